Context: an optimization exercise on an open-source flow, tuned for small area. The choices shown serve that exercise and are no tape-out recipe.
RTL that was checked went through simulation tests only; none was proved equivalent to the original.
Order is by start time. A run may have started before the one above it ended, and the first run may already hold edits.
Not every run is shown, and edits may drop behaviour that the tests do not exercise.
The RTL of runs 2, 3, 11, 17, 18, 22 and 23 was laid out without a check of its function.
Power and IR drop assume default switching activity.

**run.sh**
```bash
#!/bin/bash
# synth_recipe.tcl (not shown) runs the flow's synth.tcl, then flattens the netlist and writes it again
# the make line also repeats each setting of config.mk as NAME=value (left out here)
make -C /OpenROAD-flow-scripts/flow DESIGN_CONFIG=/design/flow/config.mk WORK_HOME=/design/flow/orfs CLKGATE_MAP_FILE= SYNTH_SCRIPT=/design/flow/synth_recipe.tcl finish
```
**constraint.sdc**
```tcl
create_clock -name core_clock -period 7.0 [get_ports {clk}]
set_input_delay 1.4000 -clock core_clock [delete_from_list [all_inputs] [get_ports {clk}]]
set_output_delay 1.4000 -clock core_clock [all_outputs]
set_load 0.01 [all_outputs]
```
**config.mk**
```make
export PLATFORM = sky130hd
export DESIGN_NAME = Processor
export DESIGN_NICKNAME = Processor
export VERILOG_FILES = /design/flow/design.v
export SDC_FILE = /design/flow/constraint.sdc
export NUM_CORES = 4
export LEC_CHECK = 0
export CAP_MARGIN = 20
export CORE_MARGIN = 2
export CORE_UTILIZATION = 40
export SLEW_MARGIN = 20
```
**design.v**
```verilog
`timescale 1ns / 1ps
module Start(
    input startSwitch,
    input clk,
    output reg reset
    );
always@ (posedge clk)
begin
	if(startSwitch == 1'b0)
		reset <= 1;
	else
		reset <= 0;
end
endmodule
`timescale 1ns / 1ps
module BranchUnit(
	input clk,
	input reset,
    input [INST_WIDTH - 1:0] Immediate,
    input branch,
    input zero,
    output reg [INST_WIDTH - 1:0] PC
    );
	parameter INST_WIDTH = 16;
wire branchSelect;
assign branchSelect = branch & (~zero); 
always@ (posedge clk)
begin
	if(reset)
		PC <= 0;
	else if (branchSelect == 1'b1)
		PC <= PC - Immediate;
	else
		PC <= PC + 16'd2;
end
endmodule
`timescale 1ns / 1ps
module Control(opcode,clk,regWrite,regDest,ALUsrc,ALUControl, MemWriteEnable, MemReadEnable, MemToReg, branch);
parameter OPCODE_WIDTH = 3;
parameter ALU_OP = 3;
    input [OPCODE_WIDTH - 1:0] opcode;
	 input clk;
    output reg regWrite;
    output reg regDest;
	 output reg ALUsrc;
	 output reg MemWriteEnable;
	 output reg MemReadEnable;
	 output reg MemToReg;
	 output reg branch;
    output reg [ALU_OP - 1:0] ALUControl;
	parameter ADDI = 3'd1;
	parameter ADD = 3'd0;
	parameter LOAD = 3'd2;
	parameter STORE = 3'd3;
	parameter BNQ = 3'd4;
	parameter SUBI = 3'd5;
	parameter SUB = 3'd6;
	always@(*)
	begin
		case(opcode)
			ADDI : 
			begin
				ALUControl = 3'b000;
				regDest = 0;
				regWrite = 1;
				ALUsrc = 1;
				MemWriteEnable = 0;
				MemReadEnable = 0;
				MemToReg = 0;
				branch = 0;
			end
			SUBI : 
			begin
				ALUControl = 3'b001;
				regDest = 0;
				regWrite = 1;
				ALUsrc = 1;
				MemWriteEnable = 0;
				MemReadEnable = 0;
				MemToReg = 0;
				branch = 0;
			end
			ADD : 
			begin
				ALUControl = 3'b000;
				ALUsrc = 0;
				regDest= 1;
				regWrite = 1;
				MemWriteEnable = 0;
				MemReadEnable = 0;
				MemToReg = 0;
				branch = 0;
			end
			SUB : 
			begin
				ALUControl = 3'b001;
				ALUsrc = 0;
				regDest= 1;
				regWrite = 1;
				MemWriteEnable = 0;
				MemReadEnable = 0;
				MemToReg = 0;
				branch = 0;
			end
			LOAD : 
			begin
				ALUControl = 3'b000;
				ALUsrc = 1;
				regDest= 0;
				regWrite = 1;
				MemWriteEnable = 0;
				MemReadEnable = 1;
				MemToReg = 1;
				branch = 0;
			end
			STORE : 
			begin
				ALUControl = 3'b000;
				ALUsrc = 1;
				regDest= 0;
				regWrite= 0;
				MemWriteEnable = 1;
				MemReadEnable = 0;
				MemToReg = 0;
				branch = 0;
			end
			BNQ: 
			begin
				ALUControl = 3'b001;
				ALUsrc = 0;
				regDest= 0;
				regWrite= 0;
				MemWriteEnable = 0;
				MemReadEnable = 0;
				MemToReg = 0;
				branch = 1;
			end
			default : 
			begin
				ALUControl = 3'b000;
				regDest = 0;
				regWrite = 0;
				ALUsrc = 0;
				MemWriteEnable = 0;
				MemReadEnable = 0;
				MemToReg = 0;
				branch = 0;
			end			
		endcase
	end
endmodule
`timescale 1ns / 1ps
module SignExtend(inst_in,inst_out);
    input [IMM_DATA_WIDTH - 1:0] inst_in;
    output reg [DATA_WIDTH - 1:0] inst_out;
	 parameter DATA_WIDTH = 16;
	 parameter IMM_DATA_WIDTH = 7;
always @ (inst_in)
begin
	inst_out[IMM_DATA_WIDTH - 2:0] <= inst_in[IMM_DATA_WIDTH - 2:0];
	if(inst_in[IMM_DATA_WIDTH - 1] == 1'b1)
		inst_out[DATA_WIDTH - 1 : IMM_DATA_WIDTH - 1] <= 10'b1111111111;
	else
		inst_out[DATA_WIDTH - 1 : IMM_DATA_WIDTH - 1] <= 10'b0000000000;
	end
endmodule
`timescale 1ns / 1ps
module RegFile(readAddr1, readAddr2, writeAddr, writeData, regWrite, readData1, readData2, sw, reset, clk, Led);
parameter DATA_WIDTH = 16;
parameter REG_WIDTH  = 3;
parameter SWITCH_WIDTH = 8;
parameter LED_WIDTH = 8;
input reset;
input clk;
input [REG_WIDTH - 1 : 0] readAddr1;
input [REG_WIDTH - 1 : 0] readAddr2;
input [REG_WIDTH - 1 : 0] writeAddr;
input [DATA_WIDTH - 1 : 0] writeData;
input regWrite;
input [SWITCH_WIDTH - 1:0] sw;
output reg [DATA_WIDTH - 1 : 0] readData1;
output reg [DATA_WIDTH - 1 : 0] readData2;
output reg [LED_WIDTH - 1:0] Led;
reg [DATA_WIDTH - 1:0] Register[0:7];  
always@(*)
begin
	if (reset) begin
		readData1 <= 0;
		readData2 <= 0;
	end	
	 else begin
	  if(readAddr1 == 0)
			readData1 <= 0;
	  else
			readData1 <= Register[readAddr1];
	  if(readAddr2 == 0)
			readData2 <= 0;
	  else
			readData2 <= Register[readAddr2];
		end
end
always@ (posedge clk) begin
    if(regWrite) begin
        Register[writeAddr] <= writeData;
    end
end
always@(*) begin
	if (sw[1] == 1'b1)
		Led <= Register[1][LED_WIDTH - 1:0];
	else if (sw[2] == 1'b1)
		Led <= Register[2][LED_WIDTH - 1:0];
	else if (sw[3] == 1'b1)
		Led <= Register[3][LED_WIDTH - 1:0];
	else if (sw[4] == 1'b1)
		Led <= Register[4][LED_WIDTH - 1:0];
	else
		Led <= 0;
end
endmodule
`timescale 1ns / 1ps
module ALU(A,B,Cin,op,OUT,Z,V,N,C);
	parameter DATA_WIDTH = 16;
	parameter ALU_OP = 3;
	 input [DATA_WIDTH - 1:0] A;
    input [DATA_WIDTH - 1:0] B;
    input Cin;
    input [ALU_OP - 1:0] op;
    output reg [DATA_WIDTH - 1:0] OUT;
    output reg Z;
    output reg N;
    output reg V;
    output reg C;
	parameter ADD_OP = 3'b0;
	parameter SUB_OP = 3'b1;
	always @ (*)
	begin  
			Z = 0;
			N = 0;
			C = 0;
			V = 0;
			case (op)
				ADD_OP: 	{C,OUT} = A + B + Cin;
				SUB_OP:	{C,OUT} = A - B - Cin;
				default: {C,OUT} = 0;
			endcase
			if (OUT == 0)
				Z = 1;
			if (OUT[DATA_WIDTH - 1] == 1)
				N = 1;
			if (OUT[DATA_WIDTH - 1] == 1 && (A[DATA_WIDTH - 1] == 0 && B[DATA_WIDTH - 1] == 0))
				V = 1;
			if (OUT[DATA_WIDTH - 1] == 0 && (A[DATA_WIDTH - 1] == 1 && B[DATA_WIDTH - 1] == 1))
				V = 1;
		end
endmodule
`timescale 1ns / 1ps
module ALUmux(immData,RegData,ALUsrc,OutData);
parameter DATA_WIDTH = 16;
    input [DATA_WIDTH - 1:0] immData;
    input [DATA_WIDTH - 1:0] RegData;
    input ALUsrc;
    output reg [DATA_WIDTH - 1:0] OutData;
always@(*)
begin
	if(ALUsrc)
		OutData = immData;
	else
		OutData = RegData;
	end
endmodule
`timescale 1ns / 1ps
module WriteBackMux(
    input MemToReg,
    input [DATA_WIDTH - 1:0] ALU_OUT,
    input [DATA_WIDTH - 1:0] MemDataOut,
    output reg [DATA_WIDTH - 1:0] WriteBack
    );
parameter DATA_WIDTH = 16;
always @(*)
    begin 
      case(MemToReg)      
          1'b0:  WriteBack <= ALU_OUT;
          1'b1:  WriteBack <= MemDataOut;
			default: WriteBack <= 0;
      endcase
    end
endmodule
`timescale 1ns / 1ps
module mux_5bit(input1,input2,sel,output1);
parameter REG_WIDTH  = 3;
    input [REG_WIDTH - 1:0] input1;
	 input [REG_WIDTH - 1:0] input2;
	 input sel;
    output reg [REG_WIDTH - 1:0] output1;
always @(*)
    begin 
      case(sel)      
          1'b0:  output1 =input1;
          1'b1:  output1 =input2;
			default: output1 = 0;			 
      endcase
    end
endmodule
`timescale 1ns / 1ps
module Processor(clk, sw, Led, imem_addr, imem_data, dmem_addr, dmem_wdata, dmem_we, dmem_re, dmem_rdata);
input clk;
input [SWITCH_WIDTH - 1:0] sw;
output [LED_WIDTH - 1:0] Led;
output [INST_WIDTH - 1:0] imem_addr;
input [INST_WIDTH - 1:0] imem_data;
output [DATA_WIDTH - 1:0] dmem_addr;
output [DATA_WIDTH - 1:0] dmem_wdata;
output dmem_we;
output dmem_re;
input [DATA_WIDTH - 1:0] dmem_rdata;
	parameter SWITCH_WIDTH = 8;
	parameter LED_WIDTH = 8;
	parameter DATA_WIDTH = 16;
	parameter INST_WIDTH = 16;
	parameter REG_WIDTH = 3;
	parameter ALU_OP = 3;
	wire [DATA_WIDTH - 1:0] WriteBack;
	wire [INST_WIDTH - 1:0] PC;
	wire[INST_WIDTH - 1:0]instData;
	wire branch;
	wire Z;
	wire reset;
	Start start(
			 .startSwitch (sw[0]),
			 .clk (clk),
			 .reset (reset)
			 );
	parameter IMM_DATA_WIDTH = 7;
	wire [DATA_WIDTH - 1:0] ImmExt;
	SignExtend signextend(.inst_in (instData[IMM_DATA_WIDTH - 1:0]),
								.inst_out(ImmExt));
	BranchUnit BranchUnit(.clk(clk),
					 .reset(reset),
					 .Immediate (ImmExt),
					 .branch(branch),
					 .zero(Z),
					 .PC(PC));
	assign imem_addr = PC;
	assign instData = imem_data;
	wire[ALU_OP - 1:0]ALUop;
	wire regWrite;
	wire regDest;
	wire ALUsrc;
	wire MemWriteEnable;
	wire MemReadEnable;
	wire MemToReg;
	Control Control(.opcode(instData[15:13]),
					  .clk(clk),
					  .regWrite(regWrite),
					  .regDest(regDest),
					  .ALUsrc(ALUsrc),
					  .ALUControl(ALUop), 
					  .MemWriteEnable(MemWriteEnable), 
					  .MemReadEnable(MemReadEnable), 
					  .MemToReg(MemToReg), 
					  .branch(branch));
	wire [REG_WIDTH - 1:0] regDestmuxOut;
	mux_5bit mux_5bit(.input1(instData[9:7]),
						  .input2(instData[6:4]),
						  .sel(regDest),
						  .output1(regDestmuxOut));
	wire[DATA_WIDTH - 1:0] Data1;
	wire[DATA_WIDTH - 1:0] Data2;
	RegFile RegFile(.readAddr1(instData[12:10]),
					  .readAddr2(instData[9:7]),
					  .writeAddr(regDestmuxOut),
					  .writeData(WriteBack), 
					  .regWrite(regWrite), 
					  .readData1(Data1), 
					  .readData2(Data2), 
					  .sw(sw), 
					  .reset(reset), 
					  .clk(clk), 
					  .Led (Led));
	wire [DATA_WIDTH - 1:0]MuxToAluData;
	ALUmux ALUmux(.immData(ImmExt),
					  .RegData(Data2),
					  .ALUsrc(ALUsrc),
					  .OutData(MuxToAluData));
	wire V;
	wire N;
	wire C;
	wire [DATA_WIDTH - 1:0]ALU_OUT; 
	ALU ALU(.A(Data1),
			  .B(MuxToAluData),
			  .Cin(1'b0),
			  .op(ALUop),
			  .OUT(ALU_OUT),
			  .Z(Z),
			  .V(V),
			  .N(N),
			  .C(C));
	wire [DATA_WIDTH - 1:0]MemDataOut; 
	assign dmem_addr = ALU_OUT;
	assign dmem_wdata = Data2;
	assign dmem_we = MemWriteEnable;
	assign dmem_re = MemReadEnable;
	assign MemDataOut = (MemReadEnable == 1'b1 && MemWriteEnable == 1'b0) ? dmem_rdata : 16'h0;
	WriteBackMux writebackmux (.MemToReg(MemToReg), 
								.ALU_OUT(ALU_OUT), 
								.MemDataOut(MemDataOut), 
								.WriteBack(WriteBack));
endmodule
```
==> impl.org, run 1 <==
** STA
- At the pin with the least slew margin, the transition time is 0.9891 ns.
- Based on the critical path, the design can be clocked at up to 144.5 MHz.
- Setup violations remaining at the end of the flow were counted as 0.
- Hold Fails Final Rpt :: 0
- Final Cycle Share :: 98.88%
- Final Hold Slack :: 0.5409 ns
- Headroom to the max-slew limit came out at 33.36%.
- Setup repair after global routing could not meet its margin everywhere.
- Minimum period implied by the final worst setup slack :: 6.921 ns
- Clock skew on the completed layout was measured at roughly 0.019 ns.
- Final Max Slew Viols :: 0
- Setup total negative slack on the finished layout was measured at 0 ns.

** Power
- Of the total power, the share spent switching nets is 34.07%.
- Proportion of power drawn by the clock network :: 29.9%
- Sequential cells burn 33.7% of the power.
- Power Density :: 241.5 nW/µm²
- Standby leakage power :: slightly below 5 nW
- Cell internal pwr :: approximately 0.0019 W
- The analysis attributes to net switching a power of 0.001006 W.
- Max rail drop VDD :: 170.0 µV
- Combinational cells account for between 30% and 40% of the total power.

** Clock network
- Worst-path clk slew :: roughly 0.07 ns
- Clock tree from TritonCTS :: built
- The H-tree was split into 4 levels.
- No sink is reached through more buffers than the 2 on the longest clock path.
- Clock insertion delay at the later pin of the skew report :: ~0.44 ns
- Inserted Clock Buffers :: 17
- Clock sink count :: 129
- The tree is rooted in a sky130_fd_sc_hd__clkbuf_16.
- Post-CTS Hold Buffers :: 0

** Drt
- # DRC :: 0
- Total via count after detailed routing :: 8003
- Using the TritonRoute via totals, the vias-per-cell ratio works out to 5.632.
- For this run, the detailed router's first-pass iteration total came to 5.
- For this block, the routed nets add up to about 29000 µm of wire.
- In this run the remaining antenna-violating nets after routing total 0.
- In this run, the number of DRC markers left after iteration 0 of detailed routing was 701.
- Dividing the detail-routed wire length by the instance count gives ~20 µm.

** Logic synthesis
- The synthesized netlist devotes between 10% and 20% of its cell area to compound gates.
- The number of nets in the synthesized netlist is 961.
- After synthesis, the cell types taking the most area are sky130_fd_sc_hd__edfxtp_1 38%, sky130_fd_sc_hd__mux4_2 5.8%, sky130_fd_sc_hd__ha_1 4.5%, sky130_fd_sc_hd__nor2_1 4.5%, sky130_fd_sc_hd__a21oi_1 4.3%.
- By instance count, the leading cell after synthesis is sky130_fd_sc_hd__edfxtp_1.
- Synthesis instantiated 78 different standard cells from the library.
- After synthesis, the largest family of logic cells by area is compound AO/OA/AOI/OAI gates.
- Flops & latches, synth :: roughly 130
- Summing the areas of all fa, ha and maj instances in the mapped netlist gives 4.933% of the synthesized area.
- Cells after synthesis :: about 890
- The Yosys step of the flow raised 9 warnings.
- Sequential cells were found to cover 41.48% of the synthesized design area.
- Asr flop ratio synth :: 0%
- Leading area contributor after synthesis :: sky130_fd_sc_hd__edfxtp_1
- In the synthesized netlist, the cells that appear most often are 112 x sky130_fd_sc_hd__edfxtp_1, 106 x sky130_fd_sc_hd__nor2_1, 76 x sky130_fd_sc_hd__a21oi_1.
- In this run the cell area of the synthesized design comes to 8929 µm².
- Fraction of post-synthesis cell area in the top cell type by area :: 37.67%
- Summing the areas of all xor and xnor instances in the mapped netlist gives 4.400% of the synthesized area.
- Multiplexer area fraction after synthesis :: around 12%
- In this run, synthesis inferred 112 flip-flops with an integrated enable.
- For this run, the leading register cell type out of synthesis is sky130_fd_sc_hd__edfxtp_1.
- Each instance of the synthesized netlist takes up on average 10.08 µm².
- Basic-gate share of the synthesized area counting and, or, nand and nor cells :: 16.62%

** Layout
- 0 antenna diodes ended up in the layout.
- Cells with a size suffix above 1 make up around 30% of the layout.
- Final Util :: 55.86%
- The net count of the finished layout is 1203.
- Compared with the post-synthesis result, the final layout area differs by 36.95%.

** Flow run
- The tool flagged a number of max-cap violations equal to 0.

** Worst setup path
- The worst setup path is of the primary input to output port kind.
- Crit-path max FO :: 6
- By instance count, the cell type seen most on the critical path is sky130_fd_sc_hd__buf_4.
- Category of the worst setup path launch point :: primary input
- For this run, the slowest stage of the critical path takes 0.38 ns.
- Critical Path Slowest Stage Cell :: sky130_fd_sc_hd__o311a_1
- Type of element capturing the critical path :: output port
- Required time at the endpoint of the critical path :: 5.60 ns
- Data on the critical path arrives at its endpoint at 5.52 ns.
- Counting both buffers and inverters, the worst setup path holds a total of 6.
- Grouping stages by cell kind, the critical path spends the most delay in compound AO/OA/AOI/OAI gates.
- Traced cell by cell, the critical path runs through buf_8 > clkbuf_16 > buf_4 > mux2i_1 > a211o_1 > a21oi_2 > mux2i_1 > buf_4 > ha_4 > nand2_4 > nor2_4 > a41o_1 > xor2_1 > ha_1 > o21a_1 > o21ai_1 > buf_4 > nor2_2 > o311a_1 > or3_4 > and2_4 > xor2_4 > buf_2.

** Global routing
- Pin count of the biggest net entering global routing :: 23
- Number of global-route vias before repair :: 7714
- After global routing the overflow that remains totals 0.
- In the global route stage, overall resource usage came out at between 20 and 25%.
- First-pass GRT wire length :: 43360 µm
- Initial antenna violation count :: 0

** Floorplanning
- Die Footprint :: 23530 µm²
- In this run the horizontal extent of the chip is 153.4 µm.
- Number of top-level pins :: 99
- Die height :: 153.4 µm
- The floorplan has 54 rows.
- The core region is 21890 µm².
- Once the floorplan was initialized, standard cells occupied 40.79% of the core.

** Min path
- The tightest min-delay check is of the flop to flop type.

** Place
- Routability-driven placement finished with a final weighted congestion of 0.9057.
- The wire-length estimate of the detail-placed layout is about 21000 µm.
- Count of buffers from port buffering :: 95

** Status
- Outcome :: no timing/DRC/antenna violations
-- layout make-up --
| class | instances | area, µm² |
|---|---|---|
| sequential | 129 | 3705 |
| timing repair buffer | 271 | 2344 |
| fill | 1938 | 9663 |
| tap | 280 | 350.3 |
| inverter | 27 | 101.3 |
| clock buffer | 17 | 425.4 |
| clock inverter | 15 | 142.6 |
| multi-input combinational | 682 | 5160 |
-- worst min-delay path, cell delays in order (launching register included) --
cell and delay, ns:
sky130_fd_sc_hd__dfxtp_1 0.33, sky130_fd_sc_hd__a21oi_1 0.11, sky130_fd_sc_hd__a211oi_1 0.05
-- cells in the final DEF, fill, tap and decap left out, types with 19 or more instances in the layout --
master | Yosys | layout
sky130_fd_sc_hd__buf_4 | 3 | 166
sky130_fd_sc_hd__edfxtp_1 | 112 | 112
sky130_fd_sc_hd__nor2_1 | 106 | 103
sky130_fd_sc_hd__clkdlybuf4s50_1 | 0 | 87
sky130_fd_sc_hd__nand2_1 | 75 | 73
sky130_fd_sc_hd__a21oi_1 | 76 | 72
sky130_fd_sc_hd__o21ai_0 | 45 | 40
sky130_fd_sc_hd__ha_1 | 32 | 31
sky130_fd_sc_hd__mux2_2 | 30 | 29
sky130_fd_sc_hd__inv_1 | 27 | 27
sky130_fd_sc_hd__nor3_1 | 28 | 25
sky130_fd_sc_hd__xnor2_1 | 24 | 24
sky130_fd_sc_hd__mux4_2 | 23 | 23
sky130_fd_sc_hd__mux2i_1 | 21 | 21
sky130_fd_sc_hd__xor2_1 | 19 | 19
-- power by group through the flow --
stage	Clock [W]	Sequential [W]	Combinational, W
2_1_floorplan	0	0.00100	0.000519
3_3_place_gp	0	0.00101	0.00101
3_5_place_dp	0	0.00101	0.00102
4_1_cts	0.000891	0.000994	0.00104
5_1_grt	0.000923	0.00100	0.00116
6_report	0.000882	0.000995	0.00108
-- what timing repair did --
action                     in CTS  in global routing
resized for setup              29                 47
buffers inserted                1                 11
cloned                          0                  1
setup endpoints to repair       7                  7
pin swaps                       2                 21
-- worst paths after layout --
kind                                                        from                             to  slack (ns)  depth (start not counted)
worst max-delay path                                imem_data[7]                  dmem_addr[15]        0.08                         23
worst max register to register  RegFile.Register[4][1]$_DFFE_PP_    BranchUnit.PC[4]$_SDFF_PP0_        2.01                         26
worst min register to register     BranchUnit.PC[0]$_SDFFE_PP0P_  BranchUnit.PC[0]$_SDFFE_PP0P_        0.54                          2
worst min-delay path               BranchUnit.PC[0]$_SDFFE_PP0P_  BranchUnit.PC[0]$_SDFFE_PP0P_        0.54                          2
-- cell families (layout without fill, tap and decap cells) --
kind of cell | count (synthesis) | after routing
xor+xnor | 44 | 44
buf+inv | 75 | 330
compound gates | 221 | 221
simple gates | 307 | 307
mux | 76 | 76
flops | 129 | 129
fa+ha+maj | 34 | 34
-- layer usage --
layer	vias up	GRT usage, %	part of all wire (%)
met5	-	0	0
met4	0	8.344	3.0
met3	46	4.338	5.6
met2	262	40.48	49
met1	3888	31.30	43
li1	3807	-	-
-- flip-flops by register name, indices dropped and copies added, names as in the netlist --
name	count
start.reset	1
RegFile.Register	112
BranchUnit.PC	16
-- metrics by stage --
stage	setup slack (ns)	total power, W	cell area, µm²	instances
2_1_floorplan	0.2167	0.001520	8929	886
3_3_place_gp	-0.7810	0.002021	11300	1376
3_5_place_dp	-0.8415	0.002033	11300	1376
4_1_cts	0.007653	0.002923	11940	1409
5_1_grt	-0.03638	0.003081	12230	1421
6_report	0.07872	0.002953	12230	1421
==> inputs of run 2 (changes only) <==
==> design.v (replaced) <==
module g_aoi222(input a1, a2, b1, b2, c1, c2, output y); assign y = ~((a1 & a2) | (b1 & b2) | (c1 & c2)); endmodule
module g_nand2(input a, b, output y); assign y = ~(a & b); endmodule
module g_nand3(input a, b, c, output y); assign y = ~(a & b & c); endmodule
module g_xor2(input a, b, output y); assign y = a ^ b; endmodule
module g_xnor2(input a, b, output y); assign y = ~(a ^ b); endmodule
module g_mux2i(input a0, a1, s, output y); assign y = ~(s ? a1 : a0); endmodule
module g_a21oi(input a1, a2, b1, output y); assign y = ~((a1 & a2) | b1); endmodule
module g_nand2b(input an, b, output y); assign y = ~(~an & b); endmodule
module g_fa(input a, b, c, output s, co); assign {co, s} = a + b + c; endmodule
module g_ha(input a, b, output s, co); assign {co, s} = a + b; endmodule
module g_o21ai(input a1, a2, b1, output y); assign y = ~((a1 | a2) & b1); endmodule
module rdport(input [7:1] sel, input [15:0] R1, R2, R3, R4, R5, R6, R7, output [15:0] D);
	genvar i;
	generate for (i = 0; i < 16; i = i + 1) begin : b
		wire x, y, z;
		g_aoi222 u0(sel[1], R1[i], sel[2], R2[i], sel[3], R3[i], x);
		g_aoi222 u1(sel[4], R4[i], sel[5], R5[i], sel[6], R6[i], y);
		g_nand2  u2(sel[7], R7[i], z);
		g_nand3  u3(x, y, z, D[i]);
	end endgenerate
endmodule
module alu(input [15:0] A, input [15:0] Bv, input [6:0] imm, input alusrc, input sub,
           output [15:0] S, output eq);
	wire nalusrc = ~alusrc;
	wire Kc = imm[6] ^ sub;
	wire kk = alusrc & Kc;
	wire kkn = ~kk;
	wire [16:0] c;         
	assign c[0] = sub;
	wire [15:0] hx;        
	wire [15:0] bx;        
	wire [16:0] cr;        
	genvar i;
	generate for (i = 0; i < 16; i = i + 1) begin : b
		if (i % 2 == 0) begin : ev
			wire tn;
			g_xnor2 ut(Bv[i], sub, tn);
			if (i < 6) begin : lo
				wire kn;
				g_xnor2 uk(imm[i], sub, kn);
				g_mux2i um(tn, kn, alusrc, bx[i]);
			end else begin : hi
				g_o21ai um(alusrc, tn, kkn, bx[i]);
			end
			g_xor2  uh(A[i], bx[i], hx[i]);
			g_mux2i uc(bx[i], c[i], hx[i], cr[i+1]);
			g_xor2  us(hx[i], c[i], S[i]);
		end else begin : od
			wire t;
			g_xor2 ut(Bv[i], sub, t);
			if (i < 6) begin : lo
				wire k;
				g_xor2 uk(imm[i], sub, k);
				g_mux2i um(t, k, alusrc, bx[i]);
			end else begin : hi
				g_a21oi um(nalusrc, t, kk, bx[i]);
			end
			g_xor2  uh(A[i], bx[i], hx[i]);
			if (i != 7 && i != 11) begin : rc
				g_mux2i uc(c[i], bx[i], hx[i], cr[i+1]);
			end
			g_xor2  us(hx[i], c[i], S[i]);
		end
		if (i != 7 && i != 11) begin : pass
			assign c[i+1] = cr[i+1];
		end
	end endgenerate
	generate for (i = 4; i < 12; i = i + 4) begin : la
		wire x1, x2, x3, G, P;
		g_nand2b ux1(hx[i], bx[i], x1);           
		g_mux2i  ux2(x1, bx[i+1], hx[i+1], x2);
		g_mux2i  ux3(bx[i+2], x2, hx[i+2], x3);
		g_mux2i  ux4(x3, bx[i+3], hx[i+3], G);
		assign P = hx[i] & ~hx[i+1] & hx[i+2] & ~hx[i+3];
		assign c[i+4] = G | (P & c[i]);
	end endgenerate
	assign eq = (&{hx[14], hx[12], hx[10], hx[8], hx[6], hx[4], hx[2], hx[0]}) &
	            ~(|{hx[15], hx[13], hx[11], hx[9], hx[7], hx[5], hx[3], hx[1]});
endmodule
module pcnext(input [15:0] PC, input rst, input taken, input [6:0] imm, output [15:0] nx);
	wire tk = taken & ~rst;
	wire ntk = ~taken & ~rst;
	wire [7:0] c;    
	wire [7:0] o;    
	wire [6:0] br, p2;
	assign nx[0] = ~rst & (PC[0] ^ (taken & imm[0]));
	assign c[1] = PC[0] | ~imm[0];
	assign p2[1] = ~PC[1];
	assign o[2] = PC[1];
	genvar i;
	generate for (i = 1; i < 7; i = i + 1) begin : lo
		g_fa f(PC[i], ~imm[i], c[i], br[i], c[i+1]);
		if (i > 1) begin : h
			g_ha h(PC[i], o[i], p2[i], o[i+1]);
		end
		assign nx[i] = (tk & br[i]) | (ntk & p2[i]);
	end endgenerate
	wire u = ~imm[6];
	wire selInc = ~rst & (taken ? (c[7] & ~u) : o[7]);
	wire selDec = ~rst & taken & ~c[7] & u;
	wire [16:7] O, Z;
	assign O[7] = 1'b1;
	assign Z[7] = 1'b1;
	generate for (i = 7; i < 16; i = i + 1) begin : hi
		assign O[i+1] = O[i] & PC[i];
		assign Z[i+1] = Z[i] & ~PC[i];
		assign nx[i] = PC[i] ^ ((rst & PC[i]) | (selInc & O[i]) | (selDec & Z[i]));
	end endgenerate
endmodule
module Processor(clk, sw, Led, imem_addr, imem_data, dmem_addr, dmem_wdata, dmem_we, dmem_re, dmem_rdata);
input clk;
input [7:0] sw;
output [7:0] Led;
output [15:0] imem_addr;
input [15:0] imem_data;
output [15:0] dmem_addr;
output [15:0] dmem_wdata;
output dmem_we;
output dmem_re;
input [15:0] dmem_rdata;
	reg reset;
	always @(posedge clk) reset <= ~sw[0];
	wire [2:0] op = imem_data[15:13];
	wire [2:0] rs = imem_data[12:10];
	wire [2:0] rt = imem_data[9:7];
	wire [2:0] rd = imem_data[6:4];
	wire [15:0] imm = {{9{imem_data[6]}}, imem_data[6:0]};
	wire is_rr    = (op == 3'd0) | (op == 3'd6);           
	wire alusrc   = (op == 3'd1) | (op == 3'd2) | (op == 3'd3) | (op == 3'd5);
	wire sub      = (op == 3'd4) | (op == 3'd5) | (op == 3'd6);
	wire memread  = (op == 3'd2);
	wire memwrite = (op == 3'd3);
	wire branch   = (op == 3'd4);
	wire regwrite = is_rr | (op == 3'd1) | (op == 3'd2) | (op == 3'd5);
	wire [2:0] waddr = is_rr ? rd : rt;
	reg [15:0] R1, R2, R3, R4, R5, R6, R7;
	wire [7:1] ss, st;
	genvar j;
	generate for (j = 1; j < 8; j = j + 1) begin : dec
		assign ss[j] = ~reset & (rs == j);
		assign st[j] = ~reset & (rt == j);
	end endgenerate
	wire [15:0] A, Bv;
	rdport pa(.sel(ss), .R1(R1), .R2(R2), .R3(R3), .R4(R4), .R5(R5), .R6(R6), .R7(R7), .D(A));
	rdport pb(.sel(st), .R1(R1), .R2(R2), .R3(R3), .R4(R4), .R5(R5), .R6(R6), .R7(R7), .D(Bv));
	wire [15:0] sum;
	wire eq;
	alu ualu(.A(A), .Bv(Bv), .imm(imem_data[6:0]), .alusrc(alusrc), .sub(sub), .S(sum), .eq(eq));
	wire taken = branch & ~eq;    
	assign dmem_addr  = sum;
	assign dmem_wdata = Bv;
	assign dmem_we    = memwrite;
	assign dmem_re    = memread;
	wire [15:0] wb = memread ? dmem_rdata : sum;
	always @(posedge clk) begin
		if (regwrite && waddr == 3'd1) R1 <= wb;
		if (regwrite && waddr == 3'd2) R2 <= wb;
		if (regwrite && waddr == 3'd3) R3 <= wb;
		if (regwrite && waddr == 3'd4) R4 <= wb;
		if (regwrite && waddr == 3'd5) R5 <= wb;
		if (regwrite && waddr == 3'd6) R6 <= wb;
		if (regwrite && waddr == 3'd7) R7 <= wb;
	end
	reg [15:0] PC;
	wire [15:0] PCn;
	pcnext upc(.PC(PC), .rst(reset), .taken(taken), .imm(imem_data[6:0]), .nx(PCn));
	always @(posedge clk) PC <= PCn;
	assign imem_addr = PC;
	assign Led = sw[1] ? R1[7:0] : sw[2] ? R2[7:0] : sw[3] ? R3[7:0] : sw[4] ? R4[7:0] : 8'd0;
endmodule
--- a/config.mk
+++ b/config.mk
@@ -10,2 +10,3 @@
 export CORE_UTILIZATION = 40
 export SLEW_MARGIN = 20
+export SYNTH_HIERARCHICAL = 1
==> impl.org, run 2 <==
** Status
- The flow ran to the end and the layout has no timing, DRC or antenna violations.

** Logic synthesis
- Syn avg cell area :: 12.15 µm²
- Count of synthesis-stage warnings from yosys :: 7
- sky130_fd_sc_hd__edfxtp_1 takes more of the synthesized area than any other cell.
- Fraction of post-synthesis cell area in the top cell type by area :: 47.82%
- Synth area leaders :: sky130_fd_sc_hd__edfxtp_1 48%, sky130_fd_sc_hd__a222oi_1 9.1%, sky130_fd_sc_hd__xor2_1 5.7%, sky130_fd_sc_hd__dfxtp_1 4.8%, sky130_fd_sc_hd__mux2i_1 4.6%
- Most common library cells after synthesis :: 112 x sky130_fd_sc_hd__edfxtp_1, 64 x sky130_fd_sc_hd__a222oi_1, 49 x sky130_fd_sc_hd__nand2_1
- Counting flops with an async set or reset pin after synthesis yields a share of 0%.
- By instance count, the leading cell after synthesis is sky130_fd_sc_hd__edfxtp_1.
- Flops & latches, synth :: 129
- In this run the cell area of the synthesized design comes to 7033 µm².
- Number of synthesized flops with an enable pin :: ~110
- Synthesis handed over a netlist of about 580 instances.
- Portion of the post-synthesis area used by sequential elements :: 52.66%
- The netlist uses 52 different library cells.
- Number of nets produced by synthesis :: around 630
- In the synthesized netlist the dominant register cell turns out to be sky130_fd_sc_hd__edfxtp_1.

** Clock network
- The clock reaches the later pin of the worst-skew pair after 0.43 ns.
- The cell sitting at the root of the clock tree is a sky130_fd_sc_hd__clkbuf_16.
- For this design, the sink count on the clock tree is roughly 130.
- The number of clock buffers added by TritonCTS is 17.
- In this run the deepest clock path goes through 2 buffers.
- Post-CTS Hold Buffers :: 0
- H-tree Lvls :: 4
- TritonCTS built the clock tree.
- Clock-pin slew was measured on the worst setup and hold paths at 0.06 ns.

** Layout
- The repair_antennas step left the layout with diodes totalling 0.
- The area growth from synthesis to layout is 39.99%.
- In the layout the commonest cells are 112 x sky130_fd_sc_hd__edfxtp_1, 105 x sky130_fd_sc_hd__buf_4, 88 x sky130_fd_sc_hd__clkdlybuf4s50_1, 64 x sky130_fd_sc_hd__a222oi_1, 49 x sky130_fd_sc_hd__nand2_1.
- The post-route netlist has a little under a quarter of its cells at a drive strength greater than 1.
- In the final layout, the multi-input gates occupy about 3400 µm².
- Registers take 3704 µm².
- The library cell used most frequently in the layout, excluding fill and tap cells, is sky130_fd_sc_hd__edfxtp_1.
- Total of fill cells in the finished design :: 1400
- Post-layout net count :: 840
- Number of standard cells in the layout, taps in and fillers out :: 1026

** Power
- Standby leakage power :: between 3 and 4 nW
- Power Density :: 303.2 nW/µm²
- The worst-case IR drop observed on VDD is 188.3 µV.

** Floorplanning
- During I/O placement, the number of pins put on the boundary was between 90 and 100.
- In this run the standard cell core region covers 17240 µm².
- Die width :: roughly 140 µm
- Number of cell rows :: 48
- Die height :: 136.6 µm
- The initial utilization of the core area, before any placement, comes to 40.80%.
- Die Footprint :: 18660 µm²

** STA
- Across all hold checks on the routed design, the worst slack comes to slightly above 0.5 ns.
- Final Cycle Share :: 97.42%
- Derived from the worst setup path, the maximum achievable clock frequency is about 150 MHz.
- Minimum period implied by the final worst setup slack :: 6.820 ns
- The number of hold violations in the final report was 0.
- For the pin with the worst max-slew slack, the measured transition is roughly 1.2 ns.
- The max-slew violation total from the final report came to 0.
- Setup violations remaining at the end of the flow were counted as 0.
- Worst slew margin relative to its limit :: 23.06%
- Max Clock Skew :: roughly 0.0065 ns

** Worst setup path
- The critical path in this run is classified as primary input to output port.
- Data on the critical path is required at its endpoint by between 5 and 6 ns.
- Origin of the worst setup path :: imem_data[9]
- Cell seen most often among critical-path stages :: sky130_fd_sc_hd__mux2i_1
- Crit path largest cell delay :: around 0.56 ns
- Cells along the critical path :: clkbuf_2 > nand2b_1 > nor3_2 > a222oi_1 > nand3_1 > xnor2_1 > mux2i_1 > xor2_2 > mux2i_1 > mux2i_1 > mux2i_1 > mux2i_1 > buf_4 > a21o_1 > buf_4 > mux2i_1 > mux2i_1 > buf_4 > xor2_1 > clkdlybuf4s50_1
- On the critical path the largest part of the delay comes from multiplexers.
- Buffer and inverter count on the worst path :: 5
- Of all nets on the critical path, the largest fanout is 6.
- The worst setup path is captured at an output port.
- Arrival time at the worst endpoint :: roughly 5.4 ns
- The worst setup path is launched from a primary input.
- Critical Path Slowest Stage Cell :: sky130_fd_sc_hd__clkdlybuf4s50_1
- Startpoint of the worst register-to-register path :: reset$_DFF_P_

** Drt
- Total routed wirelength :: ~22000 µm
- Dividing the detail-routed wire length by the instance count gives between 20 and 25 µm.
- Violation count after the first detailed-route iteration :: 727
- After detailed routing, the number of remaining DRC violations is 0.
- The detail route stage leaves a number of antenna-violating nets equal to 0.
- For this run, the detailed router's first-pass iteration total came to 7.
- Vias/cell :: just under 6
- Detailed routing inserted a total of 6037 vias.

** Global routing
- Initial antenna violation count :: 0
- Global routing used 24.04% of the available tracks.
- First-pass GRT wire length :: 32950 µm
- Number of global-route vias before repair :: 6024
- Total overflow reported by the global router :: 0
- Entering global routing, the biggest net connects 19 pins.

** Flow run
- Across the run, the number of max-cap violations was 0.

** Place
- Detailed Place HPWL :: 15460 µm
- Count of buffers from port buffering :: 95
- Placed cells :: 977
- The congestion estimate from routability-driven global placement came to roughly 0.86.

** Min path
- Worst min path class :: flop to flop
- The worst hold path begins at PC[14]$_DFF_P_.
-- run 2: changes by cell type in the layout (fill, tap and decap cells not counted), sizes merged, moves of 27 or more --
cell | before | now
a21oi | 78 | 14
o21ai | 46 | 12
nor2 | 108 | 26
a222oi | 0 | 64
ha | 32 | 5
buf | 178 | 109
xor2 | 20 | 47
-- run 2: logic make-up (layout without fill, tap and decap cells) --
| logic type | count (synthesis) | after routing | share of synthesized area (%) |
|---|---|---|---|
| AO/OA/AOI/OAI | 129 | 129 | 15.76 |
| XOR/XNOR | 59 | 59 | 7.454 |
| multiplexers | 49 | 49 | 7.276 |
| adder cells (fa/ha/maj) | 11 | 11 | 2.597 |
| buffers and inverters | 28 | 250 | 1.921 |
| AND/OR/NAND/NOR | 174 | 174 | 12.33 |
| flip-flops | 129 | 129 | 52.66 |
-- run 2: Yosys stat by module, one instance, submodules excluded, a selection --
module     cells inside  flops+latches  area [µm²]
g_ha                  1              0       12.51
g_nand2               1              0       3.754
g_a21oi               1              0       8.758
g_mux2i               1              0       10.01
g_o21ai               1              0       5.005
g_nand2b              1              0       6.256
pcnext               88              0       540.5
alu                  14              0       82.58
Processor           247            129        4502
g_fa                  1              0       20.02
g_aoi222              1              0       10.01
g_nand3               1              0       5.005
g_xnor2               1              0       8.758
g_xor2                1              0       8.758
-- run 2: per-stage QoR --
step	area (µm²)	utilization (%)	setup slack, ns	setup TNS [ns]	total power (W)
6_report	9846	57.12	0.1803	0	0.002986
5_1_grt	9846	57.12	-0.04005	-0.04005	0.003102
4_1_cts	9761	56.63	0.01437	0	0.002981
3_5_place_dp	9009	52.26	-0.6309	-3.112	0.001973
3_3_place_gp	9009	52.26	-0.5419	-2.041	0.001944
2_1_floorplan	7037	-	0.1704	0	0.001509
-- run 2: layout make-up --
class | instances | area share (%)
sequential | 129 | 37.62
multi-input combinational | 422 | 34.12
timing repair buffer | 204 | 18.12
clock buffer | 18 | 4.359
tap | 225 | 2.859
clock inverter | 14 | 2.389
inverter | 14 | 0.5337
-- run 2: what timing repair did --
action / in CTS / in global routing
setup buffers: 9 / 5
hold endpoints to repair: 0 / 0
resized for setup: 8 / 11
endpoints found under the setup margin: 10 / 9
gates cloned: 0 / 0
pin swaps: 5 / 8
-- run 2: report_power, final --
part	switching [W]	total [W]	leakage (nW)	internal (W)
logic	0.000466	0.000905	2.21	0.000440
clock network	0.000336	0.00100	0.318	0.000667
registers	0.0000456	0.00108	1.16	0.00103
-- run 2: per-layer routing --
metal | vias up | track usage (%) | routed length, µm
li1 | 2767 | - | -
met1 | 3001 | 29.08 | 8872
met2 | 227 | 42.44 | 11550
met3 | 42 | 4.556 | 1348
met4 | 0 | 8.970 | 425
met5 | - | 0 | 0
-- run 2: worst paths after layout --
| kind | end | slack (ns) | cells past startpoint |
|---|---|---|---|
| setup / recovery | dmem_addr[10] | 0.18 | 20 |
| hold / removal | PC[14]$_DFF_P_ | 0.52 | 1 |
| setup reg to reg | PC[15]$_DFF_P_ | 2.11 | 18 |
| hold reg to reg | PC[14]$_DFF_P_ | 0.52 | 1 |
==> inputs of run 3 (changes only) <==
--- a/config.mk
+++ b/config.mk
@@ -8,5 +8,7 @@
 export CAP_MARGIN = 20
 export CORE_MARGIN = 2
-export CORE_UTILIZATION = 40
+export CORE_UTILIZATION = 60
+export GPL_TIMING_DRIVEN = 0
+export PLACE_DENSITY = 0.7
 export SLEW_MARGIN = 20
 export SYNTH_HIERARCHICAL = 1
==> impl.org, run 3 <==
** Status
- Outcome :: complete, but fails checks
- In this run the layout check failures are negative setup slack.

** Worst setup path
- By startpoint and endpoint, the worst setup path is classified as primary input to output port.
- Crit-path max FO :: 7
- Type of element capturing the critical path :: output port
- Arrival time at the worst endpoint :: 5.93 ns
- Required time at the endpoint of the critical path :: between 5 and 6 ns
- The worst setup path is launched from a primary input.

** STA
- Final Max Slew Viols :: 0
- Fmax :: 136.3 MHz
- Final Hold Slack :: 0.5176 ns
- At the pin with the least slew margin, the transition time is 0.9816 ns.
- Unrepaired setup endpoints after global routing :: yes
- Headroom to the max-slew limit came out at between 30% and 40%.
- Setup violations remaining at the end of the flow were counted as 6.
- Worst path setup slack after routing :: -0.3346 ns
- Clock skew on the completed layout was measured at 0.01446 ns.
- Hold Fails Final Rpt :: 0
- Minimum period implied by the final worst setup slack :: 7.335 ns
- In the final timing run, aggregate negative setup slack is -1.220 ns.
- Final Cycle Share :: 104.8%

** Floorplanning
- After floorplanning, the core was sized to cover between 10000 and 15000 µm².
- For this configuration, the core starts out at a cell density of 61.59%.
- Number of cell rows :: 39
- The die is roughly 110 µm tall.
- Die width :: 112.3 µm
- Number of top-level pins :: 99
- Die Footprint :: 12600 µm²

** Layout
- Leaving out fill and tap cells, the most frequent cells in the layout are 112 x sky130_fd_sc_hd__edfxtp_1, 79 x sky130_fd_sc_hd__clkdlybuf4s50_1, 64 x sky130_fd_sc_hd__a222oi_1, 49 x sky130_fd_sc_hd__nand2_1.
- The library cell used most frequently in the layout, excluding fill and tap cells, is sky130_fd_sc_hd__edfxtp_1.
- The final layout contains around 800 nets.
- Share of cells above drive strength 1 :: 22.22%
- Antenna Diode Count :: 0
- Area delta synth->final :: 37.08%
- Sequential cell area :: 3704 µm²
- Total of fill cells in the finished design :: 613
- Summing all multi-input logic gate instances after layout gives 3570 µm².

** Drt
- For this block, the initial DRC count from the detailed router was 1444.
- Dividing the detail-routed wire length by the instance count gives 28.88 µm.
- Before antenna repair, the detailed router went through 14 iterations.
- Total via count after detailed routing :: 6717
- Vias/cell :: 7.472
- Total routed wirelength :: between 20000 and 30000 µm
- Once detail routing completed, the nets flagged for antenna violations numbered 0.
- # DRC :: 0

** Logic synthesis
- After synthesis, the largest family of logic cells by area is compound AO/OA/AOI/OAI gates.
- Asr flop ratio synth :: 0%
- Most common cell in the synthesized netlist :: sky130_fd_sc_hd__edfxtp_1
- During synthesis, Yosys emitted a total of 7 warnings.
- The synthesized design devotes to its leading area cell type 47.82% of total area.
- Cell variety after synth :: 52
- Most used flip-flop cell after synthesis :: sky130_fd_sc_hd__edfxtp_1
- Fraction of synthesized cell area in xor and xnor cells :: 7.454%
- The synthesized netlist devotes 12.33% of its cell area to simple gates.
- The synthesized netlist occupies a cell area of 7033 µm².
- Synthesis handed over a netlist of 579 instances.
- Counting flops with a built-in enable in the synthesized netlist gives 112.
- By count the netlist is led by 112 x sky130_fd_sc_hd__edfxtp_1, 64 x sky130_fd_sc_hd__a222oi_1, 49 x sky130_fd_sc_hd__nand2_1.
- Sequential cells were found to cover 52.66% of the synthesized design area.
- Counting every net in the synthesized netlist gives 631.
- Counting flops and latches in the post-synthesis netlist gives ~130.
- Post-synthesis adder-cell area fraction :: 2.597%
- Synth area leaders :: sky130_fd_sc_hd__edfxtp_1 48%, sky130_fd_sc_hd__a222oi_1 9.1%, sky130_fd_sc_hd__xor2_1 5.7%, sky130_fd_sc_hd__dfxtp_1 4.8%, sky130_fd_sc_hd__mux2i_1 4.6%
- The largest total area in the synthesized netlist belongs to sky130_fd_sc_hd__edfxtp_1.
- The portion of synthesized area spent on multiplexers is ~7.3%.
- Synth Area in Compound Gates :: 15.76%
- Averaged over all synthesized cells, the footprint is 12.15 µm².

** Clock network
- Clock sink count :: 129
- Clock tree synthesis inserted a total of 17 buffers.
- Worst-path clk slew :: approximately 0.050 ns
- CTS Root Buffer Type :: sky130_fd_sc_hd__clkbuf_16
- Clock insertion delay at the later pin of the skew report :: 0.44 ns
- Hold repair after CTS inserted 0 buffers.
- TritonCTS built the clock tree.
- Counting along the longest clock path gives a buffer depth of 2.
- In this run the number of H-tree levels came out at 4.

** Global routing
- Number of global-route vias before repair :: 6191
- Across every metal layer, demand over resource in global routing totals 37.06%.
- Initial antenna violation count :: 0
- Summed over all layers, the global routing overflow is 0.
- Pin count of the biggest net entering global routing :: 17
- The first global-routing pass estimated between 30000 and 40000 µm of wire.

** Place
- The HPWL after detailed placement is 15300 µm.
- Count of buffers from port buffering :: 92
- At the end of routability-driven placement, the weighted congestion stood at 0.8558.

** Min path
- Worst min path class :: flop to flop

** Power
- In this run the static leakage power is 3.538 nW.
- Max rail drop VDD :: 273.6 µV
- Power Density :: 300.3 nW/µm²

** Flow run
- # Max-Cap Violations :: 0
==> run 3: cell count changes in the layout (fill, tap and decap cells not counted), moves of 6 or more <==
cell and delta:
sky130_fd_sc_hd__buf_4 -67, sky130_fd_sc_hd__buf_6 +12, sky130_fd_sc_hd__clkdlybuf4s50_1 -9, sky130_fd_sc_hd__mux2i_1 -8
sky130_fd_sc_hd__buf_8 +7, sky130_fd_sc_hd__mux2i_2 +7, sky130_fd_sc_hd__nor3_4 +7, sky130_fd_sc_hd__nor2_1 -6
==> run 3: power by group <==
part           leakage (nW)  internal (W)  switching [W]  total (W)
clock network         0.282      0.000557       0.000352   0.000909
logic                  2.09      0.000390       0.000515   0.000905
registers              1.16       0.00103      0.0000488    0.00108
==> run 3: worst paths after layout <==
kind | start | to | slack [ns] | cells past startpoint
worst min-delay path | PC[14]$_DFF_P_ | PC[14]$_DFF_P_ | 0.52 | 1
worst min register to register | PC[14]$_DFF_P_ | PC[14]$_DFF_P_ | 0.52 | 1
worst max register to register | reset$_DFF_P_ | R1[15]$_DFFE_PP_ | 1.30 | 21
worst max-delay path | imem_data[9] | dmem_addr[15] | -0.33 | 20
==> run 3: through the flow <==
step	utilization, %	std cells	setup slack, ns	instance area (µm²)	power [W]
after floorplan	-	579	0.1704	7037	0.001509
after global placement	71.26	814	-2.749	8137	0.001804
after detailed placement	75.38	841	-1.354	8607	0.001861
after CTS	82.14	881	0.01032	9379	0.002766
after global routing	84.43	899	-0.2942	9641	0.002961
final	84.43	899	-0.3346	9641	0.002895
==> run 3: per-layer routing <==
metal | vias to the layer above | wire length [µm] | global-route usage [%]
li1 | 2687 | - | -
met1 | 3117 | 8596 | 45.31
met2 | 749 | 11940 | 58.76
met3 | 164 | 3824 | 9.989
met4 | 0 | 1597 | 23.25
met5 | - | 0 | 0
==> run 3: cells by family (layout without fill, tap and decap cells) <==
group           Yosys count  count (layout)
simple gates            174             174
compound gates          129             129
flops                   129             129
xor+xnor                 59              59
mux                      49              49
buf+inv                  28             205
fa+ha+maj                11              11
==> run 3: Yosys stat by module, one instance, submodules excluded, excerpt <==
module / cells / cell area, µm² / times used
Processor: 247 / 4502 / 1
alu: 14 / 82.58 / 1
g_a21oi: 1 / 8.758 / 5
g_aoi222: 1 / 10.01 / 64
g_fa: 1 / 20.02 / 6
g_ha: 1 / 12.51 / 5
g_mux2i: 1 / 10.01 / 25
g_nand2: 1 / 3.754 / 32
g_nand2b: 1 / 6.256 / 2
g_nand3: 1 / 5.005 / 32
g_o21ai: 1 / 5.005 / 5
g_xnor2: 1 / 8.758 / 11
g_xor2: 1 / 8.758 / 43
pcnext: 88 / 540.5 / 1
==> run 3: worst max-delay path, stage by stage <==
cell,delay (ns)
sky130_fd_sc_hd__buf_12,0.11
sky130_fd_sc_hd__nand2b_4,0.16
sky130_fd_sc_hd__nor3_4,0.07
sky130_fd_sc_hd__buf_6,0.15
sky130_fd_sc_hd__a222oi_1,0.47
sky130_fd_sc_hd__nand3_1,0.28
sky130_fd_sc_hd__xnor2_2,0.24
sky130_fd_sc_hd__mux2i_4,0.23
sky130_fd_sc_hd__xor2_2,0.23
sky130_fd_sc_hd__mux2i_2,0.31
sky130_fd_sc_hd__mux2i_1,0.14
sky130_fd_sc_hd__mux2i_1,0.31
sky130_fd_sc_hd__mux2i_2,0.20
sky130_fd_sc_hd__a21o_1,0.27
sky130_fd_sc_hd__a41o_1,0.28
sky130_fd_sc_hd__mux2i_2,0.23
sky130_fd_sc_hd__mux2i_2,0.14
sky130_fd_sc_hd__mux2i_1,0.23
sky130_fd_sc_hd__xor2_1,0.28
sky130_fd_sc_hd__buf_2,0.19
==> run 3: cell type report <==
cell class              instances  share of cell area, %
flip-flops and latches        129                  38.42
multi-input cells             422                  37.03
clock inverters                13                  1.687
repair buffers                147                  15.18
plain buffers                  13                 0.8306
inverters                      14                 0.5451
well taps                     143                  1.856
clock buffers                  18                  4.452
==> run 3: timing repair <==
action	4_1_cts	5_1_grt
hold endpoints to repair	0	0
resized for setup	49	31
pin swaps	5	13
endpoints found under the setup margin	13	9
buffers inserted	10	19
==> inputs of run 4 (changes only) <==
--- a/design.v
+++ b/design.v
@@ -9,4 +9,5 @@
 module g_fa(input a, b, c, output s, co); assign {co, s} = a + b + c; endmodule
 module g_ha(input a, b, output s, co); assign {co, s} = a + b; endmodule
+module g_a22o(input a1, a2, b1, b2, output y); assign y = (a1 & a2) | (b1 & b2); endmodule
 module g_o21ai(input a1, a2, b1, output y); assign y = ~((a1 | a2) & b1); endmodule
 module rdport(input [7:1] sel, input [15:0] R1, R2, R3, R4, R5, R6, R7, output [15:0] D);
@@ -81,7 +82,7 @@
 	wire tk = taken & ~rst;
 	wire ntk = ~taken & ~rst;
-	wire [7:0] c;    
-	wire [7:0] o;    
-	wire [6:0] br, p2;
+	wire [7:1] c;    
+	wire [7:2] o;    
+	wire [6:1] br, p2;
 	assign nx[0] = ~rst & (PC[0] ^ (taken & imm[0]));
 	assign c[1] = PC[0] | ~imm[0];
@@ -94,16 +95,20 @@
 			g_ha h(PC[i], o[i], p2[i], o[i+1]);
 		end
-		assign nx[i] = (tk & br[i]) | (ntk & p2[i]);
+		g_a22o m(tk, br[i], ntk, p2[i], nx[i]);
 	end endgenerate
-	wire u = ~imm[6];
-	wire selInc = ~rst & (taken ? (c[7] & ~u) : o[7]);
-	wire selDec = ~rst & taken & ~c[7] & u;
-	wire [16:7] O, Z;
-	assign O[7] = 1'b1;
-	assign Z[7] = 1'b1;
-	generate for (i = 7; i < 16; i = i + 1) begin : hi
-		assign O[i+1] = O[i] & PC[i];
-		assign Z[i+1] = Z[i] & ~PC[i];
-		assign nx[i] = PC[i] ^ ((rst & PC[i]) | (selInc & O[i]) | (selDec & Z[i]));
+	wire selInc = ~rst & (taken ? (c[7] & imm[6]) : o[7]);
+	wire selDec = ~rst & taken & ~c[7] & ~imm[6];
+	wire [16:8] O, Z;      
+	assign O[8] = PC[7];
+	assign Z[8] = ~PC[7];
+	assign nx[7] = PC[7] ^ ((rst & PC[7]) | selInc | selDec);
+	generate for (i = 8; i < 16; i = i + 1) begin : hi
+		wire fn;
+		if (i < 15) begin : ch
+			assign O[i+1] = O[i] & PC[i];
+			assign Z[i+1] = Z[i] & ~PC[i];
+		end
+		g_aoi222 a(rst, PC[i], selInc, O[i], selDec, Z[i], fn);
+		g_xnor2 x(PC[i], fn, nx[i]);
 	end endgenerate
 endmodule
@@ -167,4 +172,13 @@
 	always @(posedge clk) PC <= PCn;
 	assign imem_addr = PC;
-	assign Led = sw[1] ? R1[7:0] : sw[2] ? R2[7:0] : sw[3] ? R3[7:0] : sw[4] ? R4[7:0] : 8'd0;
+	wire l1 = sw[1];
+	wire l2 = ~sw[1] & sw[2];
+	wire l3 = ~sw[1] & ~sw[2] & sw[3];
+	wire l4 = ~sw[1] & ~sw[2] & ~sw[3] & sw[4];
+	generate for (j = 0; j < 8; j = j + 1) begin : led
+		wire x, y;
+		g_aoi222 u0(l1, R1[j], l2, R2[j], l3, R3[j], x);
+		g_nand2  u1(l4, R4[j], y);
+		g_nand2  u2(x, y, Led[j]);
+	end endgenerate
 endmodule
==> flow/run.sh (new file) <==
#!/bin/bash
# Standard ORFS layout with two changes: ports are buffered with buf_1 cells
# instead of the default delay-buffer cells, and CTS inserts no dummy loads.
set -euo pipefail
export BUFFER_PORTS_ARGS="-buffer_cell sky130_fd_sc_hd__buf_1"
export CTS_ARGS="-sink_clustering_enable -repair_clock_nets -dont_use_dummy_load"
bash standard.sh finish > flow.log 2>&1
==> standard.sh (new file) <==
#!/bin/bash
# synth_recipe.tcl (not shown) runs the flow's synth.tcl, then flattens the netlist and writes it again
# the make line also repeats each setting of config.mk as NAME=value (left out here)
make -C /OpenROAD-flow-scripts/flow DESIGN_CONFIG=/design/flow/config.mk WORK_HOME=/design/flow/orfs CLKGATE_MAP_FILE= SYNTH_SCRIPT=/design/flow/synth_recipe.tcl "${@:-finish}"
--- a/config.mk
+++ b/config.mk
@@ -8,7 +8,9 @@
 export CAP_MARGIN = 20
 export CORE_MARGIN = 2
-export CORE_UTILIZATION = 60
+export CORE_UTILIZATION = 40
+export CTS_BUF_LIST = sky130_fd_sc_hd__clkbuf_8
+export CTS_CLUSTER_SIZE = 30
 export GPL_TIMING_DRIVEN = 0
-export PLACE_DENSITY = 0.7
+export SETUP_SLACK_MARGIN = 0.05
 export SLEW_MARGIN = 20
 export SYNTH_HIERARCHICAL = 1
removed: run.sh
==> impl.org, run 4 <==
** Status
- The run finished with no timing, DRC or antenna violations.

** STA
- Minimum period implied by the final worst setup slack :: 6.826 ns
- Final Hold Slack :: 0.4969 ns
- On the final layout, the worst clock skew is between 0.015 and 0.02 ns.
- Final Cycle Share :: a little over nine tenths
- Unrepaired setup endpoints after global routing :: yes
- The number of hold violations in the final report came to 0.
- Setup-failing EPs final :: 0
- Final Max Slew Viols :: 0
- Fmax :: 146.5 MHz
- Final TNS setup :: 0 ns
- Worst slew margin relative to its limit :: 35.08%
- Worst-margin pin slew :: 0.9664 ns

** Global routing
- Total overflow reported by the global router :: 0
- First-pass GRT wire length :: 32620 µm
- GR Util All Layers :: approximately a quarter
- The via count of the first global-routing pass came to just under 6000.
- Entering global routing, the biggest net connects 17 pins.
- Initial antenna violation count :: 0

** Clock network
- Clock tree from TritonCTS :: built
- Clock insertion delay at the later pin of the skew report :: 0.43 ns
- Post-CTS Hold Buffers :: 0
- Worst-path clk slew :: about 0.050 ns
- Counting the buffers created by CTS gives 17.
- CTS built an H-tree with a depth of 4.
- Buffers from clock root to sink, at most :: 2
- Clock sink count :: 129
- CTS Root Buffer Type :: sky130_fd_sc_hd__clkbuf_16

** Logic synthesis
- Syn avg cell area :: 12.81 µm²
- Leading area contributor after synthesis :: sky130_fd_sc_hd__edfxtp_1
- After synthesis, the largest area contributor takes up 48.90% of total cell area.
- Synth area leaders :: sky130_fd_sc_hd__edfxtp_1 49%, sky130_fd_sc_hd__a222oi_1 12%, sky130_fd_sc_hd__xor2_1 5.9%, sky130_fd_sc_hd__dfxtp_1 4.9%, sky130_fd_sc_hd__mux2i_1 3.6%
- Number of nets produced by synthesis :: 589
- In this run the cell area of the synthesized design comes to 6878 µm².
- Count of synthesis-stage warnings from yosys :: 7
- For this run, the leading register cell type out of synthesis is sky130_fd_sc_hd__edfxtp_1.
- Cells after synthesis :: between 500 and 600
- Asr flop ratio synth :: 0%
- Number of synthesized flops with an enable pin :: 112
- Flops & latches, synth :: 129
- The netlist uses 55 different library cells.
- Portion of the post-synthesis area used by sequential elements :: 53.85%
- The commonest cells after synthesis are 112 x sky130_fd_sc_hd__edfxtp_1, 80 x sky130_fd_sc_hd__a222oi_1, 53 x sky130_fd_sc_hd__nand2_1.
- Among all cell types in the netlist, the one instantiated most often is sky130_fd_sc_hd__edfxtp_1.

** Layout
- Most frequent cells in the layout :: 112 x sky130_fd_sc_hd__edfxtp_1, 90 x sky130_fd_sc_hd__buf_1, 80 x sky130_fd_sc_hd__a222oi_1, 52 x sky130_fd_sc_hd__nand2_1, 46 x sky130_fd_sc_hd__xor2_1
- Area delta synth->final :: 26.32%
- In the final layout, the share of cells above drive strength 1 is 21.05%.
- Commonest non-fill, non-tap cell in the layout :: sky130_fd_sc_hd__edfxtp_1
- The number of antenna diodes in the final layout is 0.
- For this run, the share of the core covered by cells in the final layout is 52.02%.
- Total of fill cells in the finished design :: ~1400
- Post-layout net count :: approximately 760

** Drt
- Summing over every cut layer, the via total after detailed routing is around 5700.
- For this block, the initial DRC count from the detailed router was between 700 and 800.
- Wire length per cell after detailed routing :: around 24 µm
- After detailed routing, the number of remaining DRC violations is 0.
- The detail route stage leaves a number of antenna-violating nets equal to 0.
- In the routed layout, each cell is associated on average with a via count of 6.205.
- The first detailed-routing pass ran for 8 iterations.
- Total routed wirelength :: 22140 µm

** Floorplanning
- In this run the vertical extent of the chip is 135.1 µm.
- Number of cell rows :: 47
- Die Footprint :: 18260 µm²
- Once the floorplan was initialized, standard cells occupied 41.18% of the core.
- Std-Cell Core Area :: 16700 µm²
- Number of top-level pins :: 99
- Die width :: between 100 and 150 µm

** Worst setup path
- Data on the critical path arrives at its endpoint at 5.43 ns.
- Required time at the endpoint of the critical path :: 5.60 ns
- Type of element capturing the critical path :: output port
- Measured in cells, the most critical reg-to-reg path has a length of 18.
- The critical path is of the primary input to output port type.
- The worst setup path is launched from a primary input.
- Crit-path max FO :: 9

** Min path
- The min-delay analysis places its worst path in the category flop to flop.
- Instance count along the most critical hold path :: 1

** Power
- Power Density :: 293.8 nW/µm²
- VDD sags by at most 188.0 µV.
- Power comes to 0.002552 W.
- Standby leakage power :: about 3.1 nW

** Place
- Buffers placed on the I/O ports in this run total 94.
- Final weighted congestion of routability-driven global placement :: 0.9134
- Detailed Place HPWL :: 16130 µm

** Flow run
- # Max-Cap Violations :: 0
-- run 4: changes by cell type in the layout (fill, tap and decap cells not counted), moves of 7 or more --
cell / change
sky130_fd_sc_hd__a211oi_4: -7
sky130_fd_sc_hd__a21oi_1: -7
sky130_fd_sc_hd__a221oi_1: -8
sky130_fd_sc_hd__a222oi_1: +16
sky130_fd_sc_hd__a22oi_2: +7
sky130_fd_sc_hd__buf_1: +87
sky130_fd_sc_hd__clkdlybuf4s50_1: -79
sky130_fd_sc_hd__nor2_1: -10
sky130_fd_sc_hd__nor2b_1: -10
sky130_fd_sc_hd__o31ai_1: -9
sky130_fd_sc_hd__xnor2_1: +8
sky130_fd_sc_hd__xor2_1: +8
sky130_fd_sc_hd__xor2_2: -9
-- run 4: final timing paths --
path / startpoint / to / slack [ns]
worst max-delay path: imem_data[10] / dmem_addr[15] / 0.17
worst min-delay path: PC[15]$_DFF_P_ / PC[15]$_DFF_P_ / 0.50
worst max register to register: reset$_DFF_P_ / PC[9]$_DFF_P_ / 1.26
worst min register to register: PC[15]$_DFF_P_ / PC[15]$_DFF_P_ / 0.50
-- run 4: per-stage QoR --
stage / area [µm²] / setup slack, ns / cells
final: 8688 / 0.1744 / 923
after global routing: 8688 / 0.008422 / 923
after CTS: 8516 / 0.07452 / 909
after detailed placement: 7980 / -0.5322 / 885
after global placement: 7510 / -2.002 / 851
after floorplan: 6882 / 0.2076 / 537
-- run 4: where the power goes --
| part | internal (W) | switching (W) | total [W] | leakage, nW |
|---|---|---|---|---|
| sequential | 0.00103 | 0.0000739 | 0.00110 | 1.16 |
| combinational | 0.000299 | 0.000455 | 0.000754 | 1.78 |
| clock | 0.000418 | 0.000278 | 0.000696 | 0.209 |
| total | 0.00175 | 0.000807 | 0.00255 | 3.15 |
-- run 4: cell families (layout without fill, tap and decap cells) --
family / after synthesis / in the layout / synth area share [%]
and+or+nand+nor: 155 / 155 / 11.84
AOI/OAI and AO/OA: 116 / 116 / 15.48
muxes: 41 / 41 / 6.258
DFF: 129 / 129 / 53.85
xor gates and xnor gates: 66 / 66 / 8.678
adders and majority gates: 11 / 11 / 2.656
buffers and inverters: 19 / 185 / 1.237
-- run 4: critical path: stages --
cell                       delay [ns]
sky130_fd_sc_hd__buf_1           0.12
sky130_fd_sc_hd__nand2b_1        0.21
sky130_fd_sc_hd__nor3_2          0.60
sky130_fd_sc_hd__buf_4           0.34
sky130_fd_sc_hd__a222oi_1        0.14
sky130_fd_sc_hd__nand3_1         0.11
sky130_fd_sc_hd__xor2_1          0.23
sky130_fd_sc_hd__mux2i_1         0.31
sky130_fd_sc_hd__mux2i_2         0.13
sky130_fd_sc_hd__mux2i_2         0.23
sky130_fd_sc_hd__mux2i_2         0.16
sky130_fd_sc_hd__a21o_1          0.24
sky130_fd_sc_hd__a41o_1          0.28
sky130_fd_sc_hd__mux2i_1         0.19
sky130_fd_sc_hd__mux2i_1         0.14
sky130_fd_sc_hd__mux2i_1         0.19
sky130_fd_sc_hd__xor2_1          0.23
sky130_fd_sc_hd__buf_2           0.17
-- run 4: timing repair --
| action | CTS | global route |
|---|---|---|
| setup endpoints to repair | 6 | 5 |
| hold endpoints to repair | 0 | 0 |
| resized for setup | 16 | 24 |
| buffers inserted | 7 | 14 |
| pin swaps | 4 | 11 |
-- run 4: Yosys stat by module, one instance, submodules excluded, excerpt --
module	flops+latches	times used	cell area, µm²	cells inside
g_nand2b	0	2	6.256	1
g_mux2i	0	25	10.01	1
g_o21ai	0	5	5.005	1
g_a21oi	0	5	8.758	1
g_xor2	0	43	8.758	1
g_a22o	0	6	8.758	1
pcnext	0	1	249.0	40
-- run 4: final cells by class --
class	instances	area, µm²	share of cell area (%)
Buffer	6	38.79	0.4464
Clock buffer	17	425.4	4.896
Inverter	13	48.80	0.5616
Multi-Input combinational cell	389	3282	37.77
Sequential cell	129	3705	42.64
Tap cell	220	275.3	3.168
Timing Repair Buffer	149	913.4	10.51
-- run 4: layer usage --
layer  up-vias  share of wire (%)  wire [µm]  GRT usage [%]
li1       2565                  -          -              -
met1      2801                 37       8228          28.32
met2       303                 53      11640          43.26
met3        58                7.2       1584          4.452
met4         0                3.1        692          12.09
met5         -                  0          0              0
==> inputs of run 5 (changes only) <==
--- a/config.mk
+++ b/config.mk
@@ -11,5 +11,4 @@
 export CTS_BUF_LIST = sky130_fd_sc_hd__clkbuf_8
 export CTS_CLUSTER_SIZE = 30
-export GPL_TIMING_DRIVEN = 0
 export SETUP_SLACK_MARGIN = 0.05
 export SLEW_MARGIN = 20
==> impl.org, run 5 <==
** Floorplanning
- The die is 135.1 µm tall.
- Number of cell rows :: 47
- The core region is 16700 µm².
- Die width :: 135.1 µm
- Starting Density :: 41.18%
- Number of top-level pins :: 99
- The floorplan step defined a die boundary enclosing 18260 µm².

** Global routing
- Global routing consumed, over all layers together, 24.25% of the routing resources.
- The initial antenna violation count was 0.
- Summed over all layers, the global routing overflow is 0.
- The via count of the first global-routing pass is 5630.
- Pin count of the biggest net entering global routing :: 20
- The first global-routing pass estimated 32550 µm of wire.

** Place
- Buffers placed on the I/O ports in this run total 95.
- Final weighted congestion of routability-driven global placement :: 0.8578
- Worst setup slack before clock tree synthesis :: 0.08528 ns
- The wire-length estimate of the detail-placed layout is 14290 µm.

** Worst setup path
- Of all nets on the critical path, the largest fanout is 6.
- At the worst endpoint, the arrival time is 5.42 ns.
- Category of the worst setup path launch point :: primary input
- Kind of critical path :: primary input to output port
- The worst setup path is captured at an output port.
- Required time at the endpoint of the critical path :: 5.60 ns

** Clock network
- TritonCTS created 17 clock buffers.
- The tree is rooted in a sky130_fd_sc_hd__clkbuf_16.
- The H-tree was split into 4 levels.
- Worst-path clk slew :: 0.05 ns
- Post-CTS Hold Buffers :: 0
- Buffers from clock root to sink, at most :: 2
- Clock tree from TritonCTS :: built
- Counting every sink on the clock net gives 129.
- Clock insertion delay at the later pin of the skew report :: around 0.42 ns

** Drt
- # DRC :: 0
- Vias/cell :: 6.428
- Number of nets with antenna violations after routing :: 0
- Violation count after the first detailed-route iteration :: 940
- The detailed router placed 5811 vias in this run.
- Wire length per cell after detailed routing :: 24.58 µm
- Total routed wirelength :: 22220 µm
- Drt first pass iters :: 7

** Logic synthesis
- Most common library cells after synthesis :: 112 x sky130_fd_sc_hd__edfxtp_1, 80 x sky130_fd_sc_hd__a222oi_1, 53 x sky130_fd_sc_hd__nand2_1
- Sorting the synthesized cells by area gives the leading types as sky130_fd_sc_hd__edfxtp_1 49%, sky130_fd_sc_hd__a222oi_1 12%, sky130_fd_sc_hd__xor2_1 5.9%, sky130_fd_sc_hd__dfxtp_1 4.9%, sky130_fd_sc_hd__mux2i_1 3.6%.
- Count of synthesis-stage warnings from yosys :: 7
- In the synthesized netlist the dominant register cell turns out to be sky130_fd_sc_hd__edfxtp_1.
- Cell variety after synth :: 55
- Cells after synthesis :: 537
- Number of nets produced by synthesis :: 589
- Fraction of post-synthesis cell area in the top cell type by area :: 48.90%
- By instance count, the leading cell after synthesis is sky130_fd_sc_hd__edfxtp_1.
- Netlist area before placement :: 6878 µm²
- Flops & latches, synth :: 129
- Number of synthesized flops with an enable pin :: roughly 110
- Syn avg cell area :: 12.81 µm²
- Leading area contributor after synthesis :: sky130_fd_sc_hd__edfxtp_1
- Asr flop ratio synth :: 0%
- Sequential elements use 53.85% of the synthesized area.

** Layout
- The net count of the finished layout is about 740.
- Cells with a size suffix above 1 make up 16.52% of the layout.
- The library cells used most frequently in the layout, excluding fill and tap cells, are 112 x sky130_fd_sc_hd__edfxtp_1, 91 x sky130_fd_sc_hd__buf_1, 80 x sky130_fd_sc_hd__a222oi_1, 53 x sky130_fd_sc_hd__nand2_1, 45 x sky130_fd_sc_hd__xor2_1.
- The number of antenna diodes in the final layout is 0.
- The area growth from synthesis to layout is 20.98%.
- Leaving out fill and tap cells, the most frequent cell in the layout is sky130_fd_sc_hd__edfxtp_1.

** STA
- Final TNS setup :: 0 ns
- The max-slew violation total from the final report was 0.
- The worst path in the final design needs a cycle of 6.820 ns, including I/O delays and setup.
- Setup repair after global routing left no endpoint under its margin.
- Once routing completed, OpenROAD measured the worst setup slack at 0.1803 ns.
- Worst-margin pin slew :: 1.187 ns
- Worst slew margin relative to its limit :: 20.64%
- Hold Fails Final Rpt :: 0
- Derived from the worst setup path, the maximum achievable clock frequency is 146.6 MHz.
- Setup-failing EPs final :: 0
- On the final layout, the worst clock skew is 0.02332 ns.
- Final Cycle Share :: 97.42%

** Power
- Dividing total power by cell area gives a power density of around 300 nW/µm².
- VDD sags by at most 185.5 µV.
- Standby leakage power :: 2.987 nW

** Status
- The run finished with no timing, DRC or antenna violations.

** Min path
- Worst min path class :: flop to flop

** Flow run
- The tool flagged a number of max-cap violations equal to 0.
-- run 5: layout make-up --
type	count	area, µm²
clock buffers	17	425.4
fillers	1468	8381
multi-input cells	389	3186
well taps	220	275.3
inverters	13	48.80
flip-flops and latches	129	3704
repair buffers	136	681.9
-- run 5: kinds of logic (layout without fill, tap and decap cells) --
family / Yosys count / in the layout / share of synthesized area, %
buffers and inverters: 19 / 166 / 1.237
and+or+nand+nor: 155 / 155 / 11.84
muxes: 41 / 41 / 6.258
adders and majority gates: 11 / 11 / 2.656
AOI/OAI and AO/OA: 116 / 116 / 15.48
DFF: 129 / 129 / 53.85
xor gates and xnor gates: 66 / 66 / 8.678
-- run 5: final timing paths --
path,start,endpoint,slack [ns],depth (start not counted)
max,imem_data[9],dmem_addr[15],0.18,19
min,PC[15]$_DFF_P_,PC[15]$_DFF_P_,0.50,1
max reg2reg,reset$_DFF_P_,PC[13]$_DFF_P_,1.60,16
min reg2reg,PC[15]$_DFF_P_,PC[15]$_DFF_P_,0.50,1
-- run 5: routing by layer --
layer	wire, µm	GRT usage (%)	vias to the layer above
li1	-	-	2516
met1	8644	30.70	2879
met2	10750	40.10	348
met3	2064	4.265	68
met4	759	12.33	0
met5	0	0	-
-- run 5: per-module statistics from Yosys, one instance, submodules excluded, excerpt --
module	cells	area [µm²]
g_a21oi	1	8.758
pcnext	40	249.0
g_xnor2	1	8.758
g_xor2	1	8.758
g_a22o	1	8.758
g_nand2	1	3.754
g_ha	1	12.51
Processor	207	4295
g_nand2b	1	6.256
g_mux2i	1	10.01
g_fa	1	20.02
g_nand3	1	5.005
alu	14	82.58
-- run 5: critical path, stage by stage --
cell                       delay, ns
sky130_fd_sc_hd__clkbuf_2       0.17
sky130_fd_sc_hd__nand2b_1       0.17
sky130_fd_sc_hd__nor2_1         0.10
sky130_fd_sc_hd__a222oi_1       0.33
sky130_fd_sc_hd__nand3_1        0.22
sky130_fd_sc_hd__xnor2_1        0.18
sky130_fd_sc_hd__mux2i_1        0.25
sky130_fd_sc_hd__xor2_1         0.25
sky130_fd_sc_hd__mux2i_1        0.30
sky130_fd_sc_hd__mux2i_1        0.17
sky130_fd_sc_hd__mux2i_2        0.24
sky130_fd_sc_hd__mux2i_2        0.15
sky130_fd_sc_hd__a21o_1         0.24
sky130_fd_sc_hd__a41o_1         0.28
sky130_fd_sc_hd__mux2i_2        0.20
sky130_fd_sc_hd__mux2i_1        0.15
sky130_fd_sc_hd__mux2i_1        0.20
sky130_fd_sc_hd__xor2_1         0.23
sky130_fd_sc_hd__clkbuf_2       0.17
-- run 5: stage by stage --
step                cell area (µm²)  hold WS, ns  total power [W]  utilization, %  instances
global placement               7834       0.4664         0.001798           46.91        884
detailed placement             7834       0.4914         0.001826           46.91        884
finish                         8320       0.4962         0.002529           49.82        904
global route                   8320       0.5123         0.002630           49.82        904
floorplan                      6882       0.4875         0.001558               -        537
CTS                            8259       0.5032         0.002515           49.45        901
-- run 5: timing repair --
item,in CTS,in global routing
buffers inserted,0,3
gates resized for setup,0,10
endpoints found under the setup margin,0,3
-- run 5: report_power, final --
| group | total, W | switching [W] | leakage, nW | internal [W] |
|---|---|---|---|---|
| registers | 0.00110 | 0.0000747 | 1.16 | 0.00103 |
| clock network | 0.000691 | 0.000274 | 0.209 | 0.000418 |
| logic | 0.000734 | 0.000455 | 1.62 | 0.000279 |
| total | 0.00253 | 0.000803 | 2.99 | 0.00173 |
==> inputs of run 6 (changes only) <==
--- a/flow/run.sh
+++ b/flow/run.sh
@@ -4,4 +4,4 @@
 set -euo pipefail
 export BUFFER_PORTS_ARGS="-buffer_cell sky130_fd_sc_hd__buf_1"
-export CTS_ARGS="-sink_clustering_enable -repair_clock_nets -dont_use_dummy_load"
+export CTS_ARGS="-sink_clustering_enable -repair_clock_nets -dont_use_dummy_load -buf_list sky130_fd_sc_hd__clkbuf_8 -root_buf sky130_fd_sc_hd__clkbuf_8 -sink_clustering_size 25"
 bash standard.sh finish > flow.log 2>&1
--- a/config.mk
+++ b/config.mk
@@ -9,6 +9,4 @@
 export CORE_MARGIN = 2
 export CORE_UTILIZATION = 40
-export CTS_BUF_LIST = sky130_fd_sc_hd__clkbuf_8
-export CTS_CLUSTER_SIZE = 30
 export SETUP_SLACK_MARGIN = 0.05
 export SLEW_MARGIN = 20
==> impl.org, run 6 <==
** STA
- The max-slew violation total from the final report was 0.
- Setup total negative slack on the finished layout was measured at 0 ns.
- Setup violations remaining at the end of the flow were counted as 0.
- Worst-margin pin slew :: 1.048 ns
- The number of hold violations in the final report is 0.
- Fmax :: 146.6 MHz
- Worst slew margin relative to its limit :: 29.61%
- Max Clock Skew :: 0.03113 ns
- The final critical path takes up a little over nine tenths of the cycle.
- Unrepaired setup endpoints after global routing :: no
- Minimum period implied by the final worst setup slack :: 6.820 ns

** Floorplanning
- Std-Cell Core Area :: 16700 µm²
- Die height :: 135.1 µm
- The die covers about 18000 µm².
- Die width :: about 140 µm
- Starting Density :: 41.18%
- Number of cell rows :: 47
- Number of top-level pins :: roughly 100

** Global routing
- First-pass GRT wire length :: 32410 µm
- Number of global-route vias before repair :: 5590
- After global routing the overflow that remains totals 0.
- GR Util All Layers :: 24.18%
- Pin count of the biggest net entering global routing :: 20
- The initial antenna violation count came to 0.

** Place
- Detailed Place HPWL :: roughly 14000 µm
- Final weighted congestion of routability-driven global placement :: 0.8578
- Placed cells :: 884
- During placement, the flow inserted port buffers numbering 95.

** Worst setup path
- Across all register-to-register paths, the minimum setup slack is ~1.5 ns.
- Crit path largest cell delay :: 0.39 ns
- STA classifies the critical path endpoint as an output port.
- The worst register-to-register path begins at reset$_DFF_P_.
- Data on the critical path arrives at its endpoint at between 5 and 6 ns.
- Critical Path Slowest Stage Cell :: sky130_fd_sc_hd__a222oi_1
- The most numerous cell type found on the critical path is sky130_fd_sc_hd__mux2i_1.
- Counting cells, the worst reg-to-reg path comes to 16.
- Traced cell by cell, the critical path runs through clkbuf_2 > nand2b_4 > nor3_2 > a222oi_1 > nand3_1 > xnor2_1 > mux2i_1 > xor2_1 > mux2i_1 > mux2i_1 > mux2i_2 > mux2i_2 > a21o_1 > a41o_1 > mux2i_2 > mux2i_1 > mux2i_1 > xor2_1 > clkbuf_2.
- Category of the worst setup path launch point :: primary input
- Data on the critical path is required at its endpoint by 5.60 ns.
- Of all nets on the critical path, the largest fanout is 8.
- Kind of critical path :: primary input to output port
- Critical register-to-register path endpoint :: PC[13]$_DFF_P_

** Layout
- From synthesis to final layout, the design area changed by 18.32%.
- Most frequent cells in the layout :: 112 x sky130_fd_sc_hd__edfxtp_1, 91 x sky130_fd_sc_hd__buf_1, 80 x sky130_fd_sc_hd__a222oi_1, 53 x sky130_fd_sc_hd__nand2_1, 45 x sky130_fd_sc_hd__xor2_1
- The post-route netlist has 16.52% of its cells at a drive strength greater than 1.
- Total of fill cells in the finished design :: 1507
- Leaving out filler cells and counting taps, the final layout contains between 900 and 1000.
- Antenna Diode Count :: 0
- The library cell used most frequently in the layout, excluding fill and tap cells, is sky130_fd_sc_hd__edfxtp_1.
- Post-layout net count :: ~740

** Drt
- For this run, the detailed router's first-pass iteration total came to 6.
- # DRC :: 0
- Vias/cell :: 6.330
- In the final routed layout, each cell accounts on average for 24.53 µm.
- Violation count after the first detailed-route iteration :: 832
- The final route contains 5722 vias.
- The routed design has about 22000 µm of wire.
- Once detail routing completed, the nets flagged for antenna violations numbered 0.

** Logic synthesis
- Cells after synthesis :: roughly 540
- By area the synthesized netlist is led by sky130_fd_sc_hd__edfxtp_1 49%, sky130_fd_sc_hd__a222oi_1 12%, sky130_fd_sc_hd__xor2_1 5.9%, sky130_fd_sc_hd__dfxtp_1 4.9%, sky130_fd_sc_hd__mux2i_1 3.6%.
- Leading area contributor after synthesis :: sky130_fd_sc_hd__edfxtp_1
- For this run, the register share of the synthesized area comes to 53.85%.
- A synthesized cell averages around 13 µm².
- Fraction of post-synthesis cell area in the top cell type by area :: approximately half
- Number of nets produced by synthesis :: slightly below 600
- In this run the cell area of the synthesized design comes to 6878 µm².
- Synth Area in Compound Gates :: approximately 15%
- By area, the combinational part of the netlist is dominated by compound AO/OA/AOI/OAI gates.
- Cell variety after synth :: 55
- Fraction of synthesized cell area in xor and xnor cells :: 8.677%
- Number of synthesized flops with an enable pin :: 112
- Of the total synthesized cell area, the portion taken by AND, OR, NAND and NOR gates is 11.84%.
- Summing the areas of all fa, ha and maj instances in the mapped netlist gives 2.656% of the synthesized area.
- Most common cell in the synthesized netlist :: sky130_fd_sc_hd__edfxtp_1
- The commonest cells after synthesis are 112 x sky130_fd_sc_hd__edfxtp_1, 80 x sky130_fd_sc_hd__a222oi_1, 53 x sky130_fd_sc_hd__nand2_1.
- After synthesis, the share of flip-flops with an asynchronous set or reset is 0%.
- Count of synthesis-stage warnings from yosys :: 7
- In the synthesized netlist the dominant register cell turns out to be sky130_fd_sc_hd__edfxtp_1.
- In the synthesized netlist, mux cells make up 6.258% of the area.
- Synthesis inferred 129 register bits.

** Clock network
- The clock tree synthesis step divided the H-tree into 4 levels.
- Buffers from clock root to sink, at most :: 2
- Inserted Clock Buffers :: 17
- CTS Root Buffer Type :: sky130_fd_sc_hd__clkbuf_8
- The clock net in this run drives a total of 129 sinks.
- TritonCTS built the clock tree.
- After clock tree synthesis, the clock-pin slew on the worst setup and hold paths is 0.07 ns.
- Clock insertion delay at the later pin of the skew report :: 0.45 ns

** Power
- Across the VDD grid, the largest voltage drop is 165.2 µV.
- For this design the ratio of total power to cell area is 280.8 nW/µm².
- Tot Pwr :: about 0.0023 W
- Standby leakage power :: 2.905 nW

** Status
- The run finished with no timing, DRC or antenna violations.

** Min path
- The min-delay analysis places its worst path in the category flop to flop.
- The worst hold path begins at PC[15]$_DFF_P_.
- The worst hold path terminates at PC[15]$_DFF_P_.
- Instance count along the most critical hold path :: 1

** Flow run
- The tool flagged a number of max-cap violations equal to 0.
==> run 6: cell counts after synthesis <==
Identical to the previous run, type by type.
==> run 6: layer usage <==
| layer | vias up | global-route usage, % | wire length, µm |
|---|---|---|---|
| li1 | 2512 | - | - |
| met1 | 2831 | 31.21 | 8737 |
| met2 | 326 | 39.54 | 10790 |
| met3 | 53 | 4.302 | 1972 |
| met4 | 0 | 11.75 | 671 |
| met5 | - | 0 | 0 |
==> run 6: final cells by class <==
class	instances	area (µm²)	share of cell area (%)
inverter	13	48.80	0.5996
sequential	129	3704	45.51
timing repair buffer	136	681.9	8.379
tap	220	275.3	3.383
multi-input combinational	389	3194	39.25
clock buffer	17	234.0	2.875
==> run 6: power breakdown <==
part           leakage, nW  internal [W]  total [W]  switching [W]
Sequential            1.16       0.00103    0.00110      0.0000746
Combinational         1.62      0.000280   0.000732       0.000453
Clock                0.122      0.000213   0.000451       0.000238
==> run 6: repair_timing <==
item	CTS	global route
buffers inserted	0	3
hold endpoints to repair	0	0
hold buffers	0	0
gates resized for setup	0	10
endpoints found under the setup margin	0	3
==> run 6: through the flow <==
stage | area [µm²] | hold WS, ns | utilization, % | worst slack [ns]
final | 8138 | 0.4996 | 48.73 | 0.1803
after CTS | 8068 | 0.5061 | 48.31 | 0.08182
after detailed placement | 7834 | 0.4914 | 46.91 | 0.08528
after global routing | 8138 | 0.5154 | 48.73 | 0.01335
after floorplan | 6882 | 0.4875 | - | 0.2076
after global placement | 7834 | 0.4664 | 46.91 | 0.2189
==> run 6: kinds of logic (layout without fill, tap and decap cells) <==
kind of cell | Yosys count | after routing
simple gates | 155 | 155
mux | 41 | 41
flops | 129 | 129
xor+xnor | 66 | 66
compound gates | 116 | 116
buf+inv | 19 | 166
fa+ha+maj | 11 | 11
==> run 6: worst max-delay path, delay by kind of cell <==
| kind | cells | cell delay (ns) |
|---|---|---|
| AOI/OAI and AO/OA | 3 | 0.91 |
| xor gates and xnor gates | 3 | 0.65 |
| buffers and inverters | 2 | 0.34 |
| muxes | 8 | 1.68 |
| and+or+nand+nor | 3 | 0.43 |
==> run 6: modules after synthesis (local to each module, per instance), a selection <==
module	flip-flops and latches	cells	times used	area, µm²
Processor	129	207	1	4295
pcnext	0	40	1	249.0
alu	0	14	1	82.58
g_fa	0	1	6	20.02
g_ha	0	1	5	12.51
g_aoi222	0	1	80	10.01
g_mux2i	0	1	25	10.01
g_a21oi	0	1	5	8.758
g_a22o	0	1	6	8.758
g_xnor2	0	1	19	8.758
g_xor2	0	1	43	8.758
g_nand2b	0	1	2	6.256
g_nand3	0	1	32	5.005
g_o21ai	0	1	5	5.005
g_nand2	0	1	48	3.754
==> run 6: worst max-delay path by stage <==
stage / start / endpoint / slack, ns
after floorplan: imem_data[9] / dmem_addr[15] / 0.21
after CTS: imem_data[7] / dmem_addr[15] / 0.08
after detailed placement: imem_data[7] / dmem_addr[15] / 0.09
after global placement: imem_data[7] / dmem_addr[15] / 0.22
final: imem_data[7] / dmem_addr[15] / 0.18
after global routing: imem_data[7] / dmem_addr[15] / 0.01
==> inputs of run 7 (changes only) <==
==> flow/run.sh (replaced) <==
#!/bin/bash
# Standard ORFS layout with two changes: ports are buffered with buf_1 cells
# instead of the default delay-buffer cells, and CTS inserts no dummy loads.
set -euo pipefail
export BUFFER_PORTS_ARGS="-buffer_cell sky130_fd_sc_hd__buf_1"
export CTS_ARGS="-sink_clustering_enable -repair_clock_nets -dont_use_dummy_load -buf_list sky130_fd_sc_hd__clkbuf_4 -root_buf sky130_fd_sc_hd__clkbuf_8 -sink_clustering_size 16"
bash standard.sh finish > flow.log 2>&1
==> impl.org, run 7 <==
** Status
- The flow ran to the end and the layout has no timing, DRC or antenna violations.

** Global routing
- Number of global-route vias before repair :: approximately 5600
- First-pass GRT wire length :: between 30000 and 40000 µm
- Initial antenna violation count :: 0
- Across every metal layer, demand over resource in global routing totals 24.16%.
- Entering global routing, the biggest net connects 20 pins.
- For this run the aggregate overflow at the end of global routing stands at 0.

** Clock network
- Clock insertion delay at the later pin of the skew report :: 0.44 ns
- After clock tree synthesis, the clock-pin slew on the worst setup and hold paths is ~0.1 ns.
- The cell sitting at the root of the clock tree is a sky130_fd_sc_hd__clkbuf_8.
- H-tree Lvls :: 4
- Clock sink count :: 129
- Buffers from clock root to sink, at most :: 2
- Buffers inserted to repair hold after CTS numbered 0.
- TritonCTS built the clock tree.
- Inserted Clock Buffers :: 17

** STA
- Minimum period implied by the final worst setup slack :: 6.819 ns
- The clock arrives with 0.04311 ns of skew.
- The worst path uses 97.41% of the clock period.
- Setup repair after global routing left no endpoint under its margin.
- Fmax :: 146.7 MHz
- Final Max Slew Viols :: 0
- Setup-failing EPs final :: 0
- Final TNS setup :: 0 ns
- The number of hold violations in the final report was 0.
- For the pin with the worst max-slew slack, the measured transition is a little under 1 ns.
- Headroom to the max-slew limit came out at 33.93%.

** Place
- During placement, the flow inserted port buffers numbering 95.
- Detailed Place HPWL :: ~14000 µm
- Final weighted congestion of routability-driven global placement :: 0.8578

** Layout
- In the layout the commonest cells are 112 x sky130_fd_sc_hd__edfxtp_1, 91 x sky130_fd_sc_hd__buf_1, 80 x sky130_fd_sc_hd__a222oi_1, 53 x sky130_fd_sc_hd__nand2_1, 45 x sky130_fd_sc_hd__xor2_1.
- Commonest non-fill, non-tap cell in the layout :: sky130_fd_sc_hd__edfxtp_1
- Once layout is complete, the utilization of the core stands at between 40% and 50%.
- Antenna Diode Count :: 0
- From synthesis to final layout, the design area changed by 16.86%.
- Cells with a size suffix above 1 make up about 17% of the layout.
- Post-layout net count :: 738

** Worst setup path
- Among the stages of the critical path, the cell type that occurs most often is sky130_fd_sc_hd__mux2i_1.
- Required time at the endpoint of the critical path :: 5.60 ns
- Crit-path max FO :: 8
- Arrival time at the worst endpoint :: 5.42 ns
- Setup slack on the worst reg-to-reg path comes out at 1.57 ns.
- Category of the worst setup path launch point :: primary input
- Counting both buffers and inverters, the worst setup path holds a total of 2.
- Startpoint of the worst register-to-register path :: reset$_DFF_P_
- The kind of cell with the highest combined delay along the critical path is multiplexers.
- Critical register-to-register path endpoint :: PC[9]$_DFF_P_
- The worst register-to-register path has a depth of 16.
- STA classifies the critical path endpoint as an output port.
- Cells along the critical path :: clkbuf_2 > nand2b_4 > nor3_2 > a222oi_1 > nand3_1 > xnor2_1 > mux2i_1 > xor2_1 > mux2i_1 > mux2i_1 > mux2i_2 > mux2i_2 > a21o_1 > a41o_1 > mux2i_2 > mux2i_1 > mux2i_1 > xor2_1 > clkbuf_2
- Origin of the worst setup path :: imem_data[7]
- Crit path largest cell delay :: 0.37 ns
- Logic depth of the worst path, buffers included :: 19
- Kind of critical path :: primary input to output port
- Worst setup path endpoint :: dmem_addr[15]
- Critical Path Slowest Stage Cell :: sky130_fd_sc_hd__a222oi_1

** Power
- In this run the power density over the cells is roughly 270 nW/µm².
- Summed over all cells, the static leakage comes to 2.864 nW.
- IR analysis of the VDD net gives a maximum drop of between 150 and 200 µV.

** Drt
- Number of nets with antenna violations after routing :: 0
- Total routed wirelength :: 22180 µm
- For this run, design rule violations remaining after detail routing come to 0.
- Violation count after the first detailed-route iteration :: 852
- Across all layers, the routed design uses 5751 vias.
- Vias/cell :: 6.362
- The first detailed-routing pass ran for 6 iterations.
- Dividing the detail-routed wire length by the instance count gives 24.53 µm.

** Floorplanning
- Std-Cell Core Area :: 16700 µm²
- The die is 135.1 µm tall.
- The die is 135.1 µm wide.
- Die Footprint :: ~18000 µm²
- Starting Density :: around two fifths
- 99 I/O pins were placed.
- Number of cell rows :: 47

** Logic synthesis
- For this run, the leading register cell type out of synthesis is sky130_fd_sc_hd__edfxtp_1.
- By area the synthesized netlist is led by sky130_fd_sc_hd__edfxtp_1 49%, sky130_fd_sc_hd__a222oi_1 12%, sky130_fd_sc_hd__xor2_1 5.9%, sky130_fd_sc_hd__dfxtp_1 4.9%, sky130_fd_sc_hd__mux2i_1 3.6%.
- By instance count, the leading cell after synthesis is sky130_fd_sc_hd__edfxtp_1.
- By count the netlist is led by 112 x sky130_fd_sc_hd__edfxtp_1, 80 x sky130_fd_sc_hd__a222oi_1, 53 x sky130_fd_sc_hd__nand2_1.
- In the synthesized netlist the async set-or-reset flop fraction comes to 0%.
- Number of nets produced by synthesis :: 589
- Portion of the post-synthesis area used by sequential elements :: 53.85%
- Netlist area before placement :: 6878 µm²
- Synthesis produced 537 cells.
- The top cell type by area accounts for roughly half of the synthesized area.
- For this run, the number of Yosys warnings is 7.
- Syn avg cell area :: around 13 µm²
- Flops & latches, synth :: 129
- Of all cell types, the one taking the most synthesized area is sky130_fd_sc_hd__edfxtp_1.
- Cell variety after synth :: 55
- Yosys mapped a number of flops with a built-in enable equal to roughly 110.

** Min path
- The path class of the tightest hold or removal check is flop to flop.

** Flow run
- Across the run, the number of max-cap violations was 0.
==> run 7: cell counts after synthesis <==
Identical to the previous run, type by type.
==> run 7: worst min-delay path by stage <==
stage / start / end / slack [ns] / cells after the start
2_1_floorplan: PC[15]$_DFF_P_ / PC[15]$_DFF_P_ / 0.49 / 1
3_3_place_gp: PC[15]$_DFF_P_ / PC[15]$_DFF_P_ / 0.47 / 1
3_5_place_dp: PC[15]$_DFF_P_ / PC[15]$_DFF_P_ / 0.49 / 1
4_1_cts: PC[15]$_DFF_P_ / PC[15]$_DFF_P_ / 0.51 / 1
5_1_grt: PC[15]$_DFF_P_ / PC[15]$_DFF_P_ / 0.52 / 1
6_report: PC[15]$_DFF_P_ / PC[15]$_DFF_P_ / 0.51 / 1
==> run 7: cells by family after synthesis <==
logic type | share of synthesized area [%]
mux | 6.258
compound gates | 15.48
xor+xnor | 8.678
fa+ha+maj | 2.656
flops | 53.85
simple gates | 11.84
buf+inv | 1.237
==> run 7: layer usage <==
layer  wire length [µm]  GRT usage (%)  share of wire, %
met5                  0              0                 0
met4                593          10.13               2.7
met3               1648          4.040               7.4
met2              10830          40.16                49
met1               9105          31.46                41
==> run 7: layout make-up <==
| type | instances | area (µm²) |
|---|---|---|
| sequential | 129 | 3704 |
| fill | 1529 | 8663 |
| tap | 220 | 275.3 |
| multi-input combinational | 389 | 3194 |
| timing repair buffer | 136 | 681.9 |
| inverter | 13 | 48.80 |
| clock buffer | 17 | 133.9 |
==> run 7: what timing repair did <==
action,CTS,global route
gates resized for setup,0,10
endpoints found under the setup margin,0,3
setup buffers,0,3
==> run 7: through the flow <==
| stage | area (µm²) | total power, W | std cells | hold WS (ns) | setup WS [ns] |
|---|---|---|---|---|---|
| after global placement | 7834 | 0.001798 | 884 | 0.4664 | 0.2189 |
| after CTS | 7968 | 0.002168 | 901 | 0.5113 | 0.08183 |
| after floorplan | 6882 | 0.001558 | 537 | 0.4875 | 0.2076 |
| final | 8038 | 0.002183 | 904 | 0.5072 | 0.1812 |
| after global routing | 8038 | 0.002283 | 904 | 0.5216 | 0.01338 |
| after detailed placement | 7834 | 0.001826 | 884 | 0.4914 | 0.08528 |
==> run 7: per-module statistics from Yosys, one instance, submodules excluded, excerpt <==
module / times used / area, µm² / cells
g_aoi222: 80 / 10.01 / 1
g_ha: 5 / 12.51 / 1
g_o21ai: 5 / 5.005 / 1
g_nand2: 48 / 3.754 / 1
g_a21oi: 5 / 8.758 / 1
Processor: 1 / 4295 / 207
g_nand2b: 2 / 6.256 / 1
pcnext: 1 / 249.0 / 40
g_a22o: 6 / 8.758 / 1
g_mux2i: 25 / 10.01 / 1
g_fa: 6 / 20.02 / 1
g_nand3: 32 / 5.005 / 1
g_xor2: 43 / 8.758 / 1
==> run 7: power by group <==
part / internal [W] / total (W) / leakage, nW / switching, W
combinational: 0.000280 / 0.000734 / 1.62 / 0.000454
sequential: 0.00103 / 0.00110 / 1.16 / 0.0000747
clock: 0.000119 / 0.000348 / 0.0808 / 0.000230
==> inputs of run 8 (changes only) <==
--- a/design.v
+++ b/design.v
@@ -1,4 +1,5 @@
 module g_aoi222(input a1, a2, b1, b2, c1, c2, output y); assign y = ~((a1 & a2) | (b1 & b2) | (c1 & c2)); endmodule
 module g_nand2(input a, b, output y); assign y = ~(a & b); endmodule
+module g_and3(input a, b, c, output y); assign y = a & b & c; endmodule
 module g_nand3(input a, b, c, output y); assign y = ~(a & b & c); endmodule
 module g_xor2(input a, b, output y); assign y = a ^ b; endmodule
@@ -11,5 +12,5 @@
 module g_a22o(input a1, a2, b1, b2, output y); assign y = (a1 & a2) | (b1 & b2); endmodule
 module g_o21ai(input a1, a2, b1, output y); assign y = ~((a1 | a2) & b1); endmodule
-module rdport(input [7:1] sel, input [15:0] R1, R2, R3, R4, R5, R6, R7, output [15:0] D);
+module rdport #(parameter INVODD = 0) (input [7:1] sel, input [15:0] R1, R2, R3, R4, R5, R6, R7, output [15:0] D);
 	genvar i;
 	generate for (i = 0; i < 16; i = i + 1) begin : b
@@ -18,49 +19,35 @@
 		g_aoi222 u1(sel[4], R4[i], sel[5], R5[i], sel[6], R6[i], y);
 		g_nand2  u2(sel[7], R7[i], z);
-		g_nand3  u3(x, y, z, D[i]);
+		if (INVODD && (i % 2 == 1)) begin : n
+			g_and3 u3(x, y, z, D[i]);
+		end else begin : p
+			g_nand3 u3(x, y, z, D[i]);
+		end
 	end endgenerate
 endmodule
-module alu(input [15:0] A, input [15:0] Bv, input [6:0] imm, input alusrc, input sub,
+module alu(input [15:0] Ax, input [15:0] Bv, input [6:0] imm, input alusrc, input sub,
            output [15:0] S, output eq);
 	wire nalusrc = ~alusrc;
-	wire Kc = imm[6] ^ sub;
-	wire kk = alusrc & Kc;
-	wire kkn = ~kk;
+	wire kk = alusrc & imm[6];
 	wire [16:0] c;         
 	assign c[0] = sub;
 	wire [15:0] hx;        
-	wire [15:0] bx;        
-	wire [16:0] cr;        
+	wire [16:0] cr;
 	genvar i;
 	generate for (i = 0; i < 16; i = i + 1) begin : b
+		wire x, bn;        
+		g_xor2 ux(Ax[i], sub, x);
+		if (i < 6) begin : lo
+			g_mux2i um(Bv[i], imm[i], alusrc, bn);
+		end else begin : hi
+			g_a21oi um(nalusrc, Bv[i], kk, bn);
+		end
+		g_xnor2 uh(x, bn, hx[i]);
 		if (i % 2 == 0) begin : ev
-			wire tn;
-			g_xnor2 ut(Bv[i], sub, tn);
-			if (i < 6) begin : lo
-				wire kn;
-				g_xnor2 uk(imm[i], sub, kn);
-				g_mux2i um(tn, kn, alusrc, bx[i]);
-			end else begin : hi
-				g_o21ai um(alusrc, tn, kkn, bx[i]);
-			end
-			g_xor2  uh(A[i], bx[i], hx[i]);
-			g_mux2i uc(bx[i], c[i], hx[i], cr[i+1]);
-			g_xor2  us(hx[i], c[i], S[i]);
-		end else begin : od
-			wire t;
-			g_xor2 ut(Bv[i], sub, t);
-			if (i < 6) begin : lo
-				wire k;
-				g_xor2 uk(imm[i], sub, k);
-				g_mux2i um(t, k, alusrc, bx[i]);
-			end else begin : hi
-				g_a21oi um(nalusrc, t, kk, bx[i]);
-			end
-			g_xor2  uh(A[i], bx[i], hx[i]);
-			if (i != 7 && i != 11) begin : rc
-				g_mux2i uc(c[i], bx[i], hx[i], cr[i+1]);
-			end
-			g_xor2  us(hx[i], c[i], S[i]);
+			g_mux2i uc(Ax[i], c[i], hx[i], cr[i+1]);
+		end else if (i != 7 && i != 11) begin : od
+			g_mux2i uc(c[i], Ax[i], hx[i], cr[i+1]);
 		end
+		g_xor2 us(hx[i], c[i], S[i]);
 		if (i != 7 && i != 11) begin : pass
 			assign c[i+1] = cr[i+1];
@@ -69,8 +56,8 @@
 	generate for (i = 4; i < 12; i = i + 4) begin : la
 		wire x1, x2, x3, G, P;
-		g_nand2b ux1(hx[i], bx[i], x1);           
-		g_mux2i  ux2(x1, bx[i+1], hx[i+1], x2);
-		g_mux2i  ux3(bx[i+2], x2, hx[i+2], x3);
-		g_mux2i  ux4(x3, bx[i+3], hx[i+3], G);
+		g_nand2b ux1(hx[i], Ax[i], x1);           
+		g_mux2i  ux2(x1, Ax[i+1], hx[i+1], x2);
+		g_mux2i  ux3(Ax[i+2], x2, hx[i+2], x3);
+		g_mux2i  ux4(x3, Ax[i+3], hx[i+3], G);
 		assign P = hx[i] & ~hx[i+1] & hx[i+2] & ~hx[i+3];
 		assign c[i+4] = G | (P & c[i]);
@@ -147,9 +134,9 @@
 	end endgenerate
 	wire [15:0] A, Bv;
-	rdport pa(.sel(ss), .R1(R1), .R2(R2), .R3(R3), .R4(R4), .R5(R5), .R6(R6), .R7(R7), .D(A));
+	rdport #(.INVODD(1)) pa(.sel(ss), .R1(R1), .R2(R2), .R3(R3), .R4(R4), .R5(R5), .R6(R6), .R7(R7), .D(A));
 	rdport pb(.sel(st), .R1(R1), .R2(R2), .R3(R3), .R4(R4), .R5(R5), .R6(R6), .R7(R7), .D(Bv));
 	wire [15:0] sum;
 	wire eq;
-	alu ualu(.A(A), .Bv(Bv), .imm(imem_data[6:0]), .alusrc(alusrc), .sub(sub), .S(sum), .eq(eq));
+	alu ualu(.Ax(A), .Bv(Bv), .imm(imem_data[6:0]), .alusrc(alusrc), .sub(sub), .S(sum), .eq(eq));
 	wire taken = branch & ~eq;    
 	assign dmem_addr  = sum;
==> flow/run.sh (replaced) <==
#!/bin/bash
# Standard ORFS layout with two changes: ports are buffered with buf_1 cells
# instead of the default delay-buffer cells, and CTS inserts no dummy loads.
set -euo pipefail
export BUFFER_PORTS_ARGS="-buffer_cell sky130_fd_sc_hd__buf_1"
export CTS_ARGS="-sink_clustering_enable -repair_clock_nets -dont_use_dummy_load -buf_list sky130_fd_sc_hd__clkbuf_8 -root_buf sky130_fd_sc_hd__clkbuf_8 -sink_clustering_size 40 -sink_clustering_max_diameter 200"
bash standard.sh finish > flow.log 2>&1
==> impl.org, run 8 <==
** STA
- Final Max Slew Viols :: 0
- The clock arrives with 0.03420 ns of skew.
- Worst-margin pin slew :: just over 1 ns
- Setup-failing EPs final :: 0
- Final Hold Slack :: 0.4879 ns
- Minimum period implied by the final worst setup slack :: 6.811 ns
- Dividing the final minimum period by the clock period gives 97.30%.
- Hold Fails Final Rpt :: 0
- Worst path setup slack after routing :: 0.1890 ns
- The worst pin sits at a relative slew slack of about 30%.
- Final TNS setup :: 0 ns
- Derived from the worst setup path, the maximum achievable clock frequency is between 100 and 150 MHz.

** Drt
- Dividing the detail-routed wire length by the instance count gives 24.65 µm.
- Number of nets with antenna violations after routing :: 0
- Total routed wirelength :: 21960 µm
- Drt first pass iters :: 7
- Violation count after the first detailed-route iteration :: about 740
- In the routed layout, each cell is associated on average with a via count of 6.267.
- The routed layout has 5584 vias.
- For this run, design rule violations remaining after detail routing come to 0.

** Logic synthesis
- Post-synthesis adder-cell area fraction :: under 10%
- In the post-synthesis netlist, the biggest area contributors are sky130_fd_sc_hd__edfxtp_1 49%, sky130_fd_sc_hd__a222oi_1 12%, sky130_fd_sc_hd__dfxtp_1 5.0%, sky130_fd_sc_hd__xor2_1 4.4%, sky130_fd_sc_hd__mux2i_1 3.7%.
- Syn avg cell area :: 12.94 µm²
- Count of synthesis-stage warnings from yosys :: 7
- By area, the combinational part of the netlist is dominated by compound AO/OA/AOI/OAI gates.
- Of all cell types, the one taking the most synthesized area is sky130_fd_sc_hd__edfxtp_1.
- After synthesis, the share of flip-flops with an asynchronous set or reset is 0%.
- In this run, synthesis produced a sequential element count of 129.
- Counting every instance in the synthesized netlist gives 529.
- Counting distinct cell types in the post-synthesis netlist gives 54.
- Summing the areas of all compound-gate instances in the mapped netlist gives 15.83% of the synthesized area.
- Number of nets produced by synthesis :: approximately 580
- Yosys mapped a number of flops with a built-in enable equal to 112.
- Most common cell in the synthesized netlist :: sky130_fd_sc_hd__edfxtp_1
- Portion of the post-synthesis area used by sequential elements :: 54.11%
- Netlist area before placement :: 6844 µm²
- The share of synthesized area in the top cell type comes to 49.14%.
- Measured against the total synthesized area, the mux share comes to 6.289%.
- By count the netlist is led by 112 x sky130_fd_sc_hd__edfxtp_1, 80 x sky130_fd_sc_hd__a222oi_1, 52 x sky130_fd_sc_hd__nand2_1.
- In the synthesized netlist the dominant register cell turns out to be sky130_fd_sc_hd__edfxtp_1.
- Fraction of synthesized cell area in xor and xnor cells :: between 7 and 8%
- Of the total synthesized cell area, the portion taken by AND, OR, NAND and NOR gates is 12.08%.

** Place
- Detailed Place HPWL :: ~14000 µm
- Once placement finished, the instance area stood at approximately 7700 µm².
- Final weighted congestion of routability-driven global placement :: approximately 0.86
- Count of buffers from port buffering :: 95
- OpenSTA, run right after detailed placement, puts the worst setup slack at roughly 0.15 ns.

** Clock network
- H-tree Lvls :: 4
- Inserted Clock Buffers :: 17
- Clock insertion delay at the later pin of the skew report :: about 0.44 ns
- Worst-path clk slew :: about 0.060 ns
- Clock tree from TritonCTS :: built
- Buffers from clock root to sink, at most :: 2
- Counting every sink on the clock net gives 129.
- Post-CTS Hold Buffers :: 0
- CTS Root Buffer Type :: sky130_fd_sc_hd__clkbuf_8

** Worst setup path
- The slowest stage of the critical path belongs to the cell sky130_fd_sc_hd__buf_4.
- Crit path largest cell delay :: 0.33 ns
- Crit-path max FO :: 15
- Kind of critical path :: primary input to output port
- The startpoint identified for the worst register-to-register timing path is reset$_DFF_P_.
- Cell seen most often among critical-path stages :: sky130_fd_sc_hd__mux2i_1
- The critical path starts at imem_data[11].
- Category of the worst setup path launch point :: primary input
- Setup slack of the most critical reg-to-reg path :: 1.77 ns
- Required time at the endpoint of the critical path :: roughly 5.6 ns
- Arrival time at the worst endpoint :: between 5 and 6 ns
- Walking the worst path, the cells encountered are buf_1 > nand2b_1 > nor2_1 > buf_4 > a222oi_1 > and3_1 > xor2_1 > xnor2_2 > mux2i_2 > mux2i_1 > mux2i_1 > a21o_1 > a41o_1 > mux2i_2 > mux2i_1 > mux2i_1 > xor2_1 > buf_1.
- The worst setup path is captured at an output port.

** Layout
- Post-layout net count :: 725
- Antenna Diode Count :: 0
- Summing all non-filler instances in the final layout gives an area of ~8000 µm².
- Most frequent cells in the layout :: 112 x sky130_fd_sc_hd__edfxtp_1, 94 x sky130_fd_sc_hd__buf_1, 80 x sky130_fd_sc_hd__a222oi_1, 52 x sky130_fd_sc_hd__nand2_1, 36 x sky130_fd_sc_hd__buf_4
- Area delta synth->final :: 17.70%
- Counting the fill cells in the layout gives between 1000 and 1500.
- In the final layout, the share of cells above drive strength 1 is ~17%.
- Commonest non-fill, non-tap cell in the layout :: sky130_fd_sc_hd__edfxtp_1
- Final Util :: roughly half

** Floorplanning
- Number of cell rows :: 47
- The floorplan step defined a core boundary enclosing 16640 µm².
- Die width :: 134.8 µm
- 99 I/O pins were placed.
- Die Footprint :: ~18000 µm²
- Once the floorplan was initialized, standard cells occupied roughly two fifths of the core.
- Die height :: 134.8 µm

** Global routing
- Initial antenna violation count :: 0
- Pin count of the biggest net entering global routing :: 20
- The via count of the first global-routing pass was 5549.
- Global routing used 23.88% of the available tracks across all layers.
- Global routing finished with a remaining overflow of 0.
- First-pass GRT wire length :: 31700 µm

** Power
- Power Density :: around 270 nW/µm²
- Standby leakage power :: 2.777 nW
- The worst-case IR drop observed on VDD is 138.6 µV.

** Min path
- The tightest min-delay check is of the flop to flop type.
- The worst hold path begins at PC[15]$_DFF_P_.

** Flow run
- # Max-Cap Violations :: 0

** Status
- Outcome :: no timing/DRC/antenna violations
[run 8: cell types whose count changed after synthesis, moves of 5 or more]
cell / delta
sky130_fd_sc_hd__xnor2_1: +5
sky130_fd_sc_hd__and3_1: +8
sky130_fd_sc_hd__xor2_1: -12
sky130_fd_sc_hd__a21oi_2: +5
sky130_fd_sc_hd__nand3_1: -8
sky130_fd_sc_hd__o21ai_1: -5
[run 8: what timing repair did]
item                                    4_1_cts  5_1_grt
buffers inserted                              0        5
endpoints found under the hold margin         0        0
resized for setup                             0       11
endpoints found under the setup margin        0        2
[run 8: per-module statistics from Yosys (local to each module, per instance), a selection]
module / cell area, µm² / flops+latches / cells / times used
g_and3: 6.256 / 0 / 1 / 8
g_a22o: 8.758 / 0 / 1 / 6
g_nand2: 3.754 / 0 / 1 / 48
g_xnor2: 8.758 / 0 / 1 / 24
Processor: 4295 / 129 / 207 / 1
g_ha: 12.51 / 0 / 1 / 5
g_a21oi: 8.758 / 0 / 1 / 10
alu: 72.57 / 0 / 12 / 1
g_xor2: 8.758 / 0 / 1 / 32
[run 8: final cells by class]
| type | instances | area, µm² | share of cell area [%] |
|---|---|---|---|
| inverter | 12 | 45.04 | 0.5592 |
| sequential | 129 | 3704 | 45.98 |
| tap | 220 | 275.3 | 3.417 |
| timing repair buffer | 131 | 628.1 | 7.797 |
| clock buffer | 17 | 234.0 | 2.905 |
| multi-input combinational | 382 | 3169 | 39.34 |
[run 8: path summary, 6_finish.rpt]
kind / to / cells after the start
setup / recovery: dmem_addr[15] / 18
hold / removal: PC[15]$_DFF_P_ / 1
setup reg to reg: PC[12]$_DFF_P_ / 15
hold reg to reg: PC[15]$_DFF_P_ / 1
[run 8: per-stage QoR]
step	total power, W	std cells
after floorplan	0.001471	529
after global placement	0.001668	869
after detailed placement	0.001692	869
after CTS	0.002142	886
after global routing	0.002254	891
final	0.002154	891
[run 8: worst max-delay path, delay by kind of cell]
family,cells,cell delay (ns)
muxes,6,1.31
buffers and inverters,3,0.73
AOI/OAI and AO/OA,3,0.63
xor gates and xnor gates,3,0.74
and+or+nand+nor,3,0.59
[run 8: cells by family (layout without fill, tap and decap cells)]
kind of cell / count (synthesis) / count (layout)
AND/OR/NAND/NOR: 155 / 155
flip-flops: 129 / 129
AO/OA/AOI/OAI: 116 / 116
XOR/XNOR: 59 / 59
multiplexers: 41 / 41
buffers and inverters: 18 / 160
adder cells (fa/ha/maj): 11 / 11
[run 8: per-layer routing]
metal / track usage [%] / wire length, µm
met5: 0 / 0
met4: 10.29 / 590
met3: 5.593 / 2008
met2: 40.19 / 10860
met1: 29.44 / 8501
[run 8: power by group]
part	internal (W)	switching, W	total [W]
clock network	0.000213	0.000239	0.000451
registers	0.000997	0.0000701	0.00107
logic	0.000246	0.000390	0.000636
==> inputs of run 9 (changes only) <==
==> flow/run.sh (replaced) <==
#!/bin/bash
# Standard ORFS layout with two changes: ports are buffered with buf_1 cells
# instead of the default delay-buffer cells, and CTS inserts no dummy loads.
set -euo pipefail
export BUFFER_PORTS_ARGS="-buffer_cell sky130_fd_sc_hd__buf_1"
export CTS_ARGS="-repair_clock_nets -dont_use_dummy_load -buf_list sky130_fd_sc_hd__clkbuf_8 -root_buf sky130_fd_sc_hd__clkbuf_8"
bash standard.sh finish > flow.log 2>&1
==> impl.org, run 9 <==
** Worst setup path
- Kind of critical path :: primary input to output port
- Logic depth of the worst register-to-register path :: 15
- Crit-path max FO :: 15
- The worst setup path is captured at an output port.
- Origin of the worst setup path :: imem_data[11]
- The worst register-to-register path begins at reset$_DFF_P_.
- Category of the worst setup path launch point :: primary input
- Arrival time at the worst endpoint :: 5.41 ns
- Required time at the endpoint of the critical path :: 5.60 ns

** Drt
- # DRC :: 0
- Drt first pass iters :: 7
- After detailed routing, the average wire length per cell comes to between 20 and 25 µm.
- The detail route stage leaves a number of antenna-violating nets equal to 0.
- Total routed wirelength :: 21960 µm
- The first routing iteration left 742 violations.
- Across all layers, the routed design uses 5584 vias.
- Vias/cell :: roughly 6.3

** STA
- For the final database, setup skew stands at approximately 0.034 ns.
- The worst path meets setup with 0.1890 ns of slack.
- Final TNS setup :: 0 ns
- Fmax :: 146.8 MHz
- Minimum period implied by the final worst setup slack :: 6.811 ns
- Setup violations remaining at the end of the flow were counted as 0.
- Worst-margin pin slew :: 1.038 ns
- Final Max Slew Viols :: 0
- In this run the tightest slew margin relative to its limit is between 20% and 30%.
- Dividing the final minimum period by the clock period gives a little over nine tenths.
- The number of hold violations in the final report is 0.

** Power
- Cell internal pwr :: 0.001456 W
- The share of total power dissipated in combinational logic is about 30%.
- Tot Pwr :: about 0.0022 W
- Net switching power figure :: 0.0006982 W
- Summed over all cells, the static leakage comes to between 2 and 3 nW.
- For this design the ratio of total power to cell area is 267.4 nW/µm².
- Proportion of power drawn by the clock network :: a little over a fifth
- Part of the power in registers :: roughly 50%
- IR analysis of the VDD net gives a maximum drop of 138.6 µV.
- Switching fraction of total power :: 32.41%

** Clock network
- Inserted Clock Buffers :: 17
- The clock drives 129 sinks.
- CTS placed an instance of sky130_fd_sc_hd__clkbuf_8 at the clock tree root.
- Clock insertion delay at the later pin of the skew report :: around 0.44 ns
- Buffers from clock root to sink, at most :: 2
- Clock-pin slew was measured on the worst setup and hold paths at 0.06 ns.
- The H-tree generated during clock tree synthesis spans 4 levels.
- Buffers inserted to repair hold after CTS numbered 0.
- TritonCTS built the clock tree.

** Logic synthesis
- For this run, the number of Yosys warnings is 7.
- Flops & latches, synth :: 129
- The mapped netlist covers just under 7000 µm².
- Of the synthesized area, sequential elements account for about 54%.
- Most common cell in the synthesized netlist :: sky130_fd_sc_hd__edfxtp_1
- The top cell type by area accounts for 49.14% of the synthesized area.
- Cell variety after synth :: 54
- Number of nets produced by synthesis :: 581
- Each instance of the synthesized netlist takes up on average 12.94 µm².
- Multiplexer area fraction after synthesis :: 6.289%
- Asr flop ratio synth :: 0%
- Fraction of synthesized cell area in xor and xnor cells :: between 7 and 8%
- Summing the areas of all fa, ha and maj instances in the mapped netlist gives 2.669% of the synthesized area.
- The cell count after synthesis came out at 529.
- Largest family of logic cells by synthesized area :: compound AO/OA/AOI/OAI gates
- Leading area contributor after synthesis :: sky130_fd_sc_hd__edfxtp_1
- Summing the areas of all compound-gate instances in the mapped netlist gives 15.83% of the synthesized area.
- In the synthesized netlist the dominant register cell turns out to be sky130_fd_sc_hd__edfxtp_1.
- Synth area leaders :: sky130_fd_sc_hd__edfxtp_1 49%, sky130_fd_sc_hd__a222oi_1 12%, sky130_fd_sc_hd__dfxtp_1 5.0%, sky130_fd_sc_hd__xor2_1 4.4%, sky130_fd_sc_hd__mux2i_1 3.7%
- Of the total synthesized cell area, the portion taken by AND, OR, NAND and NOR gates is 12.08%.
- By count the netlist is led by 112 x sky130_fd_sc_hd__edfxtp_1, 80 x sky130_fd_sc_hd__a222oi_1, 52 x sky130_fd_sc_hd__nand2_1.
- Number of synthesized flops with an enable pin :: 112

** Layout
- Commonest non-fill, non-tap cell in the layout :: sky130_fd_sc_hd__edfxtp_1
- Relative to the synthesized area, the layout overhead comes to 17.70%.
- After the last flow step, the layout net total stands at between 700 and 800.
- Cells fill 48.40% of the core in the end.
- Cells with a size suffix above 1 make up 17.14% of the layout.
- Most frequent cells in the layout :: 112 x sky130_fd_sc_hd__edfxtp_1, 94 x sky130_fd_sc_hd__buf_1, 80 x sky130_fd_sc_hd__a222oi_1, 52 x sky130_fd_sc_hd__nand2_1, 36 x sky130_fd_sc_hd__buf_4
- After routing the design area is between 8000 and 9000 µm².
- 0 antenna diodes ended up in the layout.

** Place
- Detailed Place HPWL :: 13690 µm
- Post-DP Area :: 7732 µm²
- OpenSTA, run right after detailed placement, puts the worst setup slack at 0.1452 ns.
- Final weighted congestion of routability-driven global placement :: roughly 0.86
- Input and output buffers added on the ports amount to 95.

** Global routing
- The initial antenna violation count came to 0.
- Pin count of the biggest net entering global routing :: 20
- First-pass GRT wire length :: 31700 µm
- Total overflow reported by the global router :: 0
- For this run, the total global-route usage over all layers was measured as 23.88%.
- Number of global-route vias before repair :: ~5500

** Min path
- Instance count along the most critical hold path :: 1
- Startpoint of the lowest-slack hold path :: PC[15]$_DFF_P_
- Worst min path class :: flop to flop

** Floorplanning
- Die Footprint :: 18170 µm²
- Std-Cell Core Area :: 16640 µm²
- Die width :: 134.8 µm
- For this configuration, the core starts out at a cell density of 41.12%.
- Die height :: about 130 µm
- After floorplanning, the core was divided into 47 placement rows.
- Pin placement for this block handled 99 I/O pins.

** Status
- Outcome :: no timing/DRC/antenna violations

** Flow run
- The tool flagged a number of max-cap violations equal to 0.
## run 9: cell counts in the layout (fill, tap and decap cells not counted)
Identical to the previous run, type by type.
## run 9: final cells by class
cell class	instances	area (µm²)
Inverter	12	45.04
Timing Repair Buffer	131	628.1
Sequential cell	129	3704
Multi-Input combinational cell	382	3169
Clock buffer	17	234.0
Fill cell	1494	8587
Tap cell	220	275.3
## run 9: path summary, 6_finish.rpt
kind | endpoint | slack [ns]
setup / recovery | dmem_addr[15] | 0.19
hold / removal | PC[15]$_DFF_P_ | 0.49
setup reg to reg | PC[12]$_DFF_P_ | 1.77
hold reg to reg | PC[15]$_DFF_P_ | 0.49
## run 9: per-module statistics from Yosys, one instance, submodules excluded, a selection
module | cell area, µm² | flops+latches
Processor | 4295 | 129
pcnext | 249.0 | 0
alu | 72.57 | 0
g_fa | 20.02 | 0
g_ha | 12.51 | 0
g_aoi222 | 10.01 | 0
g_mux2i | 10.01 | 0
g_a21oi | 8.758 | 0
g_a22o | 8.758 | 0
g_xnor2 | 8.758 | 0
g_xor2 | 8.758 | 0
g_and3 | 6.256 | 0
g_nand2b | 6.256 | 0
g_nand3 | 5.005 | 0
g_nand2 | 3.754 | 0
## run 9: worst max-delay path: stages
cell                       delay (ns)
sky130_fd_sc_hd__buf_1           0.21
sky130_fd_sc_hd__nand2b_1        0.16
sky130_fd_sc_hd__nor2_1          0.22
sky130_fd_sc_hd__buf_4           0.33
sky130_fd_sc_hd__a222oi_1        0.14
sky130_fd_sc_hd__and3_1          0.21
sky130_fd_sc_hd__xor2_1          0.18
sky130_fd_sc_hd__xnor2_2         0.29
sky130_fd_sc_hd__mux2i_2         0.30
sky130_fd_sc_hd__mux2i_1         0.19
sky130_fd_sc_hd__mux2i_1         0.32
sky130_fd_sc_hd__a21o_1          0.23
sky130_fd_sc_hd__a41o_1          0.26
sky130_fd_sc_hd__mux2i_2         0.11
sky130_fd_sc_hd__mux2i_1         0.25
sky130_fd_sc_hd__mux2i_1         0.14
sky130_fd_sc_hd__xor2_1          0.27
sky130_fd_sc_hd__buf_1           0.19
## run 9: kinds of logic after synthesis
family,count (synthesis)
AOI/OAI and AO/OA,116
xor gates and xnor gates,59
adders and majority gates,11
buffers and inverters,18
DFF,129
muxes,41
and+or+nand+nor,155
## run 9: what timing repair did
| action | in CTS | in global routing |
|---|---|---|
| gates resized for setup | 0 | 11 |
| endpoints found under the setup margin | 0 | 2 |
| buffers inserted | 0 | 5 |
## run 9: power groups by stage
stage	clock (W)	sequential (W)	combinational [W]
floorplan	0	0.00108	0.000389
global placement	0	0.00107	0.000593
detailed placement	0	0.00108	0.000611
CTS	0.000463	0.00107	0.000613
global route	0.000489	0.00108	0.000688
finish	0.000451	0.00107	0.000636
## run 9: metrics by stage
step                hold slack (ns)  std cells
floorplan                    0.4875        529
global placement             0.4613        869
detailed placement           0.4764        869
CTS                          0.4907        886
global route                 0.5016        891
finish                       0.4879        891
## run 9: layer usage
layer / GRT usage [%] / vias to the layer above / wire, µm
li1: - / 2480 / -
met1: 29.44 / 2748 / 8501
met2: 40.19 / 307 / 10860
met3: 5.593 / 49 / 2008
met4: 10.29 / 0 / 590
met5: 0 / - / 0
==> inputs of run 10 (changes only) <==
==> flow/run.sh (replaced) <==
#!/bin/bash
# Standard ORFS layout with two changes: ports are buffered with buf_1 cells
# instead of the default delay-buffer cells, and CTS inserts no dummy loads.
set -euo pipefail
export BUFFER_PORTS_ARGS="-buffer_cell sky130_fd_sc_hd__buf_1"
export CTS_ARGS="-sink_clustering_enable -repair_clock_nets -dont_use_dummy_load -buf_list sky130_fd_sc_hd__clkbuf_8 -root_buf sky130_fd_sc_hd__clkbuf_8 -sink_clustering_size 25"
bash standard.sh finish > flow.log 2>&1
==> impl.org, run 10 <==
** Clock network
- For this design, the CTS-stage hold fixing added 0 buffers.
- The clock passes through at most 2 buffers.
- At the later pin of the worst-skew pair, clock insertion delay measures around 0.44 ns.
- Clock sink count :: 129
- H-tree Lvls :: 4
- Counting the buffers created by CTS gives 17.
- CTS Root Buffer Type :: sky130_fd_sc_hd__clkbuf_8
- TritonCTS built the clock tree.
- Clock-pin slew was measured on the worst setup and hold paths at approximately 0.06 ns.

** Floorplanning
- From bottom edge to top edge, the die measures 134.8 µm.
- Die width :: 134.8 µm
- The initial utilization of the core area, before any placement, comes to between 40 and 50%.
- Std-Cell Core Area :: 16640 µm²
- During I/O placement, the number of pins put on the boundary was 99.
- Die Footprint :: 18170 µm²
- Number of cell rows :: 47

** Logic synthesis
- Of all flip-flops after synthesis, the portion carrying an async set or reset was 0%.
- Most common library cells after synthesis :: 112 x sky130_fd_sc_hd__edfxtp_1, 80 x sky130_fd_sc_hd__a222oi_1, 52 x sky130_fd_sc_hd__nand2_1
- Number of synthesized flops with an enable pin :: between 100 and 150
- Of the synthesized area, sequential elements account for 54.11%.
- Fraction of post-synthesis cell area in the top cell type by area :: 49.14%
- Counting every net in the synthesized netlist gives 581.
- The most common cell in the synthesized netlist is sky130_fd_sc_hd__edfxtp_1.
- Synth area leaders :: sky130_fd_sc_hd__edfxtp_1 49%, sky130_fd_sc_hd__a222oi_1 12%, sky130_fd_sc_hd__dfxtp_1 5.0%, sky130_fd_sc_hd__xor2_1 4.4%, sky130_fd_sc_hd__mux2i_1 3.7%
- Syn avg cell area :: 12.94 µm²
- In this run, distinct cell masters in the synthesized netlist total 54.
- In the synthesized netlist the dominant register cell turns out to be sky130_fd_sc_hd__edfxtp_1.
- Synthesis produced a netlist whose cell count is about 530.
- Yosys printed 7 warnings.
- In this run the cell area of the synthesized design comes to about 6800 µm².
- sky130_fd_sc_hd__edfxtp_1 takes more of the synthesized area than any other cell.
- Flops & latches, synth :: 129

** Place
- Summed over all nets, the half-perimeter wirelength after detailed placement is 13690 µm.
- At the end of routability-driven placement, the weighted congestion stood at 0.8551.
- Post-DP Area :: 7732 µm²
- Count of buffers from port buffering :: 95

** Drt
- # DRC :: 0
- Total via count after detailed routing :: between 5000 and 6000
- In this run the remaining antenna-violating nets after routing total 0.
- The detailed router finished its first iteration with roughly 740 violations.
- Wire length per cell after detailed routing :: 24.65 µm
- After detailed routing, the number of vias per cell comes to 6.267.
- Drt first pass iters :: 7
- The final layout contains routed wiring with a total length of around 22000 µm.

** Layout
- Share of cells above drive strength 1 :: 17.14%
- The top cell types in the final layout, fill and taps aside, are 112 x sky130_fd_sc_hd__edfxtp_1, 94 x sky130_fd_sc_hd__buf_1, 80 x sky130_fd_sc_hd__a222oi_1, 52 x sky130_fd_sc_hd__nand2_1, 36 x sky130_fd_sc_hd__buf_4.
- Area delta synth->final :: 17.70%
- Leaving out fill and tap cells, the most frequent cell in the layout is sky130_fd_sc_hd__edfxtp_1.
- Antenna Diode Count :: 0
- After routing the design area is 8055 µm².
- Post-layout net count :: 725
- Sequential cell area :: between 3000 and 4000 µm²
- The layout has between 1000 and 1500 filler cells.
- The multi-input combinational cells in the finished layout cover a total of 3169 µm².

** Worst setup path
- Required time at the endpoint of the critical path :: roughly 5.6 ns
- The critical path is of the primary input to output port type.
- Type of element capturing the critical path :: output port
- Arrival time at the worst endpoint :: 5.41 ns
- The worst setup path is launched from a primary input.
- In this run the worst path has a maximum fanout of 15.

** Power
- Portion of total power attributed to combinational logic :: a little under 30%
- Part of the power in registers :: 49.5%
- In this run the static leakage power is 2.777 nW.
- Net switching power figure :: about 0.00070 W
- Power Density :: 267.4 nW/µm²
- Net switching is 32.41% of the power.
- Proportion of power drawn by the clock network :: a little over a fifth
- IR analysis of the VDD net gives a maximum drop of roughly 140 µV.
- Cell internal pwr :: 0.001456 W

** STA
- For the finished layout, the period the worst path requires is 6.811 ns.
- Fmax :: 146.8 MHz
- Measured against its own limit, the worst slew margin works out to between 20% and 30%.
- Worst-margin pin slew :: between 1 and 1.5 ns
- Final Hold Slack :: between 0.4 and 0.5 ns
- The number of hold violations in the final report is 0.
- Final Max Slew Viols :: 0
- Between clock sinks in the finished design, the worst skew comes to ~0.034 ns.
- Dividing the final minimum period by the clock period gives 97.30%.
- Setup-failing EPs final :: 0

** Flow run
- # Max-Cap Violations :: 0

** Status
- Outcome :: no timing/DRC/antenna violations

** Min path
- Worst min path class :: flop to flop

** Global routing
- For this run the aggregate overflow at the end of global routing stands at 0.
- GR Util All Layers :: 23.88%
- Pin count of the biggest net entering global routing :: 20
- Number of global-route vias before repair :: 5549
- Initial antenna violation count :: 0
- The first global-routing pass estimated 31700 µm of wire.
run 10: cell counts after synthesis:
Identical to the previous run, type by type.
run 10: critical path: stages:
cell and delay (ns):
sky130_fd_sc_hd__buf_1 0.21, sky130_fd_sc_hd__nand2b_1 0.16, sky130_fd_sc_hd__nor2_1 0.22, sky130_fd_sc_hd__buf_4 0.33, sky130_fd_sc_hd__a222oi_1 0.14, sky130_fd_sc_hd__and3_1 0.21
sky130_fd_sc_hd__xor2_1 0.18, sky130_fd_sc_hd__xnor2_2 0.29, sky130_fd_sc_hd__mux2i_2 0.30, sky130_fd_sc_hd__mux2i_1 0.19, sky130_fd_sc_hd__mux2i_1 0.32, sky130_fd_sc_hd__a21o_1 0.23
sky130_fd_sc_hd__a41o_1 0.26, sky130_fd_sc_hd__mux2i_2 0.11, sky130_fd_sc_hd__mux2i_1 0.25, sky130_fd_sc_hd__mux2i_1 0.14, sky130_fd_sc_hd__xor2_1 0.27, sky130_fd_sc_hd__buf_1 0.19
run 10: layout make-up:
type,count,area share [%]
Sequential cell,129,45.98
Multi-Input combinational cell,382,39.34
Timing Repair Buffer,131,7.797
Tap cell,220,3.417
Clock buffer,17,2.905
Inverter,12,0.5592
run 10: final timing paths:
path / startpoint / end / slack (ns) / depth (start not counted)
min reg2reg: PC[15]$_DFF_P_ / PC[15]$_DFF_P_ / 0.49 / 1
max: imem_data[11] / dmem_addr[15] / 0.19 / 18
max reg2reg: reset$_DFF_P_ / PC[12]$_DFF_P_ / 1.77 / 15
min: PC[15]$_DFF_P_ / PC[15]$_DFF_P_ / 0.49 / 1
run 10: power groups by stage:
| stage | clock, W | combinational [W] | sequential [W] |
|---|---|---|---|
| 5_1_grt | 0.000489 | 0.000688 | 0.00108 |
| 6_report | 0.000451 | 0.000636 | 0.00107 |
| 3_5_place_dp | 0 | 0.000611 | 0.00108 |
| 2_1_floorplan | 0 | 0.000389 | 0.00108 |
| 3_3_place_gp | 0 | 0.000593 | 0.00107 |
| 4_1_cts | 0.000463 | 0.000613 | 0.00107 |
run 10: cell families after synthesis:
kind of cell	count (synthesis)	synth area share, %
AO/OA/AOI/OAI	116	15.83
XOR/XNOR	59	7.825
adder cells (fa/ha/maj)	11	2.669
buffers and inverters	18	1.188
flip-flops	129	54.11
multiplexers	41	6.289
AND/OR/NAND/NOR	155	12.08
run 10: through the flow:
| step | instances | setup TNS (ns) | util [%] | setup slack [ns] | total power [W] |
|---|---|---|---|---|---|
| 2_1_floorplan | 529 | 0 | - | 0.3770 | 0.001471 |
| 3_3_place_gp | 869 | 0 | 46.46 | 0.2023 | 0.001668 |
| 3_5_place_dp | 869 | 0 | 46.46 | 0.1452 | 0.001692 |
| 4_1_cts | 886 | 0 | 47.87 | 0.1204 | 0.002142 |
| 5_1_grt | 891 | -0.03228 | 48.40 | -0.03228 | 0.002254 |
| 6_report | 891 | 0 | 48.40 | 0.1890 | 0.002154 |
run 10: repair_timing:
action                                  CTS  global route
endpoints found under the setup margin    0             2
resized for setup                         0            11
setup buffers                             0             5
run 10: per-layer routing:
layer	vias to the layer above	part of all wire (%)	global-route usage, %
met1	2748	39	29.44
met5	-	0	0
met3	49	9.1	5.593
met4	0	2.7	10.29
li1	2480	-	-
met2	307	49	40.19
run 10: Yosys stat by module (local to each module, per instance), excerpt:
module | area, µm² | times used
pcnext | 249.0 | 1
alu | 72.57 | 1
g_fa | 20.02 | 6
g_ha | 12.51 | 5
g_aoi222 | 10.01 | 80
g_mux2i | 10.01 | 25
g_xor2 | 8.758 | 32
g_a21oi | 8.758 | 10
g_xnor2 | 8.758 | 24
g_and3 | 6.256 | 8
g_nand2b | 6.256 | 2
g_nand3 | 5.005 | 24
==> inputs of run 11 (changes only) <==
--- a/design.v
+++ b/design.v
@@ -1,3 +1,4 @@
 module g_aoi222(input a1, a2, b1, b2, c1, c2, output y); assign y = ~((a1 & a2) | (b1 & b2) | (c1 & c2)); endmodule
+module g_inv(input a, output y); assign y = ~a; endmodule
 module g_nand2(input a, b, output y); assign y = ~(a & b); endmodule
 module g_and3(input a, b, c, output y); assign y = a & b & c; endmodule
@@ -127,9 +128,13 @@
 	wire [2:0] waddr = is_rr ? rd : rt;
 	reg [15:0] R1, R2, R3, R4, R5, R6, R7;
-	wire [7:1] ss, st;
+	wire [7:1] ss, st, we;
 	genvar j;
 	generate for (j = 1; j < 8; j = j + 1) begin : dec
-		assign ss[j] = ~reset & (rs == j);
-		assign st[j] = ~reset & (rt == j);
+		wire ssn = ~(~reset & (rs == j));
+		wire stn = ~(~reset & (rt == j));
+		wire wen = ~(regwrite & (waddr == j));
+		g_inv us(ssn, ss[j]);
+		g_inv ut(stn, st[j]);
+		g_inv uw(wen, we[j]);
 	end endgenerate
 	wire [15:0] A, Bv;
@@ -146,11 +151,11 @@
 	wire [15:0] wb = memread ? dmem_rdata : sum;
 	always @(posedge clk) begin
-		if (regwrite && waddr == 3'd1) R1 <= wb;
-		if (regwrite && waddr == 3'd2) R2 <= wb;
-		if (regwrite && waddr == 3'd3) R3 <= wb;
-		if (regwrite && waddr == 3'd4) R4 <= wb;
-		if (regwrite && waddr == 3'd5) R5 <= wb;
-		if (regwrite && waddr == 3'd6) R6 <= wb;
-		if (regwrite && waddr == 3'd7) R7 <= wb;
+		if (we[1]) R1 <= wb;
+		if (we[2]) R2 <= wb;
+		if (we[3]) R3 <= wb;
+		if (we[4]) R4 <= wb;
+		if (we[5]) R5 <= wb;
+		if (we[6]) R6 <= wb;
+		if (we[7]) R7 <= wb;
 	end
 	reg [15:0] PC;
==> impl.org, run 11 <==
** Min path
- The min-delay analysis places its worst path in the category flop to flop.
- Instance count along the most critical hold path :: 1

** Clock network
- Worst-path clk slew :: approximately 0.05 ns
- Clock insertion delay at the later pin of the skew report :: 0.45 ns
- For this design, the sink count on the clock tree is 129.
- Inserted Clock Buffers :: 17
- TritonCTS built the clock tree.
- CTS placed an instance of sky130_fd_sc_hd__clkbuf_8 at the clock tree root.
- The H-tree was split into 4 levels.
- The clock passes through at most 2 buffers.

** Place
- In this run, placement finished with an instance count of 898.
- During placement, the flow inserted port buffers numbering 95.
- Summed over all nets, the half-perimeter wirelength after detailed placement is 14470 µm.
- Final weighted congestion of routability-driven global placement :: roughly 0.83
- After detailed placement, the total cell area comes to 7759 µm².

** Worst setup path
- Kind of critical path :: primary input to output port
- For flop-to-flop paths, the worst setup slack is around 1.5 ns.
- STA classifies the critical path startpoint as a primary input.
- The worst register-to-register path has a depth of 17.
- Traced cell by cell, the critical path runs through buf_1 > nor2b_1 > nand2_1 > clkinvlp_4 > a222oi_1 > nand3_1 > xor2_1 > xnor2_1 > mux2i_1 > mux2i_2 > mux2i_2 > mux2i_2 > a21o_1 > a41o_1 > mux2i_2 > mux2i_1 > mux2i_1 > xor2_1 > clkbuf_2.
- For the worst setup path, the data arrival time is 5.30 ns.
- Data on the critical path is required at its endpoint by 5.60 ns.
- The largest single stage delay on the critical path is 0.33 ns.
- Critical Path Slowest Stage Cell :: sky130_fd_sc_hd__a222oi_1
- Along the worst path, the maximum fanout reaches 4.
- The cell that appears most often on the critical path is sky130_fd_sc_hd__mux2i_2.
- The worst setup path is captured at an output port.

** Layout
- Post-layout net count :: 755
- In the final layout, flip-flops and latches occupy about 3700 µm².
- The filler cells instantiated in the layout total between 1500 and 2000.
- The library cell used most frequently in the layout, excluding fill and tap cells, is sky130_fd_sc_hd__edfxtp_1.
- In the final layout, the share of cells above drive strength 1 is approximately 15%.
- Leaving out filler cells and counting taps, the final layout contains roughly 930.
- Once layout is done, the placed cells without fillers occupy 8115 µm².
- The multi-input combinational cells in the finished layout cover a total of 3105 µm².
- Area delta synth->final :: 16.45%
- In the layout the commonest cells are 112 x sky130_fd_sc_hd__edfxtp_1, 91 x sky130_fd_sc_hd__buf_1, 80 x sky130_fd_sc_hd__a222oi_1, 62 x sky130_fd_sc_hd__nand2_1, 37 x sky130_fd_sc_hd__buf_4.

** Logic synthesis
- Counting flops and latches in the post-synthesis netlist gives 129.
- The mapped netlist covers 6969 µm².
- By area the synthesized netlist is led by sky130_fd_sc_hd__edfxtp_1 48%, sky130_fd_sc_hd__a222oi_1 11%, sky130_fd_sc_hd__dfxtp_1 4.9%, sky130_fd_sc_hd__xor2_1 4.4%, sky130_fd_sc_hd__mux2i_1 3.7%.
- Asr flop ratio synth :: 0%
- Number of nets produced by synthesis :: 610
- The biggest area contributor in the post-synthesis netlist is sky130_fd_sc_hd__edfxtp_1.
- Syn avg cell area :: roughly 12 µm²
- The Yosys step of the flow raised 7 warnings.
- Most common library cells after synthesis :: 112 x sky130_fd_sc_hd__edfxtp_1, 80 x sky130_fd_sc_hd__a222oi_1, 62 x sky130_fd_sc_hd__nand2_1
- Summing the sequential cell areas from Yosys gives about 53% of the chip area.
- Cells after synthesis :: 558
- Most common cell in the synthesized netlist :: sky130_fd_sc_hd__edfxtp_1
- The top cell type by area accounts for 48.26% of the synthesized area.
- Most used flip-flop cell after synthesis :: sky130_fd_sc_hd__edfxtp_1
- Number of synthesized flops with an enable pin :: between 100 and 150
- Cell variety after synth :: 50

** Floorplanning
- Die width :: 136.0 µm
- The initial utilization of the core area, before any placement, comes to slightly above 40%.
- After floorplanning, the core was sized to cover about 17000 µm².
- Row generation in the floorplan step produced 48 rows.
- For this design the top-level I/O count stands at 99.
- In this run the vertical extent of the chip is ~140 µm.
- Die Footprint :: about 18000 µm²

** STA
- Final Hold Slack :: ~0.48 ns
- The smallest clock period supported by the final layout is computed as 6.699 ns.
- Fmax :: 149.3 MHz
- Max Clock Skew :: 0.03139 ns
- Worst slew margin relative to its limit :: between 30 and 40%
- Worst-margin pin slew :: 1.047 ns
- The number of hold violations in the final report was 0.
- Final TNS setup :: 0 ns
- The max-slew violation total from the final report is 0.
- The worst path uses 95.70% of the clock period.
- Setup violations remaining at the end of the flow were counted as 0.
- Setup repair after global routing left no endpoint under its margin.

** Global routing
- The first global-routing pass estimated 31270 µm of wire.
- After global routing, the most crowded layer is met2.
- For met3 alone, demand over resource in global routing was 5.779%.
- Pin count of the biggest net entering global routing :: 19
- The via count of the first global-routing pass is between 5000 and 6000.
- Initial antenna violation count :: 0
- Met1 Usage GRT :: 30.11%
- For this run, the total global-route usage over all layers was measured as 22.99%.
- Global routing consumed, on the met2 layer, 37.54% of the routing resources.
- Total overflow reported by the global router :: 0

** Power
- Power Density :: 274.5 nW/µm²
- Summing internal, switching and leakage power gives around 0.0022 W.
- Max rail drop VDD :: 152.9 µV
- Standby leakage power :: 2.956 nW

** Drt
- The first routing iteration left between 900 and 1000 violations.
- After detailed routing, the number of remaining DRC violations is 0.
- After detailed routing, the total wire length is between 20000 and 25000 µm.
- The pre-antenna-repair detailed-routing pass consisted of 10 iterations.
- Once detail routing completed, the nets flagged for antenna violations numbered 0.
- Total via count after detailed routing :: 5760
- Dividing the detail-routed wire length by the instance count gives between 20 and 25 µm.
- Vias/cell :: around 6.2

** Status
- The flow ran to the end and the layout has no timing, DRC or antenna violations.

** Flow run
- # Max-Cap Violations :: 0
## run 11: final timing paths
check,start,end
worst max-delay path,imem_data[12],dmem_addr[15]
worst min-delay path,PC[15]$_DFF_P_,PC[15]$_DFF_P_
worst max register to register,reset$_DFF_P_,PC[10]$_DFF_P_
worst min register to register,PC[15]$_DFF_P_,PC[15]$_DFF_P_
## run 11: kinds of logic after synthesis
| family | after synthesis | share of synthesized area, % |
|---|---|---|
| AND/OR/NAND/NOR | 158 | 11.78 |
| flip-flops | 129 | 53.14 |
| AO/OA/AOI/OAI | 117 | 15.60 |
| XOR/XNOR | 60 | 7.540 |
| multiplexers | 42 | 6.804 |
| buffers and inverters | 41 | 2.513 |
| adder cells (fa/ha/maj) | 11 | 2.621 |
## run 11: cell type report
type | count | area share, %
clock buffer | 17 | 2.883
antenna | 2 | 0.06167
sequential | 129 | 45.64
inverter | 35 | 1.804
timing repair buffer | 132 | 7.879
multi-input combinational | 388 | 38.27
tap | 225 | 3.469
## run 11: stage by stage
step | worst slack, ns | util, %
finish | 0.3007 | 47.25
global route | 0.07296 | 47.22
CTS | 0.1953 | 46.53
detailed placement | 0.2191 | 45.17
global placement | 0.2861 | 45.17
floorplan | 0.7790 | -
## run 11: repair_timing
item,in CTS,in global routing
resized for setup,0,15
buffers inserted,0,11
setup endpoints to repair,0,2
hold buffers,0,0
## run 11: report_power, final
part | internal, W | switching (W) | total [W]
sequential | 0.00102 | 0.0000826 | 0.00110
clock | 0.000213 | 0.000238 | 0.000451
combinational | 0.000263 | 0.000409 | 0.000671
## run 11: worst max-delay path, delay by kind of cell
family                 cells  cell delay [ns]
multiplexers               7             1.43
AO/OA/AOI/OAI              3             0.88
XOR/XNOR                   3             0.69
AND/OR/NAND/NOR            3             0.49
buffers and inverters      3             0.39
## run 11: metal layers
layer,part of all wire [%],vias to the layer above
met1,39,2792
met3,11,37
li1,-,2550
met5,0,-
met2,48,381
met4,2.1,0
## run 11: modules after synthesis, one instance, submodules excluded, excerpt
| module | cell area (µm²) | flops+latches | cells inside |
|---|---|---|---|
| g_ha | 12.51 | 0 | 1 |
| alu | 72.57 | 0 | 12 |
| g_and3 | 6.256 | 0 | 1 |
| g_xor2 | 8.758 | 0 | 1 |
| g_mux2i | 10.01 | 0 | 1 |
| g_xnor2 | 8.758 | 0 | 1 |
| g_inv | 3.754 | 0 | 1 |
| g_nand3 | 5.005 | 0 | 1 |
| g_a22o | 8.758 | 0 | 1 |
| g_aoi222 | 10.01 | 0 | 1 |
| g_nand2 | 3.754 | 0 | 1 |
| g_fa | 20.02 | 0 | 1 |
| g_a21oi | 8.758 | 0 | 1 |
| g_nand2b | 6.256 | 0 | 1 |
| Processor | 4342 | 129 | 215 |
==> inputs of run 12 (changes only) <==
--- a/design.v
+++ b/design.v
@@ -1,4 +1,3 @@
 module g_aoi222(input a1, a2, b1, b2, c1, c2, output y); assign y = ~((a1 & a2) | (b1 & b2) | (c1 & c2)); endmodule
-module g_inv(input a, output y); assign y = ~a; endmodule
 module g_nand2(input a, b, output y); assign y = ~(a & b); endmodule
 module g_and3(input a, b, c, output y); assign y = a & b & c; endmodule
@@ -128,13 +127,9 @@
 	wire [2:0] waddr = is_rr ? rd : rt;
 	reg [15:0] R1, R2, R3, R4, R5, R6, R7;
-	wire [7:1] ss, st, we;
+	wire [7:1] ss, st;
 	genvar j;
 	generate for (j = 1; j < 8; j = j + 1) begin : dec
-		wire ssn = ~(~reset & (rs == j));
-		wire stn = ~(~reset & (rt == j));
-		wire wen = ~(regwrite & (waddr == j));
-		g_inv us(ssn, ss[j]);
-		g_inv ut(stn, st[j]);
-		g_inv uw(wen, we[j]);
+		assign ss[j] = ~reset & (rs == j);
+		assign st[j] = ~reset & (rt == j);
 	end endgenerate
 	wire [15:0] A, Bv;
@@ -151,11 +146,11 @@
 	wire [15:0] wb = memread ? dmem_rdata : sum;
 	always @(posedge clk) begin
-		if (we[1]) R1 <= wb;
-		if (we[2]) R2 <= wb;
-		if (we[3]) R3 <= wb;
-		if (we[4]) R4 <= wb;
-		if (we[5]) R5 <= wb;
-		if (we[6]) R6 <= wb;
-		if (we[7]) R7 <= wb;
+		if (regwrite && waddr == 3'd1) R1 <= wb;
+		if (regwrite && waddr == 3'd2) R2 <= wb;
+		if (regwrite && waddr == 3'd3) R3 <= wb;
+		if (regwrite && waddr == 3'd4) R4 <= wb;
+		if (regwrite && waddr == 3'd5) R5 <= wb;
+		if (regwrite && waddr == 3'd6) R6 <= wb;
+		if (regwrite && waddr == 3'd7) R7 <= wb;
 	end
 	reg [15:0] PC;
--- a/flow/run.sh
+++ b/flow/run.sh
@@ -5,3 +5,4 @@
 export BUFFER_PORTS_ARGS="-buffer_cell sky130_fd_sc_hd__buf_1"
 export CTS_ARGS="-sink_clustering_enable -repair_clock_nets -dont_use_dummy_load -buf_list sky130_fd_sc_hd__clkbuf_8 -root_buf sky130_fd_sc_hd__clkbuf_8 -sink_clustering_size 25"
+export GPL_KEEP_OVERFLOW=0
 bash standard.sh finish > flow.log 2>&1
==> impl.org, run 12 <==
** Worst setup path
- STA puts the critical path data required time at 5.60 ns.
- At the worst endpoint, the arrival time is between 5 and 6 ns.
- The worst setup path is captured at an output port.
- Crit-path max FO :: 6
- The setup path with the least slack is of type primary input to output port.
- STA classifies the critical path startpoint as a primary input.

** Logic synthesis
- Summed over its instances, the top area cell type makes up between 40% and 50% of the synthesized netlist area.
- Cell variety after synth :: 54
- The number of nets handed over by synthesis was 581.
- For this run, asynchronously set or reset flops after synthesis account for 0%.
- Among all flip-flop cells after synthesis, the most frequent one is sky130_fd_sc_hd__edfxtp_1.
- The Yosys step of the flow raised 7 warnings.
- Yosys instantiated no cell more often than sky130_fd_sc_hd__edfxtp_1.
- After synthesis, the cell types taking the most area are sky130_fd_sc_hd__edfxtp_1 49%, sky130_fd_sc_hd__a222oi_1 12%, sky130_fd_sc_hd__dfxtp_1 5.0%, sky130_fd_sc_hd__xor2_1 4.4%, sky130_fd_sc_hd__mux2i_1 3.7%.
- Synthesis handed over a netlist of 529 instances.
- The synthesized netlist occupies a cell area of about 6800 µm².
- For this run, the register share of the synthesized area comes to 54.11%.
- Flops & latches, synth :: 129
- After synthesis, the most frequently instantiated cells are 112 x sky130_fd_sc_hd__edfxtp_1, 80 x sky130_fd_sc_hd__a222oi_1, 52 x sky130_fd_sc_hd__nand2_1.
- The synthesized design spends more area on one cell type than any other, namely sky130_fd_sc_hd__edfxtp_1.
- Syn avg cell area :: 12.94 µm²
- Number of synthesized flops with an enable pin :: approximately 110

** STA
- The number of hold violations in the final report is 0.
- Worst-margin pin slew :: 1.099 ns
- Setup-failing EPs final :: 0
- The max-slew violation total from the final report was 0.
- Fmax :: 146.0 MHz
- Max Clock Skew :: 0.03186 ns
- Unrepaired setup endpoints after global routing :: yes
- The worst path in the final design needs a cycle of 6.848 ns, including I/O delays and setup.
- Final Cycle Share :: 97.82%
- Worst slew margin relative to its limit :: 26.56%

** Clock network
- The H-tree generated during clock tree synthesis spans 4 levels.
- After clock tree synthesis, the clock-pin slew on the worst setup and hold paths is 0.08 ns.
- Inserted Clock Buffers :: 17
- The tree is rooted in a sky130_fd_sc_hd__clkbuf_8.
- At the later pin of the worst-skew pair, clock insertion delay measures approximately 0.45 ns.
- Buffers from clock root to sink, at most :: 2
- Clock tree from TritonCTS :: built
- The tree built by TritonCTS fans out to about 130 sinks.

** Power
- IR analysis of the VDD net gives a maximum drop of 131.3 µV.
- Overall power consumption after layout is estimated at 0.002193 W.
- The analysis attributes to cell leakage a power of approximately 2.9 nW.
- Dividing total power by cell area gives a power density of 260.4 nW/µm².

** Floorplanning
- Number of top-level pins :: 99
- The initial utilization of the core area, before any placement, comes to around two fifths.
- Die width :: 134.8 µm
- Die Footprint :: 18170 µm²
- Number of cell rows :: 47
- Die height :: 134.8 µm
- Std-Cell Core Area :: 16640 µm²

** Global routing
- Total overflow reported by the global router :: 0
- For this run, the total global-route usage over all layers was measured as between 20 and 25%.
- The initial antenna violation count is 0.
- Entering global routing, the biggest net connects 23 pins.
- First-pass GRT wire length :: 33160 µm
- Number of global-route vias before repair :: 5696

** Drt
- The pre-antenna-repair detailed-routing pass consisted of 8 iterations.
- Number of nets with antenna violations after routing :: 0
- In the routed layout, each cell is associated on average with a via count of 6.348.
- In the routed design, unresolved DRC markers number 0.
- The first routing iteration left ~940 violations.
- Total via count after detailed routing :: 5732
- After detailed routing, the average wire length per cell comes to 24.83 µm.
- Summed over all layers, the routed wires come to 22420 µm.

** Layout
- At the end of the flow, the number of nets in the layout was 737.
- In the layout the commonest cells are 112 x sky130_fd_sc_hd__edfxtp_1, 88 x sky130_fd_sc_hd__buf_1, 80 x sky130_fd_sc_hd__a222oi_1, 52 x sky130_fd_sc_hd__nand2_1, 32 x sky130_fd_sc_hd__xor2_1.
- Share of cells above drive strength 1 :: about 22%
- The count of cells in the finished layout, fillers not included, comes to 903.
- Commonest non-fill, non-tap cell in the layout :: sky130_fd_sc_hd__edfxtp_1
- Area delta synth->final :: 23.07%
- Antenna Diode Count :: 0

** Place
- Placed cells :: between 800 and 900
- After legalization and detailed placement, the total HPWL measured 16140 µm.
- Count of buffers from port buffering :: 95
- The congestion estimate from routability-driven global placement came to 0.8203.

** Min path
- Worst min path class :: flop to flop

** Flow run
- # Max-Cap Violations :: 0

** Status
- Outcome :: no timing/DRC/antenna violations
[run 12: changes by cell type in the layout (fill, tap and decap cells not counted), sizes merged, moves of 5 or more]
cell and change:
inv -20, buf +11, nand2 -10, a22oi +7, o211ai -7, nor3 +5
[run 12: through the flow]
stage	hold slack (ns)	utilization (%)	setup WS [ns]	setup TNS (ns)	cell area, µm²
floorplan	0.4875	-	0.3770	0	6844
global placement	0.4587	44.70	-2.031	-120.36	7440
global route	0.5335	50.61	-0.02782	-0.02782	8423
detailed placement	0.4803	47.55	-0.5544	-1.305	7914
CTS	0.4937	49.81	0.05049	0	8289
finish	0.4935	50.61	0.1524	0	8423
[run 12: Yosys stat by module (local to each module, per instance), a selection]
module	cells	copies in the design	flops+latches
g_xnor2	1	24	0
g_fa	1	6	0
g_xor2	1	32	0
pcnext	40	1	0
g_nand3	1	24	0
g_aoi222	1	80	0
g_mux2i	1	25	0
g_and3	1	8	0
g_nand2b	1	2	0
alu	12	1	0
Processor	207	1	129
[run 12: worst max-delay path: stages]
cell and delay (ns):
sky130_fd_sc_hd__clkbuf_2 0.17, sky130_fd_sc_hd__nand2b_2 0.20, sky130_fd_sc_hd__nor3_4 0.08, sky130_fd_sc_hd__buf_4 0.21, sky130_fd_sc_hd__a222oi_1 0.38, sky130_fd_sc_hd__nand3_1 0.18
sky130_fd_sc_hd__mux2i_1 0.26, sky130_fd_sc_hd__xnor2_2 0.18, sky130_fd_sc_hd__mux2i_2 0.32, sky130_fd_sc_hd__mux2i_1 0.14, sky130_fd_sc_hd__mux2i_1 0.17, sky130_fd_sc_hd__buf_4 0.16
sky130_fd_sc_hd__mux2i_4 0.09, sky130_fd_sc_hd__a21o_1 0.25, sky130_fd_sc_hd__a41o_1 0.29, sky130_fd_sc_hd__mux2i_2 0.20, sky130_fd_sc_hd__mux2i_1 0.13, sky130_fd_sc_hd__mux2i_1 0.18
sky130_fd_sc_hd__xor2_1 0.26, sky130_fd_sc_hd__buf_2 0.18
[run 12: cell families (layout without fill, tap and decap cells)]
kind of cell / count (synthesis) / in the layout / share of synthesized area [%]
DFF: 129 / 129 / 54.11
adders and majority gates: 11 / 11 / 2.669
xor gates and xnor gates: 59 / 59 / 7.825
muxes: 41 / 41 / 6.289
and+or+nand+nor: 155 / 155 / 12.08
buffers and inverters: 18 / 172 / 1.188
AOI/OAI and AO/OA: 116 / 116 / 15.83
[run 12: area by class of cell]
cell class | count | area, µm²
Timing Repair Buffer | 143 | 839.6
Fill cell | 1465 | 8219
Inverter | 12 | 48.80
Multi-Input combinational cell | 382 | 3321
Sequential cell | 129 | 3705
Tap cell | 220 | 275.3
Clock buffer | 17 | 234.0
[run 12: path summary, 6_finish.rpt]
check,from,endpoint,slack [ns],cells after the start
setup / recovery,imem_data[9],dmem_addr[15],0.15,20
hold / removal,PC[15]$_DFF_P_,PC[15]$_DFF_P_,0.49,1
setup reg to reg,reset$_DFF_P_,PC[15]$_DFF_P_,1.83,15
hold reg to reg,PC[15]$_DFF_P_,PC[15]$_DFF_P_,0.49,1
[run 12: power breakdown]
part,leakage [nW],internal (W),switching (W),total [W]
Combinational,1.63,0.000262,0.000401,0.000663
Clock,0.122,0.000213,0.000248,0.000461
Sequential,1.16,0.000997,0.0000719,0.00107
Total,2.91,0.00147,0.000721,0.00219
[run 12: timing repair]
action / 4_1_cts / 5_1_grt
endpoints found under the hold margin: 0 / 0
pin swaps: 1 / 8
hold buffers: 0 / 0
endpoints found under the setup margin: 6 / 4
gates resized for setup: 21 / 17
buffers inserted: 5 / 11
[run 12: routing by layer]
metal	part of all wire [%]	track usage, %	up-vias
li1	-	-	2510
met1	37	30.64	2797
met2	49	41.57	375
met3	11	5.931	50
met4	2.8	10.70	0
met5	0	0	-
==> inputs of run 13 (changes only) <==
--- a/flow/run.sh
+++ b/flow/run.sh
@@ -5,4 +5,3 @@
 export BUFFER_PORTS_ARGS="-buffer_cell sky130_fd_sc_hd__buf_1"
 export CTS_ARGS="-sink_clustering_enable -repair_clock_nets -dont_use_dummy_load -buf_list sky130_fd_sc_hd__clkbuf_8 -root_buf sky130_fd_sc_hd__clkbuf_8 -sink_clustering_size 25"
-export GPL_KEEP_OVERFLOW=0
 bash standard.sh finish > flow.log 2>&1
--- a/config.mk
+++ b/config.mk
@@ -8,5 +8,5 @@
 export CAP_MARGIN = 20
 export CORE_MARGIN = 2
-export CORE_UTILIZATION = 40
+export CORE_UTILIZATION = 50
 export SETUP_SLACK_MARGIN = 0.05
 export SLEW_MARGIN = 20
==> impl.org, run 13 <==
** Status
- The run finished with no timing, DRC or antenna violations.

** Worst setup path
- Crit path largest cell delay :: 0.33 ns
- Required time at the endpoint of the critical path :: 5.60 ns
- Critical Path Slowest Stage Cell :: sky130_fd_sc_hd__a222oi_1
- The critical path is of the primary input to output port type.
- Category of the worst setup path launch point :: primary input
- Arrival time at the worst endpoint :: between 5 and 6 ns
- STA classifies the critical path endpoint as an output port.
- Cells along the critical path :: buf_1 > nand2b_1 > nor2_1 > a222oi_1 > nand3_1 > mux2i_2 > xnor2_2 > mux2i_2 > mux2i_1 > mux2i_1 > mux2i_2 > a21o_1 > a41o_1 > mux2i_2 > mux2i_1 > mux2i_1 > xor2_1 > buf_1
- Crit-path max FO :: 8

** STA
- Dividing the final minimum period by the clock period gives just under 100%.
- After layout, the minimum clock period comes to 6.754 ns.
- Setup repair after global routing left no endpoint under its margin.
- The worst path meets setup with 0.2462 ns of slack.
- Setup violations remaining at the end of the flow were counted as 0.
- Static timing analysis puts the maximum clock frequency at 148.1 MHz.
- The max-slew violation total from the final report is 0.
- Max Clock Skew :: 0.03505 ns
- Final Hold Slack :: 0.4808 ns
- Hold Fails Final Rpt :: 0
- In the final timing run, aggregate negative setup slack is 0 ns.
- Worst-margin pin slew :: 1.108 ns
- Worst slew margin relative to its limit :: approximately 26%

** Place
- Count of buffers from port buffering :: 95
- The congestion estimate from routability-driven global placement came to around 0.89.
- OpenSTA, run right after detailed placement, puts the worst setup slack at 0.1938 ns.
- Detailed Place HPWL :: 14110 µm

** Logic synthesis
- Flops & latches, synth :: 129
- Synthesis instantiated 54 different standard cells from the library.
- Most common library cells after synthesis :: 112 x sky130_fd_sc_hd__edfxtp_1, 80 x sky130_fd_sc_hd__a222oi_1, 52 x sky130_fd_sc_hd__nand2_1
- Most common cell in the synthesized netlist :: sky130_fd_sc_hd__edfxtp_1
- Of the post-synthesis cell area, the dominant cell type holds 49.14%.
- After synthesis, the share of flip-flops with an asynchronous set or reset is 0%.
- The synthesized netlist occupies a cell area of 6844 µm².
- The number of nets handed over by synthesis was 581.
- Most used flip-flop cell after synthesis :: sky130_fd_sc_hd__edfxtp_1
- The synthesized design spends more area on one cell type than any other, namely sky130_fd_sc_hd__edfxtp_1.
- Sequential elements use roughly 54% of the synthesized area.
- During synthesis, Yosys emitted a total of 7 warnings.
- Syn avg cell area :: 12.94 µm²
- In the synthesized netlist, the number of instances is 529.
- Synth area leaders :: sky130_fd_sc_hd__edfxtp_1 49%, sky130_fd_sc_hd__a222oi_1 12%, sky130_fd_sc_hd__dfxtp_1 5.0%, sky130_fd_sc_hd__xor2_1 4.4%, sky130_fd_sc_hd__mux2i_1 3.7%
- Number of synthesized flops with an enable pin :: 112

** Floorplanning
- In this run the count of I/O pins placed on the die edge is 99.
- In this run the vertical extent of the chip is 121.0 µm.
- Die width :: 121.0 µm
- Row generation in the floorplan step produced 42 rows.
- Once the floorplan was initialized, standard cells occupied 51.48% of the core.
- Std-Cell Core Area :: 13300 µm²
- The die covers 14640 µm².

** Clock network
- CTS saw 129 sinks.
- Hold repair after CTS inserted 0 buffers.
- The cell sitting at the root of the clock tree is a sky130_fd_sc_hd__clkbuf_8.
- Inserted Clock Buffers :: 17
- In this run the number of H-tree levels came out at 4.
- In this run the deepest clock path goes through 2 buffers.
- Worst-path clk slew :: approximately 0.06 ns
- For the worst-skew pair, the clock arrives at the later sink with an insertion delay of 0.45 ns.
- TritonCTS built the clock tree.

** Layout
- The number of antenna diodes in the final layout is 0.
- After the last flow step, the layout net total stands at ~720.
- The area growth from synthesis to layout is 16.29%.
- Most frequent cells in the layout :: 112 x sky130_fd_sc_hd__edfxtp_1, 93 x sky130_fd_sc_hd__buf_1, 80 x sky130_fd_sc_hd__a222oi_1, 52 x sky130_fd_sc_hd__nand2_1, 34 x sky130_fd_sc_hd__xor2_1
- The library cell used most frequently in the layout, excluding fill and tap cells, is sky130_fd_sc_hd__edfxtp_1.
- Cells with a size suffix above 1 make up 16.32% of the layout.
- Final Util :: roughly three fifths

** Drt
- Total routed wirelength :: 21840 µm
- Vias/cell :: between 6 and 7
- Violation count after the first detailed-route iteration :: 998
- Drt first pass iters :: 9
- The routed layout has 5676 vias.
- Wire length per cell after detailed routing :: 25.88 µm
- Number of nets with antenna violations after routing :: 0
- After detailed routing, the number of remaining DRC violations is 0.

** Global routing
- The via count of the first global-routing pass was 5328.
- First-pass GRT wire length :: about 32000 µm
- For this run the aggregate overflow at the end of global routing stands at 0.
- Pin count of the biggest net entering global routing :: 18
- The initial antenna violation count was 0.
- GR Util All Layers :: 29.96%

** Power
- Summed over all cells, the static leakage comes to between 2 and 3 nW.
- Power Density :: 269.0 nW/µm²
- Max rail drop VDD :: 144.0 µV

** Flow run
- # Max-Cap Violations :: 0

** Min path
- The worst hold path belongs to the class flop to flop.
## run 13: cell count changes in the layout (fill, tap and decap cells not counted), moves of 6 or more
| cell | change |
|---|---|
| sky130_fd_sc_hd__buf_6 | -11 |
| sky130_fd_sc_hd__a22oi_1 | +6 |
| sky130_fd_sc_hd__nor3_2 | +6 |
| sky130_fd_sc_hd__a22oi_2 | -6 |
| sky130_fd_sc_hd__nor3_4 | -6 |
| sky130_fd_sc_hd__nor2_1 | +6 |
| sky130_fd_sc_hd__buf_8 | -7 |
## run 13: Yosys stat by module, one instance, submodules excluded, excerpt
module / copies in the design / area, µm² / flops+latches / cells
g_and3: 8 / 6.256 / 0 / 1
g_fa: 6 / 20.02 / 0 / 1
g_mux2i: 25 / 10.01 / 0 / 1
g_aoi222: 80 / 10.01 / 0 / 1
g_nand3: 24 / 5.005 / 0 / 1
g_a22o: 6 / 8.758 / 0 / 1
g_a21oi: 10 / 8.758 / 0 / 1
g_ha: 5 / 12.51 / 0 / 1
g_xnor2: 24 / 8.758 / 0 / 1
pcnext: 1 / 249.0 / 0 / 40
alu: 1 / 72.57 / 0 / 12
Processor: 1 / 4295 / 129 / 207
## run 13: worst max-delay path, delay by kind of cell
family                 cells  cell delay, ns
multiplexers               8            1.73
AO/OA/AOI/OAI              3            0.86
AND/OR/NAND/NOR            3            0.57
XOR/XNOR                   2            0.41
buffers and inverters      2            0.37
## run 13: timing repair
item                                    4_1_cts  5_1_grt
endpoints found under the setup margin        0        1
setup buffers                                 0        1
resized for setup                             0        8
## run 13: power by group
part | internal (W) | leakage (nW) | switching [W] | total (W)
logic | 0.000234 | 1.48 | 0.000385 | 0.000619
registers | 0.000997 | 1.16 | 0.0000708 | 0.00107
clock network | 0.000213 | 0.122 | 0.000241 | 0.000454
## run 13: cells by family after synthesis
logic type	synth area share [%]
AO/OA/AOI/OAI	15.83
XOR/XNOR	7.825
adder cells (fa/ha/maj)	2.669
buffers and inverters	1.188
flip-flops	54.11
multiplexers	6.289
AND/OR/NAND/NOR	12.08
## run 13: worst paths after layout
kind,slack (ns),to,from,cells past startpoint
max,0.25,dmem_addr[15],imem_data[8],18
min,0.48,PC[15]$_DFF_P_,PC[15]$_DFF_P_,1
max reg2reg,1.86,PC[8]$_DFF_P_,reset$_DFF_P_,15
min reg2reg,0.48,PC[15]$_DFF_P_,PC[15]$_DFF_P_,1
## run 13: per-stage QoR
stage	total power (W)	instance area (µm²)	cells
after floorplan	0.001471	6844	529
after global placement	0.001665	7685	826
after detailed placement	0.001686	7685	826
after CTS	0.002133	7919	843
after global routing	0.002241	7959	844
final	0.002141	7959	844
## run 13: cell type report
type | count | area, µm²
fill | 1118 | 5336
clock buffer | 17 | 234.0
inverter | 12 | 45.04
sequential | 129 | 3704
multi-input combinational | 382 | 3149
tap | 176 | 220.2
timing repair buffer | 128 | 606.8
## run 13: layer usage
layer / share of wire (%) / track usage [%] / vias to the layer above / wire length, µm
met1: 41 / 42.01 / 2793 / 8883
met2: 46 / 45.75 / 349 / 10010
met3: 11 / 5.780 / 57 / 2316
met4: 2.9 / 12.50 / 0 / 627
met5: 0 / 0 / - / 0
li1: - / - / 2477 / -
==> inputs of run 14 (changes only) <==
--- a/config.mk
+++ b/config.mk
@@ -6,8 +6,8 @@
 export NUM_CORES = 4
 export LEC_CHECK = 0
-export CAP_MARGIN = 20
+export CAP_MARGIN = 5
 export CORE_MARGIN = 2
-export CORE_UTILIZATION = 50
+export CORE_UTILIZATION = 40
 export SETUP_SLACK_MARGIN = 0.05
-export SLEW_MARGIN = 20
+export SLEW_MARGIN = 5
 export SYNTH_HIERARCHICAL = 1
==> impl.org, run 14 <==
** Power
- Total power for the finished layout comes to about 0.0022 W.
- Cell internal pwr :: 0.001456 W
- For this design the ratio of total power to cell area is around 270 nW/µm².
- Combinational logic is responsible for 29.5% of the overall power.
- Max rail drop VDD :: 138.6 µV
- Standby leakage power :: 2.777 nW
- Net switching is between 30% and 40% of the power.
- Net switching power figure :: 0.0006982 W
- Proportion of power drawn by the clock network :: 21.0%
- In this run, flip-flops and latches consume between 40% and 50% of the power.

** Worst setup path
- Type of element capturing the critical path :: output port
- Setup slack on the worst reg-to-reg path comes out at roughly 1.8 ns.
- The largest single stage delay on the critical path is 0.33 ns.
- The cell that appears most often on the critical path is sky130_fd_sc_hd__mux2i_1.
- Cells along the critical path :: buf_1 > nand2b_1 > nor2_1 > buf_4 > a222oi_1 > and3_1 > xor2_1 > xnor2_2 > mux2i_2 > mux2i_1 > mux2i_1 > a21o_1 > a41o_1 > mux2i_2 > mux2i_1 > mux2i_1 > xor2_1 > buf_1
- At the worst endpoint, the required time is between 5 and 6 ns.
- For the worst flop-to-flop path, the logic depth is 15.
- The critical path is of the primary input to output port type.
- Startpoint of the worst register-to-register path :: reset$_DFF_P_
- Origin of the worst setup path :: imem_data[11]
- For the worst setup path, the data arrival time is roughly 5.4 ns.
- Critical Path Slowest Stage Cell :: sky130_fd_sc_hd__buf_4
- Critical register-to-register path endpoint :: PC[12]$_DFF_P_
- Crit-path max FO :: 15
- The worst setup path is launched from a primary input.

** Clock network
- Counting every sink on the clock net gives between 100 and 150.
- Worst-path clk slew :: 0.06 ns
- TritonCTS created 17 clock buffers.
- Buffers inserted to repair hold after CTS numbered 0.
- Clock latency on the worst-skew pair, taken at its later pin, is ~0.44 ns.
- H-tree Lvls :: 4
- CTS Root Buffer Type :: sky130_fd_sc_hd__clkbuf_8
- Buffers from clock root to sink, at most :: 2
- TritonCTS built the clock tree.

** Drt
- Dividing the detail-routed via count by the number of cells gives approximately 6.3.
- Drt first pass iters :: 7
- Total routed wirelength :: roughly 22000 µm
- Total via count after detailed routing :: 5584
- Violation count after the first detailed-route iteration :: 742
- Number of nets with antenna violations after routing :: 0
- Wire length per cell after detailed routing :: around 25 µm
- # DRC :: 0

** STA
- Hold timing on the final database bottoms out at a slack of 0.4879 ns.
- For the pin with the worst max-slew slack, the measured transition is 1.038 ns.
- The max-slew violation total from the final report came to 0.
- Fmax :: 146.8 MHz
- The routed design could run at a clock period as short as 6.811 ns.
- Max Clock Skew :: 0.03420 ns
- The number of hold violations in the final report is 0.
- Setup-failing EPs final :: 0
- The worst pin sits at a relative slew slack of 29.79%.
- Of the available clock period, the critical path in the final layout requires between 90 and 100%.

** Layout
- Leaving out fill and tap cells, the most frequent cell in the layout is sky130_fd_sc_hd__edfxtp_1.
- Most frequent cells in the layout :: 112 x sky130_fd_sc_hd__edfxtp_1, 94 x sky130_fd_sc_hd__buf_1, 80 x sky130_fd_sc_hd__a222oi_1, 52 x sky130_fd_sc_hd__nand2_1, 36 x sky130_fd_sc_hd__buf_4
- The post-route netlist has between 15 and 20% of its cells at a drive strength greater than 1.
- Antenna Diode Count :: 0
- The area growth from synthesis to layout is 17.70%.
- Measured on the finished design, the core utilization comes to 48.40%.
- With fillers left out, the area of the finished cells amounts to 8055 µm².
- The final layout contains about 730 nets.

** Logic synthesis
- Counting flops with a built-in enable in the synthesized netlist gives 112.
- Syn avg cell area :: 12.94 µm²
- Cells after synthesis :: 529
- Netlist area before placement :: 6844 µm²
- In this run the biggest area consumer among cell types represents 49.14% of the synthesized area.
- Number of nets produced by synthesis :: 581
- Synth area leaders :: sky130_fd_sc_hd__edfxtp_1 49%, sky130_fd_sc_hd__a222oi_1 12%, sky130_fd_sc_hd__dfxtp_1 5.0%, sky130_fd_sc_hd__xor2_1 4.4%, sky130_fd_sc_hd__mux2i_1 3.7%
- Leading area contributor after synthesis :: sky130_fd_sc_hd__edfxtp_1
- Count of synthesis-stage warnings from yosys :: 7
- Synthesis instantiated 54 different standard cells from the library.
- Most common cell in the synthesized netlist :: sky130_fd_sc_hd__edfxtp_1
- For this run, the leading register cell type out of synthesis is sky130_fd_sc_hd__edfxtp_1.
- In the synthesized netlist the async set-or-reset flop fraction comes to 0%.
- By count the netlist is led by 112 x sky130_fd_sc_hd__edfxtp_1, 80 x sky130_fd_sc_hd__a222oi_1, 52 x sky130_fd_sc_hd__nand2_1.
- Summing the sequential cell areas from Yosys gives 54.11% of the chip area.
- Flops & latches, synth :: 129

** Flow run
- # Max-Cap Violations :: 0

** Min path
- The startpoint identified for the worst hold timing path is PC[15]$_DFF_P_.
- Hold Path End :: PC[15]$_DFF_P_
- Along the worst hold path, the cell count comes to 1.
- Worst min path class :: flop to flop

** Place
- Post-DP Area :: 7732 µm²
- Buffers placed on the I/O ports in this run total 95.
- Detailed Place HPWL :: 13690 µm
- The congestion estimate from routability-driven global placement came to between 0.8 and 0.9.

** Global routing
- First-pass GRT wire length :: 31700 µm
- Initial antenna violation count :: 0
- For this run the aggregate overflow at the end of global routing stands at 0.
- In the global route stage, overall resource usage came out at a little under a quarter.
- Entering global routing, the biggest net connects 20 pins.
- Number of global-route vias before repair :: around 5500

** Floorplanning
- Die width :: 134.8 µm
- The initial utilization of the core area, before any placement, comes to 41.12%.
- Number of top-level pins :: 99
- The die covers approximately 18000 µm².
- Measured along the y axis, the die boundary spans 134.8 µm.
- The core region is 16640 µm².
- Number of cell rows :: 47

** Status
- The run finished with no timing, DRC or antenna violations.
[run 14: area by class of cell]
class | instances | area [µm²]
Inverter | 12 | 45.04
Multi-Input combinational cell | 382 | 3169
Fill cell | 1494 | 8587
Tap cell | 220 | 275.3
Clock buffer | 17 | 234.0
Timing Repair Buffer | 131 | 628.1
Sequential cell | 129 | 3704
[run 14: kinds of logic after synthesis]
family                   count (synthesis)  share of synthesized area (%)
buffers and inverters                   18                          1.188
XOR/XNOR                                59                          7.825
AND/OR/NAND/NOR                        155                          12.08
multiplexers                            41                          6.289
AO/OA/AOI/OAI                          116                          15.83
flip-flops                             129                          54.11
adder cells (fa/ha/maj)                 11                          2.669
[run 14: power by group through the flow]
stage / sequential [W] / combinational, W / clock, W
finish: 0.00107 / 0.000636 / 0.000451
CTS: 0.00107 / 0.000613 / 0.000463
global placement: 0.00107 / 0.000593 / 0
detailed placement: 0.00108 / 0.000611 / 0
global route: 0.00108 / 0.000688 / 0.000489
floorplan: 0.00108 / 0.000389 / 0
[run 14: how the worst max path moves through the flow]
stage | endpoint | slack (ns) | cells past startpoint
after detailed placement | dmem_addr[15] | 0.15 | 18
after global placement | dmem_addr[15] | 0.20 | 18
after global routing | dmem_addr[15] | -0.03 | 18
after floorplan | dmem_addr[15] | 0.38 | 16
final | dmem_addr[15] | 0.19 | 18
after CTS | dmem_addr[15] | 0.12 | 18
[run 14: metrics by stage]
step	std cells	setup slack, ns	setup TNS, ns
global route	891	-0.03228	-0.03228
global placement	869	0.2023	0
detailed placement	869	0.1452	0
floorplan	529	0.3770	0
finish	891	0.1890	0
CTS	886	0.1204	0
[run 14: repair_timing]
action	CTS	global route
endpoints found under the setup margin	0	2
setup buffers	0	5
resized for setup	0	11
endpoints found under the hold margin	0	0
[run 14: metal layers]
layer	up-vias	GRT usage, %	wire length (µm)
li1	2480	-	-
met1	2748	29.44	8501
met2	307	40.19	10860
met3	49	5.593	2008
met4	0	10.29	590
met5	-	0	0
[run 14: per-module statistics from Yosys, one instance, submodules excluded, excerpt]
| module | flip-flops and latches | cells |
|---|---|---|
| g_nand2 | 0 | 1 |
| g_a22o | 0 | 1 |
| alu | 0 | 12 |
| Processor | 129 | 207 |
| g_nand3 | 0 | 1 |
| g_ha | 0 | 1 |
| g_a21oi | 0 | 1 |
| g_xor2 | 0 | 1 |
| g_and3 | 0 | 1 |
[run 14: critical path, delay by kind of cell]
| kind | cells | cell delay [ns] |
|---|---|---|
| AOI/OAI and AO/OA | 3 | 0.63 |
| buffers and inverters | 3 | 0.73 |
| xor gates and xnor gates | 3 | 0.74 |
| and+or+nand+nor | 3 | 0.59 |
| muxes | 6 | 1.31 |
==> inputs of run 15 (changes only) <==
--- a/config.mk
+++ b/config.mk
@@ -6,8 +6,8 @@
 export NUM_CORES = 4
 export LEC_CHECK = 0
-export CAP_MARGIN = 5
+export CAP_MARGIN = 20
 export CORE_MARGIN = 2
-export CORE_UTILIZATION = 40
+export CORE_UTILIZATION = 55
 export SETUP_SLACK_MARGIN = 0.05
-export SLEW_MARGIN = 5
+export SLEW_MARGIN = 20
 export SYNTH_HIERARCHICAL = 1
==> impl.org, run 15 <==
** Drt
- Total routed wirelength :: around 21000 µm
- Detailed routing inserted a total of approximately 5700 vias.
- # DRC :: 0
- Violation count after the first detailed-route iteration :: 870
- Drt first pass iters :: 10
- Once detail routing completed, the nets flagged for antenna violations numbered 0.
- Wire length per cell after detailed routing :: 25.40 µm
- Dividing the detail-routed via count by the number of cells gives 6.785.

** Logic synthesis
- Synthesis produced a netlist whose cell count is 529.
- Flops & latches, synth :: 129
- For this run, the register share of the synthesized area comes to 54.11%.
- Among all cell types in the netlist, the one instantiated most often is sky130_fd_sc_hd__edfxtp_1.
- Number of nets produced by synthesis :: 581
- Number of synthesized flops with an enable pin :: 112
- Count of synthesis-stage warnings from yosys :: 7
- In this run the biggest area consumer among cell types represents 49.14% of the synthesized area.
- Counting flops with an async set or reset pin after synthesis yields a share of 0%.
- Netlist area before placement :: 6844 µm²
- Most used flip-flop cell after synthesis :: sky130_fd_sc_hd__edfxtp_1
- Syn avg cell area :: approximately 13 µm²
- Cell variety after synth :: 54
- Of all cell types, the one taking the most synthesized area is sky130_fd_sc_hd__edfxtp_1.
- The commonest cells after synthesis are 112 x sky130_fd_sc_hd__edfxtp_1, 80 x sky130_fd_sc_hd__a222oi_1, 52 x sky130_fd_sc_hd__nand2_1.
- By area the synthesized netlist is led by sky130_fd_sc_hd__edfxtp_1 49%, sky130_fd_sc_hd__a222oi_1 12%, sky130_fd_sc_hd__dfxtp_1 5.0%, sky130_fd_sc_hd__xor2_1 4.4%, sky130_fd_sc_hd__mux2i_1 3.7%.

** Global routing
- Pin count of the biggest net entering global routing :: 18
- The first global-routing pass estimated 30790 µm of wire.
- The initial antenna violation count came to 0.
- GR Util All Layers :: 32.23%
- The via count of the first global-routing pass is approximately 5300.
- For this run the aggregate overflow at the end of global routing stands at 0.

** Worst setup path
- Logic depth of the worst path, buffers included :: 18
- Logic depth of the worst register-to-register path :: 15
- The most numerous cell type found on the critical path is sky130_fd_sc_hd__mux2i_1.
- Crit-path max FO :: 6
- Counting both buffers and inverters, the worst setup path holds a total of 2.
- Data on the critical path is required at its endpoint by 5.60 ns.
- The kind of cell with the highest combined delay along the critical path is multiplexers.
- The setup path with the least slack is of type primary input to output port.
- For the worst setup path, the data arrival time is 5.33 ns.
- Type of element capturing the critical path :: output port
- The worst setup path is launched from a primary input.
- In this run the register-to-register setup slack is 1.95 ns.
- Critical Path Slowest Stage Cell :: sky130_fd_sc_hd__a222oi_1
- Cells along the critical path :: buf_1 > nand2b_1 > nor3_2 > a222oi_1 > nand3_1 > mux2i_2 > xnor2_2 > mux2i_1 > mux2i_1 > mux2i_1 > mux2i_2 > a21o_1 > a41o_1 > mux2i_1 > mux2i_1 > mux2i_1 > xor2_1 > buf_1
- The largest single stage delay on the critical path is 0.33 ns.

** Clock network
- In this run, CTS created clock tree buffers numbering 17.
- Buffers from clock root to sink, at most :: 2
- Post-CTS Hold Buffers :: 0
- For the worst-skew pair, the clock arrives at the later sink with an insertion delay of 0.46 ns.
- Clock tree from TritonCTS :: built
- Worst-path clk slew :: 0.06 ns
- Clock sink count :: 129
- Clock tree synthesis selected as its root buffer the cell sky130_fd_sc_hd__clkbuf_8.
- H-tree Lvls :: 4

** STA
- Setup repair after global routing left no endpoint under its margin.
- Minimum period implied by the final worst setup slack :: around 6.7 ns
- The worst pin sits at a relative slew slack of 32.86%.
- The number of hold violations in the final report is 0.
- Final Max Slew Viols :: 0
- Final TNS setup :: 0 ns
- Setup violations remaining at the end of the flow were counted as 0.
- Max Clock Skew :: 0.02760 ns
- Final Cycle Share :: a little over nine tenths
- At the pin with the least slew margin, the transition time is 0.9994 ns.
- Based on the critical path, the design can be clocked at up to 148.7 MHz.

** Layout
- The library cells used most frequently in the layout, excluding fill and tap cells, are 112 x sky130_fd_sc_hd__edfxtp_1, 92 x sky130_fd_sc_hd__buf_1, 80 x sky130_fd_sc_hd__a222oi_1, 52 x sky130_fd_sc_hd__nand2_1, 34 x sky130_fd_sc_hd__xor2_1.
- Leaving out fill and tap cells, the most frequent cell in the layout is sky130_fd_sc_hd__edfxtp_1.
- Antenna Diode Count :: 0
- Once layout is complete, the utilization of the core stands at 65.70%.
- The area growth from synthesis to layout is 15.78%.
- At the end of the flow, the number of nets in the layout was between 700 and 800.
- In the final layout, the share of cells above drive strength 1 is 15.72%.
- After routing the design area is roughly 7900 µm².

** Floorplanning
- Number of top-level pins :: 99
- Die width :: 115.6 µm
- Die Footprint :: 13350 µm²
- Once the floorplan was initialized, standard cells occupied a little under three fifths of the core.
- The floorplan step set the die height to 115.6 µm.
- After floorplanning, the core was divided into 40 placement rows.
- The core region is 12060 µm².

** Place
- Once placement finished, the instance area stood at 7664 µm².
- Final weighted congestion of routability-driven global placement :: approximately 0.85
- Detailed placement ended at an HPWL of roughly 14000 µm.
- Count of buffers from port buffering :: between 90 and 100

** Power
- Overall power consumption after layout is estimated at 0.002141 W.
- Power Density :: about 270 nW/µm²
- IR analysis of the VDD net gives a maximum drop of 166.0 µV.
- In this run the static leakage power is 2.760 nW.

** Min path
- Instance count along the most critical hold path :: 1
- Worst min path class :: flop to flop

** Status
- Outcome :: no timing/DRC/antenna violations

** Flow run
- # Max-Cap Violations :: 0
## run 15: timing repair
| action | CTS | global route |
|---|---|---|
| buffers inserted | 0 | 1 |
| resized for setup | 0 | 6 |
| setup endpoints to repair | 0 | 1 |
## run 15: cells by family (layout without fill, tap and decap cells)
logic type / after synthesis / after routing / share of synthesized area (%)
flip-flops: 129 / 129 / 54.11
buffers and inverters: 18 / 157 / 1.188
multiplexers: 41 / 41 / 6.289
AO/OA/AOI/OAI: 116 / 116 / 15.83
XOR/XNOR: 59 / 59 / 7.825
adder cells (fa/ha/maj): 11 / 11 / 2.669
AND/OR/NAND/NOR: 155 / 155 / 12.08
## run 15: area by class of cell
class	instances	area, µm²
inverters	12	45.04
multi-input cells	382	3123
fillers	955	4138
repair buffers	128	608.1
well taps	168	210.2
flip-flops and latches	129	3704
clock buffers	17	234.0
## run 15: modules after synthesis (local to each module, per instance), a selection
module	area [µm²]	times used	flops+latches
g_a21oi	8.758	10	0
pcnext	249.0	1	0
g_mux2i	10.01	25	0
g_fa	20.02	6	0
g_and3	6.256	8	0
g_a22o	8.758	6	0
g_aoi222	10.01	80	0
g_nand2b	6.256	2	0
g_nand2	3.754	48	0
alu	72.57	1	0
g_ha	12.51	5	0
g_xnor2	8.758	24	0
g_nand3	5.005	24	0
## run 15: final timing paths
| check | from | endpoint |
|---|---|---|
| worst min-delay path | PC[15]$_DFF_P_ | PC[15]$_DFF_P_ |
| worst max register to register | reset$_DFF_P_ | PC[14]$_DFF_P_ |
| worst min register to register | PC[15]$_DFF_P_ | PC[15]$_DFF_P_ |
| worst max-delay path | imem_data[9] | dmem_addr[15] |
## run 15: where the power goes
group          internal (W)  switching, W
registers          0.000997     0.0000728
logic              0.000232      0.000387
clock network      0.000213      0.000240
total               0.00144      0.000699
## run 15: metal layers
| metal | up-vias | track usage [%] | part of all wire, % |
|---|---|---|---|
| li1 | 2482 | - | - |
| met1 | 2741 | 45.35 | 40 |
| met2 | 396 | 48.54 | 45 |
| met3 | 53 | 7.479 | 12 |
| met4 | 0 | 13.41 | 2.7 |
| met5 | - | 0 | 0 |
## run 15: metrics by stage
stage	hold WS, ns	setup slack, ns	instances
floorplan	0.4875	0.3770	529
global placement	0.4631	0.3008	818
detailed placement	0.4715	0.2532	818
CTS	0.4832	0.2547	835
global route	0.5022	0.05129	836
finish	0.4783	0.2747	836
==> inputs of run 16 (changes only) <==
--- a/config.mk
+++ b/config.mk
@@ -8,6 +8,6 @@
 export CAP_MARGIN = 20
 export CORE_MARGIN = 2
-export CORE_UTILIZATION = 55
-export SETUP_SLACK_MARGIN = 0.05
+export CORE_UTILIZATION = 50
+export SETUP_SLACK_MARGIN = 0.0
 export SLEW_MARGIN = 20
 export SYNTH_HIERARCHICAL = 1
==> impl.org, run 16 <==
** STA
- For the pin with the worst max-slew slack, the measured transition is 1.002 ns.
- The max-slew violation total from the final report is 0.
- Fmax :: 147.2 MHz
- Minimum period implied by the final worst setup slack :: 6.793 ns
- Hold timing on the final database bottoms out at a slack of 0.4785 ns.
- Setup-failing EPs final :: 0
- The worst pin sits at a relative slew slack of 32.70%.
- Final Cycle Share :: 97.04%
- The number of hold violations in the final report came to 0.
- Setup repair after global routing left no endpoint under its margin.
- Final TNS setup :: 0 ns
- Across the routed clock network, the largest skew measured is 0.03453 ns.

** Place
- At the end of routability-driven placement, the weighted congestion stood at 0.8893.
- The wire-length estimate of the detail-placed layout is ~14000 µm.
- In this run the tool buffered the top-level ports with 95 buffer cells.
- Placed cells :: around 830

** Global routing
- The initial antenna violation count came to 0.
- The first global-routing pass estimated roughly 32000 µm of wire.
- Entering global routing, the biggest net connects 18 pins.
- The total overflow left after global routing is 0.
- Global routing consumed, over all layers together, 29.96% of the routing resources.
- Number of global-route vias before repair :: between 5000 and 6000

** Drt
- The first detailed-routing pass ran for 9 iterations.
- Wire length per cell after detailed routing :: 25.81 µm
- The count of nets left with antenna violations once routing finished came out at 0.
- After detailed routing, the number of vias per cell comes to 6.734.
- Total via count after detailed routing :: approximately 5700
- The detailed router finished its first iteration with 981 violations.
- Total routed wirelength :: ~22000 µm
- # DRC :: 0

** Layout
- Commonest non-fill, non-tap cell in the layout :: sky130_fd_sc_hd__edfxtp_1
- Area delta synth->final :: 16.18%
- Antenna Diode Count :: 0
- The finished layout holds about 840 standard cells, fillers aside.
- Most frequent cells in the layout :: 112 x sky130_fd_sc_hd__edfxtp_1, 93 x sky130_fd_sc_hd__buf_1, 80 x sky130_fd_sc_hd__a222oi_1, 52 x sky130_fd_sc_hd__nand2_1, 34 x sky130_fd_sc_hd__xor2_1
- Total of fill cells in the finished design :: between 1000 and 1500
- Share of cells above drive strength 1 :: 16.19%
- Post-layout net count :: 721

** Clock network
- Post-CTS timing repair inserted 0 buffers for setup.
- Post-CTS Hold Buffers :: 0
- Buffers from clock root to sink, at most :: 2
- Clock sink count :: 129
- H-tree Lvls :: 4
- After clock tree synthesis, the clock-pin slew on the worst setup and hold paths is 0.06 ns.
- Clock tree from TritonCTS :: built
- The root buffer cell chosen for the clock tree is sky130_fd_sc_hd__clkbuf_8.
- Clock insertion delay at the later pin of the skew report :: 0.45 ns
- Inserted Clock Buffers :: 17
- After clock tree synthesis, the repair step resized 0 gates.

** Floorplanning
- The die is between 100 and 150 µm tall.
- The die is 121.0 µm wide.
- The floorplan has 42 rows.
- The total area inside the core boundary comes to 13300 µm².
- 99 I/O pins were placed.
- Once the floorplan was initialized, standard cells occupied between 50 and 60% of the core.
- The die covers about 15000 µm².

** Logic synthesis
- Dividing the synthesized area by the synthesized cell count gives 12.94 µm².
- Yosys instantiated no cell more often than sky130_fd_sc_hd__edfxtp_1.
- In this run the cell area of the synthesized design comes to 6844 µm².
- In this run, synthesis inferred between 100 and 150 flip-flops with an integrated enable.
- Synthesis handed over a netlist of 529 instances.
- Synth area leaders :: sky130_fd_sc_hd__edfxtp_1 49%, sky130_fd_sc_hd__a222oi_1 12%, sky130_fd_sc_hd__dfxtp_1 5.0%, sky130_fd_sc_hd__xor2_1 4.4%, sky130_fd_sc_hd__mux2i_1 3.7%
- Counting flops and latches in the post-synthesis netlist gives about 130.
- Of all flip-flops after synthesis, the portion carrying an async set or reset was 0%.
- After Yosys synthesis, XOR and XNOR cells account for 7.824% of the synthesized area.
- In this run the biggest area consumer among cell types represents 49.14% of the synthesized area.
- Summing the areas of all compound-gate instances in the mapped netlist gives around 16% of the synthesized area.
- Leading area contributor after synthesis :: sky130_fd_sc_hd__edfxtp_1
- Multiplexer area fraction after synthesis :: roughly 6.3%
- Largest family of logic cells by synthesized area :: compound AO/OA/AOI/OAI gates
- Cell variety after synth :: 54
- Basic-gate share of the synthesized area counting and, or, nand and nor cells :: 12.08%
- The Yosys step of the flow raised 7 warnings.
- Number of nets produced by synthesis :: just under 600
- Of the synthesized area, sequential elements account for 54.11%.
- The synthesized netlist devotes 2.669% of its cell area to adder and majority cells.
- Most common library cells after synthesis :: 112 x sky130_fd_sc_hd__edfxtp_1, 80 x sky130_fd_sc_hd__a222oi_1, 52 x sky130_fd_sc_hd__nand2_1
- Most used flip-flop cell after synthesis :: sky130_fd_sc_hd__edfxtp_1

** Worst setup path
- In this run the critical register-to-register path is captured at PC[8]$_DFF_P_.
- Type of element capturing the critical path :: output port
- Required time at the endpoint of the critical path :: 5.60 ns
- Along the worst path, the maximum fanout reaches 8.
- The worst register-to-register path begins at reset$_DFF_P_.
- The worst setup path is of the primary input to output port kind.
- Arrival time at the worst endpoint :: approximately 5.4 ns
- The worst register-to-register path has a depth of 15.
- Category of the worst setup path launch point :: primary input
- Setup slack on the worst reg-to-reg path comes out at 1.87 ns.

** Flow run
- Across the run, the number of max-cap violations was 0.

** Min path
- The worst hold path terminates at PC[15]$_DFF_P_.
- Startpoint of the lowest-slack hold path :: PC[15]$_DFF_P_
- Instance count along the most critical hold path :: 1
- The path class of the tightest hold or removal check is flop to flop.

** Status
- The flow ran to the end and the layout has no timing, DRC or antenna violations.

** Power
- Power Density :: 269.2 nW/µm²
- Standby leakage power :: around 2.8 nW
- IR analysis of the VDD net gives a maximum drop of about 140 µV.
[run 16: cell counts after synthesis]
No cell type changed its count.
[run 16: metal layers]
metal	share of wire, %	vias to the layer above	GRT usage, %
met5	0	-	0
met1	41	2813	42.01
met3	10	54	5.780
met2	46	331	45.75
met4	2.7	0	12.50
li1	-	2479	-
[run 16: final cells by class]
class                      count  area, µm²  area share [%]
tap                          176      220.2           2.769
inverter                      12      45.04          0.5665
sequential                   129       3704           46.58
clock buffer                  17      234.0           2.943
timing repair buffer         127      599.3           7.537
multi-input combinational    382       3149           39.61
[run 16: cell families after synthesis]
logic type | count (synthesis)
and+or+nand+nor | 155
DFF | 129
AOI/OAI and AO/OA | 116
xor gates and xnor gates | 59
muxes | 41
buffers and inverters | 18
adders and majority gates | 11
[run 16: worst max-delay path by stage]
stage / start / endpoint / slack (ns) / cells after the start
final: imem_data[8] / dmem_addr[15] / 0.21 / 18
after global routing: imem_data[8] / dmem_addr[15] / 0.03 / 18
after CTS: imem_data[7] / dmem_addr[15] / 0.19 / 18
after detailed placement: imem_data[7] / dmem_addr[15] / 0.19 / 18
after global placement: imem_data[7] / dmem_addr[15] / 0.32 / 18
after floorplan: imem_data[9] / dmem_addr[15] / 0.38 / 16
[run 16: Yosys stat by module, one instance, submodules excluded, excerpt]
module / copies in the design / cells / flops+latches / area [µm²]
g_nand3: 24 / 1 / 0 / 5.005
g_xor2: 32 / 1 / 0 / 8.758
g_xnor2: 24 / 1 / 0 / 8.758
g_nand2: 48 / 1 / 0 / 3.754
g_nand2b: 2 / 1 / 0 / 6.256
g_aoi222: 80 / 1 / 0 / 10.01
g_and3: 8 / 1 / 0 / 6.256
g_ha: 5 / 1 / 0 / 12.51
Processor: 1 / 207 / 129 / 4295
g_a21oi: 10 / 1 / 0 / 8.758
g_fa: 6 / 1 / 0 / 20.02
alu: 1 / 12 / 0 / 72.57
g_mux2i: 25 / 1 / 0 / 10.01
pcnext: 1 / 40 / 0 / 249.0
g_a22o: 6 / 1 / 0 / 8.758
[run 16: where the power goes]
group,switching (W),internal (W)
combinational,0.000386,0.000233
clock,0.000240,0.000213
sequential,0.0000709,0.000997
[run 16: worst max-delay path, stage by stage]
cell                       delay [ns]
sky130_fd_sc_hd__buf_1           0.20
sky130_fd_sc_hd__nand2b_1        0.22
sky130_fd_sc_hd__nor2_1          0.09
sky130_fd_sc_hd__a222oi_1        0.33
sky130_fd_sc_hd__nand3_1         0.27
sky130_fd_sc_hd__mux2i_2         0.28
sky130_fd_sc_hd__xnor2_2         0.20
sky130_fd_sc_hd__mux2i_2         0.30
sky130_fd_sc_hd__mux2i_1         0.14
sky130_fd_sc_hd__mux2i_1         0.28
sky130_fd_sc_hd__mux2i_2         0.17
sky130_fd_sc_hd__a21o_1          0.24
sky130_fd_sc_hd__a41o_1          0.29
sky130_fd_sc_hd__mux2i_2         0.22
sky130_fd_sc_hd__mux2i_1         0.15
sky130_fd_sc_hd__mux2i_1         0.22
sky130_fd_sc_hd__xor2_1          0.21
sky130_fd_sc_hd__buf_1           0.17
[run 16: per-stage QoR]
| stage | area, µm² | setup WS (ns) | utilization [%] | power, W |
|---|---|---|---|---|
| after CTS | 7919 | 0.1912 | 59.56 | 0.002133 |
| after floorplan | 6844 | 0.3770 | - | 0.001471 |
| after detailed placement | 7685 | 0.1938 | 57.80 | 0.001686 |
| after global placement | 7685 | 0.3167 | 57.80 | 0.001665 |
| final | 7951 | 0.2071 | 59.81 | 0.002140 |
| after global routing | 7951 | 0.03369 | 59.81 | 0.002239 |
==> inputs of run 17 (changes only) <==
--- a/design.v
+++ b/design.v
@@ -1,3 +1,5 @@
 module g_aoi222(input a1, a2, b1, b2, c1, c2, output y); assign y = ~((a1 & a2) | (b1 & b2) | (c1 & c2)); endmodule
+module g_inv(input a, output y); assign y = ~a; endmodule
+module g_nor4(input a, b, c, d, output y); assign y = ~(a | b | c | d); endmodule
 module g_nand2(input a, b, output y); assign y = ~(a & b); endmodule
 module g_and3(input a, b, c, output y); assign y = a & b & c; endmodule
@@ -100,4 +102,14 @@
 	end endgenerate
 endmodule
+module dec3(input en_n, input [2:0] a, output [7:1] y);
+	wire [2:0] an;
+	g_inv i0(a[0], an[0]);
+	g_inv i1(a[1], an[1]);
+	g_inv i2(a[2], an[2]);
+	genvar j;
+	generate for (j = 1; j < 8; j = j + 1) begin : d
+		g_nor4 u(en_n, (j & 4) ? an[2] : a[2], (j & 2) ? an[1] : a[1], (j & 1) ? an[0] : a[0], y[j]);
+	end endgenerate
+endmodule
 module Processor(clk, sw, Led, imem_addr, imem_data, dmem_addr, dmem_wdata, dmem_we, dmem_re, dmem_rdata);
 input clk;
@@ -127,10 +139,9 @@
 	wire [2:0] waddr = is_rr ? rd : rt;
 	reg [15:0] R1, R2, R3, R4, R5, R6, R7;
-	wire [7:1] ss, st;
+	wire [7:1] ss, st, we;
+	dec3 ds(.en_n(reset), .a(rs), .y(ss));
+	dec3 dt(.en_n(reset), .a(rt), .y(st));
+	dec3 dw(.en_n(~regwrite), .a(waddr), .y(we));
 	genvar j;
-	generate for (j = 1; j < 8; j = j + 1) begin : dec
-		assign ss[j] = ~reset & (rs == j);
-		assign st[j] = ~reset & (rt == j);
-	end endgenerate
 	wire [15:0] A, Bv;
 	rdport #(.INVODD(1)) pa(.sel(ss), .R1(R1), .R2(R2), .R3(R3), .R4(R4), .R5(R5), .R6(R6), .R7(R7), .D(A));
@@ -144,13 +155,17 @@
 	assign dmem_we    = memwrite;
 	assign dmem_re    = memread;
-	wire [15:0] wb = memread ? dmem_rdata : sum;
+	wire [15:0] wb;
+	wire nmemread = ~memread;
+	generate for (j = 0; j < 16; j = j + 1) begin : wbm
+		g_a22o u(memread, dmem_rdata[j], nmemread, sum[j], wb[j]);
+	end endgenerate
 	always @(posedge clk) begin
-		if (regwrite && waddr == 3'd1) R1 <= wb;
-		if (regwrite && waddr == 3'd2) R2 <= wb;
-		if (regwrite && waddr == 3'd3) R3 <= wb;
-		if (regwrite && waddr == 3'd4) R4 <= wb;
-		if (regwrite && waddr == 3'd5) R5 <= wb;
-		if (regwrite && waddr == 3'd6) R6 <= wb;
-		if (regwrite && waddr == 3'd7) R7 <= wb;
+		if (we[1]) R1 <= wb;
+		if (we[2]) R2 <= wb;
+		if (we[3]) R3 <= wb;
+		if (we[4]) R4 <= wb;
+		if (we[5]) R5 <= wb;
+		if (we[6]) R6 <= wb;
+		if (we[7]) R7 <= wb;
 	end
 	reg [15:0] PC;
==> impl.org, run 17 <==
** Status
- Outcome :: no timing/DRC/antenna violations

** STA
- Worst slew margin relative to its limit :: 41.42%
- The tightest hold path in the finished design has a slack of about 0.47 ns.
- For the final database, setup skew stands at ~0.028 ns.
- Worst-margin pin slew :: 0.8721 ns
- Hold Fails Final Rpt :: 0
- Derived from the worst setup path, the maximum achievable clock frequency is 148.9 MHz.
- Minimum period implied by the final worst setup slack :: 6.717 ns
- After layout, the worst path uses 95.95% of the clock period.
- Setup violations remaining at the end of the flow were counted as 0.
- The max-slew violation total from the final report was 0.

** Floorplanning
- Die width :: 120.7 µm
- Number of cell rows :: 42
- Die Footprint :: 14560 µm²
- During I/O placement, the number of pins put on the boundary was 99.
- After floorplanning, the core was sized to cover between 10000 and 15000 µm².
- The die is 120.7 µm tall.
- Once the floorplan was initialized, standard cells occupied 51.40% of the core.

** Global routing
- GR Util All Layers :: 29.66%
- Total overflow reported by the global router :: 0
- Pin count of the biggest net entering global routing :: 18
- The via count of the first global-routing pass is 5536.
- The first global-routing pass estimated 31390 µm of wire.
- The initial antenna violation count was 0.

** Min path
- The worst hold path begins at PC[15]$_DFF_P_.
- Instance count along the most critical hold path :: 1
- Worst min path class :: flop to flop

** Drt
- The detailed router finished its first iteration with a little over 800 violations.
- # DRC :: 0
- Summing over every cut layer, the via total after detailed routing is 5699.
- Dividing the detail-routed via count by the number of cells gives 6.817.
- In this run the remaining antenna-violating nets after routing total 0.
- Drt first pass iters :: 12
- Total routed wirelength :: between 20000 and 25000 µm
- In the final routed layout, each cell accounts on average for 25.71 µm.

** Logic synthesis
- Most used flip-flop cell after synthesis :: sky130_fd_sc_hd__edfxtp_1
- Synth area leaders :: sky130_fd_sc_hd__edfxtp_1 49%, sky130_fd_sc_hd__a222oi_1 12%, sky130_fd_sc_hd__dfxtp_1 5.0%, sky130_fd_sc_hd__xor2_1 4.5%, sky130_fd_sc_hd__nor4_2 3.9%
- Yosys mapped a number of flops with a built-in enable equal to 112.
- Yosys printed 7 warnings.
- Cell variety after synth :: 39
- Most common cell in the synthesized netlist :: sky130_fd_sc_hd__edfxtp_1
- In the synthesized netlist, the cells that appear most often are 112 x sky130_fd_sc_hd__edfxtp_1, 80 x sky130_fd_sc_hd__a222oi_1, 53 x sky130_fd_sc_hd__nand2_1.
- Synthesis produced a netlist with a net count of 569.
- For this run, the register share of the synthesized area comes to 54.41%.
- Syn avg cell area :: 13.17 µm²
- The synthesized netlist occupies a cell area of ~7000 µm².
- After synthesis, the largest area contributor takes up 49.41% of total cell area.
- Asr flop ratio synth :: 0%
- sky130_fd_sc_hd__edfxtp_1 takes more of the synthesized area than any other cell.
- Flops & latches, synth :: 129
- Cells after synthesis :: 517

** Clock network
- Worst-path clk slew :: about 0.07 ns
- The clock passes through at most 2 buffers.
- In this run the number of H-tree levels came out at 4.
- Clock insertion delay at the later pin of the skew report :: 0.44 ns
- The tree is rooted in a sky130_fd_sc_hd__clkbuf_8.
- TritonCTS built the clock tree.
- The number of hold buffers added after CTS was 0.
- Clock sink count :: 129
- Inserted Clock Buffers :: 17

** Layout
- Antenna Diode Count :: 0
- Total of fill cells in the finished design :: 1103
- The library cells used most frequently in the layout, excluding fill and tap cells, are 112 x sky130_fd_sc_hd__edfxtp_1, 92 x sky130_fd_sc_hd__buf_1, 80 x sky130_fd_sc_hd__a222oi_1, 53 x sky130_fd_sc_hd__nand2_1, 35 x sky130_fd_sc_hd__xor2_1.
- Share of cells above drive strength 1 :: 15.00%
- For this run, the post-layout net count is approximately 710.
- Across the whole layout, storage elements account for 3704 µm².
- Number of standard cells in the layout, taps in and fillers out :: 836
- The area growth from synthesis to layout is 18.27%.
- The multi-input combinational cells in the finished layout cover a total of 3157 µm².
- The library cell used most frequently in the layout, excluding fill and tap cells, is sky130_fd_sc_hd__edfxtp_1.
- Measured on the finished design, the core utilization comes to 60.79%.
- With fillers left out, the area of the finished cells amounts to approximately 8100 µm².

** Worst setup path
- Arrival time at the worst endpoint :: ~5.3 ns
- Buffer and inverter count on the worst path :: 3
- Required time at the endpoint of the critical path :: 5.60 ns
- Category of the worst setup path launch point :: primary input
- The kind of cell with the highest combined delay along the critical path is multiplexers.
- The slowest stage of the critical path belongs to the cell sky130_fd_sc_hd__nor4_4.
- Logic depth of the worst register-to-register path :: 17
- Kind of critical path :: primary input to output port
- The signal on the critical path passes through clkbuf_2 > clkinvlp_4 > nor4_4 > a222oi_1 > nand3_1 > xor2_1 > xnor2_2 > mux2i_2 > mux2i_1 > mux2i_2 > mux2i_2 > a21o_1 > a41o_1 > mux2i_1 > mux2i_1 > mux2i_1 > xor2_1 > buf_1.
- Along the worst path, the maximum fanout reaches 4.
- Crit path largest cell delay :: 0.31 ns
- In this run the worst setup path begins at imem_data[10].
- The most numerous cell type found on the critical path is sky130_fd_sc_hd__mux2i_1.
- The critical path crosses 18 cells after its start point.
- Startpoint of the worst register-to-register path :: reset$_DFF_P_
- Across all register-to-register paths, the minimum setup slack is 2.09 ns.
- Type of element capturing the critical path :: output port

** Power
- Power Density :: around 270 nW/µm²
- Max rail drop VDD :: about 150 µV
- Tot Pwr :: 0.002178 W
- Standby leakage power :: roughly 2.8 nW

** Place
- Once placement completed, the tool counted placed cells totaling about 820.
- The placed instances occupy a cell area of 7665 µm².
- Final weighted congestion of routability-driven global placement :: 0.9123
- Port buffering added 95 buffers.
- Detailed Place HPWL :: 13850 µm

** Flow run
- # Max-Cap Violations :: 0
==> run 17: Yosys stat by module, one instance, submodules excluded, excerpt <==
| module | cell area (µm²) | cells |
|---|---|---|
| g_aoi222 | 10.01 | 1 |
| g_xnor2 | 8.758 | 1 |
| g_a22o | 8.758 | 1 |
| g_nand3 | 5.005 | 1 |
| pcnext | 249.0 | 40 |
| g_nand2b | 6.256 | 1 |
| Processor | 3821 | 149 |
| g_and3 | 6.256 | 1 |
| g_mux2i | 10.01 | 1 |
==> run 17: final cells by class <==
cell class	instances	area share, %
tap	176	2.735
multi-input combinational	365	39.21
sequential	129	46.01
timing repair buffer	127	8.020
clock buffer	17	2.906
inverter	22	1.119
==> run 17: power breakdown <==
part           internal, W  switching, W
combinational     0.000239      0.000402
clock             0.000213      0.000244
sequential         0.00100     0.0000765
==> run 17: worst paths after layout <==
check / end
max: dmem_addr[15]
min: PC[15]$_DFF_P_
max reg2reg: R4[15]$_DFFE_PP_
min reg2reg: PC[15]$_DFF_P_
==> run 17: routing by layer <==
layer | global-route usage, % | share of wire [%] | wire length [µm] | vias up
met1 | 40.32 | 39 | 8466 | 2783
li1 | - | - | - | 2468
met3 | 6.934 | 12 | 2496 | 56
met2 | 45.13 | 46 | 9808 | 392
met5 | 0 | 0 | 0 | -
met4 | 13.88 | 3.4 | 721 | 0
==> run 17: kinds of logic (layout without fill, tap and decap cells) <==
family | Yosys count | count (layout) | share of synthesized area (%)
AOI/OAI and AO/OA | 118 | 118 | 16.51
xor gates and xnor gates | 59 | 59 | 7.592
adders and majority gates | 11 | 11 | 2.684
buffers and inverters | 23 | 166 | 1.287
DFF | 129 | 129 | 54.41
muxes | 28 | 28 | 4.173
and+or+nand+nor | 149 | 149 | 13.35
==> run 17: repair_timing <==
item,in CTS,in global routing
endpoints found under the hold margin,0,0
gates resized for setup,0,29
endpoints found under the setup margin,0,2
buffers inserted,0,2
==> run 17: stage by stage <==
step	TNS, ns	setup slack [ns]
after detailed placement	0	0.1651
after CTS	0	0.1153
after global routing	-0.03953	-0.03953
after global placement	0	0.2061
final	0	0.2832
after floorplan	0	0.4948
==> inputs of run 18 (changes only) <==
--- a/config.mk
+++ b/config.mk
@@ -8,5 +8,5 @@
 export CAP_MARGIN = 20
 export CORE_MARGIN = 2
-export CORE_UTILIZATION = 50
+export CORE_UTILIZATION = 60
 export SETUP_SLACK_MARGIN = 0.0
 export SLEW_MARGIN = 20
==> impl.org, run 18 <==
** Min path
- Instance count along the most critical hold path :: 1
- Worst min path class :: flop to flop
- Hold Path End :: PC[15]$_DFF_P_
- The worst hold path begins at PC[15]$_DFF_P_.

** Logic synthesis
- After synthesis, the largest family of logic cells by area is compound AO/OA/AOI/OAI gates.
- Fraction of post-synthesis cell area in the top cell type by area :: 49.41%
- In this run the cell area of the synthesized design comes to 6807 µm².
- For this run, asynchronously set or reset flops after synthesis account for 0%.
- Summing the areas of all xor and xnor instances in the mapped netlist gives under 10% of the synthesized area.
- Most common cell in the synthesized netlist :: sky130_fd_sc_hd__edfxtp_1
- Post-synthesis adder-cell area fraction :: between 2 and 3%
- In the synthesized netlist the dominant register cell turns out to be sky130_fd_sc_hd__edfxtp_1.
- Of the total synthesized cell area, the portion taken by AND, OR, NAND and NOR gates is 13.35%.
- Most common library cells after synthesis :: 112 x sky130_fd_sc_hd__edfxtp_1, 80 x sky130_fd_sc_hd__a222oi_1, 53 x sky130_fd_sc_hd__nand2_1
- Synth Area in Compound Gates :: 16.51%
- Count of synthesis-stage warnings from yosys :: 7
- In the synthesized netlist, mux cells make up 4.173% of the area.
- Summed over all instances, the cell type with the most area after synthesis is sky130_fd_sc_hd__edfxtp_1.
- Cells after synthesis :: 517
- Flops & latches, synth :: 129
- The synthesized design contains 112 enable-type register cells.
- The netlist uses 39 different library cells.
- Synth area leaders :: sky130_fd_sc_hd__edfxtp_1 49%, sky130_fd_sc_hd__a222oi_1 12%, sky130_fd_sc_hd__dfxtp_1 5.0%, sky130_fd_sc_hd__xor2_1 4.5%, sky130_fd_sc_hd__nor4_2 3.9%
- Synthesis produced a netlist with a net count of 569.
- Portion of the post-synthesis area used by sequential elements :: 54.41%
- Dividing the synthesized area by the synthesized cell count gives roughly 13 µm².

** Floorplanning
- Once the floorplan was initialized, standard cells occupied 62.24% of the core.
- In this run the standard cell core region covers 10940 µm².
- Number of top-level pins :: 99
- Number of cell rows :: 38
- In this run the horizontal extent of the chip is 110.5 µm.
- Die height :: 110.5 µm
- The floorplan step defined a die boundary enclosing 12210 µm².

** Drt
- Wire length per cell after detailed routing :: 25.71 µm
- Using the TritonRoute via totals, the vias-per-cell ratio works out to roughly 7.2.
- Total routed wirelength :: 20670 µm
- # DRC :: 0
- In this run the remaining antenna-violating nets after routing total 0.
- Total via count after detailed routing :: 5814
- Drt first pass iters :: 9
- Violation count after the first detailed-route iteration :: 1093

** Clock network
- The clock reaches the later pin of the worst-skew pair after 0.45 ns.
- CTS Root Buffer Type :: sky130_fd_sc_hd__clkbuf_8
- Worst-path clk slew :: 0.06 ns
- Inserted Clock Buffers :: 17
- For this design, the sink count on the clock tree is 129.
- TritonCTS built the clock tree.
- Buffers inserted to repair hold after CTS numbered 0.
- No sink is reached through more buffers than the 2 on the longest clock path.
- CTS built an H-tree with a depth of 4.

** Status
- The run finished with no timing, DRC or antenna violations.

** Global routing
- Number of global-route vias before repair :: 5610
- Initial antenna violation count :: 0
- First-pass GRT wire length :: ~31000 µm
- Total overflow reported by the global router :: 0
- Global routing used 33.16% of the available tracks across all layers.
- Entering global routing, the biggest net connects 18 pins.

** Power
- Proportion of power drawn by the clock network :: 20.7%
- Internal power comes to 0.001455 W.
- Net switching power figure :: around 0.00072 W
- Part of the power in registers :: 49.9%
- Combinational cells account for between 20 and 30% of the total power.
- Max rail drop VDD :: 223.4 µV
- Standby leakage power :: 2.826 nW
- Net switching is 33.06% of the power.
- For this design the ratio of total power to cell area is 270.2 nW/µm².

** Layout
- Of the cells placed in the final design, the portion with a size suffix greater than 1 is 15.81%.
- The layout has 738 filler cells.
- With fillers left out, the area of the finished cells amounts to 8045 µm².
- Post-layout net count :: 718
- Multi-input logic area :: roughly 3200 µm²
- Sequential cell area :: 3704 µm²
- The library cell used most frequently in the layout, excluding fill and tap cells, is sky130_fd_sc_hd__edfxtp_1.
- Area delta synth->final :: 18.20%
- Number of standard cells in the layout, taps in and fillers out :: 804
- Antenna Diode Count :: 0
- Most frequent cells in the layout :: 112 x sky130_fd_sc_hd__edfxtp_1, 92 x sky130_fd_sc_hd__buf_1, 80 x sky130_fd_sc_hd__a222oi_1, 53 x sky130_fd_sc_hd__nand2_1, 35 x sky130_fd_sc_hd__xor2_1
- Final Util :: 73.57%

** STA
- Minimum period implied by the final worst setup slack :: ~7 ns
- Setup violations remaining at the end of the flow were counted as 0.
- In this run the tightest slew margin relative to its limit is a little under a third.
- Fmax :: ~150 MHz
- The max-slew violation total from the final report was 0.
- Final Cycle Share :: 97.39%
- Max Clock Skew :: 0.03197 ns
- The number of hold violations in the final report was 0.
- For the pin with the worst max-slew slack, the measured transition is ~1.0 ns.

** Flow run
- Max-cap violations in this run came to 0.

** Worst setup path
- Required time at the endpoint of the critical path :: 5.60 ns
- Kind of critical path :: primary input to output port
- Category of the worst setup path launch point :: primary input
- The worst setup path is captured at an output port.
- The number of cells on the worst reg-to-reg path is 14.
- Setup slack of the most critical reg-to-reg path :: 2.01 ns
- Arrival time at the worst endpoint :: approximately 5.4 ns
- Of all nets on the critical path, the largest fanout is 15.
- Startpoint of the worst register-to-register path :: reset$_DFF_P_
- Critical register-to-register path endpoint :: PC[10]$_DFF_P_

** Place
- Detailed placement ended at an HPWL of 13410 µm.
- Post-DP Area :: 7647 µm²
- Count of buffers from port buffering :: 95
- In this run, placement finished with an instance count of between 700 and 800.
- Routability-driven placement finished with a final weighted congestion of 0.9120.
==> run 18: changes by cell type in the layout (fill, tap and decap cells not counted), sizes merged <==
cell,previous run,this run
buf,124,128
==> run 18: how the worst max path moves through the flow <==
stage | slack [ns] | to | startpoint
after floorplan | 0.49 | dmem_addr[15] | imem_data[9]
after global placement | 0.34 | dmem_addr[15] | imem_data[12]
after detailed placement | 0.15 | dmem_addr[15] | imem_data[12]
after CTS | 0.13 | dmem_addr[15] | imem_data[12]
after global routing | -0.004 | dmem_addr[15] | imem_data[10]
final | 0.18 | dmem_addr[15] | imem_data[9]
==> run 18: Yosys stat by module, one instance, submodules excluded, a selection <==
module / copies in the design / cell area [µm²] / cells / flip-flops and latches
g_a21oi: 10 / 8.758 / 1 / 0
pcnext: 1 / 249.0 / 40 / 0
Processor: 1 / 3821 / 149 / 129
alu: 1 / 72.57 / 12 / 0
g_xnor2: 24 / 8.758 / 1 / 0
g_mux2i: 25 / 10.01 / 1 / 0
g_ha: 5 / 12.51 / 1 / 0
g_nand2b: 2 / 6.256 / 1 / 0
g_nand3: 24 / 5.005 / 1 / 0
g_xor2: 32 / 8.758 / 1 / 0
g_inv: 9 / 3.754 / 1 / 0
g_and3: 8 / 6.256 / 1 / 0
g_nor4: 21 / 12.51 / 1 / 0
g_fa: 6 / 20.02 / 1 / 0
g_nand2: 48 / 3.754 / 1 / 0
==> run 18: worst max-delay path: stages <==
cell and delay [ns]:
sky130_fd_sc_hd__buf_1 0.29, sky130_fd_sc_hd__inv_1 0.19, sky130_fd_sc_hd__nor4_2 0.34, sky130_fd_sc_hd__buf_4 0.33
sky130_fd_sc_hd__a222oi_1 0.15, sky130_fd_sc_hd__nand3_1 0.12, sky130_fd_sc_hd__mux2i_1 0.12, sky130_fd_sc_hd__xnor2_1 0.44
sky130_fd_sc_hd__mux2i_2 0.35, sky130_fd_sc_hd__mux2i_2 0.15, sky130_fd_sc_hd__a21o_1 0.24, sky130_fd_sc_hd__a41o_1 0.28
sky130_fd_sc_hd__mux2i_1 0.22, sky130_fd_sc_hd__mux2i_1 0.15, sky130_fd_sc_hd__mux2i_1 0.20, sky130_fd_sc_hd__xor2_1 0.25
sky130_fd_sc_hd__buf_1 0.18
==> run 18: layout make-up <==
class | count | share of cell area, %
multi-input cells | 365 | 39.38
well taps | 140 | 2.177
repair buffers | 131 | 8.383
inverters | 22 | 1.120
clock buffers | 17 | 2.908
flip-flops and latches | 129 | 46.03
==> run 18: what timing repair did <==
action | 4_1_cts | 5_1_grt
endpoints found under the setup margin | 0 | 2
gates resized for setup | 0 | 24
setup buffers | 0 | 4
==> run 18: through the flow <==
stage	setup WS, ns	hold slack (ns)	power (W)	TNS (ns)
after floorplan	0.4948	0.4875	0.001487	0
after global placement	0.3385	0.4572	0.001683	0
after detailed placement	0.1457	0.4665	0.001706	0
after CTS	0.1250	0.4751	0.002147	0
after global routing	-0.004212	0.5050	0.002264	-0.004212
final	0.1825	0.4692	0.002174	0
==> run 18: kinds of logic (layout without fill, tap and decap cells) <==
family / after synthesis / after routing
adders and majority gates: 11 / 11
buffers and inverters: 23 / 170
DFF: 129 / 129
muxes: 28 / 28
and+or+nand+nor: 149 / 149
xor gates and xnor gates: 59 / 59
AOI/OAI and AO/OA: 118 / 118
==> run 18: power by group through the flow <==
stage	registers, W	logic (W)	clock network, W
2_1_floorplan	0.00109	0.000394	0
3_3_place_gp	0.00109	0.000596	0
3_5_place_dp	0.00110	0.000611	0
4_1_cts	0.00108	0.000614	0.000453
5_1_grt	0.00110	0.000682	0.000486
6_report	0.00108	0.000640	0.000449
==> run 18: layer usage <==
layer  wire length (µm)  global-route usage (%)  up-vias
li1                   -                       -     2468
met4                901                   14.50        0
met3               2641                   7.849       87
met5                  0                       0        -
met1               7456                   43.26     2816
met2               9669                   53.29      443
==> inputs of run 19 (changes only) <==
--- a/design.v
+++ b/design.v
@@ -2,4 +2,6 @@
 module g_inv(input a, output y); assign y = ~a; endmodule
 module g_nor4(input a, b, c, d, output y); assign y = ~(a | b | c | d); endmodule
+module g_and2(input a, b, output y); assign y = a & b; endmodule
+module g_nor2b(input a, bn, output y); assign y = ~(a | ~bn); endmodule
 module g_nand2(input a, b, output y); assign y = ~(a & b); endmodule
 module g_and3(input a, b, c, output y); assign y = a & b & c; endmodule
@@ -30,6 +32,5 @@
 module alu(input [15:0] Ax, input [15:0] Bv, input [6:0] imm, input alusrc, input sub,
            output [15:0] S, output eq);
-	wire nalusrc = ~alusrc;
-	wire kk = alusrc & imm[6];
+	wire kq = ~(alusrc & ~imm[6]);
 	wire [16:0] c;         
 	assign c[0] = sub;
@@ -43,5 +44,5 @@
 			g_mux2i um(Bv[i], imm[i], alusrc, bn);
 		end else begin : hi
-			g_a21oi um(nalusrc, Bv[i], kk, bn);
+			g_o21ai um(alusrc, Bv[i], kq, bn);
 		end
 		g_xnor2 uh(x, bn, hx[i]);
@@ -95,6 +96,8 @@
 		wire fn;
 		if (i < 15) begin : ch
-			assign O[i+1] = O[i] & PC[i];
-			assign Z[i+1] = Z[i] & ~PC[i];
+			g_and2  uo(O[i], PC[i], O[i+1]);
+			wire pn;
+			g_inv   ui(PC[i], pn);
+			g_and2  uz(Z[i], pn, Z[i+1]);
 		end
 		g_aoi222 a(rst, PC[i], selInc, O[i], selDec, Z[i], fn);
@@ -103,11 +106,7 @@
 endmodule
 module dec3(input en_n, input [2:0] a, output [7:1] y);
-	wire [2:0] an;
-	g_inv i0(a[0], an[0]);
-	g_inv i1(a[1], an[1]);
-	g_inv i2(a[2], an[2]);
 	genvar j;
 	generate for (j = 1; j < 8; j = j + 1) begin : d
-		g_nor4 u(en_n, (j & 4) ? an[2] : a[2], (j & 2) ? an[1] : a[1], (j & 1) ? an[0] : a[0], y[j]);
+		assign y[j] = ~en_n & (a == j);
 	end endgenerate
 endmodule
--- a/config.mk
+++ b/config.mk
@@ -8,5 +8,5 @@
 export CAP_MARGIN = 20
 export CORE_MARGIN = 2
-export CORE_UTILIZATION = 60
+export CORE_UTILIZATION = 55
 export SETUP_SLACK_MARGIN = 0.0
 export SLEW_MARGIN = 20
==> impl.org, run 19 <==
** Worst setup path
- Type of element capturing the critical path :: output port
- Logic depth of the worst register-to-register path :: 16
- Required time at the endpoint of the critical path :: 5.60 ns
- In this run the worst setup path begins at imem_data[12].
- Grouping stages by cell kind, the critical path spends the most delay in multiplexers.
- Arrival time at the worst endpoint :: between 5 and 6 ns
- By instance count, the cell type seen most on the critical path is sky130_fd_sc_hd__mux2i_1.
- Following the worst setup path forward leads to its endpoint at dmem_addr[15].
- The setup check on the worst reg-to-reg path leaves a slack of 2.15 ns.
- Cells along the critical path :: buf_1 > and4bb_2 > a222oi_1 > nand3_1 > xor2_1 > xnor2_2 > mux2i_2 > mux2i_1 > mux2i_1 > mux2i_2 > a21o_1 > a41o_1 > mux2i_2 > mux2i_1 > mux2i_1 > xor2_1 > buf_1
- Crit path largest cell delay :: around 0.38 ns
- Category of the worst setup path launch point :: primary input
- Crit-path max FO :: 7
- Counting both buffers and inverters, the worst setup path holds a total of 2.
- The startpoint identified for the worst register-to-register timing path is reset$_DFF_P_.
- The endpoint identified for the worst register-to-register timing path is R3[15]$_DFFE_PP_.
- The largest individual stage delay along the critical path comes from the cell sky130_fd_sc_hd__and4bb_2.
- Kind of critical path :: primary input to output port
- The critical path runs through a total of 17 cells.

** Logic synthesis
- Cell variety after synth :: 32
- Synth area leaders :: sky130_fd_sc_hd__edfxtp_1 50%, sky130_fd_sc_hd__a222oi_1 12%, sky130_fd_sc_hd__dfxtp_1 5.1%, sky130_fd_sc_hd__xor2_1 4.6%, sky130_fd_sc_hd__mux2i_1 3.7%
- Portion of the post-synthesis area used by sequential elements :: around 55%
- Of all flip-flops after synthesis, the portion carrying an async set or reset was 0%.
- Fraction of post-synthesis cell area in the top cell type by area :: 50.29%
- Most common library cells after synthesis :: 112 x sky130_fd_sc_hd__edfxtp_1, 80 x sky130_fd_sc_hd__a222oi_1, 53 x sky130_fd_sc_hd__nand2_1
- Among all cell types in the netlist, the one instantiated most often is sky130_fd_sc_hd__edfxtp_1.
- Leading area contributor after synthesis :: sky130_fd_sc_hd__edfxtp_1
- Most used flip-flop cell after synthesis :: sky130_fd_sc_hd__edfxtp_1
- Syn avg cell area :: 13.06 µm²
- Yosys printed 7 warnings.
- Number of nets produced by synthesis :: 564
- Flops & latches, synth :: 129
- Number of synthesized flops with an enable pin :: between 100 and 150
- After synthesis the cells add up to 6688 µm².
- Synthesis handed over a netlist of 512 instances.

** STA
- Based on the critical path, the design can be clocked at up to about 150 MHz.
- For the pin with the worst max-slew slack, the measured transition is approximately 0.96 ns.
- Worst slew margin relative to its limit :: 36.06%
- The max-slew violation total from the final report was 0.
- Max Clock Skew :: 0.02112 ns
- Hold Fails Final Rpt :: 0
- Final Cycle Share :: 97.46%
- The clock period could shrink to 6.822 ns.
- Setup violations remaining at the end of the flow were counted as 0.

** Clock network
- Clock tree from TritonCTS :: built
- No sink is reached through more buffers than the 2 on the longest clock path.
- The number of clock buffers added by TritonCTS is 17.
- In this run the number of H-tree levels came out at 4.
- Clock-pin slew was measured on the worst setup and hold paths at 0.07 ns.
- The cell sitting at the root of the clock tree is a sky130_fd_sc_hd__clkbuf_8.
- Post-CTS Setup Bufs :: 0
- CTS saw 129 sinks.
- Clock insertion delay at the later pin of the skew report :: ~0.45 ns

** Floorplanning
- Pin placement for this block handled slightly below 100 I/O pins.
- Die width :: 114.3 µm
- Number of cell rows :: 40
- The die covers 13060 µm².
- The initial utilization of the core area, before any placement, comes to 55.91%.
- The core region is 11960 µm².
- The floorplan step set the die height to 114.3 µm.

** Global routing
- Global routing used between 30% and 40% of the available tracks across all layers.
- The via count of the first global-routing pass is 5338.
- Initial antenna violation count :: 0
- Total overflow reported by the global router :: 0
- Entering global routing, the biggest net connects 18 pins.
- The first global-routing pass estimated 30530 µm of wire.

** Min path
- Worst min path class :: flop to flop
- Instance count along the most critical hold path :: 1

** Layout
- The library cell used most frequently in the layout, excluding fill and tap cells, is sky130_fd_sc_hd__edfxtp_1.
- Share of cells above drive strength 1 :: 12.18%
- Antenna Diode Count :: 0
- Area delta synth->final :: 16.86%
- After routing the design area is 7815 µm².
- Total of fill cells in the finished design :: 955
- Leaving out fill and tap cells, the most frequent cells in the layout are 112 x sky130_fd_sc_hd__edfxtp_1, 94 x sky130_fd_sc_hd__buf_1, 80 x sky130_fd_sc_hd__a222oi_1, 53 x sky130_fd_sc_hd__nand2_1, 35 x sky130_fd_sc_hd__xor2_1.
- The net count of the finished layout is slightly above 700.

** Power
- Standby leakage power :: 2.805 nW
- Max rail drop VDD :: 228.5 µV
- For this design the ratio of total power to cell area is 276.0 nW/µm².
- Tot Pwr :: 0.002157 W

** Place
- Port buffering added 95 buffers.
- Once placement finished, the instance area stood at 7548 µm².
- Detailed placement ended at an HPWL of 13360 µm.
- At the end of routability-driven placement, the weighted congestion stood at 0.8840.

** Flow run
- Across the run, the number of max-cap violations was 0.

** Drt
- The routed layout has 5655 vias.
- Number of nets with antenna violations after routing :: 0
- After detailed routing, the number of vias per cell comes to 7.034.
- Summed over all layers, the routed wires come to 20610 µm.
- Violation count after the first detailed-route iteration :: 885
- In the final routed layout, each cell accounts on average for 25.63 µm.
- Before antenna repair, the detailed router went through 9 iterations.
- # DRC :: 0

** Status
- The run finished with no timing, DRC or antenna violations.
-- run 19: changes by cell type in the layout (fill, tap and decap cells not counted), sizes merged, moves of 3 or more --
| cell | before | now |
|---|---|---|
| a21oi | 12 | 2 |
| and2 | 5 | 15 |
| and4b | 0 | 3 |
| and4bb | 1 | 10 |
| nor4 | 22 | 0 |
| nor4b | 2 | 11 |
| o21ai | 0 | 10 |
-- run 19: worst min-delay path by stage --
stage / start / to / slack, ns
2_1_floorplan: PC[15]$_DFF_P_ / PC[15]$_DFF_P_ / 0.49
3_3_place_gp: PC[15]$_DFF_P_ / PC[15]$_DFF_P_ / 0.46
3_5_place_dp: PC[15]$_DFF_P_ / PC[15]$_DFF_P_ / 0.47
4_1_cts: PC[15]$_DFF_P_ / PC[15]$_DFF_P_ / 0.49
5_1_grt: PC[15]$_DFF_P_ / PC[15]$_DFF_P_ / 0.50
6_report: PC[15]$_DFF_P_ / PC[15]$_DFF_P_ / 0.48
-- run 19: routing by layer --
metal / wire length [µm] / track usage [%] / vias to the layer above
met5: 0 / 0 / -
met4: 645 / 15.28 / 0
met3: 2731 / 7.676 / 53
met2: 9498 / 48.61 / 451
met1: 7729 / 44.18 / 2704
li1: - / - / 2447
-- run 19: worst reg2reg max path, stage by stage (launching register included) --
cell and delay (ns):
sky130_fd_sc_hd__dfxtp_1 0.64, sky130_fd_sc_hd__and4bb_2 0.41, sky130_fd_sc_hd__a222oi_1 0.36, sky130_fd_sc_hd__nand3_1 0.20, sky130_fd_sc_hd__xor2_1 0.21, sky130_fd_sc_hd__xnor2_2 0.27, sky130_fd_sc_hd__mux2i_2 0.31, sky130_fd_sc_hd__mux2i_1 0.14
sky130_fd_sc_hd__mux2i_1 0.29, sky130_fd_sc_hd__mux2i_2 0.19, sky130_fd_sc_hd__a21o_1 0.23, sky130_fd_sc_hd__a41o_1 0.30, sky130_fd_sc_hd__mux2i_2 0.23, sky130_fd_sc_hd__mux2i_1 0.14, sky130_fd_sc_hd__mux2i_1 0.19, sky130_fd_sc_hd__xor2_1 0.21
sky130_fd_sc_hd__a22o_1 0.31
-- run 19: stage by stage --
stage | TNS (ns) | hold WS, ns | instances | utilization (%) | setup WS (ns)
final | 0 | 0.4756 | 804 | 65.33 | 0.1781
after global routing | -0.003939 | 0.4974 | 804 | 65.33 | -0.003939
after CTS | 0 | 0.4884 | 804 | 65.06 | 0.1044
after detailed placement | 0 | 0.4723 | 787 | 63.11 | 0.1240
after global placement | 0 | 0.4583 | 787 | 63.11 | 0.3093
after floorplan | 0 | 0.4875 | 512 | - | 0.03328
-- run 19: timing repair --
action,CTS,global route
endpoints found under the setup margin,0,2
gates resized for setup,0,6
hold buffers,0,0
-- run 19: power by group --
group | switching, W | leakage [nW] | internal (W)
registers | 0.0000617 | 1.17 | 0.00101
logic | 0.000391 | 1.52 | 0.000241
clock network | 0.000241 | 0.122 | 0.000213
-- run 19: kinds of logic (layout without fill, tap and decap cells) --
family | Yosys count | count (layout) | synth area share (%)
AOI/OAI and AO/OA | 118 | 118 | 16.24
xor gates and xnor gates | 59 | 59 | 7.727
adders and majority gates | 11 | 11 | 2.732
buffers and inverters | 18 | 163 | 1.010
DFF | 129 | 129 | 55.38
muxes | 28 | 28 | 4.247
and+or+nand+nor | 149 | 149 | 12.67
-- run 19: cell type report --
cell class                      count  area, µm²  area share [%]
Clock buffer                       17      234.0           2.994
Inverter                           18      67.56          0.8646
Multi-Input combinational cell    365       3008           38.49
Sequential cell                   129       3704           47.39
Tap cell                          147      183.9           2.353
Timing Repair Buffer              128      618.1           7.909
-- run 19: per-module statistics from Yosys (local to each module, per instance), excerpt --
module / area, µm² / copies in the design
g_inv: 3.754 / 7
g_nand2b: 6.256 / 2
g_aoi222: 10.01 / 80
g_and3: 6.256 / 8
g_xor2: 8.758 / 32
Processor: 3821 / 1
alu: 68.82 / 1
g_xnor2: 8.758 / 24
==> inputs of run 20 (changes only) <==
--- a/config.mk
+++ b/config.mk
@@ -8,5 +8,5 @@
 export CAP_MARGIN = 20
 export CORE_MARGIN = 2
-export CORE_UTILIZATION = 55
+export CORE_UTILIZATION = 50
 export SETUP_SLACK_MARGIN = 0.0
 export SLEW_MARGIN = 20
==> impl.org, run 20 <==
** Power
- The analysis attributes to cell leakage a power of ~2.8 nW.
- Tot Pwr :: 0.002167 W
- Across the VDD grid, the largest voltage drop is 154.8 µV.
- In this run the power density over the cells is 276.2 nW/µm².

** Drt
- # DRC :: 0
- After detailed routing, the average wire length per cell comes to 25.63 µm.
- For this block, the initial DRC count from the detailed router was around 1000.
- Drt first pass iters :: 13
- The routed layout has 5612 vias.
- The count of nets left with antenna violations once routing finished came out at 0.
- Vias/cell :: 6.745
- Total routed wirelength :: 21330 µm

** Clock network
- Hold repair after CTS inserted 0 buffers.
- The tree is rooted in a sky130_fd_sc_hd__clkbuf_8.
- Clock tree from TritonCTS :: built
- CTS built an H-tree with a depth of 4.
- CTS saw 129 sinks.
- TritonCTS created 17 clock buffers.
- Worst-path clk slew :: 0.07 ns
- Clock insertion delay at the later pin of the skew report :: 0.44 ns
- In this run the deepest clock path goes through 2 buffers.

** Place
- Final weighted congestion of routability-driven global placement :: 0.8584
- Placed cells :: about 810
- After legalization and detailed placement, the total HPWL measured around 14000 µm.
- Worst setup slack before clock tree synthesis :: between 0.2 and 0.25 ns
- Count of buffers from port buffering :: 95

** Floorplanning
- Starting Density :: about 51%
- 99 I/O pins were placed.
- Die Footprint :: ~14000 µm²
- Number of cell rows :: 42
- The region available for standard cell placement spans 13140 µm².
- Die width :: 119.7 µm
- Die height :: about 120 µm

** Layout
- The library cell used most frequently in the layout, excluding fill and tap cells, is sky130_fd_sc_hd__edfxtp_1.
- Relative to the synthesized area, the layout overhead comes to 17.32%.
- In the layout the commonest cells are 112 x sky130_fd_sc_hd__edfxtp_1, 92 x sky130_fd_sc_hd__buf_1, 80 x sky130_fd_sc_hd__a222oi_1, 53 x sky130_fd_sc_hd__nand2_1, 35 x sky130_fd_sc_hd__xor2_1.
- Cells with a size suffix above 1 make up 12.65% of the layout.
- 0 antenna diodes ended up in the layout.
- Final Util :: between 50 and 60%
- The net count of the finished layout is roughly 700.
- Excluding fillers, the count of instances in the completed layout stands at 832.

** STA
- For the final routed database, the setup TNS stands at 0 ns.
- The max-slew violation total from the final report was 0.
- Setup-failing EPs final :: 0
- The number of hold violations in the final report is 0.
- Max Clock Skew :: 0.02089 ns
- Setup slack on the critical path of the routed design comes to 0.2001 ns.
- Fmax :: 147.1 MHz
- Headroom to the max-slew limit came out at 31.43%.
- Worst-margin pin slew :: 1.026 ns
- Unrepaired setup endpoints after global routing :: no
- The worst path uses 97.14% of the clock period.
- Minimum period implied by the final worst setup slack :: 6.800 ns

** Worst setup path
- The number of cells on the worst reg-to-reg path is 16.
- Startpoint of the worst register-to-register path :: reset$_DFF_P_
- Crit path largest cell delay :: 0.39 ns
- Critical register-to-register path endpoint :: R6[15]$_DFFE_PP_
- Critical Path Slowest Stage Cell :: sky130_fd_sc_hd__and4bb_2
- Crit-path max FO :: 9
- Required time at the endpoint of the critical path :: 5.60 ns
- Crit-path leading delay family :: multiplexers
- STA classifies the critical path endpoint as an output port.
- STA classifies the critical path startpoint as a primary input.
- Cells along the critical path :: clkbuf_2 > and4bb_2 > a222oi_1 > nand3_1 > mux2i_1 > xnor2_2 > mux2i_2 > mux2i_1 > mux2i_1 > mux2i_2 > a21o_1 > a41o_1 > mux2i_2 > mux2i_1 > mux2i_1 > xor2_1 > buf_1
- Arrival time at the worst endpoint :: 5.40 ns
- Kind of critical path :: primary input to output port
- In this design, the critical path's most frequently occurring cell is sky130_fd_sc_hd__mux2i_1.
- Setup slack of the most critical reg-to-reg path :: 2.18 ns
- Buffer and inverter count on the worst path :: 2

** Logic synthesis
- Leading area contributor after synthesis :: sky130_fd_sc_hd__edfxtp_1
- The synthesized design contains roughly 130 register bits.
- Most common library cells after synthesis :: 112 x sky130_fd_sc_hd__edfxtp_1, 80 x sky130_fd_sc_hd__a222oi_1, 53 x sky130_fd_sc_hd__nand2_1
- For this run, the number of Yosys warnings is 7.
- Sequential elements use between 50% and 60% of the synthesized area.
- The cell area that synthesis handed to floorplanning was 6688 µm².
- Asr flop ratio synth :: 0%
- After synthesis, the largest area contributor takes up 50.29% of total cell area.
- Synthesis instantiated 32 different standard cells from the library.
- In this run, synthesis inferred 112 flip-flops with an integrated enable.
- Cells after synthesis :: 512
- By area the synthesized netlist is led by sky130_fd_sc_hd__edfxtp_1 50%, sky130_fd_sc_hd__a222oi_1 12%, sky130_fd_sc_hd__dfxtp_1 5.1%, sky130_fd_sc_hd__xor2_1 4.6%, sky130_fd_sc_hd__mux2i_1 3.7%.
- Most common cell in the synthesized netlist :: sky130_fd_sc_hd__edfxtp_1
- Averaged over all synthesized cells, the footprint is ~13 µm².
- The number of nets in the synthesized netlist is 564.
- For this run, the leading register cell type out of synthesis is sky130_fd_sc_hd__edfxtp_1.

** Global routing
- The via count of the first global-routing pass was ~5300.
- Pin count of the biggest net entering global routing :: 18
- Total overflow reported by the global router :: 0
- Global routing used 30.02% of the available tracks.
- The initial antenna violation count came to 0.
- The first global-routing pass estimated 31000 µm of wire.

** Min path
- Counting instances, the worst hold path has a depth of 1.
- The min-delay analysis places its worst path in the category flop to flop.
- The worst hold path begins at PC[15]$_DFF_P_.
- The path with the worst hold slack has its endpoint at PC[15]$_DFF_P_.

** Status
- The run finished with no timing, DRC or antenna violations.

** Flow run
- Max-cap violations in this run came to 0.
-- run 20: cell counts after synthesis --
No cell type changed its count.
-- run 20: how the worst max path moves through the flow --
stage | from | end | slack, ns | depth (start not counted)
finish | imem_data[8] | dmem_addr[15] | 0.20 | 17
floorplan | imem_data[12] | dmem_addr[15] | 0.03 | 15
CTS | imem_data[8] | dmem_addr[15] | 0.19 | 17
global placement | imem_data[12] | dmem_addr[15] | 0.30 | 17
global route | imem_data[10] | dmem_addr[15] | 0.03 | 17
detailed placement | imem_data[8] | dmem_addr[15] | 0.21 | 17
-- run 20: power breakdown --
part | internal (W) | switching (W) | leakage [nW]
Combinational | 0.000243 | 0.000398 | 1.52
Sequential | 0.00101 | 0.0000618 | 1.17
Clock | 0.000213 | 0.000241 | 0.122
Total | 0.00147 | 0.000701 | 2.81
-- run 20: per-stage QoR --
stage               hold slack [ns]  cell area [µm²]
finish                       0.4835             7846
global route                 0.5237             7846
CTS                          0.4868             7809
detailed placement           0.4698             7575
global placement             0.4592             7575
floorplan                    0.4875             6700
-- run 20: final cells by class --
cell class	count	area, µm²
Fill cell	1120	5291
Sequential cell	129	3704
Multi-Input combinational cell	365	3008
Timing Repair Buffer	127	613.1
Clock buffer	17	234.0
Tap cell	176	220.2
Inverter	18	67.56
-- run 20: kinds of logic (layout without fill, tap and decap cells) --
kind of cell | after synthesis | count (layout) | synth area share, %
multiplexers | 28 | 28 | 4.247
AND/OR/NAND/NOR | 149 | 149 | 12.67
adder cells (fa/ha/maj) | 11 | 11 | 2.732
buffers and inverters | 18 | 162 | 1.010
XOR/XNOR | 59 | 59 | 7.727
flip-flops | 129 | 129 | 55.38
AO/OA/AOI/OAI | 118 | 118 | 16.24
-- run 20: metal layers --
layer,up-vias,track usage (%),wire length (µm)
met5,-,0,0
met4,0,10.59,350
met3,37,5.941,2867
met2,404,45.00,9681
met1,2736,43.73,8426
li1,2435,-,-
-- run 20: Yosys stat by module (local to each module, per instance), excerpt --
| module | area (µm²) | flip-flops and latches | cells inside |
|---|---|---|---|
| g_xor2 | 8.758 | 0 | 1 |
| Processor | 3821 | 129 | 149 |
| g_nand3 | 5.005 | 0 | 1 |
| g_nand2b | 6.256 | 0 | 1 |
| g_ha | 12.51 | 0 | 1 |
| g_and3 | 6.256 | 0 | 1 |
| g_inv | 3.754 | 0 | 1 |
| dec3 | 75.07 | 0 | 7 |
| pcnext | 128.9 | 0 | 24 |
| g_fa | 20.02 | 0 | 1 |
| g_nand2 | 3.754 | 0 | 1 |
| g_and2 | 6.256 | 0 | 1 |
| g_aoi222 | 10.01 | 0 | 1 |
-- run 20: timing repair --
item	4_1_cts	5_1_grt
resized for setup	0	8
endpoints found under the setup margin	0	1
buffers inserted	0	0
==> inputs of run 21 (changes only) <==
==> flow/run.sh (replaced) <==
#!/bin/bash
# Standard ORFS layout with two changes: ports are buffered with buf_1 cells
# instead of the default delay-buffer cells, and CTS inserts no dummy loads.
set -euo pipefail
export BUFFER_PORTS_ARGS="-buffer_cell sky130_fd_sc_hd__buf_1"
export CTS_ARGS="-sink_clustering_enable -repair_clock_nets -dont_use_dummy_load -buf_list sky130_fd_sc_hd__clkbuf_4 -root_buf sky130_fd_sc_hd__clkbuf_8 -sink_clustering_size 25"
bash standard.sh finish > flow.log 2>&1
==> impl.org, run 21 <==
** Status
- The run finished with no timing, DRC or antenna violations.

** Layout
- The library cells used most frequently in the layout, excluding fill and tap cells, are 112 x sky130_fd_sc_hd__edfxtp_1, 92 x sky130_fd_sc_hd__buf_1, 80 x sky130_fd_sc_hd__a222oi_1, 53 x sky130_fd_sc_hd__nand2_1, 35 x sky130_fd_sc_hd__xor2_1.
- From synthesis to final layout, the design area changed by 15.83%.
- Total of fill cells in the finished design :: 1132
- Post-layout net count :: around 700
- In the final layout, the share of cells above drive strength 1 is 12.65%.
- Cells fill 58.96% of the core in the end.
- The number of antenna diodes in the final layout is 0.
- Commonest non-fill, non-tap cell in the layout :: sky130_fd_sc_hd__edfxtp_1

** Logic synthesis
- The average instance in the mapped netlist occupies 13.06 µm².
- Of all cell types, the one taking the most synthesized area is sky130_fd_sc_hd__edfxtp_1.
- In the synthesized netlist the dominant register cell turns out to be sky130_fd_sc_hd__edfxtp_1.
- Most common cell in the synthesized netlist :: sky130_fd_sc_hd__edfxtp_1
- After synthesis, the largest area contributor takes up 50.29% of total cell area.
- Count of synthesis-stage warnings from yosys :: 7
- Number of nets produced by synthesis :: approximately 560
- Flops & latches, synth :: 129
- Synth area leaders :: sky130_fd_sc_hd__edfxtp_1 50%, sky130_fd_sc_hd__a222oi_1 12%, sky130_fd_sc_hd__dfxtp_1 5.1%, sky130_fd_sc_hd__xor2_1 4.6%, sky130_fd_sc_hd__mux2i_1 3.7%
- Number of synthesized flops with an enable pin :: 112
- Of all flip-flops after synthesis, the portion carrying an async set or reset was 0%.
- Portion of the post-synthesis area used by sequential elements :: 55.38%
- Sorting the synthesized cells by how often they occur yields 112 x sky130_fd_sc_hd__edfxtp_1, 80 x sky130_fd_sc_hd__a222oi_1, 53 x sky130_fd_sc_hd__nand2_1.
- The synthesized netlist contains 32 unique library cells.
- Synthesis produced a netlist whose cell count is 512.
- Netlist area before placement :: 6688 µm²

** Floorplanning
- Die Footprint :: 14320 µm²
- In this run the count of I/O pins placed on the die edge is 99.
- In this run the horizontal extent of the chip is 119.7 µm.
- Starting Density :: about half
- Number of cell rows :: 42
- Die height :: 119.7 µm
- In this run the standard cell core region covers around 13000 µm².

** Worst setup path
- STA puts the critical path data arrival time at 5.37 ns.
- Crit path largest cell delay :: 0.39 ns
- Measured in cells, the most critical reg-to-reg path has a length of 16.
- Type of element capturing the critical path :: output port
- Critical Path Slowest Stage Cell :: sky130_fd_sc_hd__and4bb_2
- Required time at the endpoint of the critical path :: 5.60 ns
- The worst setup path is of the primary input to output port kind.
- Category of the worst setup path launch point :: primary input
- Traced cell by cell, the critical path runs through clkbuf_2 > and4bb_2 > a222oi_1 > nand3_1 > mux2i_1 > xnor2_2 > mux2i_2 > mux2i_1 > mux2i_1 > mux2i_2 > a21o_1 > a41o_1 > mux2i_2 > mux2i_1 > mux2i_1 > xor2_1 > buf_1.
- Along the worst path, the maximum fanout reaches 9.
- Cell seen most often among critical-path stages :: sky130_fd_sc_hd__mux2i_1

** Drt
- After detailed routing, the number of remaining DRC violations is 0.
- In this run, the number of DRC markers left after iteration 0 of detailed routing was 925.
- Summed over all layers, the routed wires come to 21410 µm.
- Drt first pass iters :: 10
- Wire length per cell after detailed routing :: 25.73 µm
- The routed layout has 5614 vias.
- Number of nets with antenna violations after routing :: 0
- Dividing the detail-routed via count by the number of cells gives 6.748.

** Global routing
- Pin count of the biggest net entering global routing :: 18
- The first global-routing pass estimated about 31000 µm of wire.
- The initial antenna violation count is 0.
- The via count of the first global-routing pass is 5254.
- Global routing used 29.98% of the available tracks.
- Total overflow reported by the global router :: 0

** STA
- On the final layout, the worst clock skew is 0.03383 ns.
- The number of hold violations in the final report was 0.
- Unrepaired setup endpoints after global routing :: no
- Derived from the worst setup path, the maximum achievable clock frequency is 147.7 MHz.
- In this run the tightest slew margin relative to its limit is 27.74%.
- Setup violations remaining at the end of the flow were counted as 0.
- The tightest hold path in the finished design has a slack of 0.4837 ns.
- Final Cycle Share :: 96.72%
- Minimum period implied by the final worst setup slack :: between 6 and 7 ns
- Worst-margin pin slew :: 1.081 ns
- The max-slew violation total from the final report is 0.
- Final TNS setup :: 0 ns

** Power
- For this design the ratio of total power to cell area is 265.7 nW/µm².
- Standby leakage power :: 2.766 nW
- Across the VDD grid, the largest voltage drop is 139.5 µV.

** Flow run
- Max-cap violations in this run came to 0.

** Clock network
- Worst-path clk slew :: 0.10 ns
- CTS Root Buffer Type :: sky130_fd_sc_hd__clkbuf_8
- Buffers inserted to repair hold after CTS numbered 0.
- Clock insertion delay at the later pin of the skew report :: 0.42 ns
- Buffers from clock root to sink, at most :: 2
- In this run, CTS created clock tree buffers numbering 17.
- TritonCTS built the clock tree.
- H-tree Lvls :: 4
- The clock net in this run drives a total of approximately 130 sinks.

** Min path
- Worst min path class :: flop to flop
- Instance count along the most critical hold path :: 1

** Place
- Summed over all nets, the half-perimeter wirelength after detailed placement is 13690 µm.
- At the end of routability-driven placement, the weighted congestion stood at between 0.8 and 0.9.
- Count of buffers from port buffering :: 95
## run 21: cell counts after synthesis
No cell type changed its count.
## run 21: cells by family after synthesis
group / share of synthesized area (%)
AND/OR/NAND/NOR: 12.67
adder cells (fa/ha/maj): 2.732
flip-flops: 55.38
buffers and inverters: 1.010
multiplexers: 4.247
XOR/XNOR: 7.727
AO/OA/AOI/OAI: 16.24
## run 21: what timing repair did
| action | in CTS | in global routing |
|---|---|---|
| endpoints found under the hold margin | 0 | 0 |
| gates resized for setup | 0 | 8 |
| setup endpoints to repair | 0 | 1 |
| setup buffers | 0 | 0 |
## run 21: path summary, 6_finish.rpt
kind                  start               end  slack, ns
max            imem_data[8]     dmem_addr[15]       0.23
min          PC[15]$_DFF_P_    PC[15]$_DFF_P_       0.48
max reg2reg   reset$_DFF_P_  R6[15]$_DFFE_PP_       2.20
min reg2reg  PC[15]$_DFF_P_    PC[15]$_DFF_P_       0.48
## run 21: layout make-up
type,count,area (µm²),share of cell area (%)
Clock buffer,17,133.9,1.728
Timing Repair Buffer,127,613.1,7.915
Sequential cell,129,3704,47.81
Tap cell,176,220.2,2.843
Multi-Input combinational cell,365,3008,38.83
Inverter,18,67.56,0.8722
## run 21: through the flow
stage | cell area (µm²) | worst slack, ns | power (W) | cells
6_report | 7746 | 0.2296 | 0.002058 | 832
2_1_floorplan | 6700 | 0.03328 | 0.001483 | 512
5_1_grt | 7746 | 0.02646 | 0.002159 | 832
4_1_cts | 7709 | 0.1851 | 0.002048 | 831
3_3_place_gp | 7575 | 0.3036 | 0.001692 | 814
3_5_place_dp | 7575 | 0.2075 | 0.001709 | 814
## run 21: per-module statistics from Yosys (local to each module, per instance), excerpt
module,cell area (µm²),times used
g_aoi222,10.01,80
g_mux2i,10.01,25
g_and2,6.256,14
pcnext,128.9,1
g_xnor2,8.758,24
dec3,75.07,3
g_and3,6.256,8
## run 21: where the power goes
group / switching [W] / internal [W]
clock network: 0.000227 / 0.000119
registers: 0.0000617 / 0.00101
logic: 0.000399 / 0.000243
## run 21: layer usage
metal / global-route usage (%) / vias to the layer above / part of all wire (%)
li1: - / 2440 / -
met1: 43.70 / 2765 / 40
met2: 45.36 / 379 / 46
met3: 4.943 / 30 / 13
met4: 11.18 / 0 / 1.5
met5: 0 / - / 0
## run 21: worst max-delay path, delay by kind of cell
| family | cells | cell delay (ns) |
|---|---|---|
| XOR/XNOR | 2 | 0.43 |
| multiplexers | 8 | 1.78 |
| AND/OR/NAND/NOR | 2 | 0.58 |
| AO/OA/AOI/OAI | 3 | 0.82 |
| buffers and inverters | 2 | 0.36 |
==> inputs of run 22 (changes only) <==
--- a/design.v
+++ b/design.v
@@ -108,5 +108,6 @@
 	genvar j;
 	generate for (j = 1; j < 8; j = j + 1) begin : d
-		assign y[j] = ~en_n & (a == j);
+		wire yn = ~(~en_n & (a == j));
+		g_inv u(yn, y[j]);    
 	end endgenerate
 endmodule
==> impl.org, run 22 <==
** Clock network
- The tree is rooted in a sky130_fd_sc_hd__clkbuf_8.
- Inserted Clock Buffers :: 17
- Post-CTS Hold Buffers :: 0
- Worst-path clk slew :: 0.09 ns
- Clock sink count :: between 100 and 150
- The clock passes through at most 2 buffers.
- H-tree Lvls :: 4
- The later pin in the worst-skew pair is clocked with a latency of 0.44 ns.
- Clock tree from TritonCTS :: built

** Drt
- The first detailed-routing pass ran for 7 iterations.
- Wire length per cell after detailed routing :: 25.31 µm
- Total via count after detailed routing :: 5677
- For this run, design rule violations remaining after detail routing come to 0.
- Number of nets with antenna violations after routing :: 0
- Vias/cell :: 6.640
- After the first detailed-routing iteration, the DRC count stood at approximately 740.
- For this block, the routed nets add up to between 20000 and 25000 µm of wire.

** STA
- The max-slew violation total from the final report was 0.
- Worst path setup slack after routing :: ~0.21 ns
- Max Clock Skew :: 0.04572 ns
- Worst slew margin relative to its limit :: 30.40%
- Setup total negative slack on the finished layout was measured at 0 ns.
- On the final layout, the worst hold slack is just under 0.5 ns.
- Worst-margin pin slew :: roughly 1.0 ns
- Setup violations remaining at the end of the flow were counted as 0.
- Minimum period implied by the final worst setup slack :: 6.793 ns
- Dividing the final minimum period by the clock period gives 97.04%.
- The number of hold violations in the final report came to 0.
- Based on the critical path, the design can be clocked at up to 147.2 MHz.
- Unrepaired setup endpoints after global routing :: no

** Global routing
- Pin count of the biggest net entering global routing :: 29
- Summed over all layers, the global routing overflow is 0.
- First-pass GRT wire length :: 31930 µm
- Initial antenna violation count :: 0
- The via count of the first global-routing pass was 5464.
- Global routing used a little under a third of the available tracks.

** Logic synthesis
- Flops & latches, synth :: ~130
- Cells after synthesis :: 533
- The largest total area in the synthesized netlist belongs to sky130_fd_sc_hd__edfxtp_1.
- Summing every instance area after synthesis gives just under 7000 µm².
- In the synthesized netlist the dominant register cell turns out to be sky130_fd_sc_hd__edfxtp_1.
- Number of nets produced by synthesis :: 585
- Yosys printed 7 warnings.
- In this run, synthesis inferred about 110 flip-flops with an integrated enable.
- sky130_fd_sc_hd__edfxtp_1 is the most common cell in the netlist.
- By count the netlist is led by 112 x sky130_fd_sc_hd__edfxtp_1, 80 x sky130_fd_sc_hd__a222oi_1, 53 x sky130_fd_sc_hd__nand2_1.
- Cell variety after synth :: 32
- Of all flip-flops after synthesis, the portion carrying an async set or reset was 0%.
- For this run, the register share of the synthesized area comes to 54.79%.
- Syn avg cell area :: 12.68 µm²
- Fraction of post-synthesis cell area in the top cell type by area :: 49.76%
- By area the synthesized netlist is led by sky130_fd_sc_hd__edfxtp_1 50%, sky130_fd_sc_hd__a222oi_1 12%, sky130_fd_sc_hd__dfxtp_1 5.0%, sky130_fd_sc_hd__xor2_1 4.5%, sky130_fd_sc_hd__mux2i_1 3.7%.

** Layout
- Number of standard cells in the layout, taps in and fillers out :: 855
- Most frequent cells in the layout :: 112 x sky130_fd_sc_hd__edfxtp_1, 95 x sky130_fd_sc_hd__buf_1, 80 x sky130_fd_sc_hd__a222oi_1, 53 x sky130_fd_sc_hd__nand2_1, 39 x sky130_fd_sc_hd__inv_1
- In the final layout, the share of cells above drive strength 1 is 8.247%.
- The number of antenna diodes in the final layout is 0.
- Area delta synth->final :: 14.40%
- The library cell used most frequently in the layout, excluding fill and tap cells, is sky130_fd_sc_hd__edfxtp_1.
- Post-layout net count :: between 700 and 800

** Floorplanning
- From bottom edge to top edge, the die measures roughly 120 µm.
- Std-Cell Core Area :: 13240 µm²
- The die covers 14460 µm².
- Die width :: 120.3 µm
- Pin placement for this block handled 99 I/O pins.
- The floorplan has 42 rows.
- Once the floorplan was initialized, standard cells occupied 51.04% of the core.

** Power
- Standby leakage power :: 2.926 nW
- The internal portion of the total power is 0.001371 W.
- For this design the ratio of total power to cell area is 267.7 nW/µm².
- The share of total power dissipated in combinational logic is 31.2%.
- Max rail drop VDD :: 155.0 µV
- Net switching is roughly a third of the power.
- Tot Pwr :: 0.002070 W
- Part of the power in registers :: approximately half
- In this run, the clock network consumes 17.2% of the power.
- The analysis attributes to net switching a power of between 0.0006 and 0.0007 W.

** Min path
- Hold Path End :: PC[15]$_DFF_P_
- Instance count along the most critical hold path :: 1
- In this run the worst hold path is classified as flop to flop.
- The worst hold path begins at PC[15]$_DFF_P_.

** Worst setup path
- STA puts the critical path data arrival time at approximately 5.4 ns.
- Required time at the endpoint of the critical path :: 5.60 ns
- Critical Path Slowest Stage Cell :: sky130_fd_sc_hd__or4b_1
- STA classifies the critical path endpoint as an output port.
- Crit-path leading delay family :: multiplexers
- Cells along the critical path :: buf_1 > or4b_1 > inv_1 > buf_4 > a222oi_1 > and3_1 > xor2_1 > xnor2_1 > mux2i_1 > mux2i_1 > mux2i_2 > a21o_1 > a41o_1 > mux2i_1 > mux2i_1 > mux2i_1 > xor2_1 > buf_1
- In this run the register-to-register setup slack is 2.29 ns.
- Among the stages of the critical path, the cell type that occurs most often is sky130_fd_sc_hd__mux2i_1.
- Along the worst path, the maximum fanout reaches 7.
- In this run the critical register-to-register path is captured at R3[15]$_DFFE_PP_.
- Counting cells, the worst reg-to-reg path comes to 18.
- Buffer and inverter count on the worst path :: 4
- Category of the worst setup path launch point :: primary input
- The startpoint identified for the worst register-to-register timing path is reset$_DFF_P_.
- Kind of critical path :: primary input to output port
- In this design, the stage delay of the slowest critical-path cell is 0.53 ns.

** Place
- OpenSTA, run right after detailed placement, puts the worst setup slack at 0.1723 ns.
- After legalization and detailed placement, the total HPWL measured between 10000 and 15000 µm.
- Final weighted congestion of routability-driven global placement :: between 0.8 and 0.9
- Placed cells :: 834
- Count of buffers from port buffering :: 95

** Flow run
- The tool flagged a number of max-cap violations equal to 0.

** Status
- The flow ran to the end and the layout has no timing, DRC or antenna violations.
## run 22: per-layer routing
metal	up-vias	wire, µm	track usage, %
met1	2784	8324	39.18
met5	-	0	0
met3	51	2288	8.538
met4	0	637	11.63
li1	2485	-	-
met2	357	10390	49.22
## run 22: worst max-delay path by stage
stage / start / to / cells past startpoint
after floorplan: imem_data[8] / dmem_addr[15] / 16
after global placement: imem_data[11] / dmem_addr[15] / 18
after detailed placement: imem_data[11] / dmem_addr[15] / 18
after CTS: imem_data[11] / dmem_addr[15] / 18
after global routing: imem_data[12] / dmem_addr[15] / 18
final: imem_data[11] / dmem_addr[15] / 18
## run 22: kinds of logic (layout without fill, tap and decap cells)
kind of cell,after synthesis,after routing,share of synthesized area [%]
buffers and inverters,39,185,2.166
adder cells (fa/ha/maj),11,11,2.703
multiplexers,28,28,4.202
AO/OA/AOI/OAI,118,118,16.07
AND/OR/NAND/NOR,149,149,12.42
flip-flops,129,129,54.79
XOR/XNOR,59,59,7.645
## run 22: what timing repair did
item,4_1_cts,5_1_grt
buffers inserted,0,4
endpoints found under the setup margin,0,1
resized for setup,0,1
## run 22: area by class of cell
cell class | count | area [µm²]
fillers | 1158 | 5510
flip-flops and latches | 129 | 3704
well taps | 176 | 220.2
inverters | 39 | 146.4
multi-input cells | 365 | 2917
clock buffers | 17 | 133.9
repair buffers | 129 | 611.8
## run 22: Yosys stat by module, one instance, submodules excluded, a selection
module    flops+latches  cells inside  times used  area (µm²)
pcnext                0            24           1       128.9
g_and3                0             1           8       6.256
g_mux2i               0             1          25       10.01
g_nand2               0             1          48       3.754
g_ha                  0             1           5       12.51
alu                   0            11           1       68.82
dec3                  0             7           3       72.57
g_inv                 0             1          28       3.754
g_and2                0             1          14       6.256
g_xor2                0             1          32       8.758
g_o21ai               0             1          10       5.005
g_xnor2               0             1          24       8.758
g_nand2b              0             1           2       6.256
g_aoi222              0             1          80       10.01
g_a22o                0             1          22       8.758
g_fa                  0             1           6       20.02
## run 22: metrics by stage
step,util (%),instance area [µm²]
final,58.39,7732
after global routing,58.39,7732
after CTS,58.13,7699
after detailed placement,57.12,7565
after global placement,57.12,7565
after floorplan,-,6759
## run 22: power by group through the flow
| stage | sequential (W) | clock (W) | combinational [W] |
|---|---|---|---|
| 6_report | 0.00107 | 0.000355 | 0.000645 |
| 5_1_grt | 0.00108 | 0.000390 | 0.000694 |
| 4_1_cts | 0.00107 | 0.000361 | 0.000630 |
| 3_5_place_dp | 0.00109 | 0 | 0.000627 |
| 3_3_place_gp | 0.00108 | 0 | 0.000610 |
| 2_1_floorplan | 0.00109 | 0 | 0.000396 |
## run 22: worst reg2reg max path: stages, from the launching register on
cell	delay, ns
sky130_fd_sc_hd__dfxtp_1	0.31
sky130_fd_sc_hd__buf_4	0.20
sky130_fd_sc_hd__or4b_1	0.52
sky130_fd_sc_hd__inv_1	0.19
sky130_fd_sc_hd__buf_4	0.20
sky130_fd_sc_hd__a222oi_1	0.11
sky130_fd_sc_hd__and3_1	0.23
sky130_fd_sc_hd__xor2_1	0.15
sky130_fd_sc_hd__xnor2_1	0.28
sky130_fd_sc_hd__mux2i_1	0.28
sky130_fd_sc_hd__mux2i_1	0.15
sky130_fd_sc_hd__mux2i_2	0.27
sky130_fd_sc_hd__a21o_1	0.22
sky130_fd_sc_hd__a41o_1	0.27
sky130_fd_sc_hd__mux2i_1	0.14
sky130_fd_sc_hd__mux2i_1	0.29
sky130_fd_sc_hd__mux2i_1	0.14
sky130_fd_sc_hd__xor2_1	0.20
sky130_fd_sc_hd__a22o_1	0.28
==> inputs of run 23 (changes only) <==
==> flow/run.sh (replaced) <==
#!/bin/bash
# Standard ORFS layout with two changes: ports are buffered with buf_1 cells
# instead of the default delay-buffer cells, and CTS inserts no dummy loads.
set -euo pipefail
export BUFFER_PORTS_ARGS="-buffer_cell sky130_fd_sc_hd__buf_1"
export CTS_ARGS="-sink_clustering_enable -repair_clock_nets -dont_use_dummy_load -buf_list sky130_fd_sc_hd__clkbuf_8 -root_buf sky130_fd_sc_hd__clkbuf_8 -sink_clustering_size 25"
bash standard.sh finish > flow.log 2>&1
==> impl.org, run 23 <==
** Layout
- Area delta synth->final :: 15.94%
- Post-layout net count :: about 730
- The post-route netlist has 8.395% of its cells at a drive strength greater than 1.
- Fill cells in the final layout number 1150.
- Antenna Diode Count :: 0
- The finished layout holds 855 standard cells, fillers aside.
- In the layout the commonest cells are 112 x sky130_fd_sc_hd__edfxtp_1, 95 x sky130_fd_sc_hd__buf_1, 80 x sky130_fd_sc_hd__a222oi_1, 53 x sky130_fd_sc_hd__nand2_1, 38 x sky130_fd_sc_hd__inv_1.
- Leaving out fill and tap cells, the most frequent cell in the layout is sky130_fd_sc_hd__edfxtp_1.

** Logic synthesis
- Among all flip-flop cells after synthesis, the most frequent one is sky130_fd_sc_hd__edfxtp_1.
- Flops & latches, synth :: 129
- In this run the cell area of the synthesized design comes to 6759 µm².
- Synth area leaders :: sky130_fd_sc_hd__edfxtp_1 50%, sky130_fd_sc_hd__a222oi_1 12%, sky130_fd_sc_hd__dfxtp_1 5.0%, sky130_fd_sc_hd__xor2_1 4.5%, sky130_fd_sc_hd__mux2i_1 3.7%
- Number of nets produced by synthesis :: 585
- A synthesized cell averages between 10 and 15 µm².
- The netlist uses 32 different library cells.
- sky130_fd_sc_hd__edfxtp_1 is the most common cell in the netlist.
- The cell count after synthesis came out at ~530.
- Counting flops with an async set or reset pin after synthesis yields a share of 0%.
- Most common library cells after synthesis :: 112 x sky130_fd_sc_hd__edfxtp_1, 80 x sky130_fd_sc_hd__a222oi_1, 53 x sky130_fd_sc_hd__nand2_1
- The biggest area contributor in the post-synthesis netlist is sky130_fd_sc_hd__edfxtp_1.
- Count of synthesis-stage warnings from yosys :: 7
- The synthesized design contains around 110 enable-type register cells.
- Portion of the post-synthesis area used by sequential elements :: ~55%
- Fraction of post-synthesis cell area in the top cell type by area :: about half

** Status
- The flow ran to the end and the layout has no timing, DRC or antenna violations.

** Clock network
- Post-CTS Hold Buffers :: 0
- CTS Root Buffer Type :: sky130_fd_sc_hd__clkbuf_8
- Clock-pin slew was measured on the worst setup and hold paths at roughly 0.070 ns.
- CTS built an H-tree with a depth of 4.
- For this design, the sink count on the clock tree is 129.
- The longest clock path from root to sink contains 2 buffers.
- The later pin in the worst-skew pair is clocked with a latency of ~0.45 ns.
- In this run, CTS created clock tree buffers numbering 17.
- TritonCTS built the clock tree.

** Drt
- Total routed wirelength :: 21760 µm
- Routed met1 length :: 8399 µm
- Vias/cell :: about 6.6
- The highest metal layer carrying signal wires in the routed design is met4.
- Amount of wire on met3 after detailed routing :: 2533 µm
- For this block, the initial DRC count from the detailed router was roughly 850.
- Number of nets with antenna violations after routing :: 0
- Drt first pass iters :: 9
- Wire length per cell after detailed routing :: 25.45 µm
- Total via count after detailed routing :: 5671
- Detailed routing placed a total of 10370 µm of wire on met2.
- # DRC :: 0

** Power
- Max rail drop VDD :: 170.3 µV
- For this design the total switching power over the nets is 0.0007142 W.
- Part of the power in registers :: 49.2%
- Power Density :: about 280 nW/µm²
- Of the total power, the share spent switching nets is around 33%.
- Per report_power, the combinational group accounts for 29.6% of the total.
- Cell internal pwr :: 0.001463 W
- The analysis attributes to cell leakage a power of 2.959 nW.
- Proportion of power drawn by the clock network :: 21.3%
- Tot Pwr :: 0.002178 W

** Floorplanning
- The floorplan step defined a core boundary enclosing 13240 µm².
- Measured along the y axis, the die boundary spans 120.3 µm.
- Starting Density :: between 50% and 60%
- After floorplanning, the core was divided into 42 placement rows.
- Die width :: between 100 and 150 µm
- Number of top-level pins :: 99
- Die Footprint :: 14460 µm²

** Worst setup path
- Cell seen most often among critical-path stages :: sky130_fd_sc_hd__mux2i_1
- Type of element capturing the critical path :: output port
- The signal on the critical path passes through buf_1 > or4b_1 > inv_1 > buf_4 > a222oi_1 > and3_1 > xor2_1 > xnor2_1 > mux2i_1 > mux2i_1 > mux2i_2 > a21o_1 > a41o_1 > mux2i_1 > mux2i_1 > mux2i_1 > xor2_1 > buf_1.
- Arrival time at the worst endpoint :: 5.36 ns
- The critical path contains buffers and inverters numbering 4 combined.
- At the worst endpoint, the required time is approximately 5.6 ns.
- The worst setup path is launched from a primary input.
- Critical Path Slowest Stage Cell :: sky130_fd_sc_hd__or4b_1
- The setup path with the least slack is of type primary input to output port.
- Crit-path leading delay family :: multiplexers
- Crit-path max FO :: 7
- The largest single stage delay on the critical path is 0.53 ns.

** STA
- Setup-failing EPs final :: 0
- Final Hold Slack :: 0.4837 ns
- The number of hold violations in the final report is 0.
- Max Clock Skew :: 0.02870 ns
- Adding up every negative setup slack in the final design gives 0 ns.
- Setup repair after global routing left no endpoint under its margin.
- The smallest clock period supported by the final layout is computed as approximately 6.8 ns.
- Worst slew margin relative to its limit :: 30.96%
- Worst-margin pin slew :: 1.034 ns
- Dividing the final minimum period by the clock period gives 96.54%.
- The worst path meets setup with 0.2424 ns of slack.
- Final Max Slew Viols :: 0
- Static timing analysis puts the maximum clock frequency at 148.0 MHz.

** Place
- Timing analysis after detailed placement gives a worst setup slack of 0.1723 ns.
- Count of buffers from port buffering :: 95
- Detailed Place HPWL :: around 14000 µm
- Final weighted congestion of routability-driven global placement :: 0.8810
- Counting tap cells, the placed design contains a total of 834 instances.

** Global routing
- Global routing used 30.47% of the available tracks.
- First-pass GRT wire length :: 32070 µm
- Total overflow reported by the global router :: 0
- The via count of the first global-routing pass is 5444.
- Initial antenna violation count :: 0
- Pin count of the biggest net entering global routing :: 29

** Flow run
- Across the run, the number of max-cap violations was 0.

** Min path
- Worst min path class :: flop to flop
[run 23: cell counts after synthesis]
No cell type changed its count.
[run 23: power by group through the flow]
stage,Combinational (W),Clock [W],Sequential [W]
6_report,0.000644,0.000463,0.00107
5_1_grt,0.000690,0.000499,0.00108
4_1_cts,0.000630,0.000468,0.00107
3_5_place_dp,0.000627,0,0.00109
3_3_place_gp,0.000610,0,0.00108
2_1_floorplan,0.000396,0,0.00109
[run 23: path summary, 6_finish.rpt]
check,slack [ns],end,cells after the start,from
worst min-delay path,0.48,PC[15]$_DFF_P_,1,PC[15]$_DFF_P_
worst min register to register,0.48,PC[15]$_DFF_P_,1,PC[15]$_DFF_P_
worst max register to register,2.32,R1[15]$_DFFE_PP_,18,reset$_DFF_P_
worst max-delay path,0.24,dmem_addr[15],18,imem_data[11]
[run 23: per-module statistics from Yosys (local to each module, per instance), a selection]
module | area (µm²) | times used | cells | flops+latches
g_xnor2 | 8.758 | 24 | 1 | 0
Processor | 3821 | 1 | 149 | 129
g_a22o | 8.758 | 22 | 1 | 0
alu | 68.82 | 1 | 11 | 0
g_nand3 | 5.005 | 24 | 1 | 0
g_inv | 3.754 | 28 | 1 | 0
g_mux2i | 10.01 | 25 | 1 | 0
g_and3 | 6.256 | 8 | 1 | 0
g_nand2 | 3.754 | 48 | 1 | 0
g_nand2b | 6.256 | 2 | 1 | 0
g_aoi222 | 10.01 | 80 | 1 | 0
g_xor2 | 8.758 | 32 | 1 | 0
[run 23: what timing repair did]
action	CTS	global route
setup buffers	0	4
gates resized for setup	0	2
endpoints found under the setup margin	0	1
[run 23: cell families (layout without fill, tap and decap cells)]
logic type,count (synthesis),after routing,synth area share [%]
buffers and inverters,39,185,2.166
AND/OR/NAND/NOR,149,149,12.42
flip-flops,129,129,54.79
adder cells (fa/ha/maj),11,11,2.703
AO/OA/AOI/OAI,118,118,16.07
multiplexers,28,28,4.202
XOR/XNOR,59,59,7.645
[run 23: final cells by class]
cell class / instances / area (µm²) / area share (%)
clock buffer: 17 / 234.0 / 2.986
inverter: 39 / 150.1 / 1.916
multi-input combinational: 365 / 2917 / 37.22
sequential: 129 / 3704 / 47.26
tap: 176 / 220.2 / 2.810
timing repair buffer: 129 / 611.8 / 7.808
[run 23: stage by stage]
stage / cell area (µm²) / util [%]
after CTS: 7799 / 58.89
after global routing: 7836 / 59.17
after detailed placement: 7565 / 57.12
after global placement: 7565 / 57.12
final: 7836 / 59.17
after floorplan: 6759 / -
[run 23: worst reg2reg max path, delay by kind of cell (launching register included)]
kind / cells / cell delay (ns)
and+or+nand+nor: 2 / 0.73
AOI/OAI and AO/OA: 4 / 0.89
DFF: 1 / 0.30
xor gates and xnor gates: 3 / 0.61
muxes: 6 / 1.29
buffers and inverters: 3 / 0.57
[run 23: routing by layer]
metal	vias to the layer above	global-route usage, %
li1	2483	-
met1	2771	39.70
met2	381	50.04
met3	36	7.830
met4	0	9.884
met5	-	0
==> inputs of run 24 (changes only) <==
--- a/design.v
+++ b/design.v
@@ -108,6 +108,5 @@
 	genvar j;
 	generate for (j = 1; j < 8; j = j + 1) begin : d
-		wire yn = ~(~en_n & (a == j));
-		g_inv u(yn, y[j]);    
+		assign y[j] = ~en_n & (a == j);
 	end endgenerate
 endmodule
==> flow/run.sh (replaced) <==
#!/bin/bash
# Standard ORFS layout with two changes: ports are buffered with buf_1 cells
# instead of the default delay-buffer cells, and CTS inserts no dummy loads.
set -euo pipefail
export BUFFER_PORTS_ARGS="-buffer_cell sky130_fd_sc_hd__buf_1"
export CTS_ARGS="-sink_clustering_enable -repair_clock_nets -dont_use_dummy_load -buf_list sky130_fd_sc_hd__clkbuf_4 -root_buf sky130_fd_sc_hd__clkbuf_8 -sink_clustering_size 25"
bash standard.sh finish > flow.log 2>&1
--- a/config.mk
+++ b/config.mk
@@ -8,5 +8,5 @@
 export CAP_MARGIN = 20
 export CORE_MARGIN = 2
-export CORE_UTILIZATION = 50
+export CORE_UTILIZATION = 45
 export SETUP_SLACK_MARGIN = 0.0
 export SLEW_MARGIN = 20
==> impl.org, run 24 <==
** Drt
- Dividing the detail-routed wire length by the instance count gives around 25 µm.
- In the routed layout, each cell is associated on average with a via count of 6.547.
- Total via count after detailed routing :: 5526
- Number of nets with antenna violations after routing :: 0
- Violation count after the first detailed-route iteration :: roughly 960
- # DRC :: 0
- Total routed wirelength :: 21270 µm
- Drt first pass iters :: 8

** Worst setup path
- The cell that appears most often on the critical path is sky130_fd_sc_hd__mux2i_1.
- Together, buffers and inverters on the worst path number 2.
- STA classifies the critical path endpoint as an output port.
- Required time at the endpoint of the critical path :: 5.60 ns
- Of all nets on the critical path, the largest fanout is 8.
- Kind of critical path :: primary input to output port
- Category of the worst setup path launch point :: primary input
- For this run, the slowest stage of the critical path takes 0.37 ns.
- Data on the critical path arrives at its endpoint at ~5.4 ns.
- Critical Path Slowest Stage Cell :: sky130_fd_sc_hd__and4bb_2
- Cells along the critical path :: clkbuf_2 > and4bb_2 > a222oi_1 > nand3_1 > xor2_1 > xnor2_2 > mux2i_2 > mux2i_1 > mux2i_1 > mux2i_2 > a21o_1 > a41o_1 > mux2i_2 > mux2i_1 > mux2i_1 > xor2_1 > buf_1
- Crit-path leading delay family :: multiplexers

** Clock network
- Clock-pin slew was measured on the worst setup and hold paths at 0.10 ns.
- Post-CTS Hold Buffers :: 0
- TritonCTS built the clock tree.
- CTS Root Buffer Type :: sky130_fd_sc_hd__clkbuf_8
- Buffers from clock root to sink, at most :: 2
- Inserted Clock Buffers :: 17
- The H-tree was split into 4 levels.
- At the later pin of the worst-skew pair, clock insertion delay measures 0.41 ns.
- Clock sink count :: 129

** Layout
- From synthesis to final layout, the design area changed by 16.58%.
- Registers take 3704 µm².
- Antenna Diode Count :: 0
- Counting the fill cells in the layout gives 1318.
- Share of cells above drive strength 1 :: 13.48%
- Final Util :: approximately 54%
- In the layout the commonest cells are 112 x sky130_fd_sc_hd__edfxtp_1, 89 x sky130_fd_sc_hd__buf_1, 80 x sky130_fd_sc_hd__a222oi_1, 53 x sky130_fd_sc_hd__nand2_1, 36 x sky130_fd_sc_hd__buf_4.
- Multi-input logic area :: 3027 µm²
- Commonest non-fill, non-tap cell in the layout :: sky130_fd_sc_hd__edfxtp_1
- In the final design database the tool counted 714 nets.

** Flow run
- # Max-Cap Violations :: 0

** STA
- Dividing the final minimum period by the clock period gives 97.62%.
- Fmax :: 146.3 MHz
- Final Max Slew Viols :: 0
- Minimum period implied by the final worst setup slack :: 6.834 ns
- Setup repair after global routing left no endpoint under its margin.
- For the final routed database, the setup TNS stands at 0 ns.
- Setup-failing EPs final :: 0
- Final Hold Slack :: ~0.48 ns
- Hold Fails Final Rpt :: 0
- Max Clock Skew :: between 0.02 and 0.03 ns
- For the pin with the worst max-slew slack, the measured transition is about 0.9 ns.
- Headroom to the max-slew limit came out at 39.80%.

** Floorplanning
- Number of top-level pins :: 99
- Measured along the y axis, the die boundary spans 125.9 µm.
- The floorplan step set the die width to 125.9 µm.
- Number of cell rows :: 44
- The floorplan step defined a die boundary enclosing 15850 µm².
- Std-Cell Core Area :: 14530 µm²
- Starting Density :: 46.01%

** Power
- The clock network is responsible for 16.9% of the overall power.
- For this design the static power due to leakage is 2.803 nW.
- Switching fraction of total power :: about a third
- The worst-case IR drop observed on VDD is 149.3 µV.
- For this design the total switching power over the nets is 0.0006950 W.
- Power Density :: 265.1 nW/µm²
- The share of total power dissipated in sequential elements is 51.9%.
- Cell internal pwr :: between 0.001 and 0.0015 W
- Portion of total power attributed to combinational logic :: 31.2%

** Logic synthesis
- Most used flip-flop cell after synthesis :: sky130_fd_sc_hd__edfxtp_1
- In this run, distinct cell masters in the synthesized netlist total 32.
- Counting flops and latches in the post-synthesis netlist gives 129.
- Summed over its instances, the top area cell type makes up between 50% and 60% of the synthesized netlist area.
- Sequential elements use 55.38% of the synthesized area.
- Sorting the synthesized cells by how often they occur yields 112 x sky130_fd_sc_hd__edfxtp_1, 80 x sky130_fd_sc_hd__a222oi_1, 53 x sky130_fd_sc_hd__nand2_1.
- Syn avg cell area :: roughly 13 µm²
- Synthesis handed over a netlist of 512 instances.
- Most common cell in the synthesized netlist :: sky130_fd_sc_hd__edfxtp_1
- Summed over all instances, the cell type with the most area after synthesis is sky130_fd_sc_hd__edfxtp_1.
- Count of synthesis-stage warnings from yosys :: 7
- Asr flop ratio synth :: 0%
- Yosys mapped a number of flops with a built-in enable equal to 112.
- The number of nets in the synthesized netlist is around 560.
- Synth area leaders :: sky130_fd_sc_hd__edfxtp_1 50%, sky130_fd_sc_hd__a222oi_1 12%, sky130_fd_sc_hd__dfxtp_1 5.1%, sky130_fd_sc_hd__xor2_1 4.6%, sky130_fd_sc_hd__mux2i_1 3.7%
- Netlist area before placement :: between 6000 and 7000 µm²

** Place
- Final weighted congestion of routability-driven global placement :: 0.8475
- The HPWL after detailed placement is roughly 14000 µm.
- Count of buffers from port buffering :: 95

** Global routing
- Number of global-route vias before repair :: around 5300
- Initial antenna violation count :: 0
- The first global-routing pass estimated 31480 µm of wire.
- Pin count of the biggest net entering global routing :: 18
- Summed over all layers, the global routing overflow is 0.
- GR Util All Layers :: 26.45%

** Min path
- Worst min path class :: flop to flop

** Status
- Outcome :: no timing/DRC/antenna violations
## run 24: stage by stage
step	total power, W	setup slack, ns	instances	cell area [µm²]
after floorplan	0.001483	0.03328	512	6700
after CTS	0.002056	0.04136	843	7736
after detailed placement	0.001714	0.08081	826	7602
final	0.002067	0.1665	844	7796
after global placement	0.001693	0.1533	826	7602
after global routing	0.002168	0.02335	844	7796
## run 24: cell type report
cell class              instances  share of cell area (%)
well taps                     184                   2.953
multi-input cells             365                   38.82
inverters                      18                  0.8666
clock buffers                  17                   1.717
flip-flops and latches        129                   47.50
repair buffers                131                   8.137
## run 24: per-layer routing
layer / global-route usage (%) / share of wire [%] / vias to the layer above
li1: - / - / 2450
met1: 37.33 / 41 / 2662
met2: 41.08 / 45 / 366
met3: 5.523 / 12 / 48
met4: 8.727 / 2.4 / 0
met5: 0 / 0 / -
## run 24: power groups by stage
stage | Clock [W] | Sequential (W) | Combinational, W
floorplan | 0 | 0.00109 | 0.000395
global placement | 0 | 0.00108 | 0.000611
detailed placement | 0 | 0.00109 | 0.000626
CTS | 0.000357 | 0.00107 | 0.000628
global route | 0.000386 | 0.00108 | 0.000698
finish | 0.000350 | 0.00107 | 0.000645
## run 24: cell families after synthesis
group / share of synthesized area, %
AOI/OAI and AO/OA: 16.24
xor gates and xnor gates: 7.727
adders and majority gates: 2.732
buffers and inverters: 1.010
DFF: 55.38
muxes: 4.247
and+or+nand+nor: 12.67
## run 24: what timing repair did
item	in CTS	in global routing
buffers inserted	0	1
gates resized for setup	0	13
setup endpoints to repair	0	3
## run 24: worst paths after layout
kind / startpoint / end / slack [ns] / cells after the start
setup / recovery: imem_data[10] / dmem_addr[15] / 0.17 / 17
hold reg to reg: PC[15]$_DFF_P_ / PC[15]$_DFF_P_ / 0.48 / 1
hold / removal: PC[15]$_DFF_P_ / PC[15]$_DFF_P_ / 0.48 / 1
setup reg to reg: reset$_DFF_P_ / R7[15]$_DFFE_PP_ / 2.04 / 18
## run 24: per-module statistics from Yosys, one instance, submodules excluded, a selection
module | copies in the design | cell area (µm²)
pcnext | 1 | 128.9
g_ha | 5 | 12.51
g_a22o | 22 | 8.758
g_xnor2 | 24 | 8.758
g_nand2b | 2 | 6.256
g_and2 | 14 | 6.256
g_and3 | 8 | 6.256
g_o21ai | 10 | 5.005
g_nand3 | 24 | 5.005
g_nand2 | 48 | 3.754

## static timing again, ports no longer ideal
Ports are ideal in the flow. The routed layouts listed here were re-timed in OpenROAD.
Step 1 assumes that a clkbuf_16 drives the clock port and a buf_2 every other input.
Step 2, shift: input delay + t, output delay - t, t = (earliest + latest rising clock arrival at the registers) / 2. This alone moves slack from input paths to output paths.
Slacks: ideal / step 1 / step 2; pairs: ideal / step 1.
run | t (ns) | setup slack, ns | latest minus earliest clock arrival (ns)
run 1 | 0.476 | 0.079 / 0.036 / 0.036 | 0.019 / 0.019
run 2 | 0.470 | 0.180 / 0.131 / 0.131 | 0.007 / 0.006
run 3 | 0.471 | -0.335 / -0.397 / -0.397 | 0.014 / 0.014
run 4 | 0.458 | 0.174 / 0.150 / 0.150 | 0.016 / 0.016
run 5 | 0.454 | 0.180 / 0.141 / 0.141 | 0.023 / 0.023
run 6 | 0.468 | 0.180 / 0.154 / 0.154 | 0.031 / 0.031
run 7 | 0.453 | 0.181 / 0.155 / 0.155 | 0.043 / 0.043
run 8 | 0.461 | 0.189 / 0.167 / 0.167 | 0.034 / 0.034
run 9 | 0.461 | 0.189 / 0.167 / 0.167 | 0.034 / 0.034
run 10 | 0.461 | 0.189 / 0.167 / 0.167 | 0.034 / 0.034
run 11 | 0.470 | 0.301 / 0.260 / 0.260 | 0.031 / 0.031
run 12 | 0.468 | 0.152 / 0.121 / 0.121 | 0.032 / 0.032
run 13 | 0.468 | 0.246 / 0.226 / 0.226 | 0.035 / 0.035
run 14 | 0.461 | 0.189 / 0.167 / 0.167 | 0.034 / 0.034
run 15 | 0.481 | 0.275 / 0.246 / 0.246 | 0.027 / 0.028
run 16 | 0.467 | 0.207 / 0.187 / 0.187 | 0.034 / 0.034
run 17 | 0.466 | 0.283 / 0.250 / 0.250 | 0.028 / 0.028
run 18 | 0.471 | 0.183 / 0.160 / 0.160 | 0.032 / 0.031
run 19 | 0.472 | 0.178 / 0.141 / 0.141 | 0.021 / 0.021
run 20 | 0.468 | 0.200 / 0.160 / 0.160 | 0.021 / 0.021
run 21 | 0.445 | 0.230 / 0.193 / 0.193 | 0.034 / 0.034
run 22 | 0.460 | 0.207 / 0.186 / 0.186 | 0.045 / 0.045
run 23 | 0.474 | 0.242 / 0.220 / 0.220 | 0.028 / 0.029
run 24 | 0.436 | 0.166 / 0.126 / 0.126 | 0.027 / 0.027
The setup slack of run 3, which loses most, moves by -0.062 ns with the drivers and by -0.062 ns with both steps.
